Background: an optimization exercise with open tools, aiming at small area, a short achievable clock period and few clock cycles. Do not read the settings as production practice. Where RTL was checked, it was by simulation tests only, not by an equivalence proof against the original. The runs stand in the order in which they began. Some may have run side by side, so a run need not build on the results above it, and the first need not be the original design. Not every run is shown, and edits may drop behaviour that the tests do not exercise. No functional check of the RTL was part of runs 2 to 4, 7 and 16.

==> flow/design.v <==
`timescale 1ns / 1ps
module ALU(ALUConf, Sign, In1, In2, Zero, Result);
    input [4:0] ALUConf;
    input Sign;
    input [31:0] In1;
    input [31:0] In2;
    output Zero;
    output reg [31:0] Result;
    assign Zero = (Result == 0);
    wire ss;
    wire lt_31;
    wire lt_signed;
    assign ss = {In1[31], In2[31]};
    assign lt_31 = (In1[30:0] < In2[30:0]);
    assign lt_signed = (In1[31] ^ In2[31])? ((ss == 2'b01)? 0: 1): lt_31;
    always @(*) begin
        case (ALUConf)
            5'b00000: Result <= In1 + In2;
            5'b00001: Result <= In1 | In2;
            5'b00010: Result <= In1 & In2;
            5'b00110: Result <= In1 - In2;
            5'b00111: Result <= {31'h00000000, Sign? lt_signed: (In1 < In2)};
            5'b01100: Result <= ~(In1 | In2);
            5'b01101: Result <= In1 ^ In2;
            5'b10000: Result <= (In2 >> In1[4:0]);
            5'b11000: Result <= ({{32{In2[31]}}, In2} >> In1[4:0]);
            5'b11001: Result <= (In2 << In1[4:0]);
            default: Result <= 32'h00000000;
        endcase
    end
endmodule
`timescale 1ns / 1ps
module ALUControl(ALUOp, Funct, ALUConf, Sign);
    input [3:0] ALUOp;
    input [5:0] Funct;
    output reg [4:0] ALUConf;
    output Sign;
    parameter aluADD = 5'b00000;
    parameter aluOR  = 5'b00001;
    parameter aluAND = 5'b00010;
    parameter aluSUB = 5'b00110;
    parameter aluSLT = 5'b00111;
    parameter aluNOR = 5'b01100;
    parameter aluXOR = 5'b01101;
    parameter aluSRL = 5'b10000;
    parameter aluSRA = 5'b11000;
    parameter aluSLL = 5'b11001;
    assign Sign = (ALUOp[2:0] == 3'b010)? ~Funct[0]: ~ALUOp[3];
    reg [4:0] aluFunct;
    always @(*)
        case (Funct)
            6'b00_0000: aluFunct <= aluSLL;
            6'b00_0010: aluFunct <= aluSRL;
            6'b00_0011: aluFunct <= aluSRA;
            6'b10_0000: aluFunct <= aluADD;
            6'b10_0001: aluFunct <= aluADD;
            6'b10_0010: aluFunct <= aluSUB;
            6'b10_0011: aluFunct <= aluSUB;
            6'b10_0100: aluFunct <= aluAND;
            6'b10_0101: aluFunct <= aluOR;
            6'b10_0110: aluFunct <= aluXOR;
            6'b10_0111: aluFunct <= aluNOR;
            6'b10_1010: aluFunct <= aluSLT;
            6'b10_1011: aluFunct <= aluSLT;
            default: aluFunct <= aluADD;
        endcase
    always @(*)
        case (ALUOp[2:0])
            3'b000: ALUConf <= aluADD;
            3'b001: ALUConf <= aluSUB;
            3'b100: ALUConf <= aluAND;
            3'b101: ALUConf <= aluSLT;
            3'b010: ALUConf <= aluFunct;
            default: ALUConf <= aluADD;
        endcase
endmodule
`timescale 1ns / 1ps
module ImmProcess(ExtOp, LuiOp, Immediate, ImmExtOut, ImmExtShift); 
    input ExtOp;  
    input LuiOp;  
    input [15:0] Immediate;
    output [31:0] ImmExtOut;
    output [31:0] ImmExtShift;
    wire [31:0] ImmExt;
    assign ImmExt = {ExtOp? {16{Immediate[15]}}: 16'h0000, Immediate};
    assign ImmExtShift = ImmExt << 2;
    assign ImmExtOut = LuiOp? {Immediate, 16'h0000}: ImmExt;
endmodule
`timescale 1ns / 1ps
module InstReg(reset, clk, IRWrite, Instruction, OpCode, rs, rt, rd, Shamt, Funct);
    input reset;
    input clk;
    input IRWrite;
    input [31:0] Instruction;
    output reg [5:0]  OpCode;
    output reg [4:0]  rs;
    output reg [4:0]  rt;
    output reg [4:0]  rd;
    output reg [4:0]  Shamt;
    output reg [5:0]  Funct;
    reg [31:0] instruction;
    always @(posedge reset or posedge clk) begin
        if (reset) begin
            OpCode <= 6'b000000;
            rs <= 5'b00000;
            rt <= 5'b00000;
            rd <= 5'b00000;
            Shamt <= 5'b00000;
            Funct <= 6'b000000;
            instruction <= 32'b0;
        end
        else if (IRWrite) begin
            OpCode <= Instruction[31:26];
            rs <= Instruction[25:21];
            rt <= Instruction[20:16];
            rd <= Instruction[15:11];
            Shamt <= Instruction[10:6];
            Funct <= Instruction[5:0];
            instruction <= Instruction;
        end
        else begin
            OpCode <= OpCode;
            rs <= rs;
            rt <= rt;
            rd <= rd;
            Shamt <= Shamt;
            Funct <= Funct;
            instruction <= instruction;
        end
    end
endmodule
`timescale 1ns / 1ps
module PC(reset, clk, PCWrite, PC_i, PC_o);
    input reset;             
    input clk;
    input PCWrite;
    input [31:0] PC_i;
    output reg [31:0] PC_o; 
    always@(posedge reset or posedge clk)
    begin
        if(reset) begin
            PC_o <= 0;
        end else if (PCWrite) begin
            PC_o <= PC_i;
        end else begin
            PC_o <= PC_o;
        end
    end
endmodule
`timescale 1ns / 1ps
module RegTemp(reset, clk, Data_i, Data_o);
    input reset;
    input clk;
    input [31:0] Data_i;
    output reg [31:0] Data_o;
    always@(posedge reset or posedge clk) begin
        if (reset) begin
            Data_o <= 32'h00000000;
        end else begin
            Data_o <= Data_i;
        end
    end
endmodule
`timescale 1ns / 1ps
module RegisterFile(reset, clk, RegWrite, Read_register1, Read_register2, Write_register, Write_data, Read_data1, Read_data2);
	input reset;
	input clk;
	input RegWrite;
	input [4:0] Read_register1;
	input [4:0] Read_register2; 
	input [4:0] Write_register;
	input [31:0] Write_data;
	output [31:0] Read_data1;
	output [31:0] Read_data2;
	reg [31:0] RF_data[31:1];
	assign Read_data1 = (Read_register1 == 5'b00000)? 32'h00000000: RF_data[Read_register1];
	assign Read_data2 = (Read_register2 == 5'b00000)? 32'h00000000: RF_data[Read_register2];
	integer i;
	always @(posedge reset or posedge clk) begin
		if (reset) begin
			for (i = 1; i < 32; i = i + 1) begin
				RF_data[i] <= 32'h00000000;
			end
		end else if (RegWrite && (Write_register != 5'b00000)) begin
			RF_data[Write_register] <= Write_data;
		end
	end
endmodule
`timescale 1ns / 1ps
module Controller(reset, clk, OpCode, Funct, 
                PCWrite, PCWriteCond, IorD, MemWrite, MemRead,
                IRWrite, MemtoReg, RegDst, RegWrite, ExtOp, LuiOp,
                ALUSrcA, ALUSrcB, ALUOp, PCSource);
    input reset;
    input clk;
    input  [5:0] OpCode;
    input  [5:0] Funct;
    output reg PCWrite;
    output reg PCWriteCond;
    output reg IorD;
    output reg MemWrite;
    output reg MemRead;
    output reg IRWrite;
    output reg [1:0] MemtoReg;
    output reg [1:0] RegDst;
    output reg RegWrite;
    output reg ExtOp;
    output reg LuiOp;
    output reg [1:0] ALUSrcA;
    output reg [1:0] ALUSrcB;
    output reg [3:0] ALUOp;
    output reg [1:0] PCSource;
     reg [2:0] state;  
     reg [2:0] next_state;  
     parameter sIF = 3'b0 ,sID = 3'b1; 
    always @(posedge reset or posedge clk) 
    begin
        if (reset) 
            begin
                state <= 3'b0;
                next_state <=3'b0;
                PCWrite <= 1'b0;
                PCWriteCond <= 1'b0;
                IorD <= 1'b0;
                MemWrite <= 1'b0;
                MemRead <= 1'b0;
                IRWrite <= 1'b0;
                MemtoReg <= 2'b00;
                RegDst <= 2'b0;
                RegWrite <= 1'b0;
                ExtOp <= 1'b0;
                LuiOp <= 1'b0;
                ALUSrcA <= 2'b0;
                ALUSrcB <= 2'b0;
                PCSource <=2'b0;
            end
        else
        begin
            if (next_state == sIF) 
                begin
                    state <= next_state;
                    next_state <= next_state + 3'b1;
                    MemRead <= 1'b1;
                    IRWrite <= 1'b1;
                    PCWrite <= 1'b1;
                    PCSource <= 2'b00;
                    ALUSrcA <= 2'b00;
                    IorD <= 1'b0;
                    ALUSrcB <= 2'b01;
                    PCWriteCond <= 1'b0;
                    MemWrite <= 1'b0;
                    MemtoReg <= 2'b00;
                    RegDst <= 2'b0;
                    RegWrite <= 1'b0;
                    ExtOp <= 1'b0;
                    LuiOp <= 1'b0;
                end
            else if (next_state == sID) 
                begin
                    state <= next_state;
                    next_state <= next_state + 3'b1;
                    ALUSrcA <= 2'b00;
                    ALUSrcB <= 2'b11;    
                    ExtOp <= 1'b1;
                    PCWrite <= 1'b0;
                    PCWriteCond <= 1'b0;
                    IorD <= 1'b0;
                    MemWrite <= 1'b0;
                    MemRead <= 1'b0;
                    IRWrite <= 1'b0;
                    MemtoReg <= 2'b00;
                    RegDst <= 2'b0;
                    RegWrite <= 1'b0;
                    LuiOp <= 1'b0;
                    PCSource <=2'b0;
                end
            else if (next_state == 3'd2) 
                begin
                    state <= next_state;
                    case(OpCode)
                        6'h00: 
                            begin
                                ALUSrcA <= (Funct==6'h00 || Funct==6'h02 || Funct==6'h03 ) ? 2'b10 : 2'b01; 
                                ALUSrcB <= 2'b00;                       
                                case(Funct)
                                    6'h08:      
                                        begin
                                            PCSource <= 2'b00;
                                            PCWrite  <= 1'b1;
                                            next_state <= sIF;
                                        end
                                    6'h09:        
                                        begin
                                            PCSource <= 2'b00;
                                            PCWrite  <= 1'b1;
                                            next_state <= sIF;
                                            RegDst <= 2'b01;   
                                            MemtoReg <= 2'b10;
                                            RegWrite <= 1'b1;
                                        end
                                    default:
                                        begin
                                            next_state <= next_state + 3'b1;
                                        end
                                endcase
                            end
                        6'h23,6'h2b,6'h0f,6'h08,6'h09,6'h0c,6'h0b,6'h0a:      
                            begin
                                ALUSrcA <= 2'b01;   
                                ALUSrcB <= 2'b10;   
                                ExtOp <=((OpCode==6'h0c)? 0 : 1);      
                                LuiOp <=((OpCode==6'h0f)? 1 : 0);      
                                next_state <= next_state +3'b1;
                            end
                        6'h04: 
                            begin
                                PCWriteCond <= 1'b1;
                                ALUSrcA <= 2'b01;
                                ALUSrcB <= 2'b00;
                                PCSource <= 2'b01;
                                next_state <= sIF;
                            end
                        6'h02: 
                            begin
                                PCWrite <= 1'b1;
                                PCSource <= 2'b10;
                                next_state <= sIF;
                            end
                        6'h03: 
                            begin
                                PCWrite <= 1'b1;
                                PCSource <= 2'b10;
                                RegDst <=  2'b10;   
                                MemtoReg <= 2'b10;
                                RegWrite <= 1'b1;
                                next_state <= sIF;
                            end 
                        default: 
                            begin
                                next_state <= sIF;
                            end
                    endcase
                end
            else if (next_state == 3'd3) 
                begin
                    state<=next_state;
                    case(OpCode)
                        6'h00: 
                            begin
                                RegWrite <= 1'b1;
                                RegDst <= 2'b01;
                                MemtoReg <= 2'b01;
                                next_state <= sIF;
                            end
                        6'h2b:      
                            begin
                                MemWrite<=1'b1;
                                IorD <=1'b1;
                                next_state <= sIF;
                            end
                        6'h08,6'h09,6'h0c,6'h0b,6'h0a,6'h0f:      
                            begin
                                RegWrite <= 1'b1;
                                RegDst <= 2'b00;
                                MemtoReg <= 2'b01;
                                next_state <= sIF;
                            end
                        6'h23:      
                            begin
                                MemRead <= 1'b1;
                                IorD <= 1'b1;
                                IRWrite <=1'b0;
                                next_state <= next_state +3'b001;
                            end
                        default: 
                            begin
                                next_state <= sIF;
                            end
                    endcase
                end
            else if (next_state == 3'd4) 
                begin
                    state<=next_state;
                    case(OpCode)
                        6'h23: 
                            begin
                                RegWrite <= 1'b1;
                                RegDst <= 2'b00;
                                MemtoReg <= 2'b00;
                                next_state <= sIF;
                            end
                        default: 
                            begin
                                next_state <= sIF;
                            end
                    endcase
                 end
         end
    end
    always @(*) begin
        ALUOp[3] = OpCode[0];
        if (state == sIF || state == sID) begin
            ALUOp[2:0] = 3'b000;
        end 
        else begin
            case(OpCode)
                6'h00: ALUOp[2:0] = 3'b010;
                6'h04: ALUOp[2:0] = 3'b001;
                6'h0c: ALUOp[2:0] = 3'b100;
                6'h0a, 6'h0b: ALUOp[2:0] = 3'b101;
                default: ALUOp[2:0] = 3'b000;
            endcase
        end
    end
endmodule
`timescale 1ns / 1ps
module MultiCycleCPU (reset, clk, mem_addr, mem_wdata, mem_we, mem_rdata);
    input reset;
    input clk;
    output [31:0] mem_addr;
    output [31:0] mem_wdata;
    output mem_we;
    input  [31:0] mem_rdata;
    wire PCWrite_;
    wire [31:0] PC_i;
    wire [31:0] PC_o;
    PC PC(reset, clk, PCWrite_, PC_i, PC_o);
    wire [31:0] Address;
    wire [31:0] InstAndDataMemory_Write_data;
    wire MemRead;
    wire MemWrite;
    wire [31:0] Mem_data;
    assign mem_addr = Address;
    assign mem_wdata = InstAndDataMemory_Write_data;
    assign mem_we = MemWrite;
    assign Mem_data = MemRead? mem_rdata: 32'h00000000;
    wire IRWrite;
    wire [5:0] OpCode;
    wire [4:0] rs;
    wire [4:0] rt;
    wire [4:0] rd;
    wire [4:0] Shamt;
    wire [5:0] Funct;
    InstReg InstReg(reset, clk, IRWrite, Mem_data, OpCode, rs, rt, rd, Shamt, Funct);
    wire [31:0] Mem_data_save;
    RegTemp MemDataReg(reset, clk, Mem_data, Mem_data_save);
    wire RegWrite;
    wire [4:0] Write_register;
    wire [31:0] RegisterFile_Write_data;
    wire [31:0] Read_data1;
    wire [31:0] Read_data2;
    RegisterFile RegisterFile(reset, clk, RegWrite, rs, rt, Write_register, 
                              RegisterFile_Write_data, Read_data1, Read_data2);
    wire [31:0] Read_data1_save;
    wire [31:0] Read_data2_save;
    RegTemp Read_data_A_Reg(reset, clk, Read_data1, Read_data1_save);
    RegTemp Read_data_B_Reg(reset, clk, Read_data2, Read_data2_save);
    wire [3:0] ALUop;
    wire [4:0] ALUConf;
    wire Sign;
    ALUControl ALUControl(ALUop, Funct, ALUConf, Sign);
    wire [31:0] In1;
    wire [31:0] In2;
    wire Zero;
    wire [31:0] Result;
    ALU ALU(ALUConf, Sign, In1, In2, Zero, Result);
    wire [31:0] Result_save;
    RegTemp ALUOut(reset, clk, Result, Result_save);
    wire [15:0] Immediate;
    wire ExtOp;
    wire LuiOp;
    wire [31:0] ImmExtOut;
    wire [31:0] ImmExtShift;
    ImmProcess ImmProcess(ExtOp, LuiOp, Immediate, ImmExtOut, ImmExtShift);
    wire PCWrite;
    wire PCWriteCond;
    assign PCWrite_ = PCWrite | (PCWriteCond & Zero);
    wire [1:0] PCSource;
    assign PC_i = (PCSource == 2'b00)? Result:
                  (PCSource == 2'b01)? Result_save:
                  (PCSource == 2'b10)? {PC_o[31:28], rs, rt, rd, Shamt, Funct, 2'b00}:
                  (PCSource == 2'b11)? Read_data1_save:
                  Result_save;
    wire IorD;
    assign Address = (IorD == 1'b0)? PC_o: Result_save;
    assign InstAndDataMemory_Write_data = Read_data2_save;
    wire [1:0] RegDst;
    assign Write_register = (RegDst == 2'b00)? rt:
                            (RegDst == 2'b01)? rd:
                            (RegDst == 2'b10)? 5'd31:
                            rd;
    wire [1:0] MemtoReg;
    assign RegisterFile_Write_data = (MemtoReg == 2'b00)? Mem_data_save:
                                     (MemtoReg == 2'b01)? Result_save:
                                     (MemtoReg == 2'b10)? PC_o:
                                     Result_save;
    wire [1:0] ALUSrcA;
    assign In1 = (ALUSrcA == 2'b00)? PC_o:
                 (ALUSrcA == 2'b01)? Read_data1_save:
                 (ALUSrcA == 2'b10)? Shamt:
                 Read_data1_save;
    wire [1:0] ALUSrcB;
    assign In2 = (ALUSrcB == 2'b00)? Read_data2_save:
                 (ALUSrcB == 2'b01)? 32'd4:
                 (ALUSrcB == 2'b10)? ImmExtOut:
                 (ALUSrcB == 2'b11)? ImmExtShift:
                 Read_data2_save;
    assign Immediate = {rd, Shamt, Funct};
    Controller Controller(reset, clk, OpCode, Funct, PCWrite,
                          PCWriteCond, IorD, MemWrite, MemRead,
                          IRWrite, MemtoReg, RegDst, RegWrite,
                          ExtOp, LuiOp, ALUSrcA, ALUSrcB, ALUop,PCSource);                    
endmodule
==> flow/run.sh <==
#!/bin/bash
# synth_recipe.tcl (not shown) runs the flow's synth.tcl, then flattens the netlist and writes it again
# the make line also repeats each setting of config.mk as NAME=value (left out here)
make -C /OpenROAD-flow-scripts/flow DESIGN_CONFIG=/design/flow/config.mk WORK_HOME=/design/flow/orfs CLKGATE_MAP_FILE= SYNTH_SCRIPT=/design/flow/synth_recipe.tcl finish
==> flow/config.mk <==
export PLATFORM = sky130hd
export DESIGN_NAME = MultiCycleCPU
export DESIGN_NICKNAME = MultiCycleCPU
export VERILOG_FILES = /design/flow/design.v
export SDC_FILE = /design/flow/constraint.sdc
export NUM_CORES = 8
export LEC_CHECK = 0
export CAP_MARGIN = 30
export CORE_MARGIN = 2
export CORE_UTILIZATION = 40
export SLEW_MARGIN = 30
==> flow/constraint.sdc <==
create_clock -name core_clock -period 9.0 [get_ports {clk}]
set_input_delay 1.8000 -clock core_clock [delete_from_list [all_inputs] [get_ports {clk}]]
set_output_delay 1.8000 -clock core_clock [all_outputs]
set_load 0.01 [all_outputs]
==> results of run 1 <==
[through the flow]
step | cell area [um2] | instances | hold slack, ns | setup slack (ns) | util
6_report | 76700 | 9751 | 0.506 | 1.20 | 0.458
3_5_place_dp | 71800 | 9475 | 0.494 | 1.43 | 0.429
3_3_place_gp | 71600 | 9473 | 0.483 | 1.55 | 0.428
5_1_grt | 76600 | 9728 | 0.520 | 0.982 | 0.458
2_1_floorplan | 67600 | 7603 | 0.462 | -9.49 | -
4_1_cts | 76400 | 9721 | 0.508 | 1.38 | 0.456
[cells in the mapped netlist (21+ instances only)]
cell type  count
nor2_1       296
a22oi_1      340
nand2b_1      31
inv_1        114
clkbuf_1     614
mux2i_1      130
a221oi_1     272
buf_2         23
buf_1         52
o22ai_1       33
or3_1         27
a22o_1       295
mux2_2        86
a21oi_1      349
a211oi_1      44
a21o_1        22
nand2_1     1298
a222oi_1      65
nor3_1       146
o211ai_1      46
dfrtp_1     1208
o221ai_1      22
nor2b_1       22
nor4_1        22
o21ai_0     1120
ha_1         107
nand4_1      161
and2_1        53
and3_1        32
mux4_2        30
a31oi_1       29
nand3_1      137
mux2_4        21
[layout make-up]
cell class,instances,area [um2],area share
Antenna cell,23,57.6,0.000751
Clock buffer,195,3970,0.0518
Clock inverter,51,644,0.00840
Inverter,120,459,0.00599
Multi-Input combinational cell,5578,35200,0.459
Sequential cell,1208,30200,0.394
Tap cell,2204,2760,0.0360
Timing Repair Buffer,372,3320,0.0434
[worst max-delay path, stage by stage (launching register included)]
cell      delay, ns
dfrtp_1        0.81
nand2b_1       0.51
nand2_1        0.36
nand2_1        0.09
a22oi_1        0.76
ha_1           0.51
nor4_1         0.55
and3_1         0.29
o211ai_1       0.14
nand2_1        0.13
o21ai_0        0.08
a22o_1         0.22
or3_1          0.50
or4_1          0.62
nor4_2         0.65
nand3_2        0.33
o31ai_4        0.31
buf_4          0.35
mux2_2         0.38
[metal layers]
layer | track usage | routed length (um) | vias up
li1 | - | - | 27900
met1 | 0.542 | 141000 | 34200
met2 | 0.621 | 158000 | 6293
met3 | 0.179 | 55700 | 1994
met4 | 0.326 | 37100 | 24
met5 | 0.0178 | 678 | -
[path summary, 6_finish.rpt]
| kind | startpoint | cells past startpoint | slack, ns | to |
|---|---|---|---|---|
| max reg2reg | Controller.LuiOp$_DFFE_PP0P_ | 18 | 1.20 | PC.PC_o[19]$_DFFE_PP0P_ |
| min in group asynchronous | reset | 2 | 1.35 | RegisterFile.RF_data[24][31]$_DFFE_PP0P_ |
| max | Controller.LuiOp$_DFFE_PP0P_ | 18 | 1.20 | PC.PC_o[19]$_DFFE_PP0P_ |
| max in group asynchronous | reset | 5 | 5.65 | RegisterFile.RF_data[21][0]$_DFFE_PP0P_ |
| min reg2reg | RegisterFile.RF_data[1][11]$_DFFE_PP0P_ | 2 | 0.51 | RegisterFile.RF_data[1][11]$_DFFE_PP0P_ |
| min | RegisterFile.RF_data[1][11]$_DFFE_PP0P_ | 2 | 0.51 | RegisterFile.RF_data[1][11]$_DFFE_PP0P_ |
[layout by cell type, fill, tap and decap left out, types with 20 or more instances in the layout]
| master | netlist | final |
|---|---|---|
| nand2_1 | 1298 | 1277 |
| dfrtp_1 | 1208 | 1198 |
| o21ai_0 | 1120 | 1116 |
| a22oi_1 | 340 | 340 |
| a21oi_1 | 349 | 317 |
| a22o_1 | 295 | 295 |
| a221oi_1 | 272 | 272 |
| buf_4 | 4 | 249 |
| nor2_1 | 296 | 232 |
| nand4_1 | 161 | 161 |
| clkbuf_16 | 0 | 139 |
| nor3_1 | 146 | 138 |
| nand3_1 | 137 | 137 |
| mux2i_1 | 130 | 130 |
| inv_1 | 114 | 112 |
| ha_1 | 107 | 107 |
| clkdlybuf4s50_1 | 0 | 98 |
| mux2_2 | 86 | 86 |
| a222oi_1 | 65 | 65 |
| nor2_4 | 0 | 61 |
| and2_1 | 53 | 53 |
| o211ai_1 | 46 | 46 |
| a211oi_1 | 44 | 44 |
| o22ai_1 | 33 | 33 |
| and3_1 | 32 | 32 |
| nand2b_1 | 31 | 31 |
| mux4_2 | 30 | 30 |
| a31oi_1 | 29 | 28 |
| clkbuf_1 | 614 | 28 |
| clkbuf_8 | 0 | 28 |
| clkinv_2 | 0 | 25 |
| a21oi_2 | 3 | 24 |
| diode_2 | 0 | 23 |
| nor2b_1 | 22 | 22 |
| a21o_1 | 22 | 22 |
| o221ai_1 | 22 | 22 |
| mux2_4 | 21 | 21 |
| or3_1 | 27 | 21 |
| nor4_1 | 22 | 20 |
[kinds of logic after synthesis]
family | after synthesis | synth area share
buf+inv | 817 | 0.0467
xor+xnor | 18 | 0.00233
flops | 1208 | 0.447
fa+ha+maj | 109 | 0.0204
simple gates | 2326 | 0.154
mux | 267 | 0.0483
compound gates | 2858 | 0.281
==> metrics.md, run 1 <==
| Metric | Value |
|---|---|
| CTS clk-pin slew, worst paths | `around 0.06 ns` |
| Width of the die | `415 um` |
| CP startpoint kind | `flip-flop` |
| Post-synth EDFFs | `0` |
| Drt pass-1 iters | `17` |
| Root buffer cell | `clkbuf_16` |
| Vias in the first global route | `65.1k` |
| Biggest register | `RegisterFile.RF_data` |
| Flops & latches, synth | `1208` |
| Final Hold Viols | `0` |
| RSZ-0062 raised after global routing | `no` |
| Post-CTS sizing | `0` |
| Gr ovfl total | `0` |
| Final setup fails | `0` |
| Total number of vias | `roughly 70k` |
| Synth area leader | `dfrtp_1` |
| Netlist cell types | `98` |
| Syn_area_per_cell | `between 8 and 9 um2` |
| Number of max-cap violations | `0` |
| Final Max Slew Viols | `0` |
| WL/cell | `40.2 um` |
| Area grow syn2layout | `13.5%` |
| Synth top area cells | `dfrtp_1, o21ai_0, nand2_1` |
| Ys async rst share | `1.00` |
| Fmax | `about 130 MHz` |
| GRT Total Usage | `0.442` |
| Max reg flops | `992` |
| Final min period | `about 7.8 ns` |
| TritonCTS Buffers | `138` |
| Main flop type after synthesis | `dfrtp_1` |
| H-tree depth | `4` |
| Relative slew slack | `0.238` |
| Core Box Area | `0.167 mm2` |
| Layout Nets | `7561` |
| Row count | `150` |
| Die span in y | `415 um` |
| # port buffers | `between 90 and 100` |
| Initial Utilization | `0.404` |
| CTS tree | `yes` |
| Critical Path Sink Type | `flip-flop` |
| Largest net degree at the start of global routing | `159` |
| Share of cells above drive strength 1 | `0.112` |
| Min-Delay Path Class | `reg -> reg` |
| Setup Buffers After CTS | `0` |
| Share of the synthesized area in the top cell type | `0.447` |
| Antenna Nets Post-Route | `0` |
| Detailed placement HPWL | `249 mm` |
| Worst slew pin tran | `between 1 and 1.5 ns` |
| Synth Instances | `7603` |
| Die ar. | `0.172 mm2` |
| Syn Std Cell Area | `0.0676 mm2` |
| Final WL | `392 mm` |
| Latest clock arrival within the worst-skew pair | `0.81 ns` |
| Setup CP Type | `reg -> reg` |
| Setup TNS | `0 ns` |
| Final period util | `0.866` |
| DRC Markers | `0` |
| Placer Congestion | `1.09` |
| Iter 0 DRT Violations | `12.3k` |
| Syn nets | `7746` |
| Register area share after synthesis | `0.447` |
| Crit path arrival time | `roughly 8.4 ns` |
| Clock buffer depth | `3` |
| Initial antenna violation count | `26` |
| Vias per inst | `7.22` |
| Filler cells | `16.3k` |
| Run status | `finished clean` |
| Clock Skews | `0.0843 ns` |
| Hold-fix buffers, CTS | `0` |
| Syn. warnings | `8` |
| Max FO, Critical Path | `24` |
| Worst Path Required | `9.62 ns` |
| First-pass GRT wire length | `537 mm` |
| CTS sink cnt | `about 1.2k` |
| Ports | `99` |
Testbench counts, summed over its fixed seeds: cycles 343,499.
Power of run 1 is not shown: the default activity estimate is doubtful for this run.
==> inputs of run 2 (changes only) <==
==> flow/design.v (replaced) <==
module ALU(op, a, b, shamt, result, sum);
    input [3:0] op;
    input [31:0] a;
    input [31:0] b;
    input [4:0] shamt;
    output reg [31:0] result;
    output [31:0] sum;
    wire sub = (op == 4'd1) || (op == 4'd6) || (op == 4'd7);
    wire [32:0] s = {1'b0, a} + {1'b0, b ^ {32{sub}}} + {32'd0, sub};
    assign sum = s[31:0];
    wire lt  = (a[31] ^ b[31]) ? a[31] : s[31];
    wire ltu = ~s[32];
    wire signed [31:0] bs = b;
    always @(*) begin
        case (op)
            4'd0, 4'd1: result = s[31:0];
            4'd2:  result = a & b;
            4'd3:  result = a | b;
            4'd4:  result = a ^ b;
            4'd5:  result = ~(a | b);
            4'd6:  result = {31'd0, lt};
            4'd7:  result = {31'd0, ltu};
            4'd8:  result = b << shamt;
            4'd9:  result = b >> shamt;
            4'd10: result = bs >>> shamt;
            default: result = s[31:0];
        endcase
    end
endmodule
module RegisterFile(reset, clk, we, wa, wd, ra1, ra2, rd1, rd2);
    input reset;
    input clk;
    input we;
    input [4:0] wa;
    input [31:0] wd;
    input [4:0] ra1;
    input [4:0] ra2;
    output [31:0] rd1;
    output [31:0] rd2;
    reg [31:0] data [1:31];
    reg [31:1] vld;
    wire wen = we && (wa != 5'd0);
    integer i;
    always @(posedge reset or posedge clk) begin
        if (reset)
            vld <= 31'd0;
        else if (wen)
            vld[wa] <= 1'b1;
    end
    always @(posedge clk) begin
        if (wen)
            data[wa] <= wd;
    end
    assign rd1 = (ra1 != 5'd0 && vld[ra1]) ? data[ra1] : 32'd0;
    assign rd2 = (ra2 != 5'd0 && vld[ra2]) ? data[ra2] : 32'd0;
endmodule
module MultiCycleCPU (reset, clk, mem_addr, mem_wdata, mem_we, mem_rdata);
    input reset;
    input clk;
    output [31:0] mem_addr;
    output [31:0] mem_wdata;
    output mem_we;
    input  [31:0] mem_rdata;
    reg [31:0] maddr;       
    reg        mem_cyc;     
    reg        mem_ld;      
    reg [4:0]  mem_rd;      
    reg        st_we;
    reg [31:0] st_data;
    reg        ex_valid;
    reg [31:0] ir;
    reg [31:0] ex_pc4;      
    reg [31:0] ra, rb;
    assign mem_addr  = maddr;
    assign mem_we    = st_we;
    assign mem_wdata = st_data;
    wire [5:0]  op    = ir[31:26];
    wire [5:0]  fn    = ir[5:0];
    wire [4:0]  ir_rs = ir[25:21];
    wire [4:0]  ir_rt = ir[20:16];
    wire [4:0]  ir_rd = ir[15:11];
    wire [15:0] imm   = ir[15:0];
    wire is_r    = (op == 6'h00);
    wire is_jr   = is_r && (fn == 6'h08);
    wire is_jalr = is_r && (fn == 6'h09);
    wire is_j    = (op == 6'h02);
    wire is_jal  = (op == 6'h03);
    wire is_beq  = (op == 6'h04);
    wire is_lw   = (op == 6'h23);
    wire is_sw   = (op == 6'h2b);
    wire is_andi = (op == 6'h0c);
    wire is_lui  = (op == 6'h0f);
    wire is_alui = (op == 6'h08) || (op == 6'h09) || (op == 6'h0a) ||
                   (op == 6'h0b) || is_andi || is_lui;
    reg [3:0] alu_op;
    always @(*) begin
        if (is_r) begin
            case (fn)
                6'h00: alu_op = 4'd8;
                6'h02: alu_op = 4'd9;
                6'h03: alu_op = 4'd10;
                6'h22, 6'h23: alu_op = 4'd1;
                6'h24: alu_op = 4'd2;
                6'h25: alu_op = 4'd3;
                6'h26: alu_op = 4'd4;
                6'h27: alu_op = 4'd5;
                6'h2a: alu_op = 4'd6;
                6'h2b: alu_op = 4'd7;
                default: alu_op = 4'd0;
            endcase
        end else begin
            case (op)
                6'h0a: alu_op = 4'd6;
                6'h0b: alu_op = 4'd7;
                6'h0c: alu_op = 4'd2;
                default: alu_op = 4'd0;
            endcase
        end
    end
    wire use_imm = is_alui || is_lw || is_sw;
    wire [31:0] immv = is_lui  ? {imm, 16'h0000} :
                       is_andi ? {16'h0000, imm} :
                                 {{16{imm[15]}}, imm};
    wire [31:0] opb = use_imm ? immv : rb;
    wire [31:0] alu_res, alu_sum;
    ALU ALU(.op(alu_op), .a(ra), .b(opb), .shamt(ir[10:6]), .result(alu_res), .sum(alu_sum));
    wire link = is_jal || is_jalr;
    wire [31:0] ex_wdata = link ? ex_pc4 : alu_res;
    wire ex_writes = ex_valid && ((is_r && !is_jr) || is_alui || is_jal);
    wire [4:0] ex_wreg = is_jal ? 5'd31 : is_r ? ir_rd : ir_rt;
    wire ex_run = ex_valid && !mem_cyc;
    wire taken = is_beq && (ra == rb);
    wire redirect = ex_run && (is_jr || is_jalr || taken);
    wire [31:0] btarget = ex_pc4 + {{14{imm[15]}}, imm, 2'b00};
    wire [31:0] rtarget = is_beq ? btarget : alu_sum;
    wire to_mem = ex_run && (is_lw || is_sw);
    wire [31:0] inst = mem_rdata;
    wire [4:0]  f_rs = inst[25:21];
    wire [4:0]  f_rt = inst[20:16];
    wire [31:0] pc4f = maddr + 32'd4;
    wire f_isj = (inst[31:27] == 5'b00001);   
    wire [31:0] jtarget_f = {pc4f[31:28], inst[25:0], 2'b00};
    wire rf_we = mem_cyc ? mem_ld : (ex_run && ex_writes);
    wire [4:0] rf_wa = mem_cyc ? mem_rd : ex_wreg;
    wire [31:0] rf_wd = mem_cyc ? mem_rdata : ex_wdata;
    wire [31:0] rf_a, rf_b;
    RegisterFile RegisterFile(.reset(reset), .clk(clk), .we(rf_we), .wa(rf_wa), .wd(rf_wd),
                              .ra1(f_rs), .ra2(f_rt), .rd1(rf_a), .rd2(rf_b));
    wire ex_fwd = ex_writes && (ex_wreg != 5'd0);
    wire fwd_a = ex_fwd && (ex_wreg == f_rs);
    wire fwd_b = ex_fwd && (ex_wreg == f_rt);
    wire ld_fwd = mem_ld && (mem_rd != 5'd0);
    always @(posedge reset or posedge clk) begin
        if (reset) begin
            maddr    <= 32'd0;
            mem_cyc  <= 1'b0;
            st_we    <= 1'b0;
            ex_valid <= 1'b0;
        end else if (mem_cyc) begin
            mem_cyc <= 1'b0;
            st_we   <= 1'b0;
            maddr   <= (is_j || is_jal) ? {ex_pc4[31:28], ir[25:0], 2'b00} : ex_pc4;
        end else begin
            ex_valid <= !redirect;
            if (redirect) begin
                maddr <= rtarget;
            end else if (to_mem) begin
                maddr   <= alu_sum;
                mem_cyc <= 1'b1;
                st_we   <= is_sw;
            end else if (f_isj) begin
                maddr <= jtarget_f;
            end else begin
                maddr <= pc4f;
            end
        end
    end
    always @(posedge clk) begin
        if (mem_cyc) begin
            if (ld_fwd && mem_rd == ir_rs) ra <= mem_rdata;
            if (ld_fwd && mem_rd == ir_rt) rb <= mem_rdata;
        end else begin
            ir     <= inst;
            ex_pc4 <= pc4f;
            ra     <= fwd_a ? ex_wdata : rf_a;
            rb     <= fwd_b ? ex_wdata : rf_b;
            if (to_mem) begin
                mem_ld  <= is_lw;
                mem_rd  <= ir_rt;
                st_data <= rb;
            end
        end
    end
endmodule
==> run 2 against run 1 <==
  * Count of clock-buffer cells in the layout decreased by 29
  * Sequential share of layout area increased by 7.1 points
  * Area after synthesis increased by 2.0%
  * Setup slack improved by 0.59 ns
  * Clock skew decreased by 0.019 ns
  * Critical path type unchanged
  * Largest cell class is now sequential cells
  * Highest routed layer unchanged
==> metrics.md, run 2 <==
| Metric | Value |
|---|---|
| Detailed placement HPWL | `185 mm (was 249 mm)` |
| Drt pass-1 iters | `6 (was 17)` |
| Netlist cell types | `108 (was 98)` |
| H-tree depth | `4 (unchanged)` |
| Final Max Slew Viols | `0 (unchanged)` |
| Count leader, synth | `edfxtp_1 (was nand2_1)` |
| CP bufs+invs | `2 (was 1)` |
| Final WL | `271 mm (was 392 mm)` |
| Largest family of logic cells by synthesized area | `multiplexers (was compound AO/OA/AOI/OAI gates)` |
| TritonCTS Buffers | `136 (was 138)` |
| Row count | `152 (was 150)` |
| WL/cell | `37.0 um (was 40.2 um)` |
| CP Cell Sequence | `nor3_1, nand2_1, or3_1, o41ai_4, buf_4, buf_4, xor2_1, ha_1, nand2_1, a21o_1, a211oi_1, a21o_1, a21oi_1, xor2_1, o21ai_0, o32ai_1, a21oi_4 (was nand2b_1, nand2_1, nand2_1, a22oi_1, ha_1, nor4_1, and3_1, o211ai_1, nand2_1, o21ai_0, a22o_1, or3_1, or4_1, nor4_2, nand3_2, o31ai_4, buf_4, mux2_2)` |
| Iter 0 DRT Violations | `7229 (was 12.3k)` |
| Gr ovfl total | `0 (unchanged)` |
| Crit path arrival time | `7.62 ns (was 8.42 ns)` |
| Top cells by count, synth | `edfxtp_1, mux4_2, nor2_1, nand2_1, a21oi_1 (was nand2_1, dfrtp_1, o21ai_0, clkbuf_1, a21oi_1)` |
| Post-synth EDFFs | `1158 (was 0)` |
| First-pass GRT wire length | `377 mm (was 537 mm)` |
| Syn. warnings | `3 (was 8)` |
| Layout Nets | `5074 (was 7561)` |
| Crit-path max cell delay | `0.97 ns (was 0.81 ns)` |
| DRC Markers | `0 (unchanged)` |
| Worst reg2reg setup slack | `1.80 ns (was 1.20 ns)` |
| Placer Congestion | `1.06 (was 1.09)` |
| Latest clock arrival within the worst-skew pair | `0.83 ns (was 0.81 ns)` |
| Reg2reg end | `RegisterFile.data[22][14]$_DFFE_PP_ (was PC.PC_o[19]$_DFFE_PP0P_)` |
| Footprint of the multi-input gates | `0.0313 mm2 (was 0.0352 mm2)` |
| Die ar. | `0.176 mm2 (was 0.172 mm2)` |
| Final period util | `0.801 (was 0.866)` |
| Most common cell after layout, fill and taps aside | `edfxtp_1 (was nand2_1)` |
| Synth top area cells | `edfxtp_1, mux4_2, mux2i_1 (was dfrtp_1, o21ai_0, nand2_1)` |
| Worst slew pin tran | `1.16 ns (was 1.13 ns)` |
| Syn Std Cell Area | `0.0689 mm2 (was 0.0676 mm2)` |
| Share of the synthesized area in the top cell type | `0.504 (was 0.447)` |
| Total number of vias | `48.9k (was 70.4k)` |
| CTS sink cnt | `1224 (was 1208)` |
| Syn nets | `4985 (was 7746)` |
| Relative slew slack | `0.225 (was 0.238)` |
| WHS Path Cells | `0 (was 2)` |
| Initial antenna violation count | `13 (was 26)` |
| Synth area leader | `edfxtp_1 (was dfrtp_1)` |
| Setup TNS | `0 ns (unchanged)` |
| Ys async rst share | `0.0539 (was 1.00)` |
| RSZ-0062 raised after global routing | `no (unchanged)` |
| Biggest register | `RegisterFile.data (was RegisterFile.RF_data)` |
| Worst R2R Path Depth | `17 (was 18)` |
| Share of cells above drive strength 1 | `0.233 (was 0.112)` |
| Vias in the first global route | `47.5k (was 65.1k)` |
| Multiplexer share of the synthesized area | `0.239 (was 0.0483)` |
| Register area share after synthesis | `0.528 (was 0.447)` |
| # port buffers | `98 (unchanged)` |
| Simple-Gate Fraction of Synth Area | `0.0607 (was 0.154)` |
| Max FO, Critical Path | `31 (was 24)` |
| Fin cells | `7323 (was 9751)` |
| Hold path endpoint | `ex_pc4[0]$_DFFE_PN_ (was RegisterFile.RF_data[1][11]$_DFFE_PP0P_)` |
| Root buffer cell | `clkbuf_16 (unchanged)` |
| Final min period | `7.20 ns (was 7.80 ns)` |
| Final setup fails | `0 (unchanged)` |
| Slowest CP cell | `o32ai_1 (was dfrtp_1)` |
| GRT Total Usage | `0.308 (was 0.442)` |
| Ports | `99 (unchanged)` |
| Post-synthesis adder-cell area fraction | `0.0253 (was 0.0204)` |
| Run status | `finished clean (unchanged)` |
| Width of the die | `419 um (was 415 um)` |
| Post-synthesis compound-gate area fraction | `0.0983 (was 0.281)` |
| Max reg flops | `992 (unchanged)` |
| Filler cells | `15.0k (was 16.3k)` |
| XOR/XNOR share of the synthesized area | `0.0217 (was 0.00233)` |
| CP startpoint kind | `flip-flop (unchanged)` |
| Worst Path Required | `9.41 ns (was 9.62 ns)` |
| Min-Delay Path Class | `reg -> reg (unchanged)` |
| Vias per inst | `6.67 (was 7.22)` |
| Post-CTS sizing | `0 (unchanged)` |
| Fmax | `139 MHz (was 128 MHz)` |
| Syn_area_per_cell | `14.3 um2 (was 8.89 um2)` |
| Setup Buffers After CTS | `0 (unchanged)` |
| Clock buffer depth | `3 (unchanged)` |
| Cell depth of the worst setup path | `17 (was 18)` |
| Setup CP Type | `reg -> reg (unchanged)` |
| Number of max-cap violations | `0 (unchanged)` |
| Hold-fix buffers, CTS | `0 (unchanged)` |
| Largest net degree at the start of global routing | `88 (was 159)` |
| Most frequent cells in the layout | `edfxtp_1, mux4_2, nor2_1 (was nand2_1, dfrtp_1, o21ai_0)` |
| CTS clk-pin slew, worst paths | `0.06 ns (about the same)` |
| Synth Instances | `4813 (was 7603)` |
| Initial Utilization | `0.402 (was 0.404)` |
| Main flop type after synthesis | `edfxtp_1 (was dfrtp_1)` |
| CP startpoint | `ir[27]$_DFFE_PN_ (was Controller.LuiOp$_DFFE_PP0P_)` |
| Placed insts | `7072 (was 9475)` |
| CTS tree | `yes (unchanged)` |
| Die span in y | `419 um (was 415 um)` |
| Flops & latches, synth | `1224 (was 1208)` |
| Critical Path Sink Type | `flip-flop (unchanged)` |
| Core Util, Final | `0.457 (was 0.458)` |
| Crit path max-delay family | `compound AO/OA/AOI/OAI gates (was simple AND/OR/NAND/NOR gates)` |
| Clock Skews | `0.0649 ns (was 0.0843 ns)` |
| Seq. cell area | `0.0364 mm2 (was 0.0302 mm2)` |
| Final Hold Viols | `0 (unchanged)` |
| Reg2reg start | `ir[27]$_DFFE_PN_ (was Controller.LuiOp$_DFFE_PP0P_)` |
| Area grow syn2layout | `13.6% (was 13.5%)` |
| Antenna Nets Post-Route | `0 (unchanged)` |
| Core Box Area | `0.171 mm2 (was 0.167 mm2)` |
| Critical hold path startpoint | `maddr[0]$_DFFE_PP0P_ (was RegisterFile.RF_data[1][11]$_DFFE_PP0P_)` |
-- run 2: changes by cell type after synthesis, moves of 81 or more --
cell / delta
edfxtp_1: +1158
dfrtp_1: -1142
nand2_1: -1013
o21ai_0: -889
mux4_2: +586
clkbuf_1: -386
a22oi_1: -331
a22o_1: -282
a221oi_1: -245
nand4_1: -140
a21oi_1: -92
nor3_1: -90
xnor2_1: +83
mux2i_1: +81
-- run 2: logic make-up (layout without fill, tap and decap cells) --
| logic type | Yosys count | in the layout |
|---|---|---|
| buffers and inverters | 454 | 644 |
| AO/OA/AOI/OAI | 1028 | 1028 |
| XOR/XNOR | 171 | 171 |
| other | 0 | 10 |
| adder cells (fa/ha/maj) | 138 | 138 |
| flip-flops | 1224 | 1224 |
| AND/OR/NAND/NOR | 926 | 926 |
| multiplexers | 872 | 872 |
-- run 2: layout make-up --
type,instances,share of cell area
diodes,10,0.000320
clock buffers,166,0.0458
clock inverters,73,0.00975
inverters,123,0.00593
multi-input cells,3135,0.399
flip-flops and latches,1224,0.465
well taps,2310,0.0369
repair buffers,282,0.0363
-- run 2: worst max-delay path by stage --
stage	endpoint
finish	RegisterFile.data[22][14]$_DFFE_PP_
global route	RegisterFile.data[30][23]$_DFFE_PP_
CTS	RegisterFile.data[16][14]$_DFFE_PP_
detailed placement	RegisterFile.data[13][14]$_DFFE_PP_
global placement	RegisterFile.data[13][28]$_DFFE_PP_
floorplan	RegisterFile.data[10][28]$_DFFE_PP_
-- run 2: metrics by stage --
| step | hold WS [ns] | cell area (um2) | setup slack [ns] |
|---|---|---|---|
| after floorplan | 0.439 | 68900 | 2.35 |
| after global placement | 0.461 | 73200 | 1.64 |
| after detailed placement | 0.463 | 73800 | 1.78 |
| after CTS | 0.480 | 78200 | 1.76 |
| after global routing | 0.491 | 78300 | 1.50 |
| final | 0.481 | 78300 | 1.80 |
-- run 2: layer usage --
layer | share of wire | track usage
met5 | 0.00014 | 0
met3 | 0.095 | 0.0650
met2 | 0.47 | 0.484
met4 | 0.068 | 0.182
met1 | 0.37 | 0.395
Power of run 2 is not shown: the default activity estimate is doubtful for this run.
==> inputs of run 3 (changes only) <==
==> flow/design.v (replaced) <==
module ALU(sub, rsel, shl, sha, a, b, shamt, link, sd, result, sum);
    input sub;
    input [9:0] rsel;
    input shl;
    input sha;
    input [31:0] a;
    input [31:0] b;
    input [4:0] shamt;
    input [31:0] link;
    input [31:0] sd;       
    output [31:0] result;
    output [31:0] sum;
    wire [32:0] s = {1'b0, a} + {1'b0, b ^ {32{sub}}} + {32'd0, sub};
    assign sum = s[31:0];
    wire lt  = (a[31] ^ b[31]) ? a[31] : s[31];
    wire ltu = ~s[32];
    function [31:0] rev(input [31:0] x);
        integer k;
        for (k = 0; k < 32; k = k + 1) rev[k] = x[31 - k];
    endfunction
    wire [31:0] sin = shl ? rev(b) : b;
    wire signed [32:0] sx = {sha & b[31], sin};
    wire [32:0] sr = sx >>> shamt;
    wire [31:0] shv = shl ? rev(sr[31:0]) : sr[31:0];
    assign result = ({32{rsel[0]}} & s[31:0])
                  | ({32{rsel[1]}} & (a & b))
                  | ({32{rsel[2]}} & (a | b))
                  | ({32{rsel[3]}} & (a ^ b))
                  | ({32{rsel[4]}} & ~(a | b))
                  | {31'd0, rsel[5] & lt}
                  | {31'd0, rsel[6] & ltu}
                  | ({32{rsel[7]}} & shv)
                  | ({32{rsel[8]}} & link)
                  | ({32{rsel[9]}} & sd);
endmodule
module RegisterFile(reset, clk, we, wa, wd, ra1, ra2, bpw, bpw1, bpw2, rd1, rd2);
    input reset;
    input clk;
    input we;
    input [4:0] wa;
    input [31:0] wd;
    input [4:0] ra1;
    input [4:0] ra2;
    input [31:0] bpw;
    input bpw1, bpw2;
    output [31:0] rd1;
    output [31:0] rd2;
    reg [31:0] data [1:31];
    reg [31:1] vld;
    integer i;
    always @(posedge reset or posedge clk) begin
        if (reset)
            vld <= 31'd0;
        else if (we && wa != 5'd0)
            vld[wa] <= 1'b1;
    end
    wire [31:0] s1, s2;
    assign s1[0] = bpw1;
    assign s2[0] = bpw2;
    wire [31:1] wsel;
    genvar r, b, g;
    generate
        for (r = 1; r < 32; r = r + 1) begin : row
            assign s1[r] = (ra1 == r) && vld[r] && !bpw1;
            assign s2[r] = (ra2 == r) && vld[r] && !bpw2;
            assign wsel[r] = we && (wa == r);
            wire nsel = !wsel[r];
            for (b = 0; b < 32; b = b + 1) begin : bt
                wire dn;
                RfHold hold(.we(wsel[r]), .nwe(nsel), .d(wd[b]), .q(data[r][b]), .y(dn));
                always @(posedge clk) data[r][b] <= dn;
            end
        end
        for (b = 0; b < 32; b = b + 1) begin : col
            wire [31:0] d;
            assign d[0] = bpw[b];
            for (r = 1; r < 32; r = r + 1) begin : din
                assign d[r] = data[r][b];
            end
            wire [10:0] n1, n2;
            RfAoi2 a1(.s0(s1[30]), .d0(d[30]), .s1(s1[31]), .d1(d[31]), .y(n1[10]));
            RfAoi2 a2(.s0(s2[30]), .d0(d[30]), .s1(s2[31]), .d1(d[31]), .y(n2[10]));
            for (g = 0; g < 10; g = g + 1) begin : grp
                RfAoi3 a1(.s0(s1[3*g]), .d0(d[3*g]), .s1(s1[3*g+1]), .d1(d[3*g+1]),
                          .s2(s1[3*g+2]), .d2(d[3*g+2]), .y(n1[g]));
                RfAoi3 a2(.s0(s2[3*g]), .d0(d[3*g]), .s1(s2[3*g+1]), .d1(d[3*g+1]),
                          .s2(s2[3*g+2]), .d2(d[3*g+2]), .y(n2[g]));
            end
            assign rd1[b] = ~&n1;
            assign rd2[b] = ~&n2;
        end
    endgenerate
endmodule
module RfAoi3(s0, d0, s1, d1, s2, d2, y);
    input s0, d0, s1, d1, s2, d2;
    output y;
    assign y = ~((s0 & d0) | (s1 & d1) | (s2 & d2));
endmodule
module RfAoi2(s0, d0, s1, d1, y);
    input s0, d0, s1, d1;
    output y;
    assign y = ~((s0 & d0) | (s1 & d1));
endmodule
module RfHold(we, nwe, d, q, y);
    input we, nwe, d, q;
    output y;
    assign y = (we & d) | (nwe & q);
endmodule
module MultiCycleCPU (reset, clk, mem_addr, mem_wdata, mem_we, mem_rdata);
    input reset;
    input clk;
    output [31:0] mem_addr;
    output [31:0] mem_wdata;
    output mem_we;
    input  [31:0] mem_rdata;
    reg [31:0] maddr;       
    reg        mem_cyc;     
    reg        mem_ld;      
    reg [4:0]  mem_rd;      
    reg        st_we;
    reg        ex_valid;
    reg [31:0] ir;
    reg [31:0] ex_pc4;      
    reg [31:0] ra, rb;      
    reg [31:0] opb;         
    reg        d_sub, d_useimm, d_shl;
    reg        d_wen;       
    reg [4:0]  d_wreg;
    reg        wb_we;
    reg [4:0]  wb_reg;
    reg [31:0] wb_data;
    assign mem_addr  = maddr;
    assign mem_we    = st_we;
    assign mem_wdata = wb_data;    
    wire [5:0]  op    = ir[31:26];
    wire [5:0]  fn    = ir[5:0];
    wire [4:0]  ir_rt = ir[20:16];
    wire [15:0] imm   = ir[15:0];
    wire is_r    = (op == 6'h00);
    wire is_jr   = is_r && (fn == 6'h08 || fn == 6'h09);    
    wire is_jj   = (op[5:1] == 5'b00001);                   
    wire is_beq  = (op == 6'h04);
    wire is_lw   = (op == 6'h23);
    wire is_sw   = (op == 6'h2b);
    wire [9:0] rsel;
    assign rsel[1] = (is_r && fn == 6'h24) || op == 6'h0c;
    assign rsel[2] = is_r && fn == 6'h25;
    assign rsel[3] = is_r && fn == 6'h26;
    assign rsel[4] = is_r && fn == 6'h27;
    assign rsel[5] = (is_r && fn == 6'h2a) || op == 6'h0a;
    assign rsel[6] = (is_r && fn == 6'h2b) || op == 6'h0b;
    assign rsel[7] = is_r && (fn == 6'h00 || fn == 6'h02 || fn == 6'h03);
    assign rsel[8] = (op == 6'h03) || (is_r && fn == 6'h09);
    assign rsel[9] = is_sw;
    assign rsel[0] = ~|rsel[9:1];
    wire [31:0] alu_res, alu_sum;
    ALU ALU(.sub(d_sub), .rsel(rsel), .shl(d_shl), .sha(fn[0]), .a(ra), .b(opb),
            .shamt(ir[10:6]), .link(ex_pc4), .sd(rb), .result(alu_res), .sum(alu_sum));
    wire ex_run   = ex_valid && !mem_cyc;
    wire taken    = is_beq && (ra == rb);
    wire redirect = ex_run && (is_jr || taken);
    wire [31:0] btarget = ex_pc4 + {{14{imm[15]}}, imm, 2'b00};
    wire [31:0] rtarget = is_beq ? btarget : alu_sum;
    wire to_mem   = ex_run && (is_lw || is_sw);
    wire [31:0] inst = mem_rdata;
    wire [5:0]  f_op = inst[31:26];
    wire [5:0]  f_fn = inst[5:0];
    wire [4:0]  f_rs = inst[25:21];
    wire [4:0]  f_rt = inst[20:16];
    wire [4:0]  f_rd = inst[15:11];
    wire [31:0] pc4f = maddr + 32'd4;
    wire f_isj = (f_op[5:1] == 5'b00001);   
    wire [31:0] jtarget_f = {pc4f[31:28], inst[25:0], 2'b00};
    wire f_r    = (f_op == 6'h00);
    wire f_lui  = (f_op == 6'h0f);
    wire f_andi = (f_op == 6'h0c);
    wire f_sub  = (f_r && (f_fn == 6'h22 || f_fn == 6'h23 || f_fn == 6'h2a || f_fn == 6'h2b)) ||
                  f_op == 6'h0a || f_op == 6'h0b;
    wire f_useimm = (f_op[5:3] == 3'b001) || f_op == 6'h23 || f_op == 6'h2b;
    wire [31:0] f_imm = f_lui  ? {inst[15:0], 16'h0000} :
                        f_andi ? {16'h0000, inst[15:0]} :
                                 {{16{inst[15]}}, inst[15:0]};
    wire f_jal  = (f_op == 6'h03);
    wire f_writes = (f_r && f_fn != 6'h08) || (f_op[5:3] == 3'b001) || f_jal;
    wire [4:0] f_wreg = f_jal ? 5'd31 : f_r ? f_rd : f_rt;
    wire bpe_a = ex_valid && d_wen && (d_wreg == f_rs);
    wire bpe_b = ex_valid && d_wen && (d_wreg == f_rt);
    wire bpw_a = wb_we && (wb_reg == f_rs);
    wire bpw_b = wb_we && (wb_reg == f_rt);
    wire [31:0] rf_a, rf_b;
    RegisterFile RegisterFile(.reset(reset), .clk(clk), .we(wb_we), .wa(wb_reg), .wd(wb_data),
                              .ra1(f_rs), .ra2(f_rt),
                              .bpw(wb_data), .bpw1(bpw_a), .bpw2(bpw_b),
                              .rd1(rf_a), .rd2(rf_b));
    wire ld_fwd = mem_ld && (mem_rd != 5'd0);
    always @(posedge reset or posedge clk) begin
        if (reset) begin
            maddr    <= 32'd0;
            mem_cyc  <= 1'b0;
            st_we    <= 1'b0;
            ex_valid <= 1'b0;
            wb_we    <= 1'b0;
        end else if (mem_cyc) begin
            mem_cyc <= 1'b0;
            st_we   <= 1'b0;
            wb_we   <= ld_fwd;
            maddr   <= is_jj ? {ex_pc4[31:28], ir[25:0], 2'b00} : ex_pc4;
        end else begin
            ex_valid <= !redirect;
            wb_we    <= ex_valid && d_wen;
            if (redirect) begin
                maddr <= rtarget;
            end else if (to_mem) begin
                maddr   <= alu_sum;
                mem_cyc <= 1'b1;
                st_we   <= is_sw;
            end else if (f_isj) begin
                maddr <= jtarget_f;
            end else begin
                maddr <= pc4f;
            end
        end
    end
    always @(posedge clk) begin
        if (mem_cyc) begin
            wb_reg  <= mem_rd;
            wb_data <= mem_rdata;
            if (ld_fwd && mem_rd == ir[25:21]) ra <= mem_rdata;
            if (ld_fwd && mem_rd == ir[20:16]) rb <= mem_rdata;
            if (ld_fwd && mem_rd == ir[20:16] && !d_useimm) opb <= mem_rdata;
        end else begin
            wb_reg   <= d_wreg;
            wb_data  <= alu_res;
            ir       <= inst;
            ex_pc4   <= pc4f;
            ra       <= bpe_a ? alu_res : rf_a;
            rb       <= bpe_b ? alu_res : rf_b;
            opb      <= f_useimm ? f_imm : bpe_b ? alu_res : rf_b;
            d_sub    <= f_sub;
            d_useimm <= f_useimm;
            d_shl    <= f_r && (f_fn == 6'h00);
            d_wen    <= f_writes && (f_wreg != 5'd0);
            d_wreg   <= f_wreg;
            if (to_mem) begin
                mem_ld  <= is_lw;
                mem_rd  <= ir_rt;
            end
        end
    end
endmodule
--- a/flow/config.mk
+++ b/flow/config.mk
@@ -8,4 +8,6 @@
 export CAP_MARGIN = 30
 export CORE_MARGIN = 2
 export CORE_UTILIZATION = 40
+export SETUP_SLACK_MARGIN = 5
 export SLEW_MARGIN = 30
+export SYNTH_HIERARCHICAL = 1
==> run 3 against run 2 <==
  * Setup slack better by 1.8 ns
  * Clock skew up 0.00084 ns
  * Register-to-register slack better by 2.4 ns
  * Cell area down 3.4%
  * First-iteration DRC count up 88%
  * Highest routed layer unchanged
  * Maximum frequency up 34%
  * Synthesized cell count up 18%
  * Still clean
  * Sequential share of layout area down 10 points
  * Utilization up 3.6 points
  * Die area down 10%
==> metrics.md, run 3 <==
| Metric | Value |
|---|---|
| Run status | `finished clean (unchanged)` |
| Fmax | `187 MHz (was 139 MHz)` |
| Final Hold Viols | `0 (unchanged)` |
| Share of cells above drive strength 1 | `0.179 (was 0.233)` |
| Met3 routed WL | `49.6 mm (was 25.8 mm)` |
| Pre-CTS WS | `1.89 ns (was 1.78 ns)` |
| Detailed placement HPWL | `193 mm (was 185 mm)` |
| Syn nets | `5858 (was 4985)` |
| Top cells by count, synth | `dfxtp_1, a22o_1, a222oi_1, nand2_1, nor2_1 (was edfxtp_1, mux4_2, nor2_1, nand2_1, a21oi_1)` |
| Hold-fix buffers, CTS | `0 (unchanged)` |
| Max FO, Critical Path | `7 (was 31)` |
| Area grow syn2layout | `22.6% (was 13.6%)` |
| Largest net degree at the start of global routing | `84 (was 88)` |
| Max reg flops | `992 (unchanged)` |
| Die span in y | `397 um (was 419 um)` |
| GRT Total Usage | `0.393 (was 0.308)` |
| WL/cell | `38.9 um (was 37.0 um)` |
| H-tree depth | `4 (unchanged)` |
| Min-Delay Path Class | `reg -> reg (unchanged)` |
| Syn_area_per_cell | `10.9 um2 (was 14.3 um2)` |
| Latest clock arrival within the worst-skew pair | `0.83 ns (about the same)` |
| Netlist cell types | `92 (was 108)` |
| Worst slew pin tran | `1.20 ns (was 1.16 ns)` |
| Width of the die | `397 um (was 419 um)` |
| Final setup fails | `0 (unchanged)` |
| Most frequent cells in the layout | `dfxtp_1, a22o_1, a222oi_1 (was edfxtp_1, mux4_2, nor2_1)` |
| Ys async rst share | `0.0527 (was 0.0539)` |
| TritonCTS Buffers | `136 (unchanged)` |
| Crit-path max cell delay | `0.72 ns (was 0.97 ns)` |
| Synth Instances | `5681 (was 4813)` |
| Final Instance Area | `0.0756 mm2 (was 0.0783 mm2)` |
| Initial antenna violation count | `14 (was 13)` |
| Root buffer cell | `clkbuf_16 (unchanged)` |
| Initial Utilization | `0.402 (about the same)` |
| Worst Path Required | `9.51 ns (was 9.41 ns)` |
| Synth top area cells | `dfxtp_1, a22o_1, a222oi_1 (was edfxtp_1, mux4_2, mux2i_1)` |
| CP Cell Sequence | `buf_6, buf_8, xor2_4, nor4_4, and3_4, nand2b_4, buf_12, buf_6, nor2_4, and3_4, buf_4, buf_6, a222oi_1, nand4_1, nor2_2, nand4_1, mux2i_1, a21oi_1 (was nor3_1, nand2_1, or3_1, o41ai_4, buf_4, buf_4, xor2_1, ha_1, nand2_1, a21o_1, a211oi_1, a21o_1, a21oi_1, xor2_1, o21ai_0, o32ai_1, a21oi_4)` |
| Ports | `99 (unchanged)` |
| Syn Std Cell Area | `0.0617 mm2 (was 0.0689 mm2)` |
| Antenna Nets Post-Route | `0 (unchanged)` |
| Final min period | `5.36 ns (was 7.20 ns)` |
| Setup CP Type | `in -> reg (was reg -> reg)` |
| Post-synth EDFFs | `175 (was 1158)` |
| CP startpoint kind | `input port (was flip-flop)` |
| DRC Markers | `0 (unchanged)` |
| Clock Skews | `0.0657 ns (was 0.0649 ns)` |
| Final WS setup | `3.64 ns (was 1.80 ns)` |
| Metal1 wirelength | `111 mm (was 101 mm)` |
| CTS clk-pin slew, worst paths | `0.06 ns (about the same)` |
| Vias per inst | `7.56 (was 6.67)` |
| Gr ovfl total | `0 (unchanged)` |
| Iter 0 DRT Violations | `13.6k (was 7229)` |
| Most used cell, CP | `buf_6` |
| Clock buffer depth | `3 (unchanged)` |
| Register area share after synthesis | `0.447 (was 0.528)` |
| WHS Path Cells | `1 (was 0)` |
| Setup TNS | `0 ns (unchanged)` |
| Synth area leader | `dfxtp_1 (was edfxtp_1)` |
| Layout Nets | `6356 (was 5074)` |
| Biggest register | `RegisterFile.data (unchanged)` |
| Top sig layer | `met5 (unchanged)` |
| Count leader, synth | `dfxtp_1 (was edfxtp_1)` |
| Placer Congestion | `1.03 (was 1.06)` |
| Core Box Area | `0.154 mm2 (was 0.171 mm2)` |
| Crit path arrival time | `5.87 ns (was 7.62 ns)` |
| Critical Path Sink Type | `flip-flop (unchanged)` |
| Slowest CP cell | `nand4_1 (was o32ai_1)` |
| DP Area | `0.0662 mm2 (was 0.0738 mm2)` |
| Most common cell after layout, fill and taps aside | `dfxtp_1 (was edfxtp_1)` |
| CTS sink cnt | `1271 (was 1224)` |
| Die ar. | `0.157 mm2 (was 0.176 mm2)` |
| Final WL | `324 mm (was 271 mm)` |
| RSZ-0062 raised after global routing | `yes (was no)` |
| Row count | `144 (was 152)` |
| Vias in the first global route | `57.6k (was 47.5k)` |
| Syn. warnings | `11 (was 3)` |
| First-pass GRT wire length | `448 mm (was 377 mm)` |
| Number of max-cap violations | `0 (unchanged)` |
| Metal2 WL | `131 mm (was 126 mm)` |
| Share of the synthesized area in the top cell type | `0.334 (was 0.504)` |
| Flops & latches, synth | `1271 (was 1224)` |
| Final period util | `0.595 (was 0.801)` |
| Total number of vias | `63.0k (was 48.9k)` |
| Worst R2R Path Depth | `15 (was 17)` |
| Relative slew slack | `0.195 (was 0.225)` |
| Main flop type after synthesis | `dfxtp_1 (was edfxtp_1)` |
| CTS tree | `yes (unchanged)` |
| # port buffers | `98 (unchanged)` |
| Final Max Slew Viols | `0 (unchanged)` |
| Drt pass-1 iters | `17 (was 6)` |
==> run 3: modules after synthesis, one instance, submodules excluded <==
| module | flops+latches | cells inside | copies in the design | cell area, um2 |
|---|---|---|---|---|
| ALU | 0 | 980 | 1 | 7810 |
| RfHold | 0 | 1 | 992 | 8.76 |
| RfAoi2 | 0 | 1 | 64 | 12.5 |
| MultiCycleCPU | 248 | 1390 | 1 | 13900 |
| RegisterFile | 1023 | 1615 | 1 | 24000 |
| RfAoi3 | 0 | 1 | 640 | 10.0 |
==> run 3: final cells by class <==
type,instances,area (um2)
Antenna cell,6,15.0
Clock buffer,186,3870
Clock inverter,63,915
Fill cell,13800,77900
Inverter,199,756
Multi-Input combinational cell,4066,34600
Sequential cell,1271,27600
Tap cell,2044,2560
Timing Repair Buffer,505,5270
==> run 3: final timing paths <==
check                                                  start                           endpoint  slack, ns
max                                            mem_rdata[21]                    ra[2]$_DFFE_PP_       3.64
min                        RegisterFile.data[25][28]$_DFF_P_  RegisterFile.data[25][28]$_DFF_P_       0.50
max reg2reg                                wb_reg[3]$_DFF_P_                    rb[8]$_DFFE_PP_       4.21
min reg2reg                RegisterFile.data[25][28]$_DFF_P_  RegisterFile.data[25][28]$_DFF_P_       0.50
max in group asynchronous                              reset                  mem_cyc$_DFF_PP0_       6.98
min in group asynchronous                              reset   RegisterFile.vld[17]$_DFFE_PP0P_       1.45
==> run 3: what timing repair did <==
item / in CTS / in global routing
setup buffers: 104 / 91
cloned: 42 / 2
pin swaps: 296 / 244
setup endpoints to repair: 183 / 159
gates resized for setup: 446 / 143
hold endpoints to repair: 0 / 0
==> run 3: layer usage <==
metal	up-vias	track usage
met1	30700	0.470
met2	5670	0.561
li1	25200	-
met5	-	0.0157
met4	20	0.304
met3	1497	0.156
==> run 3: worst max-delay path: cells and delay by family <==
kind,cells,cell delay (ns)
AND/OR/NAND/NOR,8,2.46
AO/OA/AOI/OAI,2,0.56
multiplexers,1,0.18
XOR/XNOR,1,0.18
buffers and inverters,6,0.67
==> run 3: cell families after synthesis <==
group / count (synthesis) / share of synthesized area
AO/OA/AOI/OAI: 2407 / 0.333
flip-flops: 1271 / 0.447
AND/OR/NAND/NOR: 1067 / 0.0882
buffers and inverters: 369 / 0.0239
multiplexers: 246 / 0.0531
XOR/XNOR: 178 / 0.0254
adder cells (fa/ha/maj): 143 / 0.0293
==> run 3: per-stage QoR <==
stage          hold slack, ns  utilization  instances
4_1_cts                 0.496        0.484       8241
3_3_place_gp            0.472        0.431       7846
2_1_floorplan           0.441            -       5681
3_5_place_dp            0.477        0.431       7846
5_1_grt                 0.508        0.492       8335
6_report                0.498        0.492       8340
Power of run 3 is not shown: the default activity estimate is doubtful for this run.
==> inputs of run 4 (changes only) <==
--- a/flow/design.v
+++ b/flow/design.v
@@ -33,7 +33,7 @@
                   | ({32{rsel[8]}} & link)
                   | ({32{rsel[9]}} & sd);
 endmodule
-module RegisterFile(reset, clk, we, wa, wd, ra1, ra2, bpw, bpw1, bpw2, rd1, rd2);
+module RegisterFile(reset, clk, we, wa, wd, ra1, ra2, rd1, rd2);
     input reset;
     input clk;
     input we;
@@ -41,8 +41,6 @@
     input [31:0] wd;
     input [4:0] ra1;
     input [4:0] ra2;
-    input [31:0] bpw;
-    input bpw1, bpw2;
     output [31:0] rd1;
     output [31:0] rd2;
     reg [31:0] data [1:31];
@@ -54,15 +52,17 @@
         else if (we && wa != 5'd0)
             vld[wa] <= 1'b1;
     end
-    wire [31:0] s1, s2;
-    assign s1[0] = bpw1;
-    assign s2[0] = bpw2;
+    wire [3:0] lo1 = 4'b0001 << ra1[1:0];
+    wire [7:0] hi1 = 8'b00000001 << ra1[4:2];
+    wire [3:0] lo2 = 4'b0001 << ra2[1:0];
+    wire [7:0] hi2 = 8'b00000001 << ra2[4:2];
+    wire [31:1] s1, s2;
     wire [31:1] wsel;
     genvar r, b, g;
     generate
         for (r = 1; r < 32; r = r + 1) begin : row
-            assign s1[r] = (ra1 == r) && vld[r] && !bpw1;
-            assign s2[r] = (ra2 == r) && vld[r] && !bpw2;
+            assign s1[r] = hi1[r / 4] && lo1[r % 4] && vld[r];
+            assign s2[r] = hi2[r / 4] && lo2[r % 4] && vld[r];
             assign wsel[r] = we && (wa == r);
             wire nsel = !wsel[r];
             for (b = 0; b < 32; b = b + 1) begin : bt
@@ -72,19 +72,18 @@
             end
         end
         for (b = 0; b < 32; b = b + 1) begin : col
-            wire [31:0] d;
-            assign d[0] = bpw[b];
+            wire [31:1] d;
             for (r = 1; r < 32; r = r + 1) begin : din
                 assign d[r] = data[r][b];
             end
             wire [10:0] n1, n2;
-            RfAoi2 a1(.s0(s1[30]), .d0(d[30]), .s1(s1[31]), .d1(d[31]), .y(n1[10]));
-            RfAoi2 a2(.s0(s2[30]), .d0(d[30]), .s1(s2[31]), .d1(d[31]), .y(n2[10]));
+            assign n1[10] = ~(s1[31] & d[31]);
+            assign n2[10] = ~(s2[31] & d[31]);
             for (g = 0; g < 10; g = g + 1) begin : grp
-                RfAoi3 a1(.s0(s1[3*g]), .d0(d[3*g]), .s1(s1[3*g+1]), .d1(d[3*g+1]),
-                          .s2(s1[3*g+2]), .d2(d[3*g+2]), .y(n1[g]));
-                RfAoi3 a2(.s0(s2[3*g]), .d0(d[3*g]), .s1(s2[3*g+1]), .d1(d[3*g+1]),
-                          .s2(s2[3*g+2]), .d2(d[3*g+2]), .y(n2[g]));
+                RfAoi3 a1(.s0(s1[3*g+1]), .d0(d[3*g+1]), .s1(s1[3*g+2]), .d1(d[3*g+2]),
+                          .s2(s1[3*g+3]), .d2(d[3*g+3]), .y(n1[g]));
+                RfAoi3 a2(.s0(s2[3*g+1]), .d0(d[3*g+1]), .s1(s2[3*g+2]), .d1(d[3*g+2]),
+                          .s2(s2[3*g+3]), .d2(d[3*g+3]), .y(n2[g]));
             end
             assign rd1[b] = ~&n1;
             assign rd2[b] = ~&n2;
@@ -95,11 +94,6 @@
     input s0, d0, s1, d1, s2, d2;
     output y;
     assign y = ~((s0 & d0) | (s1 & d1) | (s2 & d2));
-endmodule
-module RfAoi2(s0, d0, s1, d1, y);
-    input s0, d0, s1, d1;
-    output y;
-    assign y = ~((s0 & d0) | (s1 & d1));
 endmodule
 module RfHold(we, nwe, d, q, y);
     input we, nwe, d, q;
@@ -190,7 +184,6 @@
     wire [31:0] rf_a, rf_b;
     RegisterFile RegisterFile(.reset(reset), .clk(clk), .we(wb_we), .wa(wb_reg), .wd(wb_data),
                               .ra1(f_rs), .ra2(f_rt),
-                              .bpw(wb_data), .bpw1(bpw_a), .bpw2(bpw_b),
                               .rd1(rf_a), .rd2(rf_b));
     wire ld_fwd = mem_ld && (mem_rd != 5'd0);
     always @(posedge reset or posedge clk) begin
@@ -233,9 +226,9 @@
             wb_data  <= alu_res;
             ir       <= inst;
             ex_pc4   <= pc4f;
-            ra       <= bpe_a ? alu_res : rf_a;
-            rb       <= bpe_b ? alu_res : rf_b;
-            opb      <= f_useimm ? f_imm : bpe_b ? alu_res : rf_b;
+            ra       <= bpe_a ? alu_res : bpw_a ? wb_data : rf_a;
+            rb       <= bpe_b ? alu_res : bpw_b ? wb_data : rf_b;
+            opb      <= f_useimm ? f_imm : bpe_b ? alu_res : bpw_b ? wb_data : rf_b;
             d_sub    <= f_sub;
             d_useimm <= f_useimm;
             d_shl    <= f_r && (f_fn == 6'h00);
==> run 4 against run 3 <==
  * Still clean
  * Count of clock-buffer cells in the layout is 28 higher
  * Critical path depth is 3 lower
  * Non-clock buffer count is 82 higher
  * Clock skew is 0.0065 ns higher
  * Synthesized cell count is 0.44% higher
  * Sequential share of layout area is 0.39 points lower
  * Die area hardly changed
==> metrics.md, run 4 <==
| Metric | Value |
|---|---|
| Area grow syn2layout | `23.8% (was 22.6%)` |
| Iter 0 DRT Violations | `13.6k (about the same)` |
| Pre-CTS WS | `2.66 ns (was 1.89 ns)` |
| Biggest register | `RegisterFile.data (unchanged)` |
| Initial antenna violation count | `28 (was 14)` |
| Ports | `99 (unchanged)` |
| TritonCTS Buffers | `143 (was 136)` |
| CTS clk-pin slew, worst paths | `0.06 ns (about the same)` |
| Syn Std Cell Area | `0.0617 mm2 (about the same)` |
| Seq. cell area | `0.0275 mm2 (was 0.0276 mm2)` |
| Most frequent cells in the layout | `dfxtp_1, a22o_1, a222oi_1 (unchanged)` |
| Syn_area_per_cell | `10.8 um2 (was 10.9 um2)` |
| Post-synth EDFFs | `175 (unchanged)` |
| CP startpoint | `mem_rdata[16] (was mem_rdata[21])` |
| Core Box Area | `0.154 mm2 (about the same)` |
| Width of the die | `397 um (about the same)` |
| Reg2reg end | `opb[26]$_DFFE_PP_ (was rb[8]$_DFFE_PP_)` |
| Register area share after synthesis | `0.446 (was 0.447)` |
| Top cells by count, synth | `dfxtp_1, a22o_1, a222oi_1, nand2_1, o21ai_0 (was dfxtp_1, a22o_1, a222oi_1, nand2_1, nor2_1)` |
| Antenna Nets Post-Route | `0 (unchanged)` |
| Detailed placement HPWL | `197 mm (was 193 mm)` |
| Vias in the first global route | `57.9k (was 57.6k)` |
| Most common cell after layout, fill and taps aside | `dfxtp_1 (unchanged)` |
| Vias per inst | `7.54 (was 7.56)` |
| Die ar. | `0.157 mm2 (about the same)` |
| Ys async rst share | `0.0527 (unchanged)` |
| Number of max-cap violations | `0 (unchanged)` |
| Die span in y | `397 um (about the same)` |
| Share of cells above drive strength 1 | `0.160 (was 0.179)` |
| Final Max Slew Viols | `0 (unchanged)` |
| CP startpoint kind | `input port (unchanged)` |
| Synth Instances | `5706 (was 5681)` |
| Final Hold Viols | `0 (unchanged)` |
| Setup CP Type | `in -> reg (unchanged)` |
| Flops & latches, synth | `1271 (unchanged)` |
| WL/cell | `39.9 um (was 38.9 um)` |
| Final min period | `4.65 ns (was 5.36 ns)` |
| Worst slew pin tran | `1.14 ns (was 1.20 ns)` |
| Synth area leader | `dfxtp_1 (unchanged)` |
| First-pass GRT wire length | `456 mm (was 448 mm)` |
| # port buffers | `98 (unchanged)` |
| Final WL | `337 mm (was 324 mm)` |
| Layout Nets | `6441 (was 6356)` |
| Share of the synthesized area in the top cell type | `0.334 (about the same)` |
| Row count | `144 (unchanged)` |
| Initial Utilization | `0.401 (was 0.402)` |
| RSZ-0062 raised after global routing | `yes (unchanged)` |
| Main flop type after synthesis | `dfxtp_1 (unchanged)` |
| End point of the critical path | `opb[16]$_DFFE_PP_ (was ra[2]$_DFFE_PP_)` |
| Synth top area cells | `dfxtp_1, a22o_1, a222oi_1 (unchanged)` |
| Footprint of the multi-input gates | `0.0336 mm2 (was 0.0346 mm2)` |
| Fmax | `215 MHz (was 187 MHz)` |
| Total number of vias | `63.7k (was 63.0k)` |
| DRC Markers | `0 (unchanged)` |
| Netlist cell types | `95 (was 92)` |
| Final setup fails | `0 (unchanged)` |
| Gr ovfl total | `0 (unchanged)` |
| Worst reg2reg setup slack | `4.80 ns (was 4.21 ns)` |
| Reg2reg start | `d_shl$_DFFE_PN_ (was wb_reg[3]$_DFF_P_)` |
| Filler cells | `13.6k (was 13.8k)` |
| Cell depth of the worst setup path | `15 (was 18)` |
| Slowest CP cell | `a2111o_1 (was nand4_1)` |
| Placer Congestion | `1.02 (was 1.03)` |
| Max FO, Critical Path | `6 (was 7)` |
| Latest clock arrival within the worst-skew pair | `0.85 ns (was 0.83 ns)` |
| Relative slew slack | `0.237 (was 0.195)` |
| Final period util | `0.516 (was 0.595)` |
| Count leader, synth | `dfxtp_1 (unchanged)` |
| Syn. warnings | `11 (unchanged)` |
| Clock buffer depth | `3 (unchanged)` |
| Worst Path Required | `9.55 ns (was 9.51 ns)` |
| Max reg flops | `992 (unchanged)` |
| Syn nets | `5881 (was 5858)` |
| Min-Delay Path Class | `reg -> reg (unchanged)` |
| Setup TNS | `0 ns (unchanged)` |
| Worst R2R Path Depth | `12 (was 15)` |
| CP bufs+invs | `5 (was 6)` |
| Crit path arrival time | `5.19 ns (was 5.87 ns)` |
| Most used cell, CP | `buf_12 (was buf_6)` |
| H-tree depth | `4 (unchanged)` |
| Largest net degree at the start of global routing | `101 (was 84)` |
| Critical Path Sink Type | `flip-flop (unchanged)` |
| Run status | `finished clean (unchanged)` |
| Root buffer cell | `clkbuf_16 (unchanged)` |
| Crit-path max cell delay | `0.62 ns (was 0.72 ns)` |
| Crit path max-delay family | `compound AO/OA/AOI/OAI gates (was simple AND/OR/NAND/NOR gates)` |
| GRT Total Usage | `0.403 (was 0.393)` |
| Final WS setup | `4.35 ns (was 3.64 ns)` |
| Clock Skews | `0.0722 ns (was 0.0657 ns)` |
| CP Cell Sequence | `buf_6, buf_12, buf_4, nor2_2, and3_4, buf_12, bufbuf_16, a222oi_1, nand4_1, a2111o_1, mux2i_1, nand2_1, o21ai_0, nor2b_1, o31ai_1 (was buf_6, buf_8, xor2_4, nor4_4, and3_4, nand2b_4, buf_12, buf_6, nor2_4, and3_4, buf_4, buf_6, a222oi_1, nand4_1, nor2_2, nand4_1, mux2i_1, a21oi_1)` |
| CTS tree | `yes (unchanged)` |
| Drt pass-1 iters | `15 (was 17)` |
| CTS sink cnt | `1271 (unchanged)` |
==> run 4: changes by cell type after synthesis, sizes merged, moves of 18 or more <==
cell | before | now
a2111o | 0 | 65
a21oi | 191 | 127
a22oi | 133 | 59
and2 | 13 | 32
and3 | 79 | 97
nand2 | 257 | 411
nand3 | 72 | 54
nand4 | 236 | 157
nor2 | 239 | 112
o21ai | 158 | 263
==> run 4: how the worst min path moves through the flow <==
stage / from / end / depth (start not counted)
floorplan: RegisterFile.vld[12]$_DFFE_PP0P_ / RegisterFile.vld[12]$_DFFE_PP0P_ / 2
global placement: maddr[0]$_DFFE_PP0P_ / ex_pc4[0]$_DFFE_PN_ / 0
detailed placement: maddr[0]$_DFFE_PP0P_ / ex_pc4[0]$_DFFE_PN_ / 0
CTS: maddr[0]$_DFFE_PP0P_ / ex_pc4[0]$_DFFE_PN_ / 0
global route: RegisterFile.data[2][0]$_DFF_P_ / RegisterFile.data[2][0]$_DFF_P_ / 1
finish: maddr[0]$_DFFE_PP0P_ / ex_pc4[0]$_DFFE_PN_ / 0
==> run 4: per-stage QoR <==
step	hold WS [ns]	cells	area (um2)	utilization
6_report	0.479	8448	76400	0.497
5_1_grt	0.504	8433	76300	0.497
4_1_cts	0.481	8346	75100	0.489
3_5_place_dp	0.467	7873	66200	0.431
3_3_place_gp	0.466	7871	66100	0.430
2_1_floorplan	0.441	5706	61800	-
==> run 4: timing repair <==
action,4_1_cts,5_1_grt
gates resized for setup,415,113
hold buffers,0,0
gates cloned,42,14
buffers inserted,168,68
pin swaps,195,150
setup endpoints to repair,161,138
==> run 4: worst reg2reg max path, delay by kind of cell, from the launching register on <==
family          cells  cell delay (ns)
mux                 2             1.10
simple gates        2             0.34
buf+inv             2             0.49
flops               1             0.53
compound gates      6             1.45
==> run 4: final cells by class <==
type / instances / area share
diodes: 20 / 0.000655
clock buffers: 214 / 0.0550
clock inverters: 49 / 0.00988
inverters: 191 / 0.00942
multi-input cells: 4072 / 0.440
flip-flops and latches: 1271 / 0.361
well taps: 2044 / 0.0335
repair buffers: 587 / 0.0910
==> run 4: logic make-up (layout without fill, tap and decap cells) <==
logic type      after synthesis  after routing  synth area share
fa+ha+maj                   141            141            0.0288
flops                      1271           1271             0.446
xor+xnor                    177            177            0.0256
buf+inv                     374           1041            0.0249
compound gates             2469           2469             0.339
mux                         245            245            0.0526
simple gates               1029           1040            0.0828
other cells                   0             20                 0
==> run 4: modules after synthesis, one instance, submodules excluded <==
| module | cell area (um2) | copies in the design |
|---|---|---|
| ALU | 7810 | 1 |
| MultiCycleCPU | 14400 | 1 |
| RegisterFile | 24400 | 1 |
| RfAoi3 | 10.0 | 640 |
| RfHold | 8.76 | 992 |
==> run 4: per-layer routing <==
metal,part of all wire,wire [um],vias up,global-route usage
met3,0.15,51800,1602,0.175
li1,-,-,25400,-
met5,0.0020,662,-,0.0185
met4,0.095,32200,34,0.286
met2,0.40,135000,5712,0.570
met1,0.35,118000,31000,0.484
Power of run 4 is not shown: the default activity estimate is doubtful for this run.
==> inputs of run 5 (changes only) <==
--- a/flow/design.v
+++ b/flow/design.v
@@ -33,7 +33,7 @@
                   | ({32{rsel[8]}} & link)
                   | ({32{rsel[9]}} & sd);
 endmodule
-module RegisterFile(reset, clk, we, wa, wd, ra1, ra2, rd1, rd2);
+module RegisterFile(reset, clk, we, wa, wd, ra1, ra2, rn1, rn2);
     input reset;
     input clk;
     input we;
@@ -41,8 +41,8 @@
     input [31:0] wd;
     input [4:0] ra1;
     input [4:0] ra2;
-    output [31:0] rd1;
-    output [31:0] rd2;
+    output [351:0] rn1;
+    output [351:0] rn2;
     reg [31:0] data [1:31];
     reg [31:1] vld;
     integer i;
@@ -85,8 +85,8 @@
                 RfAoi3 a2(.s0(s2[3*g+1]), .d0(d[3*g+1]), .s1(s2[3*g+2]), .d1(d[3*g+2]),
                           .s2(s2[3*g+3]), .d2(d[3*g+3]), .y(n2[g]));
             end
-            assign rd1[b] = ~&n1;
-            assign rd2[b] = ~&n2;
+            assign rn1[11*b +: 11] = n1;
+            assign rn2[11*b +: 11] = n2;
         end
     endgenerate
 endmodule
@@ -181,11 +181,33 @@
     wire bpe_b = ex_valid && d_wen && (d_wreg == f_rt);
     wire bpw_a = wb_we && (wb_reg == f_rs);
     wire bpw_b = wb_we && (wb_reg == f_rt);
-    wire [31:0] rf_a, rf_b;
+    wire [351:0] rn_a, rn_b;
     RegisterFile RegisterFile(.reset(reset), .clk(clk), .we(wb_we), .wa(wb_reg), .wd(wb_data),
-                              .ra1(f_rs), .ra2(f_rt),
-                              .rd1(rf_a), .rd2(rf_b));
+                              .ra1(f_rs), .ra2(f_rt), .rn1(rn_a), .rn2(rn_b));
     wire ld_fwd = mem_ld && (mem_rd != 5'd0);
+    wire ld_a = ld_fwd && (mem_rd == ir[25:21]);
+    wire ld_b = ld_fwd && (mem_rd == ir[20:16]);
+    function [31:0] opsel(input s_ld, input s_hold, input s_alu, input s_wb, input s_imm,
+                          input s_rf, input [31:0] hold, input [31:0] alu, input [351:0] rn);
+        integer k;
+        for (k = 0; k < 32; k = k + 1)
+            opsel[k] = (s_ld & mem_rdata[k]) | (s_hold & hold[k]) | (s_alu & alu[k]) |
+                       (s_wb & wb_data[k]) | (s_imm & f_imm[k]) | (s_rf & ~&rn[11*k +: 11]);
+    endfunction
+    wire fa_alu = !mem_cyc && bpe_a;
+    wire fa_wb  = !mem_cyc && !bpe_a && bpw_a;
+    wire fa_rf  = !mem_cyc && !bpe_a && !bpw_a;
+    wire fb_alu = !mem_cyc && bpe_b;
+    wire fb_wb  = !mem_cyc && !bpe_b && bpw_b;
+    wire fb_rf  = !mem_cyc && !bpe_b && !bpw_b;
+    wire fo_imm = !mem_cyc && f_useimm;
+    wire fo_ld  = mem_cyc && ld_b && !d_useimm;
+    wire [31:0] ra_n  = opsel(mem_cyc && ld_a, mem_cyc && !ld_a, fa_alu, fa_wb, 1'b0, fa_rf,
+                              ra, alu_res, rn_a);
+    wire [31:0] rb_n  = opsel(mem_cyc && ld_b, mem_cyc && !ld_b, fb_alu, fb_wb, 1'b0, fb_rf,
+                              rb, alu_res, rn_b);
+    wire [31:0] opb_n = opsel(fo_ld, mem_cyc && !fo_ld, fb_alu && !f_useimm, fb_wb && !f_useimm,
+                              fo_imm, fb_rf && !f_useimm, opb, alu_res, rn_b);
     always @(posedge reset or posedge clk) begin
         if (reset) begin
             maddr    <= 32'd0;
@@ -215,20 +237,17 @@
         end
     end
     always @(posedge clk) begin
+        ra  <= ra_n;
+        rb  <= rb_n;
+        opb <= opb_n;
         if (mem_cyc) begin
             wb_reg  <= mem_rd;
             wb_data <= mem_rdata;
-            if (ld_fwd && mem_rd == ir[25:21]) ra <= mem_rdata;
-            if (ld_fwd && mem_rd == ir[20:16]) rb <= mem_rdata;
-            if (ld_fwd && mem_rd == ir[20:16] && !d_useimm) opb <= mem_rdata;
         end else begin
             wb_reg   <= d_wreg;
             wb_data  <= alu_res;
             ir       <= inst;
             ex_pc4   <= pc4f;
-            ra       <= bpe_a ? alu_res : bpw_a ? wb_data : rf_a;
-            rb       <= bpe_b ? alu_res : bpw_b ? wb_data : rf_b;
-            opb      <= f_useimm ? f_imm : bpe_b ? alu_res : bpw_b ? wb_data : rf_b;
             d_sub    <= f_sub;
             d_useimm <= f_useimm;
             d_shl    <= f_r && (f_fn == 6'h00);
==> run 5 against run 4 <==
  * Setup slack better by 0.39 ns
  * Critical path depth is 4 lower
  * Wire length is 3.2% lower
  * Critical path type unchanged
  * Highest routed layer unchanged
==> metrics.md, run 5 <==
| Metric | Value |
|---|---|
| Run status | `finished clean (unchanged)` |
| Clock buffer depth | `3 (unchanged)` |
| Clock Skews | `0.0566 ns (was 0.0722 ns)` |
| Ys async rst share | `0.0527 (unchanged)` |
| Share of cells above drive strength 1 | `0.158 (was 0.160)` |
| Placed insts | `8024 (was 7873)` |
| Number of max-cap violations | `0 (unchanged)` |
| Main flop type after synthesis | `dfxtp_1 (unchanged)` |
| Fmax | `235 MHz (was 215 MHz)` |
| Layout Nets | `6433 (was 6441)` |
| Final WL | `327 mm (was 337 mm)` |
| Vias in the first global route | `57.3k (was 57.9k)` |
| Hold-fix buffers, CTS | `0 (unchanged)` |
| Post-synth EDFFs | `79 (was 175)` |
| Register area share after synthesis | `0.430 (was 0.446)` |
| Syn_area_per_cell | `10.5 um2 (was 10.8 um2)` |
| Fin cells | `8415 (was 8448)` |
| Worst slew pin tran | `1.07 ns (was 1.14 ns)` |
| Drt pass-1 iters | `17 (was 15)` |
| First-pass GRT wire length | `449 mm (was 456 mm)` |
| Syn. warnings | `11 (unchanged)` |
| WL/cell | `38.8 um (was 39.9 um)` |
| Worst Path Required | `9.65 ns (was 9.55 ns)` |
| Antenna Nets Post-Route | `0 (unchanged)` |
| Root buffer cell | `clkbuf_16 (unchanged)` |
| Netlist cell types | `106 (was 95)` |
| Width of the die | `397 um (about the same)` |
| # port buffers | `98 (unchanged)` |
| Share of the synthesized area in the top cell type | `0.365 (was 0.334)` |
| Global route hottest layer | `met2 (unchanged)` |
| Area grow syn2layout | `20.3% (was 23.8%)` |
| Relative slew slack | `0.283 (was 0.237)` |
| Most frequent cells in the layout | `dfxtp_1, a22o_1, a222oi_1 (unchanged)` |
| Count leader, synth | `dfxtp_1 (unchanged)` |
| Max FO, Critical Path | `32 (was 6)` |
| Detailed placement HPWL | `201 mm (was 197 mm)` |
| Final min period | `4.25 ns (was 4.65 ns)` |
| Largest net degree at the start of global routing | `56 (was 101)` |
| CP startpoint kind | `input port (unchanged)` |
| Critical Path Sink Type | `flip-flop (unchanged)` |
| Worst R2R Path Depth | `15 (was 12)` |
| Iter 0 DRT Violations | `13.1k (was 13.6k)` |
| Die span in y | `397 um (about the same)` |
| Core Box Area | `0.154 mm2 (unchanged)` |
| Final setup fails | `0 (unchanged)` |
| Vias per inst | `7.49 (was 7.54)` |
| RSZ-0062 raised after global routing | `yes (unchanged)` |
| Row count | `144 (unchanged)` |
| Setup TNS | `0 ns (unchanged)` |
| Synth Instances | `5903 (was 5706)` |
| Syn Std Cell Area | `0.0618 mm2 (was 0.0617 mm2)` |
| Final Max Slew Viols | `0 (unchanged)` |
| Placer Congestion | `1.01 (was 1.02)` |
| Die ar. | `0.158 mm2 (was 0.157 mm2)` |
| WHS Path Cells | `1 (was 0)` |
| Biggest register | `RegisterFile.data (unchanged)` |
| CTS sink cnt | `1271 (unchanged)` |
| Setup CP Type | `in -> reg (unchanged)` |
| GRT Total Usage | `0.392 (was 0.403)` |
| Latest clock arrival within the worst-skew pair | `0.82 ns (was 0.85 ns)` |
| H-tree depth | `4 (unchanged)` |
| TritonCTS Buffers | `142 (was 143)` |
| Syn nets | `6079 (was 5881)` |
| Top cells by count, synth | `dfxtp_1, a22o_1, a222oi_1, nand2_1, nor2_1 (was dfxtp_1, a22o_1, a222oi_1, nand2_1, o21ai_0)` |
| Crit path arrival time | `4.91 ns (was 5.19 ns)` |
| Flops & latches, synth | `1271 (unchanged)` |
| Met3 Use GR | `0.124 (was 0.175)` |
| Routing usage on met1 | `0.496 (was 0.484)` |
| Min-Delay Path Class | `reg -> reg (unchanged)` |
| Final Hold Viols | `0 (unchanged)` |
| DRC Markers | `0 (unchanged)` |
| CTS tree | `yes (unchanged)` |
| Final period util | `0.473 (was 0.516)` |
| CTS clk-pin slew, worst paths | `0.06 ns (about the same)` |
| Ports | `99 (unchanged)` |
| Most common cell after layout, fill and taps aside | `dfxtp_1 (unchanged)` |
| Initial antenna violation count | `19 (was 28)` |
| Synth area leader | `dfxtp_1 (unchanged)` |
| Synth top area cells | `dfxtp_1, a22o_1, a222oi_1 (unchanged)` |
| Initial Utilization | `0.402 (was 0.401)` |
| Total number of vias | `63.0k (was 63.7k)` |
| Gr ovfl total | `0 (unchanged)` |
| Max reg flops | `992 (unchanged)` |
| Met2 GRT Util | `0.563 (was 0.570)` |
[run 5: cell types whose count changed in the layout (fill, tap and decap cells not counted), sizes merged, moves of 73 or more]
cell    change
o21ai      -76
buf       -159
nor2       +99
nand3      +96
dfxtp      +96
nor3       +73
edfxtp     -96
[run 5: area by class of cell]
type | count | area [um2]
diodes | 6 | 15.0
inverters | 144 | 544
flip-flops and latches | 1271 | 26600
clock inverters | 51 | 647
fillers | 14100 | 79300
well taps | 2044 | 2560
multi-input cells | 4278 | 35500
clock buffers | 201 | 4070
repair buffers | 420 | 4430
[run 5: timing repair]
item | 4_1_cts | 5_1_grt
hold endpoints to repair | 0 | 0
resized for setup | 376 | 137
cloned | 20 | 13
endpoints found under the setup margin | 169 | 130
buffers inserted | 39 | 61
pin swaps | 132 | 83
[run 5: modules after synthesis, one instance, submodules excluded]
module	flip-flops and latches	cells inside	area, um2	times used
RegisterFile	1023	1389	22800	1
RfHold	0	1	8.76	992
MultiCycleCPU	248	1902	16100	1
RfAoi3	0	1	10.0	640
ALU	0	980	7810	1
[run 5: kinds of logic after synthesis]
logic type,after synthesis,share of synthesized area
AOI/OAI and AO/OA,2420,0.331
DFF,1271,0.430
and+or+nand+nor,1255,0.103
buffers and inverters,365,0.0241
muxes,278,0.0585
xor gates and xnor gates,172,0.0247
adders and majority gates,142,0.0290
[run 5: stage by stage]
| step | setup slack [ns] | cell area (um2) | utilization | hold WS [ns] |
|---|---|---|---|---|
| after floorplan | 5.10 | 61800 | - | 0.442 |
| after global placement | 3.04 | 66100 | 0.430 | 0.469 |
| after detailed placement | 3.05 | 66100 | 0.430 | 0.470 |
| after CTS | 4.85 | 73000 | 0.475 | 0.493 |
| after global routing | 4.77 | 74300 | 0.484 | 0.504 |
| final | 4.75 | 74400 | 0.484 | 0.495 |
[run 5: critical path, stage by stage]
cell and delay, ns:
buf_6 0.10, buf_12 0.13, and2_4 0.16, and3_1 0.18
buf_6 0.23, a222oi_1 0.50, nand4_1 0.81, nor3_4 0.58
a21oi_2 0.11, mux2i_1 0.19, mux2i_1 0.09
[run 5: final timing paths]
path / startpoint / to / slack, ns
max: mem_rdata[19] / rb[11]$_DFF_P_ / 4.75
min: RegisterFile.vld[26]$_DFFE_PP0P_ / RegisterFile.vld[26]$_DFFE_PP0P_ / 0.49
max reg2reg: d_sub$_DFFE_PN_ / opb[25]$_DFF_P_ / 4.94
min reg2reg: RegisterFile.vld[26]$_DFFE_PP0P_ / RegisterFile.vld[26]$_DFFE_PP0P_ / 0.49
max in group asynchronous: reset / RegisterFile.vld[1]$_DFFE_PP0P_ / 6.61
min in group asynchronous: reset / RegisterFile.vld[31]$_DFFE_PP0P_ / 1.67
[run 5: metal layers]
metal | routed length [um] | vias up
met3 | 45500 | 1289
met1 | 118000 | 30800
met2 | 133000 | 5284
met4 | 29800 | 26
li1 | - | 25700
met5 | 244 | -
Testbench counts for the RTL of run 5, summed over its fixed seeds: cycles 111,946.
Power of run 5 is not shown: the default activity estimate is doubtful for this run.
==> inputs of run 6 (changes only) <==
--- a/flow/config.mk
+++ b/flow/config.mk
@@ -8,6 +8,6 @@
 export CAP_MARGIN = 30
 export CORE_MARGIN = 2
 export CORE_UTILIZATION = 40
-export SETUP_SLACK_MARGIN = 5
+export SETUP_SLACK_MARGIN = 4
 export SLEW_MARGIN = 30
 export SYNTH_HIERARCHICAL = 1
==> run 6 against run 5 <==
  * Setup slack got worse by 0.93 ns
  * Cell area decreased by 4.4%
  * Global-route usage shrank 1.3 points
  * Die area unchanged
  * Utilization shrank 2.1 points
  * Clock skew decreased by 0.0022 ns
  * First-iteration DRC count is 8.5% lower
  * Flip-flop and latch count did not move
  * Area after synthesis stayed put
  * Critical path depth is 1 higher
  * Non-clock buffer count fell by 122
  * Register-to-register slack worse by 0.74 ns
  * Still clean
==> metrics.md, run 6 <==
| Metric | Value |
|---|---|
| CTS tree | `yes (unchanged)` |
| Vias in the first global route | `56.6k (was 57.3k)` |
| Largest net degree at the start of global routing | `56 (unchanged)` |
| Die ar. | `0.158 mm2 (unchanged)` |
| Final WL | `312 mm (was 327 mm)` |
| Count leader, synth | `dfxtp_1 (unchanged)` |
| RSZ-0062 raised after global routing | `yes (unchanged)` |
| Core Box Area | `0.154 mm2 (unchanged)` |
| Clock buffer depth | `3 (unchanged)` |
| Syn. warnings | `11 (unchanged)` |
| WHS Path Cells | `1 (unchanged)` |
| Worst reg2reg setup slack | `4.20 ns (was 4.94 ns)` |
| Worst Hold Margin | `0.494 ns (was 0.495 ns)` |
| Layout Nets | `6300 (was 6433)` |
| Die span in y | `397 um (unchanged)` |
| # port buffers | `98 (unchanged)` |
| Top cells by count, synth | `dfxtp_1, a22o_1, a222oi_1, nand2_1, nor2_1 (unchanged)` |
| Crit path arrival time | `5.86 ns (was 4.91 ns)` |
| Root buffer cell | `clkbuf_16 (unchanged)` |
| Core Util, Final | `0.462 (was 0.484)` |
| Clock Skews | `0.0544 ns (was 0.0566 ns)` |
| Setup CP Type | `in -> reg (unchanged)` |
| Syn_area_per_cell | `10.5 um2 (unchanged)` |
| Iter 0 DRT Violations | `12.0k (was 13.1k)` |
| Total number of vias | `61.2k (was 63.0k)` |
| Area grow syn2layout | `15.0% (was 20.3%)` |
| Run status | `finished clean (unchanged)` |
| Synth area leader | `dfxtp_1 (unchanged)` |
| Netlist cell types | `106 (unchanged)` |
| Fmax | `193 MHz (was 235 MHz)` |
| Worst slew pin tran | `1.12 ns (was 1.07 ns)` |
| Reg2reg end | `opb[25]$_DFF_P_ (unchanged)` |
| Vias per inst | `7.40 (was 7.49)` |
| GRT Total Usage | `0.379 (was 0.392)` |
| Final period util | `0.576 (was 0.473)` |
| Syn Std Cell Area | `0.0618 mm2 (unchanged)` |
| Setup Buffers After CTS | `0 (was 39)` |
| Antenna Nets Post-Route | `0 (unchanged)` |
| Most frequent cells in the layout | `dfxtp_1, a22o_1, a222oi_1 (unchanged)` |
| Biggest register | `RegisterFile.data (unchanged)` |
| Share of cells above drive strength 1 | `0.112 (was 0.158)` |
| Ys async rst share | `0.0527 (unchanged)` |
| Initial Utilization | `0.402 (unchanged)` |
| Flops & latches, synth | `1271 (unchanged)` |
| Critical hold path startpoint | `RegisterFile.vld[29]$_DFFE_PP0P_ (was RegisterFile.vld[26]$_DFFE_PP0P_)` |
| Synth top area cells | `dfxtp_1, a22o_1, a222oi_1 (unchanged)` |
| H-tree depth | `4 (unchanged)` |
| CTS clk-pin slew, worst paths | `0.06 ns (about the same)` |
| Worst R2R Path Depth | `13 (was 15)` |
| Drt pass-1 iters | `14 (was 17)` |
| Final min period | `5.18 ns (was 4.25 ns)` |
| Worst Path Required | `9.68 ns (was 9.65 ns)` |
| Final Max Slew Viols | `0 (unchanged)` |
| DRC Markers | `0 (unchanged)` |
| Placer Congestion | `1.01 (unchanged)` |
| CTS sink cnt | `1271 (unchanged)` |
| Hold path endpoint | `RegisterFile.vld[29]$_DFFE_PP0P_ (was RegisterFile.vld[26]$_DFFE_PP0P_)` |
| Min-Delay Path Class | `reg -> reg (unchanged)` |
| Most common cell after layout, fill and taps aside | `dfxtp_1 (unchanged)` |
| Detailed placement HPWL | `201 mm (unchanged)` |
| Syn nets | `6079 (unchanged)` |
| Reg2reg start | `opb[6]$_DFF_P_ (was d_sub$_DFFE_PN_)` |
| CP startpoint kind | `input port (unchanged)` |
| Max reg flops | `992 (unchanged)` |
| Register area share after synthesis | `0.430 (unchanged)` |
| WL/cell | `37.7 um (was 38.8 um)` |
| Post-synth EDFFs | `79 (unchanged)` |
| Final Hold Viols | `0 (unchanged)` |
| First-pass GRT wire length | `436 mm (was 449 mm)` |
| Filler cells | `14.4k (was 14.1k)` |
| Width of the die | `397 um (unchanged)` |
| Setup TNS | `0 ns (unchanged)` |
| Ports | `99 (unchanged)` |
| Row count | `144 (unchanged)` |
| Max FO, Critical Path | `32 (unchanged)` |
| Main flop type after synthesis | `dfxtp_1 (unchanged)` |
| Share of the synthesized area in the top cell type | `0.365 (unchanged)` |
| Initial antenna violation count | `5 (was 19)` |
| TritonCTS Buffers | `142 (unchanged)` |
| Final setup fails | `0 (unchanged)` |
| Relative slew slack | `0.250 (was 0.283)` |
| Synth Instances | `5903 (unchanged)` |
| Gr ovfl total | `0 (unchanged)` |
| Latest clock arrival within the worst-skew pair | `0.82 ns (about the same)` |
| Critical Path Sink Type | `flip-flop (unchanged)` |
| Number of max-cap violations | `0 (unchanged)` |
## run 6: cell counts after synthesis
No cell type changed its count.
## run 6: final cells by class
class	count	area [um2]	share of cell area
Tap cell	2044	2560	0.0360
Clock inverter	51	647	0.00910
Sequential cell	1271	26600	0.374
Multi-Input combinational cell	4267	34100	0.480
Antenna cell	1	2.50	0.0000352
Clock buffer	201	4070	0.0572
Inverter	144	543	0.00764
Timing Repair Buffer	298	2490	0.0351
## run 6: critical path, stage by stage
cell	delay [ns]
clkdlybuf4s50_1	0.45
buf_4	0.31
nor2b_1	0.17
and2_1	0.22
and3_1	0.18
buf_4	0.29
a222oi_1	0.73
nand4_1	0.63
nor4_1	0.70
nor3_1	0.13
a21oi_1	0.15
nand2_1	0.07
## run 6: worst max-delay path by stage
stage / slack (ns) / startpoint / to
6_report: 3.82 / mem_rdata[25] / ra[12]$_DFF_P_
5_1_grt: 3.90 / mem_rdata[17] / rb[18]$_DFF_P_
4_1_cts: 4.00 / mem_rdata[17] / opb[25]$_DFF_P_
3_5_place_dp: 3.05 / mem_rdata[17] / rb[18]$_DFF_P_
3_3_place_gp: 3.04 / mem_rdata[16] / opb[16]$_DFF_P_
2_1_floorplan: 5.10 / mem_rdata[18] / opb[29]$_DFF_P_
## run 6: cells by family (layout without fill, tap and decap cells)
| group | Yosys count | count (layout) | share of synthesized area |
|---|---|---|---|
| AO/OA/AOI/OAI | 2420 | 2420 | 0.331 |
| flip-flops | 1271 | 1271 | 0.430 |
| AND/OR/NAND/NOR | 1255 | 1255 | 0.103 |
| buffers and inverters | 365 | 694 | 0.0241 |
| multiplexers | 278 | 278 | 0.0585 |
| XOR/XNOR | 172 | 172 | 0.0247 |
| adder cells (fa/ha/maj) | 142 | 142 | 0.0290 |
| other | 0 | 1 | 0 |
## run 6: per-stage QoR
step | area [um2] | std cells | setup slack [ns]
3_5_place_dp | 66100 | 8024 | 3.05
3_3_place_gp | 66100 | 8023 | 3.04
4_1_cts | 70900 | 8276 | 4.00
5_1_grt | 71100 | 8276 | 3.90
6_report | 71100 | 8277 | 3.82
2_1_floorplan | 61800 | 5903 | 5.10
## run 6: timing repair
| action | CTS | global route |
|---|---|---|
| pin swaps | 0 | 10 |
| hold buffers | 0 | 0 |
| endpoints found under the setup margin | 23 | 50 |
| resized for setup | 16 | 33 |
## run 6: Yosys stat by module, one instance, submodules excluded
module / times used / cells inside
MultiCycleCPU: 1 / 1902
ALU: 1 / 980
RegisterFile: 1 / 1389
RfHold: 992 / 1
RfAoi3: 640 / 1
## run 6: layer usage
metal,wire [um],part of all wire,vias up,global-route usage
li1,-,-,25300,-
met1,116000,0.37,30000,0.481
met2,129000,0.41,4841,0.552
met3,41200,0.13,1053,0.116
met4,25500,0.082,8,0.252
met5,48,0.00015,-,0
Power of run 6 is not shown: the default activity estimate is doubtful for this run.
==> inputs of run 7 (changes only) <==
--- a/flow/design.v
+++ b/flow/design.v
@@ -1,38 +1,3 @@
-module ALU(sub, rsel, shl, sha, a, b, shamt, link, sd, result, sum);
-    input sub;
-    input [9:0] rsel;
-    input shl;
-    input sha;
-    input [31:0] a;
-    input [31:0] b;
-    input [4:0] shamt;
-    input [31:0] link;
-    input [31:0] sd;       
-    output [31:0] result;
-    output [31:0] sum;
-    wire [32:0] s = {1'b0, a} + {1'b0, b ^ {32{sub}}} + {32'd0, sub};
-    assign sum = s[31:0];
-    wire lt  = (a[31] ^ b[31]) ? a[31] : s[31];
-    wire ltu = ~s[32];
-    function [31:0] rev(input [31:0] x);
-        integer k;
-        for (k = 0; k < 32; k = k + 1) rev[k] = x[31 - k];
-    endfunction
-    wire [31:0] sin = shl ? rev(b) : b;
-    wire signed [32:0] sx = {sha & b[31], sin};
-    wire [32:0] sr = sx >>> shamt;
-    wire [31:0] shv = shl ? rev(sr[31:0]) : sr[31:0];
-    assign result = ({32{rsel[0]}} & s[31:0])
-                  | ({32{rsel[1]}} & (a & b))
-                  | ({32{rsel[2]}} & (a | b))
-                  | ({32{rsel[3]}} & (a ^ b))
-                  | ({32{rsel[4]}} & ~(a | b))
-                  | {31'd0, rsel[5] & lt}
-                  | {31'd0, rsel[6] & ltu}
-                  | ({32{rsel[7]}} & shv)
-                  | ({32{rsel[8]}} & link)
-                  | ({32{rsel[9]}} & sd);
-endmodule
 module RegisterFile(reset, clk, we, wa, wd, ra1, ra2, rn1, rn2);
     input reset;
     input clk;
@@ -147,9 +112,28 @@
     assign rsel[8] = (op == 6'h03) || (is_r && fn == 6'h09);
     assign rsel[9] = is_sw;
     assign rsel[0] = ~|rsel[9:1];
-    wire [31:0] alu_res, alu_sum;
-    ALU ALU(.sub(d_sub), .rsel(rsel), .shl(d_shl), .sha(fn[0]), .a(ra), .b(opb),
-            .shamt(ir[10:6]), .link(ex_pc4), .sd(rb), .result(alu_res), .sum(alu_sum));
+    wire [32:0] alu_s = {1'b0, ra} + {1'b0, opb ^ {32{d_sub}}} + {32'd0, d_sub};
+    wire [31:0] alu_sum = alu_s[31:0];
+    wire alu_lt  = (ra[31] ^ opb[31]) ? ra[31] : alu_s[31];
+    wire alu_ltu = ~alu_s[32];
+    function [31:0] rev(input [31:0] x);
+        integer k;
+        for (k = 0; k < 32; k = k + 1) rev[k] = x[31 - k];
+    endfunction
+    wire [31:0] sh_in = d_shl ? rev(opb) : opb;
+    wire signed [32:0] sh_x = {fn[0] & opb[31], sh_in};
+    wire [32:0] sh_r = sh_x >>> ir[10:6];
+    wire [31:0] shv = d_shl ? rev(sh_r[31:0]) : sh_r[31:0];
+    wire [31:0] alu_res = ({32{rsel[0]}} & alu_s[31:0])
+                        | ({32{rsel[1]}} & (ra & opb))
+                        | ({32{rsel[2]}} & (ra | opb))
+                        | ({32{rsel[3]}} & (ra ^ opb))
+                        | ({32{rsel[4]}} & ~(ra | opb))
+                        | {31'd0, rsel[5] & alu_lt}
+                        | {31'd0, rsel[6] & alu_ltu}
+                        | ({32{rsel[7]}} & shv)
+                        | ({32{rsel[8]}} & ex_pc4)
+                        | ({32{rsel[9]}} & rb);
     wire ex_run   = ex_valid && !mem_cyc;
     wire taken    = is_beq && (ra == rb);
     wire redirect = ex_run && (is_jr || taken);
--- a/flow/config.mk
+++ b/flow/config.mk
@@ -8,6 +8,6 @@
 export CAP_MARGIN = 30
 export CORE_MARGIN = 2
 export CORE_UTILIZATION = 40
-export SETUP_SLACK_MARGIN = 4
+export SETUP_SLACK_MARGIN = 5
 export SLEW_MARGIN = 30
 export SYNTH_HIERARCHICAL = 1
==> run 7 against run 6 <==
  * Die area is 1.3% lower
  * Critical path type unchanged
  * Maximum frequency is 16% higher
  * Count of clock-buffer cells in the layout is 3 lower
  * Critical path depth stayed put
  * Global-route usage is 5.2 points higher
  * First-iteration DRC count is 29% higher
  * Highest routed layer unchanged
  * Non-clock buffer count is 208 higher
==> metrics.md, run 7 <==
| Metric | Value |
|---|---|
| Crit-path max cell delay | `0.75 ns (was 0.73 ns)` |
| # port buffers | `98 (unchanged)` |
| Synth top area cells | `dfxtp_1, a22o_1, a222oi_1 (unchanged)` |
| Netlist cell types | `99 (was 106)` |
| Detailed placement HPWL | `223 mm (was 201 mm)` |
| Root buffer cell | `clkbuf_16 (unchanged)` |
| Relative slew slack | `0.238 (was 0.250)` |
| Clock Skews | `0.0492 ns (was 0.0544 ns)` |
| Initial Utilization | `0.402 (about the same)` |
| Final setup fails | `0 (unchanged)` |
| CP startpoint kind | `input port (unchanged)` |
| Share of cells above drive strength 1 | `0.173 (was 0.112)` |
| Fmax | `224 MHz (was 193 MHz)` |
| Final Max Slew Viols | `0 (unchanged)` |
| DRC Markers | `0 (unchanged)` |
| Row count | `143 (was 144)` |
| Syn Std Cell Area | `0.0610 mm2 (was 0.0618 mm2)` |
| Max FO, Critical Path | `5 (was 32)` |
| CTS clk-pin slew, worst paths | `0.06 ns (about the same)` |
| Gr ovfl total | `0 (unchanged)` |
| GRT Total Usage | `0.430 (was 0.379)` |
| Initial antenna violation count | `41 (was 5)` |
| Worst reg2reg setup slack | `4.93 ns (was 4.20 ns)` |
| Main flop type after synthesis | `dfxtp_1 (unchanged)` |
| Setup TNS | `0 ns (unchanged)` |
| CP Cell Sequence | `buf_6, buf_8, and2_4, nor2b_4, and3_4, buf_12, a222oi_1, nand4_1, or4_4, o21ai_4, nor2_1, a211o_1 (was clkdlybuf4s50_1, buf_4, nor2b_1, and2_1, and3_1, buf_4, a222oi_1, nand4_1, nor4_1, nor3_1, a21oi_1, nand2_1)` |
| Area grow syn2layout | `22.9% (was 15.0%)` |
| RSZ-0062 raised after global routing | `yes (unchanged)` |
| Vias per inst | `7.71 (was 7.40)` |
| Hold-fix buffers, CTS | `0 (unchanged)` |
| CTS sink cnt | `1271 (unchanged)` |
| Final Instance Area | `0.0749 mm2 (was 0.0711 mm2)` |
| Fin cells | `8473 (was 8277)` |
| Worst Hold Margin | `0.496 ns (was 0.494 ns)` |
| Core Box Area | `0.152 mm2 (was 0.154 mm2)` |
| Final Hold Viols | `0 (unchanged)` |
| Max reg flops | `992 (unchanged)` |
| WL/cell | `41.7 um (was 37.7 um)` |
| Run status | `finished clean (unchanged)` |
| Clock buffer depth | `3 (unchanged)` |
| Share of the synthesized area in the top cell type | `0.369 (was 0.365)` |
| Most common cell after layout, fill and taps aside | `dfxtp_1 (unchanged)` |
| Synth area leader | `dfxtp_1 (unchanged)` |
| Vias in the first global route | `59.2k (was 56.6k)` |
| CTS tree | `yes (unchanged)` |
| Width of the die | `394 um (was 397 um)` |
| Worst slew pin tran | `1.14 ns (was 1.12 ns)` |
| Drt pass-1 iters | `15 (was 14)` |
| Top cells by count, synth | `dfxtp_1, a22o_1, a222oi_1, nand2_1, nor2_1 (unchanged)` |
| Layout Nets | `6490 (was 6300)` |
| Number of max-cap violations | `0 (unchanged)` |
| Min-Delay Path Class | `reg -> reg (unchanged)` |
| TritonCTS Buffers | `143 (was 142)` |
| Die span in y | `394 um (was 397 um)` |
| Setup CP Type | `in -> reg (unchanged)` |
| Syn_area_per_cell | `10.4 um2 (was 10.5 um2)` |
| Final period util | `0.495 (was 0.576)` |
| Ports | `99 (unchanged)` |
| Final WL | `353 mm (was 312 mm)` |
| Register area share after synthesis | `0.436 (was 0.430)` |
| Flops & latches, synth | `1271 (unchanged)` |
| Total number of vias | `65.4k (was 61.2k)` |
| Slowest CP cell | `nand4_1 (was a222oi_1)` |
| Die ar. | `0.156 mm2 (was 0.158 mm2)` |
| Placer Congestion | `1.09 (was 1.01)` |
| DP Area | `0.0658 mm2 (was 0.0661 mm2)` |
| First-pass GRT wire length | `481 mm (was 436 mm)` |
| H-tree depth | `4 (unchanged)` |
| Critical Path Sink Type | `flip-flop (unchanged)` |
| CP bufs+invs | `3 (unchanged)` |
| Ys async rst share | `0.0527 (unchanged)` |
| Final min period | `4.46 ns (was 5.18 ns)` |
| Iter 0 DRT Violations | `15.5k (was 12.0k)` |
| Crit path max-delay family | `simple AND/OR/NAND/NOR gates (unchanged)` |
| Largest net degree at the start of global routing | `53 (was 56)` |
| Latest clock arrival within the worst-skew pair | `0.83 ns (was 0.82 ns)` |
| Synth Instances | `5841 (was 5903)` |
| Most frequent cells in the layout | `dfxtp_1, a22o_1, a222oi_1 (unchanged)` |
| Post-synth EDFFs | `79 (unchanged)` |
| Placed insts | `8008 (was 8024)` |
| Antenna Nets Post-Route | `0 (unchanged)` |
| Count leader, synth | `dfxtp_1 (unchanged)` |
| Biggest register | `RegisterFile.data (unchanged)` |
| Syn nets | `6017 (was 6079)` |
| Worst Path Required | `9.69 ns (was 9.68 ns)` |
| Syn. warnings | `10 (was 11)` |
| Crit path arrival time | `5.15 ns (was 5.86 ns)` |
run 7: changes by cell type after synthesis, moves of 18 or more:
cell,before,now
a221oi_1,14,35
nor2_1,209,235
o211ai_1,29,48
o221ai_1,1,20
nor3_1,100,74
a22oi_1,108,7
mux2i_1,157,101
mux4_2,58,39
nand3_1,148,125
a21oi_1,171,153
a222oi_1,642,665
run 7: through the flow:
step	utilization	worst slack, ns
after floorplan	-	5.00
after global placement	0.433	2.68
after detailed placement	0.433	2.65
after CTS	0.486	4.84
after global routing	0.494	4.74
final	0.494	4.54
run 7: layout make-up:
cell class / instances / area [um2]
Multi-Input combinational cell: 4233 / 35000
Tap cell: 2030 / 2540
Sequential cell: 1271 / 26600
Inverter: 159 / 604
Fill cell: 13900 / 76800
Clock inverter: 62 / 716
Antenna cell: 14 / 35.0
Clock buffer: 198 / 4140
Timing Repair Buffer: 506 / 5300
run 7: cell families (layout without fill, tap and decap cells):
| family | Yosys count | after routing | share of synthesized area |
|---|---|---|---|
| AOI/OAI and AO/OA | 2429 | 2429 | 0.340 |
| DFF | 1271 | 1271 | 0.436 |
| and+or+nand+nor | 1264 | 1282 | 0.104 |
| buffers and inverters | 355 | 925 | 0.0228 |
| muxes | 207 | 207 | 0.0435 |
| xor gates and xnor gates | 173 | 173 | 0.0251 |
| adders and majority gates | 142 | 142 | 0.0294 |
| other | 0 | 14 | 0 |
run 7: per-layer routing:
| metal | routed length [um] | track usage | part of all wire |
|---|---|---|---|
| met1 | 121000 | 0.509 | 0.34 |
| met2 | 140000 | 0.605 | 0.40 |
| met4 | 35300 | 0.328 | 0.10 |
| met5 | 427 | 0.00616 | 0.0012 |
| met3 | 55900 | 0.194 | 0.16 |
run 7: worst register-to-register path, stage by stage, from the launching register on:
cell and delay, ns:
edfxtp_1 0.44, buf_12 0.21, xor2_1 0.17, ha_1 0.41, a21oi_1 0.43, nor3b_2 0.37
a211oi_1 0.12, a311oi_1 0.43, xor2_2 0.23, o211ai_1 0.78, a221o_1 0.38
run 7: per-module statistics from Yosys (local to each module, per instance):
module	flops+latches	cells inside	cell area, um2	times used
MultiCycleCPU	248	2820	23100	1
RegisterFile	1023	1389	22800	1
RfAoi3	0	1	10.0	640
RfHold	0	1	8.76	992
run 7: repair_timing:
item | in CTS | in global routing
setup endpoints to repair | 177 | 125
buffers inserted | 101 | 51
pin swaps | 178 | 141
cloned | 32 | 6
resized for setup | 441 | 153
run 7: worst paths after layout:
path                                                    from                                 to  cells after the start
hold reg to reg            RegisterFile.data[28][23]$_DFF_P_  RegisterFile.data[28][23]$_DFF_P_                      1
setup / recovery                               mem_rdata[17]                     rb[26]$_DFF_P_                     12
setup reg to reg                             d_sub$_DFFE_PN_                     ra[16]$_DFF_P_                     10
min in group asynchronous                              reset                 maddr[8]$_DFF_PP0_                      2
hold / removal             RegisterFile.data[28][23]$_DFF_P_  RegisterFile.data[28][23]$_DFF_P_                      1
max in group asynchronous                              reset                  mem_cyc$_DFF_PP0_                      3
Power of run 7 is not shown: the default activity estimate is doubtful for this run.
==> inputs of run 8 (changes only) <==
--- a/flow/design.v
+++ b/flow/design.v
@@ -171,13 +171,6 @@
     wire ld_fwd = mem_ld && (mem_rd != 5'd0);
     wire ld_a = ld_fwd && (mem_rd == ir[25:21]);
     wire ld_b = ld_fwd && (mem_rd == ir[20:16]);
-    function [31:0] opsel(input s_ld, input s_hold, input s_alu, input s_wb, input s_imm,
-                          input s_rf, input [31:0] hold, input [31:0] alu, input [351:0] rn);
-        integer k;
-        for (k = 0; k < 32; k = k + 1)
-            opsel[k] = (s_ld & mem_rdata[k]) | (s_hold & hold[k]) | (s_alu & alu[k]) |
-                       (s_wb & wb_data[k]) | (s_imm & f_imm[k]) | (s_rf & ~&rn[11*k +: 11]);
-    endfunction
     wire fa_alu = !mem_cyc && bpe_a;
     wire fa_wb  = !mem_cyc && !bpe_a && bpw_a;
     wire fa_rf  = !mem_cyc && !bpe_a && !bpw_a;
@@ -186,12 +179,25 @@
     wire fb_rf  = !mem_cyc && !bpe_b && !bpw_b;
     wire fo_imm = !mem_cyc && f_useimm;
     wire fo_ld  = mem_cyc && ld_b && !d_useimm;
-    wire [31:0] ra_n  = opsel(mem_cyc && ld_a, mem_cyc && !ld_a, fa_alu, fa_wb, 1'b0, fa_rf,
-                              ra, alu_res, rn_a);
-    wire [31:0] rb_n  = opsel(mem_cyc && ld_b, mem_cyc && !ld_b, fb_alu, fb_wb, 1'b0, fb_rf,
-                              rb, alu_res, rn_b);
-    wire [31:0] opb_n = opsel(fo_ld, mem_cyc && !fo_ld, fb_alu && !f_useimm, fb_wb && !f_useimm,
-                              fo_imm, fb_rf && !f_useimm, opb, alu_res, rn_b);
+    wire [31:0] ra_x  = ({32{mem_cyc && ld_a}} & mem_rdata) | ({32{mem_cyc && !ld_a}} & ra) |
+                        ({32{fa_wb}} & wb_data);
+    wire [31:0] rb_x  = ({32{mem_cyc && ld_b}} & mem_rdata) | ({32{mem_cyc && !ld_b}} & rb) |
+                        ({32{fb_wb}} & wb_data);
+    wire [31:0] opb_x = ({32{fo_ld}} & mem_rdata) | ({32{mem_cyc && !fo_ld}} & opb) |
+                        ({32{fb_wb && !f_useimm}} & wb_data) | ({32{fo_imm}} & f_imm);
+    wire [31:0] ra_n, rb_n, opb_n;
+    genvar k;
+    generate
+        for (k = 0; k < 32; k = k + 1) begin : opf
+            OpFinal fa(.m0(~&rn_a[11*k +: 4]), .m1(~&rn_a[11*k+4 +: 4]), .m2(~&rn_a[11*k+8 +: 3]),
+                       .s(fa_rf), .a(alu_res[k]), .t(fa_alu), .x(ra_x[k]), .y(ra_n[k]));
+            OpFinal fb(.m0(~&rn_b[11*k +: 4]), .m1(~&rn_b[11*k+4 +: 4]), .m2(~&rn_b[11*k+8 +: 3]),
+                       .s(fb_rf), .a(alu_res[k]), .t(fb_alu), .x(rb_x[k]), .y(rb_n[k]));
+            OpFinal fo(.m0(~&rn_b[11*k +: 4]), .m1(~&rn_b[11*k+4 +: 4]), .m2(~&rn_b[11*k+8 +: 3]),
+                       .s(fb_rf && !f_useimm), .a(alu_res[k]), .t(fb_alu && !f_useimm),
+                       .x(opb_x[k]), .y(opb_n[k]));
+        end
+    endgenerate
     always @(posedge reset or posedge clk) begin
         if (reset) begin
             maddr    <= 32'd0;
@@ -244,3 +250,8 @@
         end
     end
 endmodule
+module OpFinal(m0, m1, m2, s, a, t, x, y);
+    input m0, m1, m2, s, a, t, x;
+    output y;
+    assign y = (s & (m0 | m1 | m2)) | (t & a) | x;
+endmodule
==> run 8 against run 7 <==
  * Still clean on timing, DRC and antenna
  * Critical path depth fell by 3
  * First-iteration DRC count rose by 0.33%
  * Wire length fell by 8.7%
  * Clock skew rose by 0.0027 ns
  * Global-route usage fell by 4.0 points
  * Critical endpoint is now ra[26]$_DFF_P_
  * Largest cell class unchanged
==> metrics.md, run 8 <==
| Metric | Value |
|---|---|
| CTS tree | `yes (unchanged)` |
| CP startpoint kind | `input port (unchanged)` |
| Die span in y | `395 um (was 394 um)` |
| Count leader, synth | `dfxtp_1 (unchanged)` |
| Placer Congestion | `1.08 (was 1.09)` |
| Largest net degree at the start of global routing | `74 (was 53)` |
| Layout Nets | `6386 (was 6490)` |
| Setup TNS | `0 ns (unchanged)` |
| GRT Total Usage | `0.390 (was 0.430)` |
| Antenna Nets Post-Route | `0 (unchanged)` |
| RSZ-0062 raised after global routing | `yes (unchanged)` |
| Synth area leader | `dfxtp_1 (unchanged)` |
| Max reg flops | `992 (unchanged)` |
| WL/cell | `38.6 um (was 41.7 um)` |
| Critical hold path startpoint | `RegisterFile.vld[27]$_DFFE_PP0P_ (was RegisterFile.data[28][23]$_DFF_P_)` |
| CTS sink cnt | `1271 (unchanged)` |
| Hold path endpoint | `RegisterFile.vld[27]$_DFFE_PP0P_ (was RegisterFile.data[28][23]$_DFF_P_)` |
| Worst Path Required | `9.71 ns (was 9.69 ns)` |
| Drt pass-1 iters | `14 (was 15)` |
| Final min period | `4.29 ns (was 4.46 ns)` |
| Share of cells above drive strength 1 | `0.138 (was 0.173)` |
| Critical Path Sink Type | `flip-flop (unchanged)` |
| WHS Path Cells | `1 (unchanged)` |
| Syn Std Cell Area | `0.0611 mm2 (was 0.0610 mm2)` |
| Syn_area_per_cell | `10.4 um2 (about the same)` |
| TritonCTS Buffers | `139 (was 143)` |
| Width of the die | `395 um (was 394 um)` |
| Ys async rst share | `0.0527 (unchanged)` |
| Synth top area cells | `dfxtp_1, a22o_1, a222oi_1 (unchanged)` |
| Netlist cell types | `105 (was 99)` |
| Share of the synthesized area in the top cell type | `0.369 (about the same)` |
| Reg2reg start | `d_sub$_DFFE_PN_ (unchanged)` |
| Synth Instances | `5857 (was 5841)` |
| First-pass GRT wire length | `445 mm (was 481 mm)` |
| Syn. warnings | `10 (unchanged)` |
| Min-Delay Path Class | `reg -> reg (unchanged)` |
| Main flop type after synthesis | `dfxtp_1 (unchanged)` |
| Final period util | `0.476 (was 0.495)` |
| # port buffers | `98 (unchanged)` |
| Final Max Slew Viols | `0 (unchanged)` |
| Syn nets | `6033 (was 6017)` |
| Area grow syn2layout | `19.0% (was 22.9%)` |
| Max FO, Critical Path | `32 (was 5)` |
| H-tree depth | `4 (unchanged)` |
| Most common cell after layout, fill and taps aside | `dfxtp_1 (unchanged)` |
| Hold-fix buffers, CTS | `0 (unchanged)` |
| Most frequent cells in the layout | `dfxtp_1, a22o_1, a222oi_1 (unchanged)` |
| Crit path arrival time | `4.99 ns (was 5.15 ns)` |
| Vias per inst | `7.61 (was 7.71)` |
| Initial Utilization | `0.402 (about the same)` |
| Setup CP Type | `in -> reg (unchanged)` |
| CTS clk-pin slew, worst paths | `0.06 ns (about the same)` |
| DRC Markers | `0 (unchanged)` |
| Fmax | `233 MHz (was 224 MHz)` |
| Run status | `finished clean (unchanged)` |
| Vias in the first global route | `58.2k (was 59.2k)` |
| Row count | `143 (unchanged)` |
| Ports | `99 (unchanged)` |
| Final Hold Viols | `0 (unchanged)` |
| Worst R2R Path Depth | `14 (was 10)` |
| Clock buffer depth | `3 (unchanged)` |
| Worst slew pin tran | `1.09 ns (was 1.14 ns)` |
| Relative slew slack | `0.273 (was 0.238)` |
| Iter 0 DRT Violations | `15.5k (about the same)` |
| Clock Skews | `0.0519 ns (was 0.0492 ns)` |
| Top cells by count, synth | `dfxtp_1, a22o_1, a222oi_1, nand2_1, a21oi_1 (was dfxtp_1, a22o_1, a222oi_1, nand2_1, nor2_1)` |
| Latest clock arrival within the worst-skew pair | `0.84 ns (was 0.83 ns)` |
| Flops & latches, synth | `1271 (unchanged)` |
| Reg2reg end | `rb[15]$_DFF_P_ (was ra[16]$_DFF_P_)` |
| Total number of vias | `63.6k (was 65.4k)` |
| Biggest register | `RegisterFile.data (unchanged)` |
| Worst reg2reg setup slack | `4.99 ns (was 4.93 ns)` |
| Number of max-cap violations | `0 (unchanged)` |
| Final WL | `322 mm (was 353 mm)` |
| Die ar. | `0.156 mm2 (about the same)` |
| Detailed placement HPWL | `198 mm (was 223 mm)` |
| Final setup fails | `0 (unchanged)` |
| Initial antenna violation count | `10 (was 41)` |
| Gr ovfl total | `0 (unchanged)` |
| Post-synth EDFFs | `79 (unchanged)` |
| Register area share after synthesis | `0.435 (was 0.436)` |
| Root buffer cell | `clkbuf_16 (unchanged)` |
| Core Box Area | `0.152 mm2 (unchanged)` |
==> run 8: critical path, stage by stage <==
cell and delay [ns]:
clkdlybuf4s50_1 0.51, buf_12 0.18, nor3_1 0.12, and3_1 0.22, buf_12 0.20, a222oi_1 0.53, nand4_1 0.84, o31ai_2 0.47
nand2_1 0.08
==> run 8: timing repair <==
| item | 4_1_cts | 5_1_grt |
|---|---|---|
| buffers inserted | 64 | 25 |
| pin swaps | 65 | 50 |
| gates cloned | 2 | 5 |
| setup endpoints to repair | 161 | 121 |
| gates resized for setup | 150 | 140 |
==> run 8: kinds of logic after synthesis <==
group | count (synthesis) | synth area share
AO/OA/AOI/OAI | 2478 | 0.343
flip-flops | 1271 | 0.435
AND/OR/NAND/NOR | 1231 | 0.0984
buffers and inverters | 330 | 0.0219
multiplexers | 232 | 0.0473
XOR/XNOR | 173 | 0.0251
adder cells (fa/ha/maj) | 142 | 0.0293
==> run 8: stage by stage <==
stage | instance area (um2) | cells | hold WS, ns | util | setup WS [ns]
after floorplan | 61100 | 5857 | 0.442 | - | 5.02
after global placement | 65600 | 8002 | 0.469 | 0.432 | 3.33
after detailed placement | 65600 | 8002 | 0.470 | 0.432 | 3.26
after CTS | 71700 | 8320 | 0.477 | 0.473 | 4.68
after global routing | 72600 | 8351 | 0.505 | 0.479 | 4.83
final | 72600 | 8360 | 0.479 | 0.479 | 4.71
==> run 8: Yosys stat by module, one instance, submodules excluded <==
module	cells inside	flip-flops and latches	times used
OpFinal	3	0	96
RfHold	1	0	992
RegisterFile	1389	1023	1
MultiCycleCPU	2548	248	1
RfAoi3	1	0	640
==> run 8: cell type report <==
type | count | area, um2
inverters | 147 | 557
well taps | 2030 | 2540
multi-input cells | 4258 | 34200
fillers | 14000 | 79100
repair buffers | 393 | 3830
diodes | 9 | 22.5
flip-flops and latches | 1271 | 26600
clock buffers | 196 | 4050
clock inverters | 56 | 858
==> run 8: metal layers <==
metal	up-vias	global-route usage	share of wire
li1	25400	-	-
met3	1352	0.155	0.17
met4	20	0.259	0.081
met1	30700	0.504	0.36
met5	-	0.0108	0.0017
met2	6227	0.530	0.39
==> run 8: worst max path at each step <==
stage,startpoint,cells past startpoint,endpoint
after global placement,mem_rdata[18],8,opb[2]$_DFF_P_
after global routing,mem_rdata[24],9,ra[26]$_DFF_P_
after detailed placement,mem_rdata[18],8,opb[2]$_DFF_P_
after CTS,mem_rdata[21],10,ra[26]$_DFF_P_
final,mem_rdata[24],9,ra[26]$_DFF_P_
after floorplan,mem_rdata[19],7,opb[0]$_DFF_P_
Testbench counts for the RTL of run 8, summed over its fixed seeds: cycles 111,946.
Power of run 8 is not shown: the default activity estimate is doubtful for this run.
==> inputs of run 9 (changes only) <==
--- a/flow/config.mk
+++ b/flow/config.mk
@@ -8,6 +8,8 @@
 export CAP_MARGIN = 30
 export CORE_MARGIN = 2
 export CORE_UTILIZATION = 40
+export CTS_BUF_LIST = sky130_fd_sc_hd__clkbuf_8
+export CTS_CLUSTER_SIZE = 20
 export SETUP_SLACK_MARGIN = 5
 export SLEW_MARGIN = 30
 export SYNTH_HIERARCHICAL = 1
==> run 9 against run 8 <==
  * Still clean on timing, DRC and antenna
  * Setup slack better by 0.11 ns
  * Maximum frequency is 2.6% higher
  * Non-clock buffer count increased by 13
  * Synthesized cell count did not move
  * Global-route usage grew 0.50 points
  * Cell count is 1.7% higher
  * Critical path depth rose by 1
  * Die area unchanged
  * Register-to-register slack got worse by 0.07 ns
  * First-iteration DRC count decreased by 0.57%
  * Critical path type unchanged
==> metrics.md, run 9 <==
| Metric | Value |
|---|---|
| Run status | `finished clean (unchanged)` |
| CP startpoint kind | `input port (unchanged)` |
| Crit path arrival time | `5.09 ns (was 4.99 ns)` |
| Final WS setup | `4.82 ns (was 4.71 ns)` |
| Worst Path Required | `9.91 ns (was 9.71 ns)` |
| Gr ovfl total | `0 (unchanged)` |
| Syn. warnings | `10 (unchanged)` |
| Initial Utilization | `0.402 (unchanged)` |
| Critical Path Sink Type | `flip-flop (unchanged)` |
| Core Box Area | `0.152 mm2 (unchanged)` |
| Top cells by count, synth | `dfxtp_1, a22o_1, a222oi_1, nand2_1, a21oi_1 (unchanged)` |
| Slowest CP cell | `nand4_1 (unchanged)` |
| Flops & latches, synth | `1271 (unchanged)` |
| CTS sink cnt | `1271 (unchanged)` |
| Latest clock arrival within the worst-skew pair | `1.03 ns (was 0.84 ns)` |
| Detailed placement HPWL | `198 mm (unchanged)` |
| Most used cell, CP | `buf_12 (unchanged)` |
| Pre-CTS WS | `3.26 ns (unchanged)` |
| Final WL | `326 mm (was 322 mm)` |
| Ports | `99 (unchanged)` |
| CP bufs+invs | `3 (unchanged)` |
| Min-Delay Path Class | `reg -> reg (unchanged)` |
| TritonCTS Buffers | `208 (was 139)` |
| Synth top area cells | `dfxtp_1, a22o_1, a222oi_1 (unchanged)` |
| Netlist cell types | `105 (unchanged)` |
| Die ar. | `0.156 mm2 (unchanged)` |
| Row count | `143 (unchanged)` |
| CTS clk-pin slew, worst paths | `0.07 ns (was 0.06 ns)` |
| First-pass GRT wire length | `449 mm (was 445 mm)` |
| Post-synth EDFFs | `79 (unchanged)` |
| Most common cell after layout, fill and taps aside | `dfxtp_1 (unchanged)` |
| Setup CP Type | `in -> reg (unchanged)` |
| Main flop type after synthesis | `dfxtp_1 (unchanged)` |
| Final period util | `0.464 (was 0.476)` |
| Final min period | `4.18 ns (was 4.29 ns)` |
| Initial antenna violation count | `22 (was 10)` |
| CTS tree | `yes (unchanged)` |
| Die span in y | `395 um (unchanged)` |
| Most frequent cells in the layout | `dfxtp_1, a22o_1, a222oi_1 (unchanged)` |
| Share of cells above drive strength 1 | `0.150 (was 0.138)` |
| CP Cell Sequence | `clkdlybuf4s50_1, buf_12, nor2b_4, nor2b_2, and3_4, buf_12, a222oi_1, nand4_1, o31ai_2, nand2_1 (was clkdlybuf4s50_1, buf_12, nor3_1, and3_1, buf_12, a222oi_1, nand4_1, o31ai_2, nand2_1)` |
| Vias per inst | `7.55 (was 7.61)` |
| WL/cell | `38.3 um (was 38.6 um)` |
| Synth Instances | `5857 (unchanged)` |
| Number of max-cap violations | `0 (unchanged)` |
| Filler cells | `14.1k (was 14.0k)` |
| DRC Markers | `0 (unchanged)` |
| Fmax | `239 MHz (was 233 MHz)` |
| Setup TNS | `0 ns (unchanged)` |
| Max reg flops | `992 (unchanged)` |
| Ys async rst share | `0.0527 (unchanged)` |
| Syn nets | `6033 (unchanged)` |
| Layout Nets | `6468 (was 6386)` |
| Width of the die | `395 um (unchanged)` |
| Vias in the first global route | `58.6k (was 58.2k)` |
| Register area share after synthesis | `0.435 (unchanged)` |
| Antenna Nets Post-Route | `0 (unchanged)` |
| H-tree depth | `4 (unchanged)` |
| Final Hold Viols | `0 (unchanged)` |
| Share of the synthesized area in the top cell type | `0.369 (unchanged)` |
| Root buffer cell | `clkbuf_8 (was clkbuf_16)` |
| Iter 0 DRT Violations | `15.4k (was 15.5k)` |
| Placer Congestion | `1.08 (unchanged)` |
| Clock buffer depth | `3 (unchanged)` |
| Largest net degree at the start of global routing | `74 (unchanged)` |
| Crit-path max cell delay | `0.86 ns (was 0.84 ns)` |
| Final setup fails | `0 (unchanged)` |
| Core Util, Final | `0.479 (about the same)` |
| Synth area leader | `dfxtp_1 (unchanged)` |
| Final Max Slew Viols | `0 (unchanged)` |
| Drt pass-1 iters | `17 (was 14)` |
| Crit path max-delay family | `simple AND/OR/NAND/NOR gates (unchanged)` |
| Clock Skews | `0.122 ns (was 0.0519 ns)` |
| Max FO, Critical Path | `16 (was 32)` |
| Syn_area_per_cell | `10.4 um2 (unchanged)` |
| Syn Std Cell Area | `0.0611 mm2 (unchanged)` |
| Total number of vias | `64.2k (was 63.6k)` |
| Relative slew slack | `0.256 (was 0.273)` |
| Area grow syn2layout | `18.9% (was 19.0%)` |
| Hold-fix buffers, CTS | `0 (unchanged)` |
| Biggest register | `RegisterFile.data (unchanged)` |
| GRT Total Usage | `0.395 (was 0.390)` |
| Fin cells | `8505 (was 8360)` |
| Placed insts | `8002 (unchanged)` |
| Count leader, synth | `dfxtp_1 (unchanged)` |
| # port buffers | `98 (unchanged)` |
| Worst slew pin tran | `1.10 ns (was 1.09 ns)` |
| RSZ-0062 raised after global routing | `yes (unchanged)` |
-- run 9: cell types whose count changed in the layout (fill, tap and decap cells not counted), sizes merged, moves of 6 or more --
cell and change:
bufbuf +7, clkbuf +74, buf +9, diode +6, inv +55, clkinv -7
-- run 9: layer usage --
metal / global-route usage / vias up / share of wire
li1: - / 25600 / -
met1: 0.503 / 30900 / 0.36
met3: 0.166 / 1416 / 0.17
met5: 0.0188 / - / 0.0017
met4: 0.279 / 30 / 0.086
met2: 0.531 / 6267 / 0.38
-- run 9: stage by stage --
stage / hold slack, ns / area (um2)
6_report: 0.486 / 72600
3_5_place_dp: 0.470 / 65600
2_1_floorplan: 0.442 / 61100
5_1_grt: 0.490 / 72600
3_3_place_gp: 0.469 / 65600
4_1_cts: 0.478 / 71300
-- run 9: what timing repair did --
action / CTS / global route
buffers inserted: 35 / 61
gates cloned: 9 / 4
resized for setup: 118 / 131
pin swaps: 18 / 67
setup endpoints to repair: 162 / 117
-- run 9: path summary, 6_finish.rpt --
kind | from | end | slack [ns] | depth (start not counted)
max in group asynchronous | reset | mem_cyc$_DFF_PP0_ | 7.13 | 3
worst max register to register | d_sub$_DFFE_PN_ | rb[15]$_DFF_P_ | 4.92 | 13
min in group asynchronous | reset | RegisterFile.vld[1]$_DFFE_PP0P_ | 1.36 | 3
worst min register to register | RegisterFile.vld[27]$_DFFE_PP0P_ | RegisterFile.vld[27]$_DFFE_PP0P_ | 0.49 | 1
worst max-delay path | mem_rdata[21] | ra[26]$_DFF_P_ | 4.82 | 10
worst min-delay path | RegisterFile.vld[27]$_DFFE_PP0P_ | RegisterFile.vld[27]$_DFFE_PP0P_ | 0.49 | 1
-- run 9: Yosys stat by module (local to each module, per instance) --
module,cell area [um2],flip-flops and latches,copies in the design,cells
RegisterFile,22800,1023,1,1389
OpFinal,16.3,0,96,3
MultiCycleCPU,21600,248,1,2548
RfHold,8.76,0,992,1
RfAoi3,10.0,0,640,1
-- run 9: final cells by class --
cell class | instances | area [um2] | area share
Multi-Input combinational cell | 4258 | 34100 | 0.470
Clock inverter | 105 | 967 | 0.0133
Inverter | 147 | 557 | 0.00767
Tap cell | 2030 | 2540 | 0.0350
Antenna cell | 15 | 37.5 | 0.000517
Clock buffer | 273 | 3760 | 0.0517
Timing Repair Buffer | 406 | 4000 | 0.0551
Sequential cell | 1271 | 26600 | 0.367
-- run 9: worst register-to-register path, delay by kind of cell, from the launching register on --
kind            cells  cell delay [ns]
compound gates      6             1.99
xor+xnor            2             0.63
fa+ha+maj           1             0.37
buf+inv             2             0.33
flops               1             0.43
simple gates        2             0.31
-- run 9: cell families after synthesis --
family,after synthesis,share of synthesized area
AOI/OAI and AO/OA,2478,0.343
muxes,232,0.0473
DFF,1271,0.435
xor gates and xnor gates,173,0.0251
adders and majority gates,142,0.0293
and+or+nand+nor,1231,0.0984
buffers and inverters,330,0.0219
Power of run 9 is not shown: the default activity estimate is doubtful for this run.
==> inputs of run 10 (changes only) <==
==> flow/flow/run.sh (new file) <==
#!/bin/bash
# The standard layout (standard.sh), unchanged except that the port
# buffers that global placement inserts on every input and output are
# sky130_fd_sc_hd__buf_4 cells instead of the delay cells buffer_ports picks by
# default. All of make's output goes to standard.log in this folder; ORFS's
# per-step logs are under orfs/logs/.
set -euo pipefail
bash standard.sh "BUFFER_PORTS_ARGS=-buffer_cell sky130_fd_sc_hd__buf_4" finish > standard.log 2>&1
==> flow/standard.sh (new file) <==
#!/bin/bash
# synth_recipe.tcl (not shown) runs the flow's synth.tcl, then flattens the netlist and writes it again
# the make line also repeats each setting of config.mk as NAME=value (left out here)
make -C /OpenROAD-flow-scripts/flow DESIGN_CONFIG=/design/flow/config.mk WORK_HOME=/design/flow/orfs CLKGATE_MAP_FILE= SYNTH_SCRIPT=/design/flow/synth_recipe.tcl "${@:-finish}"
--- a/flow/config.mk
+++ b/flow/config.mk
@@ -8,8 +8,6 @@
 export CAP_MARGIN = 30
 export CORE_MARGIN = 2
 export CORE_UTILIZATION = 40
-export CTS_BUF_LIST = sky130_fd_sc_hd__clkbuf_8
-export CTS_CLUSTER_SIZE = 20
 export SETUP_SLACK_MARGIN = 5
 export SLEW_MARGIN = 30
 export SYNTH_HIERARCHICAL = 1
removed: flow/run.sh
==> run 10 against run 9 <==
  * Die area unchanged
  * Count of clock-buffer cells in the layout shrank 77
  * Sequential share of layout area rose by 0.94 points
  * Cell area fell by 2.6%
  * Area after synthesis is the same
  * Non-clock buffer count is 94 lower
  * Register-to-register slack worse by 0.02 ns
  * Cell count is 2.7% lower
  * Utilization shrank 1.2 points
==> metrics.md, run 10 <==
| Metric | Value |
|---|---|
| Run status | `finished clean (unchanged)` |
| Met2 GRT Util | `0.516 (was 0.531)` |
| WHS Path Cells | `1 (unchanged)` |
| Met3 Use GR | `0.142 (was 0.166)` |
| Placer Congestion | `1.08 (about the same)` |
| Die span in y | `395 um (unchanged)` |
| Crit-path max cell delay | `0.80 ns (was 0.86 ns)` |
| Setup TNS | `0 ns (unchanged)` |
| CTS sink cnt | `1271 (unchanged)` |
| Worst R2R Path Depth | `11 (was 13)` |
| Critical Path Sink Type | `flip-flop (unchanged)` |
| Syn Std Cell Area | `0.0611 mm2 (unchanged)` |
| RSZ-0062 raised after global routing | `yes (unchanged)` |
| # port buffers | `98 (unchanged)` |
| DP Area | `0.0653 mm2 (was 0.0656 mm2)` |
| CP Cell Sequence | `buf_4, nor2b_1, and2_1, and3_2, a222oi_1, nand4_1, o31ai_1, nand2_1 (was clkdlybuf4s50_1, buf_12, nor2b_4, nor2b_2, and3_4, buf_12, a222oi_1, nand4_1, o31ai_2, nand2_1)` |
| Final setup fails | `0 (unchanged)` |
| Die ar. | `0.156 mm2 (unchanged)` |
| Syn. warnings | `10 (unchanged)` |
| Final Instance Area | `0.0707 mm2 (was 0.0726 mm2)` |
| CP bufs+invs | `1 (was 3)` |
| CTS clk-pin slew, worst paths | `0.06 ns (was 0.07 ns)` |
| H-tree depth | `4 (unchanged)` |
| Largest net degree at the start of global routing | `97 (was 74)` |
| Seq. cell area | `0.0266 mm2 (about the same)` |
| Critical hold path startpoint | `RegisterFile.vld[31]$_DFFE_PP0P_ (was RegisterFile.vld[27]$_DFFE_PP0P_)` |
| Biggest register | `RegisterFile.data (unchanged)` |
| Worst Hold Margin | `0.484 ns (was 0.486 ns)` |
| Fmax | `237 MHz (was 239 MHz)` |
| Min-Delay Path Class | `reg -> reg (unchanged)` |
| Area grow syn2layout | `15.8% (was 18.9%)` |
| Relative slew slack | `0.285 (was 0.256)` |
| Final Hold Viols | `0 (unchanged)` |
| Footprint of the multi-input gates | `0.0337 mm2 (was 0.0341 mm2)` |
| Crit path arrival time | `4.87 ns (was 5.09 ns)` |
| First-pass GRT wire length | `431 mm (was 449 mm)` |
| Netlist cell types | `105 (unchanged)` |
| Total number of vias | `62.2k (was 64.2k)` |
| Latest clock arrival within the worst-skew pair | `0.82 ns (was 1.03 ns)` |
| CTS tree | `yes (unchanged)` |
| Vias per inst | `7.52 (was 7.55)` |
| Synth area leader | `dfxtp_1 (unchanged)` |
| Gr ovfl total | `0 (unchanged)` |
| Row count | `143 (unchanged)` |
| Detailed placement HPWL | `195 mm (was 198 mm)` |
| Slowest CP cell | `o31ai_1 (was nand4_1)` |
| CP startpoint kind | `input port (unchanged)` |
| Post-synth EDFFs | `79 (unchanged)` |
| Count leader, synth | `dfxtp_1 (unchanged)` |
| Width of the die | `395 um (unchanged)` |
| Iter 0 DRT Violations | `14.3k (was 15.4k)` |
| GRT Total Usage | `0.376 (was 0.395)` |
| Antenna Nets Post-Route | `0 (unchanged)` |
| Syn nets | `6033 (unchanged)` |
| Filler cells | `14.1k (about the same)` |
| Crit path max-delay family | `simple AND/OR/NAND/NOR gates (unchanged)` |
| Ports | `99 (unchanged)` |
| Final WL | `310 mm (was 326 mm)` |
| Final min period | `4.22 ns (was 4.18 ns)` |
| Share of the synthesized area in the top cell type | `0.369 (unchanged)` |
| TritonCTS Buffers | `141 (was 208)` |
| Initial antenna violation count | `10 (was 22)` |
| Main flop type after synthesis | `dfxtp_1 (unchanged)` |
| Synth top area cells | `dfxtp_1, a22o_1, a222oi_1 (unchanged)` |
| Worst reg2reg setup slack | `4.90 ns (was 4.92 ns)` |
| Global route hottest layer | `met2 (unchanged)` |
| Reg2reg start | `d_sub$_DFFE_PN_ (unchanged)` |
| Initial Utilization | `0.402 (unchanged)` |
| Vias in the first global route | `56.8k (was 58.6k)` |
| Syn_area_per_cell | `10.4 um2 (unchanged)` |
| Share of cells above drive strength 1 | `0.134 (was 0.150)` |
| Number of max-cap violations | `0 (unchanged)` |
| Hold path endpoint | `RegisterFile.vld[31]$_DFFE_PP0P_ (was RegisterFile.vld[27]$_DFFE_PP0P_)` |
| Root buffer cell | `clkbuf_16 (was clkbuf_8)` |
| Ys async rst share | `0.0527 (unchanged)` |
| Most common cell after layout, fill and taps aside | `dfxtp_1 (unchanged)` |
| Max reg flops | `992 (unchanged)` |
| Synth Instances | `5857 (unchanged)` |
| DRC Markers | `0 (unchanged)` |
| Final Max Slew Viols | `0 (unchanged)` |
| Clock Skews | `0.0658 ns (was 0.122 ns)` |
| Worst slew pin tran | `1.07 ns (was 1.10 ns)` |
| Most frequent cells in the layout | `dfxtp_1, a22o_1, a222oi_1 (unchanged)` |
| Hold-fix buffers, CTS | `0 (unchanged)` |
| Worst Path Required | `9.65 ns (was 9.91 ns)` |
| Clock buffer depth | `3 (unchanged)` |
| Drt pass-1 iters | `15 (was 17)` |
| Register area share after synthesis | `0.435 (unchanged)` |
| Flops & latches, synth | `1271 (unchanged)` |
| Setup CP Type | `in -> reg (unchanged)` |
| Layout Nets | `6306 (was 6468)` |
| Final period util | `0.469 (was 0.464)` |
| Core Box Area | `0.152 mm2 (unchanged)` |
| WL/cell | `37.4 um (was 38.3 um)` |
| Reg2reg end | `wb_data[17]$_DFF_P_ (was rb[15]$_DFF_P_)` |
| Max FO, Critical Path | `32 (was 16)` |
| Routing usage on met1 | `0.492 (was 0.503)` |
| Top cells by count, synth | `dfxtp_1, a22o_1, a222oi_1, nand2_1, a21oi_1 (unchanged)` |
[run 10: cell counts after synthesis]
Identical to the previous run, type by type.
[run 10: what timing repair did]
action                                 CTS  global route
setup endpoints to repair               60           101
resized for setup                       26            52
gates cloned                             1             1
pin swaps                                4            15
buffers inserted                         3            11
endpoints found under the hold margin    0             0
[run 10: Yosys stat by module (local to each module, per instance)]
module	copies in the design	flops+latches	area (um2)
RfHold	992	0	8.76
RegisterFile	1	1023	22800
RfAoi3	640	0	10.0
OpFinal	96	0	16.3
MultiCycleCPU	1	248	21600
[run 10: layout make-up]
cell class / instances / area share
timing repair buffer: 312 / 0.0338
clock buffer: 196 / 0.0572
multi-input combinational: 4257 / 0.477
clock inverter: 52 / 0.0114
tap: 2030 / 0.0359
inverter: 147 / 0.00787
antenna: 7 / 0.000248
sequential: 1271 / 0.376
[run 10: cell families after synthesis]
group	count (synthesis)	synth area share
muxes	232	0.0473
DFF	1271	0.435
AOI/OAI and AO/OA	2478	0.343
adders and majority gates	142	0.0293
xor gates and xnor gates	173	0.0251
and+or+nand+nor	1231	0.0984
buffers and inverters	330	0.0219
[run 10: worst max-delay path by stage]
stage / start / end / slack [ns] / cells after the start
5_1_grt: mem_rdata[18] / opb[19]$_DFF_P_ / 4.94 / 8
6_report: mem_rdata[18] / opb[19]$_DFF_P_ / 4.78 / 8
2_1_floorplan: mem_rdata[19] / opb[0]$_DFF_P_ / 5.02 / 7
3_5_place_dp: mem_rdata[25] / ra[25]$_DFF_P_ / 4.10 / 8
4_1_cts: d_sub$_DFFE_PN_ / wb_data[23]$_DFF_P_ / 5.00 / 12
3_3_place_gp: mem_rdata[25] / ra[25]$_DFF_P_ / 4.11 / 8
[run 10: per-stage QoR]
| stage | util | worst slack, ns | cells |
|---|---|---|---|
| after floorplan | - | 5.02 | 5857 |
| after global placement | 0.430 | 4.11 | 8001 |
| after detailed placement | 0.430 | 4.10 | 8001 |
| after CTS | 0.463 | 5.00 | 8253 |
| after global routing | 0.466 | 4.94 | 8266 |
| final | 0.466 | 4.78 | 8272 |
[run 10: layer usage]
metal | part of all wire | vias to the layer above
li1 | - | 25200
met1 | 0.37 | 30100
met2 | 0.39 | 5802
met3 | 0.16 | 1116
met4 | 0.076 | 14
met5 | 0.00084 | -
Power of run 10 is not shown: the default activity estimate is doubtful for this run.
==> inputs of run 11 (changes only) <==
==> flow/flow/run.sh (replaced) <==
#!/bin/bash
# The standard layout (standard.sh), with two changes to how timing is
# repaired: the port buffers that global placement inserts on every input and
# output are sky130_fd_sc_hd__buf_4 cells instead of the delay cells
# buffer_ports picks by default, and the resizer may change a cell's drive
# strength even when that changes its width (MATCH_CELL_FOOTPRINT=0).
# All of make's output goes to standard.log in this folder; ORFS's per-step
# logs are under orfs/logs/.
set -euo pipefail
bash standard.sh "BUFFER_PORTS_ARGS=-buffer_cell sky130_fd_sc_hd__buf_4" MATCH_CELL_FOOTPRINT=0 finish > standard.log 2>&1
==> run 11 against run 10 <==
  * Still clean
  * Cell count down 0.19%
  * Non-clock buffer count fell by 20
  * Cell area is 0.47% lower
  * Critical endpoint is now rb[21]$_DFF_P_
  * Largest cell class unchanged
  * Highest routed layer unchanged
==> metrics.md, run 11 <==
| Metric | Value |
|---|---|
| Run status | `finished clean (unchanged)` |
| Placed insts | `7979 (was 8001)` |
| RSZ-0062 raised after global routing | `yes (unchanged)` |
| CTS tree | `yes (unchanged)` |
| Most frequent cells in the layout | `dfxtp_1, a22o_1, a222oi_1 (unchanged)` |
| Relative slew slack | `0.246 (was 0.285)` |
| Syn nets | `6033 (unchanged)` |
| CTS clk-pin slew, worst paths | `0.07 ns (was 0.06 ns)` |
| Syn_area_per_cell | `10.4 um2 (unchanged)` |
| Share of cells above drive strength 1 | `0.131 (was 0.134)` |
| Core Box Area | `0.152 mm2 (unchanged)` |
| WHS Path Cells | `0 (was 1)` |
| Worst R2R Path Depth | `13 (was 11)` |
| Register area share after synthesis | `0.435 (unchanged)` |
| Setup CP Type | `in -> reg (unchanged)` |
| Synth Instances | `5857 (unchanged)` |
| Fmax | `242 MHz (was 237 MHz)` |
| Detailed placement HPWL | `202 mm (was 195 mm)` |
| Synth top area cells | `dfxtp_1, a22o_1, a222oi_1 (unchanged)` |
| Iter 0 DRT Violations | `13.5k (was 14.3k)` |
| H-tree depth | `4 (unchanged)` |
| Flops & latches, synth | `1271 (unchanged)` |
| Seq. cell area | `0.0266 mm2 (about the same)` |
| GRT Total Usage | `0.388 (was 0.376)` |
| Ports | `99 (unchanged)` |
| Fin cells | `8256 (was 8272)` |
| Most common cell after layout, fill and taps aside | `dfxtp_1 (unchanged)` |
| Die span in y | `395 um (unchanged)` |
| Ys async rst share | `0.0527 (unchanged)` |
| Crit path arrival time | `4.84 ns (was 4.87 ns)` |
| CTS sink cnt | `1271 (unchanged)` |
| Clock buffer depth | `3 (unchanged)` |
| Worst Path Required | `9.70 ns (was 9.65 ns)` |
| Max reg flops | `992 (unchanged)` |
| Hold-fix buffers, CTS | `0 (unchanged)` |
| Syn Std Cell Area | `0.0611 mm2 (unchanged)` |
| Top cells by count, synth | `dfxtp_1, a22o_1, a222oi_1, nand2_1, a21oi_1 (unchanged)` |
| Final Max Slew Viols | `0 (unchanged)` |
| Netlist cell types | `105 (unchanged)` |
| Syn. warnings | `10 (unchanged)` |
| Final Hold Viols | `0 (unchanged)` |
| Root buffer cell | `clkbuf_16 (unchanged)` |
| Count leader, synth | `dfxtp_1 (unchanged)` |
| Filler cells | `14.3k (was 14.1k)` |
| Share of the synthesized area in the top cell type | `0.369 (unchanged)` |
| CP startpoint kind | `input port (unchanged)` |
| Width of the die | `395 um (unchanged)` |
| Vias per inst | `7.55 (was 7.52)` |
| Antenna Nets Post-Route | `0 (unchanged)` |
| Die ar. | `0.156 mm2 (unchanged)` |
| # port buffers | `98 (unchanged)` |
| First-pass GRT wire length | `440 mm (was 431 mm)` |
| Vias in the first global route | `56.8k (about the same)` |
| Layout Nets | `6284 (was 6306)` |
| Post-synth EDFFs | `79 (unchanged)` |
| Final period util | `0.460 (was 0.469)` |
| Critical Path Sink Type | `flip-flop (unchanged)` |
| DRC Markers | `0 (unchanged)` |
| Gr ovfl total | `0 (unchanged)` |
| Final min period | `4.14 ns (was 4.22 ns)` |
| Placer Congestion | `1.10 (was 1.08)` |
| Final WL | `318 mm (was 310 mm)` |
| Min-Delay Path Class | `reg -> reg (unchanged)` |
| Largest net degree at the start of global routing | `83 (was 97)` |
| Initial Utilization | `0.402 (unchanged)` |
| Drt pass-1 iters | `17 (was 15)` |
| Footprint of the multi-input gates | `0.0337 mm2 (about the same)` |
| Max FO, Critical Path | `25 (was 32)` |
| Worst slew pin tran | `1.13 ns (was 1.07 ns)` |
| Biggest register | `RegisterFile.data (unchanged)` |
| Final setup fails | `0 (unchanged)` |
| Synth area leader | `dfxtp_1 (unchanged)` |
| Number of max-cap violations | `0 (unchanged)` |
| WL/cell | `38.5 um (was 37.4 um)` |
| Total number of vias | `62.3k (was 62.2k)` |
| TritonCTS Buffers | `139 (was 141)` |
| Latest clock arrival within the worst-skew pair | `0.84 ns (was 0.82 ns)` |
| Initial antenna violation count | `10 (unchanged)` |
| Clock Skews | `0.0876 ns (was 0.0658 ns)` |
| Setup TNS | `0 ns (unchanged)` |
| Area grow syn2layout | `15.3% (was 15.8%)` |
| Row count | `143 (unchanged)` |
| Main flop type after synthesis | `dfxtp_1 (unchanged)` |
[run 11: cell counts after synthesis]
No cell type changed its count.
[run 11: per-stage QoR]
| step | worst slack [ns] | utilization | instance area [um2] | hold WS, ns |
|---|---|---|---|---|
| 6_report | 4.86 | 0.464 | 70400 | 0.448 |
| 4_1_cts | 4.92 | 0.462 | 70000 | 0.464 |
| 3_3_place_gp | 3.99 | 0.429 | 65100 | 0.465 |
| 2_1_floorplan | 5.02 | - | 61100 | 0.442 |
| 5_1_grt | 4.96 | 0.464 | 70400 | 0.457 |
| 3_5_place_dp | 4.00 | 0.429 | 65100 | 0.466 |
[run 11: critical path, cell delays in order]
cell      delay (ns)
buf_4           0.20
nor2b_1         0.22
nor2b_1         0.21
and3_2          0.39
buf_4           0.35
a222oi_1        0.54
nand4_1         0.37
o31ai_2         0.57
nand2_1         0.11
[run 11: what timing repair did]
action	CTS	global route
pin swaps	5	11
buffers inserted	4	12
gates resized for setup	29	45
setup endpoints to repair	92	127
cloned	1	0
hold endpoints to repair	0	0
[run 11: worst paths after layout]
kind / start / to / slack [ns]
worst max-delay path: mem_rdata[16] / rb[21]$_DFF_P_ / 4.86
worst min-delay path: ir[17]$_DFFE_PN_ / mem_rd[1]$_DFFE_PP_ / 0.45
worst max register to register: d_sub$_DFFE_PN_ / opb[18]$_DFF_P_ / 5.02
worst min register to register: ir[17]$_DFFE_PN_ / mem_rd[1]$_DFFE_PP_ / 0.45
max in group asynchronous: reset / mem_cyc$_DFF_PP0_ / 7.24
min in group asynchronous: reset / RegisterFile.vld[16]$_DFFE_PP0P_ / 1.14
[run 11: per-module statistics from Yosys, one instance, submodules excluded]
module / times used / flip-flops and latches
MultiCycleCPU: 1 / 248
RfHold: 992 / 0
RfAoi3: 640 / 0
OpFinal: 96 / 0
RegisterFile: 1 / 1023
[run 11: logic make-up (layout without fill, tap and decap cells)]
logic type      count (synthesis)  count (layout)  synth area share
xor+xnor                      173             173            0.0251
fa+ha+maj                     142             142            0.0293
flops                        1271            1271             0.435
buf+inv                       330             692            0.0219
mux                           232             232            0.0473
other cells                     0               6                 0
compound gates               2478            2478             0.343
simple gates                 1231            1232            0.0984
[run 11: cell type report]
| cell class | count | area share |
|---|---|---|
| multi-input cells | 4257 | 0.479 |
| clock inverters | 50 | 0.00994 |
| inverters | 147 | 0.00803 |
| repair buffers | 292 | 0.0319 |
| flip-flops and latches | 1271 | 0.378 |
| well taps | 2030 | 0.0361 |
| diodes | 6 | 0.000213 |
| clock buffers | 203 | 0.0568 |
[run 11: routing by layer]
metal	GRT usage	vias up	part of all wire
li1	-	25200	-
met1	0.498	30200	0.36
met2	0.531	5688	0.39
met3	0.148	1230	0.16
met4	0.266	14	0.083
met5	0.00862	-	0.00074
Power of run 11 is not shown: the default activity estimate is doubtful for this run.
==> inputs of run 12 (changes only) <==
==> flow/flow/run.sh (replaced) <==
#!/bin/bash
# The standard layout (standard.sh), with two changes to how timing is
# repaired: the port buffers that global placement inserts on every input and
# output are sky130_fd_sc_hd__buf_4 cells instead of the delay cells
# buffer_ports picks by default, and the resizer may change a cell's drive
# strength even when that changes its width (MATCH_CELL_FOOTPRINT=0), and
# timing repair aims for a setup slack of 5 ns at the design's clock period.
# All of make's output goes to standard.log in this folder; ORFS's per-step
# logs are under orfs/logs/.
set -euo pipefail
bash standard.sh "BUFFER_PORTS_ARGS=-buffer_cell sky130_fd_sc_hd__buf_4" MATCH_CELL_FOOTPRINT=0 SETUP_SLACK_MARGIN=5 finish > standard.log 2>&1
--- a/flow/config.mk
+++ b/flow/config.mk
@@ -8,6 +8,6 @@
 export CAP_MARGIN = 30
 export CORE_MARGIN = 2
 export CORE_UTILIZATION = 40
-export SETUP_SLACK_MARGIN = 5
 export SLEW_MARGIN = 30
 export SYNTH_HIERARCHICAL = 1
+export TNS_END_PERCENT = 5
==> run 12 against run 11 <==
  * Sequential share of layout area barely moved
  * Die area did not move
  * First-iteration DRC count fell by 5.1%
  * Utilization fell by 0.060 points
  * Via count rose by 0.11%
  * Still clean
  * Hold slack improved by 0.030 ns
  * Highest routed layer unchanged
  * Area after synthesis did not move
  * Cell count barely moved
  * Maximum frequency fell by 5.3%
  * Clock skew fell by 0.060 ns
  * Register-to-register slack got worse by 0.18 ns
  * Flip-flop and latch count did not move
==> metrics.md, run 12 <==
| Metric | Value |
|---|---|
| Most frequent cells in the layout | `dfxtp_1, a22o_1, a222oi_1 (unchanged)` |
| Drt pass-1 iters | `14 (was 17)` |
| Syn Std Cell Area | `0.0611 mm2 (unchanged)` |
| Detailed placement HPWL | `193 mm (was 202 mm)` |
| DRC Markers | `0 (unchanged)` |
| Largest net degree at the start of global routing | `96 (was 83)` |
| CTS clk-pin slew, worst paths | `0.06 ns (was 0.07 ns)` |
| CTS sink cnt | `1271 (unchanged)` |
| Layout Nets | `6287 (was 6284)` |
| Setup CP Type | `in -> reg (unchanged)` |
| Final setup fails | `0 (unchanged)` |
| Core Box Area | `0.152 mm2 (unchanged)` |
| Initial Utilization | `0.402 (unchanged)` |
| Area grow syn2layout | `15.1% (was 15.3%)` |
| Most common cell after layout, fill and taps aside | `dfxtp_1 (unchanged)` |
| Relative slew slack | `0.225 (was 0.246)` |
| Syn nets | `6033 (unchanged)` |
| First-pass GRT wire length | `437 mm (was 440 mm)` |
| Register area share after synthesis | `0.435 (unchanged)` |
| Min-Delay Path Class | `reg -> reg (unchanged)` |
| Worst slew pin tran | `1.16 ns (was 1.13 ns)` |
| Antenna Nets Post-Route | `0 (unchanged)` |
| Latest clock arrival within the worst-skew pair | `0.83 ns (was 0.84 ns)` |
| Die span in y | `395 um (unchanged)` |
| Main flop type after synthesis | `dfxtp_1 (unchanged)` |
| CTS tree | `yes (unchanged)` |
| Critical Path Sink Type | `flip-flop (unchanged)` |
| Width of the die | `395 um (unchanged)` |
| WL/cell | `38.0 um (was 38.5 um)` |
| Max reg flops | `992 (unchanged)` |
| Synth top area cells | `dfxtp_1, a22o_1, a222oi_1 (unchanged)` |
| Root buffer cell | `clkbuf_16 (unchanged)` |
| Total number of vias | `62.4k (was 62.3k)` |
| Final Max Slew Viols | `0 (unchanged)` |
| Worst Path Required | `9.65 ns (was 9.70 ns)` |
| Top cells by count, synth | `dfxtp_1, a22o_1, a222oi_1, nand2_1, a21oi_1 (unchanged)` |
| Fmax | `229 MHz (was 242 MHz)` |
| Clock Skews | `0.0280 ns (was 0.0876 ns)` |
| Post-synth EDFFs | `79 (unchanged)` |
| Die ar. | `0.156 mm2 (unchanged)` |
| GRT Total Usage | `0.383 (was 0.388)` |
| Number of max-cap violations | `0 (unchanged)` |
| Vias per inst | `7.55 (about the same)` |
| Ys async rst share | `0.0527 (unchanged)` |
| Count leader, synth | `dfxtp_1 (unchanged)` |
| Ports | `99 (unchanged)` |
| # port buffers | `98 (unchanged)` |
| Initial antenna violation count | `6 (was 10)` |
| Share of the synthesized area in the top cell type | `0.369 (unchanged)` |
| Synth area leader | `dfxtp_1 (unchanged)` |
| Final Hold Viols | `0 (unchanged)` |
| Syn. warnings | `10 (unchanged)` |
| Placer Congestion | `1.04 (was 1.10)` |
| RSZ-0062 raised after global routing | `yes (unchanged)` |
| H-tree depth | `4 (unchanged)` |
| Iter 0 DRT Violations | `12.8k (was 13.5k)` |
| Syn_area_per_cell | `10.4 um2 (unchanged)` |
| Gr ovfl total | `0 (unchanged)` |
| Netlist cell types | `105 (unchanged)` |
| Final min period | `4.37 ns (was 4.14 ns)` |
| CP startpoint kind | `input port (unchanged)` |
| Row count | `143 (unchanged)` |
| Filler cells | `14.2k (was 14.3k)` |
| Synth Instances | `5857 (unchanged)` |
| Max FO, Critical Path | `32 (was 25)` |
| Crit path arrival time | `5.03 ns (was 4.84 ns)` |
| Vias in the first global route | `57.3k (was 56.8k)` |
| Final period util | `0.486 (was 0.460)` |
| Run status | `finished clean (unchanged)` |
| Biggest register | `RegisterFile.data (unchanged)` |
| Placed insts | `7993 (was 7979)` |
| Setup TNS | `0 ns (unchanged)` |
| Share of cells above drive strength 1 | `0.125 (was 0.131)` |
| Fin cells | `8264 (was 8256)` |
| Final WL | `314 mm (was 318 mm)` |
| TritonCTS Buffers | `142 (was 139)` |
| Flops & latches, synth | `1271 (unchanged)` |
| Clock buffer depth | `3 (unchanged)` |
[run 12: cell count changes in the layout (fill, tap and decap cells not counted), sizes merged]
cell / change
clkinv: +2
diode: +4
inv: -4
clkinvlp: -1
clkbuf: +7
[run 12: path summary, 6_finish.rpt]
path                            cells past startpoint                                to  slack (ns)                        startpoint
worst min-delay path                                1  RegisterFile.vld[26]$_DFFE_PP0P_        0.48  RegisterFile.vld[26]$_DFFE_PP0P_
max in group asynchronous                           3                 mem_cyc$_DFF_PP0_        7.34                             reset
worst min register to register                      1  RegisterFile.vld[26]$_DFFE_PP0P_        0.48  RegisterFile.vld[26]$_DFFE_PP0P_
min in group asynchronous                           3  RegisterFile.vld[12]$_DFFE_PP0P_        1.14                             reset
worst max-delay path                                9                   opb[23]$_DFF_P_        4.63                     mem_rdata[16]
worst max register to register                     11                    rb[27]$_DFF_P_        4.84                   d_shl$_DFFE_PN_
[run 12: cell families after synthesis]
logic type	share of synthesized area
buffers and inverters	0.0219
XOR/XNOR	0.0251
multiplexers	0.0473
adder cells (fa/ha/maj)	0.0293
AO/OA/AOI/OAI	0.343
flip-flops	0.435
AND/OR/NAND/NOR	0.0984
[run 12: critical path, stage by stage]
cell      delay, ns
buf_4          0.26
nor2b_1        0.19
nor2b_1        0.22
and3_2         0.22
buf_4          0.36
a222oi_1       0.51
nand4_1        0.36
o31ai_1        0.92
nand2_1        0.13
[run 12: repair_timing]
action / 4_1_cts / 5_1_grt
endpoints found under the setup margin: 92 / 103
hold endpoints to repair: 0 / 0
setup buffers: 2 / 1
gates cloned: 0 / 1
gates resized for setup: 7 / 15
hold buffers: 0 / 0
pin swaps: 0 / 1
[run 12: area by class of cell]
type                    count  area, um2  share of cell area
diodes                     10       25.0            0.000356
clock buffers             210       4280              0.0609
clock inverters            47        602             0.00856
inverters                 147        557             0.00792
multi-input cells        4257      33500               0.476
flip-flops and latches   1271      26600               0.379
well taps                2030       2540              0.0361
repair buffers            292       2210              0.0315
[run 12: Yosys stat by module (local to each module, per instance)]
module / copies in the design / area [um2]
OpFinal: 96 / 16.3
RfHold: 992 / 8.76
RegisterFile: 1 / 22800
MultiCycleCPU: 1 / 21600
RfAoi3: 640 / 10.0
[run 12: routing by layer]
layer  GRT usage  routed length (um)  vias to the layer above
li1            -                   -                    25200
met1       0.501              116000                    30200
met2       0.524              123000                     5766
met3       0.143               50700                     1247
met4       0.246               25000                        4
met5           0                  21                        -
[run 12: stage by stage]
stage | instance area, um2 | util | hold slack, ns | setup WS [ns]
2_1_floorplan | 61100 | - | 0.442 | 4.62
3_3_place_gp | 65200 | 0.430 | 0.465 | 4.13
3_5_place_dp | 65200 | 0.430 | 0.469 | 4.16
4_1_cts | 70200 | 0.462 | 0.482 | 4.91
5_1_grt | 70300 | 0.463 | 0.504 | 4.79
6_report | 70300 | 0.463 | 0.479 | 4.63
Power of run 12 is not shown: the default activity estimate is doubtful for this run.
==> inputs of run 13 (changes only) <==
==> flow/flow/run.sh (replaced) <==
#!/bin/bash
# The standard layout (standard.sh), with two changes to how timing is
# repaired: the port buffers that global placement inserts on every input and
# output are sky130_fd_sc_hd__buf_4 cells instead of the delay cells
# buffer_ports picks by default, and the resizer may change a cell's drive
# strength even when that changes its width (MATCH_CELL_FOOTPRINT=0), and
# timing repair aims for a setup slack of 6 ns at the design's clock period.
# All of make's output goes to standard.log in this folder; ORFS's per-step
# logs are under orfs/logs/.
set -euo pipefail
bash standard.sh "BUFFER_PORTS_ARGS=-buffer_cell sky130_fd_sc_hd__buf_4" MATCH_CELL_FOOTPRINT=0 SETUP_SLACK_MARGIN=6 finish > standard.log 2>&1
==> run 13 against run 12 <==
  * First-iteration DRC count is 5.3% higher
  * Setup slack improved by 0.46 ns
  * Cell area up 4.5%
  * Critical path depth is the same
  * Synthesized cell count did not move
  * Area after synthesis did not move
  * Clock skew up 0.040 ns
  * Non-clock buffer count is 134 higher
  * Maximum frequency increased by 12%
  * Via count grew 0.87%
  * Global-route usage shrank 0.052 points
  * Largest cell class unchanged
  * Highest routed layer unchanged
==> metrics.md, run 13 <==
| Metric | Value |
|---|---|
| Largest net degree at the start of global routing | `70 (was 96)` |
| Biggest register | `RegisterFile.data (unchanged)` |
| Area grow syn2layout | `20.3% (was 15.1%)` |
| Register area share after synthesis | `0.435 (unchanged)` |
| Clock buffer depth | `3 (unchanged)` |
| Count leader, synth | `dfxtp_1 (unchanged)` |
| Relative slew slack | `0.287 (was 0.225)` |
| Final min period | `3.91 ns (was 4.37 ns)` |
| Setup CP Type | `in -> reg (unchanged)` |
| CP startpoint kind | `input port (unchanged)` |
| Share of the synthesized area in the top cell type | `0.369 (unchanged)` |
| Met2 GRT Util | `0.529 (was 0.524)` |
| Syn Std Cell Area | `0.0611 mm2 (unchanged)` |
| Latest clock arrival within the worst-skew pair | `0.82 ns (was 0.83 ns)` |
| Final setup fails | `0 (unchanged)` |
| Hold path endpoint | `RegisterFile.vld[27]$_DFFE_PP0P_ (was RegisterFile.vld[26]$_DFFE_PP0P_)` |
| Final period util | `0.435 (was 0.486)` |
| First-pass GRT wire length | `437 mm (about the same)` |
| Synth Instances | `5857 (unchanged)` |
| Number of max-cap violations | `0 (unchanged)` |
| Min-Delay Path Class | `reg -> reg (unchanged)` |
| GRT Total Usage | `0.382 (was 0.383)` |
| Gr ovfl total | `0 (unchanged)` |
| Max reg flops | `992 (unchanged)` |
| Root buffer cell | `clkbuf_16 (unchanged)` |
| H-tree depth | `4 (unchanged)` |
| Ports | `99 (unchanged)` |
| Total number of vias | `63.0k (was 62.4k)` |
| WL/cell | `37.8 um (was 38.0 um)` |
| Critical hold path startpoint | `RegisterFile.vld[27]$_DFFE_PP0P_ (was RegisterFile.vld[26]$_DFFE_PP0P_)` |
| Crit path arrival time | `4.59 ns (was 5.03 ns)` |
| Critical Path Sink Type | `flip-flop (unchanged)` |
| Global route hottest layer | `met2 (unchanged)` |
| Main flop type after synthesis | `dfxtp_1 (unchanged)` |
| Flops & latches, synth | `1271 (unchanged)` |
| CTS sink cnt | `1271 (unchanged)` |
| CTS clk-pin slew, worst paths | `0.07 ns (was 0.06 ns)` |
| WHS Path Cells | `1 (unchanged)` |
| Routing usage on met1 | `0.499 (was 0.501)` |
| Antenna Nets Post-Route | `0 (unchanged)` |
| Die ar. | `0.156 mm2 (unchanged)` |
| DRC Markers | `0 (unchanged)` |
| Layout Nets | `6421 (was 6287)` |
| Synth area leader | `dfxtp_1 (unchanged)` |
| Most common cell after layout, fill and taps aside | `dfxtp_1 (unchanged)` |
| Most frequent cells in the layout | `dfxtp_1, a22o_1, a222oi_1 (unchanged)` |
| Setup TNS | `0 ns (unchanged)` |
| Worst Path Required | `9.67 ns (was 9.65 ns)` |
| Reg2reg start | `d_sub$_DFFE_PN_ (was d_shl$_DFFE_PN_)` |
| CTS tree | `yes (unchanged)` |
| Run status | `finished clean (unchanged)` |
| RSZ-0062 raised after global routing | `yes (unchanged)` |
| Synth top area cells | `dfxtp_1, a22o_1, a222oi_1 (unchanged)` |
| Share of cells above drive strength 1 | `0.175 (was 0.125)` |
| Syn. warnings | `10 (unchanged)` |
| Worst slew pin tran | `1.07 ns (was 1.16 ns)` |
| TritonCTS Buffers | `139 (was 142)` |
| # port buffers | `98 (unchanged)` |
| Worst R2R Path Depth | `13 (was 11)` |
| Core Box Area | `0.152 mm2 (unchanged)` |
| Netlist cell types | `105 (unchanged)` |
| Reg2reg end | `wb_data[11]$_DFF_P_ (was rb[27]$_DFF_P_)` |
| Post-synth EDFFs | `79 (unchanged)` |
| Fmax | `256 MHz (was 229 MHz)` |
| Final Hold Viols | `0 (unchanged)` |
| Max FO, Critical Path | `32 (unchanged)` |
| Initial Utilization | `0.402 (unchanged)` |
| Syn nets | `6033 (unchanged)` |
| Met3 Use GR | `0.133 (was 0.143)` |
| Die span in y | `395 um (unchanged)` |
| Ys async rst share | `0.0527 (unchanged)` |
| Iter 0 DRT Violations | `13.5k (was 12.8k)` |
| Detailed placement HPWL | `194 mm (was 193 mm)` |
| Vias in the first global route | `57.3k (about the same)` |
| Filler cells | `13.9k (was 14.2k)` |
| Drt pass-1 iters | `16 (was 14)` |
| Initial antenna violation count | `16 (was 6)` |
| Placer Congestion | `1.04 (about the same)` |
| Vias per inst | `7.50 (was 7.55)` |
| Syn_area_per_cell | `10.4 um2 (unchanged)` |
| Worst reg2reg setup slack | `5.10 ns (was 4.84 ns)` |
| Clock Skews | `0.0683 ns (was 0.0280 ns)` |
| Final WL | `317 mm (was 314 mm)` |
| Width of the die | `395 um (unchanged)` |
| Top cells by count, synth | `dfxtp_1, a22o_1, a222oi_1, nand2_1, a21oi_1 (unchanged)` |
| Final Max Slew Viols | `0 (unchanged)` |
| Row count | `143 (unchanged)` |
run 13: final cells by class:
cell class	count	area (um2)	area share
flip-flops and latches	1271	26600	0.363
inverters	147	561	0.00763
repair buffers	426	4030	0.0548
clock buffers	210	4150	0.0564
clock inverters	46	589	0.00802
diodes	5	12.5	0.000170
well taps	2030	2540	0.0346
multi-input cells	4260	35000	0.476
run 13: repair_timing:
item                                    in CTS  in global routing
gates resized for setup                    295                180
hold buffers                                 0                  0
pin swaps                                   80                 87
buffers inserted                            61                 64
endpoints found under the setup margin     570                892
gates cloned                                13                  7
run 13: per-module statistics from Yosys, one instance, submodules excluded:
| module | cells | flip-flops and latches | area [um2] |
|---|---|---|---|
| RfHold | 1 | 0 | 8.76 |
| MultiCycleCPU | 2548 | 248 | 21600 |
| RegisterFile | 1389 | 1023 | 22800 |
| RfAoi3 | 1 | 0 | 10.0 |
| OpFinal | 3 | 0 | 16.3 |
run 13: worst max path at each step:
stage | startpoint | to | slack (ns) | cells after the start
final | mem_rdata[18] | opb[16]$_DFF_P_ | 5.09 | 9
after global placement | mem_rdata[20] | opb[9]$_DFF_P_ | 4.06 | 11
after floorplan | mem_rdata[20] | opb[0]$_DFF_P_ | 5.12 | 7
after global routing | d_sub$_DFFE_PN_ | ra[30]$_DFF_P_ | 5.07 | 15
after detailed placement | mem_rdata[17] | opb[15]$_DFF_P_ | 4.10 | 11
after CTS | wb_reg[1]$_DFF_P_ | RegisterFile.vld[12]$_DFFE_PP0P_ | 5.21 | 13
run 13: routing by layer:
layer / wire length, um / share of wire / vias to the layer above
met5: 250 / 0.00079 / -
met4: 25800 / 0.081 / 18
met3: 50000 / 0.16 / 1203
met2: 126000 / 0.40 / 5639
met1: 116000 / 0.36 / 30700
li1: - / - / 25400
run 13: cells by family (layout without fill, tap and decap cells):
family	count (synthesis)	in the layout	share of synthesized area
compound gates	2478	2478	0.343
flops	1271	1271	0.435
simple gates	1231	1235	0.0984
buf+inv	330	829	0.0219
mux	232	232	0.0473
xor+xnor	173	173	0.0251
fa+ha+maj	142	142	0.0293
other cells	0	5	0
run 13: stage by stage:
| step | cells | hold WS [ns] | utilization | cell area, um2 | setup WS, ns |
|---|---|---|---|---|---|
| 6_report | 8395 | 0.489 | 0.484 | 73500 | 5.09 |
| 5_1_grt | 8390 | 0.505 | 0.484 | 73500 | 5.07 |
| 4_1_cts | 8318 | 0.484 | 0.474 | 72000 | 5.21 |
| 3_3_place_gp | 7987 | 0.464 | 0.430 | 65200 | 4.06 |
| 3_5_place_dp | 7988 | 0.470 | 0.430 | 65300 | 4.10 |
| 2_1_floorplan | 5857 | 0.442 | - | 61200 | 5.12 |
run 13: critical path, stage by stage:
cell and delay (ns):
buf_6 0.15, nor2b_1 0.20, and2_1 0.21, and3_2 0.21, buf_4 0.28, a222oi_1 0.55, nand4_1 0.46, o31ai_1 0.55
nand2_1 0.10
Power of run 13 is not shown: the default activity estimate is doubtful for this run.
==> inputs of run 14 (changes only) <==
--- a/flow/design.v
+++ b/flow/design.v
@@ -82,7 +82,8 @@
     reg [31:0] ex_pc4;      
     reg [31:0] ra, rb;      
     reg [31:0] opb;         
-    reg        d_sub, d_useimm, d_shl;
+    reg        d_useimm;
+    reg        d_sub, d_shl;    
     reg        d_wen;       
     reg [4:0]  d_wreg;
     reg        wb_we;
@@ -226,7 +227,12 @@
             end
         end
     end
+    wire d_sub_n, d_shl_n;
+    RfHold sub_hold(.we(!mem_cyc), .nwe(mem_cyc), .d(f_sub), .q(d_sub), .y(d_sub_n));
+    RfHold shl_hold(.we(!mem_cyc), .nwe(mem_cyc), .d(f_r && (f_fn == 6'h00)), .q(d_shl), .y(d_shl_n));
     always @(posedge clk) begin
+        d_sub <= d_sub_n;
+        d_shl <= d_shl_n;
         ra  <= ra_n;
         rb  <= rb_n;
         opb <= opb_n;
@@ -238,9 +244,7 @@
             wb_data  <= alu_res;
             ir       <= inst;
             ex_pc4   <= pc4f;
-            d_sub    <= f_sub;
             d_useimm <= f_useimm;
-            d_shl    <= f_r && (f_fn == 6'h00);
             d_wen    <= f_writes && (f_wreg != 5'd0);
             d_wreg   <= f_wreg;
             if (to_mem) begin
==> run 14 against run 13 <==
  * Global-route usage rose by 2.9 points
  * Flip-flop and latch count stayed put
  * Count of clock-buffer cells in the layout decreased by 7
  * Highest routed layer unchanged
  * Critical endpoint is now rb[28]$_DFF_P_
  * Still clean
==> metrics.md, run 14 <==
| Metric | Value |
|---|---|
| Run status | `finished clean (unchanged)` |
| CP bufs+invs | `4 (was 2)` |
| TritonCTS Buffers | `141 (was 139)` |
| Reg2reg start | `d_sub$_DFF_P_ (was d_sub$_DFFE_PN_)` |
| Drt pass-1 iters | `15 (was 16)` |
| Fmax | `272 MHz (was 256 MHz)` |
| Top cells by count, synth | `dfxtp_1, a22o_1, a222oi_1, nand2_1, a21oi_1 (unchanged)` |
| Clock Skews | `0.0426 ns (was 0.0683 ns)` |
| First-pass GRT wire length | `464 mm (was 437 mm)` |
| Seq. cell area | `0.0266 mm2 (about the same)` |
| Share of the synthesized area in the top cell type | `0.370 (was 0.369)` |
| Synth top area cells | `dfxtp_1, a22o_1, a222oi_1 (unchanged)` |
| WL/cell | `39.9 um (was 37.8 um)` |
| Width of the die | `395 um (about the same)` |
| CTS tree | `yes (unchanged)` |
| Hold path endpoint | `RegisterFile.vld[27]$_DFFE_PP0P_ (unchanged)` |
| Ys async rst share | `0.0527 (unchanged)` |
| Ports | `99 (unchanged)` |
| Min-Delay Path Class | `reg -> reg (unchanged)` |
| Final Hold Viols | `0 (unchanged)` |
| Detailed placement HPWL | `200 mm (was 194 mm)` |
| Hold-fix buffers, CTS | `0 (unchanged)` |
| Clock buffer depth | `3 (unchanged)` |
| Root buffer cell | `clkbuf_16 (unchanged)` |
| Simple-Gate Fraction of Synth Area | `0.0984 (about the same)` |
| Die ar. | `0.156 mm2 (about the same)` |
| Syn. warnings | `9 (was 10)` |
| Footprint of the multi-input gates | `0.0355 mm2 (was 0.0350 mm2)` |
| Max FO, Critical Path | `6 (was 32)` |
| Filler cells | `13.8k (was 13.9k)` |
| Final setup fails | `0 (unchanged)` |
| Syn_area_per_cell | `10.4 um2 (about the same)` |
| RSZ-0062 raised after global routing | `yes (unchanged)` |
| Most frequent cells in the layout | `dfxtp_1, a22o_1, a222oi_1 (unchanged)` |
| Layout Nets | `6528 (was 6421)` |
| Area grow syn2layout | `23.4% (was 20.3%)` |
| Max reg flops | `992 (unchanged)` |
| XOR/XNOR share of the synthesized area | `0.0251 (about the same)` |
| Relative slew slack | `0.326 (was 0.287)` |
| GRT Total Usage | `0.412 (was 0.382)` |
| Syn nets | `6035 (was 6033)` |
| Largest net degree at the start of global routing | `86 (was 70)` |
| Setup TNS | `0 ns (unchanged)` |
| Crit path max-delay family | `compound AO/OA/AOI/OAI gates (was simple AND/OR/NAND/NOR gates)` |
| Worst reg2reg setup slack | `5.32 ns (was 5.10 ns)` |
| Worst slew pin tran | `1.01 ns (was 1.07 ns)` |
| Initial antenna violation count | `15 (was 16)` |
| Final WL | `339 mm (was 317 mm)` |
| Number of max-cap violations | `0 (unchanged)` |
| CP startpoint kind | `flip-flop (was input port)` |
| WHS Path Cells | `1 (unchanged)` |
| Crit path arrival time | `4.36 ns (was 4.59 ns)` |
| Core Box Area | `0.152 mm2 (unchanged)` |
| Synth Instances | `5859 (was 5857)` |
| Share of cells above drive strength 1 | `0.201 (was 0.175)` |
| Antenna Nets Post-Route | `0 (unchanged)` |
| Crit-path max cell delay | `0.40 ns (was 0.55 ns)` |
| Row count | `143 (unchanged)` |
| CTS clk-pin slew, worst paths | `0.06 ns (was 0.07 ns)` |
| Reg2reg end | `rb[28]$_DFF_P_ (was wb_data[11]$_DFF_P_)` |
| CP Cell Sequence | `clkbuf_16, buf_6, xor2_1, ha_2, o211ai_1, a21oi_4, o21ai_4, o21ai_4, a311oi_4, buf_6, o21ai_4, buf_4, a31o_4, mux2i_4, nand2_4, a21oi_2, nand2_1 (was buf_6, nor2b_1, and2_1, and3_2, buf_4, a222oi_1, nand4_1, o31ai_1, nand2_1)` |
| Setup CP Type | `reg -> reg (was in -> reg)` |
| Vias in the first global route | `59.1k (was 57.3k)` |
| Latest clock arrival within the worst-skew pair | `0.83 ns (was 0.82 ns)` |
| Die span in y | `395 um (about the same)` |
| Largest family of logic cells by synthesized area | `compound AO/OA/AOI/OAI gates (unchanged)` |
| Iter 0 DRT Violations | `14.3k (was 13.5k)` |
| Initial Utilization | `0.402 (about the same)` |
| Main flop type after synthesis | `dfxtp_1 (unchanged)` |
| Critical Path Sink Type | `flip-flop (unchanged)` |
| Worst Path Required | `9.68 ns (was 9.67 ns)` |
| Syn Std Cell Area | `0.0611 mm2 (about the same)` |
| Flops & latches, synth | `1271 (unchanged)` |
| Post-synthesis compound-gate area fraction | `0.343 (about the same)` |
| Netlist cell types | `105 (unchanged)` |
| Post-synthesis adder-cell area fraction | `0.0293 (about the same)` |
| Slowest CP cell | `dfxtp_4 (was a222oi_1)` |
| Final min period | `3.68 ns (was 3.91 ns)` |
| Biggest register | `RegisterFile.data (unchanged)` |
| Gr ovfl total | `0 (unchanged)` |
| Most common cell after layout, fill and taps aside | `dfxtp_1 (unchanged)` |
| Register area share after synthesis | `0.435 (about the same)` |
| # port buffers | `98 (unchanged)` |
| H-tree depth | `4 (unchanged)` |
| CTS sink cnt | `1271 (unchanged)` |
| Worst R2R Path Depth | `17 (was 13)` |
| Multiplexer share of the synthesized area | `0.0473 (about the same)` |
| Final period util | `0.409 (was 0.435)` |
| Post-synth EDFFs | `77 (was 79)` |
| Final Max Slew Viols | `0 (unchanged)` |
| Most used cell, CP | `o21ai_4` |
| Critical hold path startpoint | `RegisterFile.vld[27]$_DFFE_PP0P_ (unchanged)` |
| Synth area leader | `dfxtp_1 (unchanged)` |
| Vias per inst | `7.60 (was 7.50)` |
| DRC Markers | `0 (unchanged)` |
| Placer Congestion | `1.09 (was 1.04)` |
| Total number of vias | `64.6k (was 63.0k)` |
| Count leader, synth | `dfxtp_1 (unchanged)` |
## run 14: worst reg2reg max path: cells and delay by family, from the launching register on
kind	cells	cell delay [ns]
flip-flops	1	0.40
multiplexers	1	0.38
adder cells (fa/ha/maj)	1	0.40
buffers and inverters	4	0.62
XOR/XNOR	1	0.15
AO/OA/AOI/OAI	8	1.38
AND/OR/NAND/NOR	2	0.19
## run 14: how the worst max path moves through the flow
stage / from / endpoint / slack [ns] / cells past startpoint
6_report: d_sub$_DFF_P_ / rb[28]$_DFF_P_ / 5.32 / 17
5_1_grt: d_sub$_DFF_P_ / ra[28]$_DFF_P_ / 5.30 / 17
4_1_cts: wb_data[28]$_DFF_P_ / mem_wdata[28] / 5.46 / 2
3_5_place_dp: mem_rdata[31] / opb[17]$_DFF_P_ / 4.00 / 9
3_3_place_gp: mem_rdata[31] / opb[20]$_DFF_P_ / 3.96 / 9
2_1_floorplan: mem_rdata[20] / opb[0]$_DFF_P_ / 5.12 / 7
## run 14: per-stage QoR
stage               worst slack, ns  std cells  hold WS, ns   util  instance area [um2]
floorplan                      5.12       5859        0.437      -                61200
global placement               3.96       7992        0.473  0.430                65300
detailed placement             4.00       7992        0.476  0.430                65300
CTS                            5.46       8418        0.489  0.487                73900
global route                   5.30       8494        0.499  0.496                75300
finish                         5.32       8495        0.493  0.496                75300
## run 14: final cells by class
type | instances | share of cell area
multi-input cells | 4265 | 0.472
clock inverters | 47 | 0.00767
flip-flops and latches | 1271 | 0.354
diodes | 6 | 0.000199
clock buffers | 203 | 0.0548
inverters | 147 | 0.00756
well taps | 2030 | 0.0337
repair buffers | 526 | 0.0707
## run 14: metal layers
metal,routed length (um),track usage
met5,440,0.0185
met4,30800,0.299
met3,56300,0.178
met2,131000,0.554
met1,120000,0.517
## run 14: kinds of logic (layout without fill, tap and decap cells)
logic type	count (synthesis)	in the layout
muxes	232	232
DFF	1271	1271
other	0	6
xor gates and xnor gates	173	173
buffers and inverters	330	923
AOI/OAI and AO/OA	2480	2480
and+or+nand+nor	1231	1238
adders and majority gates	142	142
## run 14: Yosys stat by module, one instance, submodules excluded
module	area [um2]	times used	flops+latches	cells inside
OpFinal	16.3	96	0	3
RfAoi3	10.0	640	0	1
RfHold	8.76	994	0	1
RegisterFile	22800	1	1023	1389
MultiCycleCPU	21600	1	248	2548
## run 14: timing repair
| item | 4_1_cts | 5_1_grt |
|---|---|---|
| resized for setup | 497 | 171 |
| gates cloned | 25 | 7 |
| endpoints found under the setup margin | 819 | 979 |
| setup buffers | 151 | 64 |
| pin swaps | 197 | 79 |
Testbench counts for the RTL of run 14, summed over its fixed seeds: cycles 111,946.
Power of run 14 is not shown: the default activity estimate is doubtful for this run.
==> inputs of run 15 (changes only) <==
==> flow/flow/run.sh (replaced) <==
#!/bin/bash
# The standard layout (standard.sh), with two changes to how timing is
# repaired: the port buffers that global placement inserts on every input and
# output are sky130_fd_sc_hd__buf_4 cells instead of the delay cells
# buffer_ports picks by default, and the resizer may change a cell's drive
# strength even when that changes its width (MATCH_CELL_FOOTPRINT=0), and
# timing repair aims for a setup slack of 6.5 ns at the design's clock period.
# All of make's output goes to standard.log in this folder; ORFS's per-step
# logs are under orfs/logs/.
set -euo pipefail
bash standard.sh "BUFFER_PORTS_ARGS=-buffer_cell sky130_fd_sc_hd__buf_4" MATCH_CELL_FOOTPRINT=0 SETUP_SLACK_MARGIN=6.5 finish > standard.log 2>&1
--- a/flow/config.mk
+++ b/flow/config.mk
@@ -10,4 +10,4 @@
 export CORE_UTILIZATION = 40
 export SLEW_MARGIN = 30
 export SYNTH_HIERARCHICAL = 1
-export TNS_END_PERCENT = 5
+export TNS_END_PERCENT = 1
==> run 15 against run 14 <==
  * Still clean on timing, DRC and antenna
  * Sequential share of layout area grew 1.0 points
  * First-iteration DRC count shrank 2.6%
  * Clock skew grew 0.0035 ns
  * Critical endpoint is now ra[30]$_DFF_P_
  * Largest cell class unchanged
==> metrics.md, run 15 <==
| Metric | Value |
|---|---|
| Run status | `finished clean (unchanged)` |
| Synth area leader | `dfxtp_1 (unchanged)` |
| Ports | `99 (unchanged)` |
| Share of cells above drive strength 1 | `0.174 (was 0.201)` |
| Clock Skews | `0.0460 ns (was 0.0426 ns)` |
| CP startpoint kind | `input port (was flip-flop)` |
| # port buffers | `98 (unchanged)` |
| CP startpoint | `mem_rdata[21] (was d_sub$_DFF_P_)` |
| Main flop type after synthesis | `dfxtp_1 (unchanged)` |
| Post-synth EDFFs | `77 (unchanged)` |
| Syn nets | `6035 (unchanged)` |
| Syn. warnings | `9 (unchanged)` |
| Iter 0 DRT Violations | `13.9k (was 14.3k)` |
| Crit path arrival time | `4.46 ns (was 4.36 ns)` |
| H-tree depth | `4 (unchanged)` |
| Final min period | `3.76 ns (was 3.68 ns)` |
| Max reg flops | `992 (unchanged)` |
| Register area share after synthesis | `0.435 (unchanged)` |
| Die span in y | `395 um (unchanged)` |
| Netlist cell types | `105 (unchanged)` |
| Root buffer cell | `clkbuf_16 (unchanged)` |
| Latest clock arrival within the worst-skew pair | `0.83 ns (about the same)` |
| Final Max Slew Viols | `0 (unchanged)` |
| Synth Instances | `5859 (unchanged)` |
| Gr ovfl total | `0 (unchanged)` |
| Layout Nets | `6431 (was 6528)` |
| Syn_area_per_cell | `10.4 um2 (unchanged)` |
| Antenna Nets Post-Route | `0 (unchanged)` |
| Width of the die | `395 um (unchanged)` |
| Final period util | `0.418 (was 0.409)` |
| Largest net degree at the start of global routing | `86 (unchanged)` |
| Min-Delay Path Class | `reg -> reg (unchanged)` |
| Synth top area cells | `dfxtp_1, a22o_1, a222oi_1 (unchanged)` |
| Critical hold path startpoint | `RegisterFile.data[8][14]$_DFF_P_ (was RegisterFile.vld[27]$_DFFE_PP0P_)` |
| Total number of vias | `63.7k (was 64.6k)` |
| Initial antenna violation count | `19 (was 15)` |
| Fmax | `266 MHz (was 272 MHz)` |
| Core Box Area | `0.152 mm2 (unchanged)` |
| Setup TNS | `0 ns (unchanged)` |
| Detailed placement HPWL | `200 mm (unchanged)` |
| Reg2reg start | `d_sub$_DFF_P_ (unchanged)` |
| Worst slew pin tran | `1.04 ns (was 1.01 ns)` |
| Vias in the first global route | `58.4k (was 59.1k)` |
| Die ar. | `0.156 mm2 (unchanged)` |
| Most common cell after layout, fill and taps aside | `dfxtp_1 (unchanged)` |
| Met3 routed WL | `53.3 mm (was 56.3 mm)` |
| Syn Std Cell Area | `0.0611 mm2 (unchanged)` |
| Clock buffer depth | `3 (unchanged)` |
| CTS clk-pin slew, worst paths | `0.06 ns (about the same)` |
| Metal2 WL | `129 mm (was 131 mm)` |
| Count leader, synth | `dfxtp_1 (unchanged)` |
| Final setup fails | `0 (unchanged)` |
| First-pass GRT wire length | `456 mm (was 464 mm)` |
| Ys async rst share | `0.0527 (unchanged)` |
| Placer Congestion | `1.09 (unchanged)` |
| Top sig layer | `met5 (unchanged)` |
| Max FO, Critical Path | `32 (was 6)` |
| Row count | `143 (unchanged)` |
| Area grow syn2layout | `19.9% (was 23.4%)` |
| Top cells by count, synth | `dfxtp_1, a22o_1, a222oi_1, nand2_1, a21oi_1 (unchanged)` |
| Drt pass-1 iters | `14 (was 15)` |
| RSZ-0062 raised after global routing | `yes (unchanged)` |
| Most frequent cells in the layout | `dfxtp_1, a22o_1, a222oi_1 (unchanged)` |
| DRC Markers | `0 (unchanged)` |
| Critical Path Sink Type | `flip-flop (unchanged)` |
| TritonCTS Buffers | `141 (unchanged)` |
| Initial Utilization | `0.402 (unchanged)` |
| Number of max-cap violations | `0 (unchanged)` |
| Final WL | `330 mm (was 339 mm)` |
| Flops & latches, synth | `1271 (unchanged)` |
| Biggest register | `RegisterFile.data (unchanged)` |
| Worst Path Required | `9.70 ns (was 9.68 ns)` |
| Filler cells | `14.0k (was 13.8k)` |
| Share of the synthesized area in the top cell type | `0.370 (unchanged)` |
| Metal1 wirelength | `119 mm (was 120 mm)` |
| Vias per inst | `7.59 (was 7.60)` |
| Relative slew slack | `0.299 (was 0.326)` |
| Final Hold Viols | `0 (unchanged)` |
| GRT Total Usage | `0.403 (was 0.412)` |
| Setup CP Type | `in -> reg (was reg -> reg)` |
| CTS sink cnt | `1271 (unchanged)` |
| WL/cell | `39.3 um (was 39.9 um)` |
| CTS tree | `yes (unchanged)` |
-- run 15: kinds of logic after synthesis --
kind of cell               synth area share
muxes                                0.0473
buffers and inverters                0.0219
AOI/OAI and AO/OA                     0.343
xor gates and xnor gates             0.0251
and+or+nand+nor                      0.0984
adders and majority gates            0.0293
DFF                                   0.435
-- run 15: what timing repair did --
action / 4_1_cts / 5_1_grt
buffers inserted: 109 / 28
endpoints found under the hold margin: 0 / 0
endpoints found under the setup margin: 1259 / 1269
pin swaps: 152 / 23
hold buffers: 0 / 0
cloned: 13 / 0
gates resized for setup: 382 / 53
-- run 15: cell type report --
cell class | instances | area, um2 | area share
multi-input cells | 4264 | 34700 | 0.475
flip-flops and latches | 1271 | 26600 | 0.364
clock buffers | 203 | 4130 | 0.0564
repair buffers | 430 | 4010 | 0.0547
well taps | 2030 | 2540 | 0.0347
clock inverters | 47 | 578 | 0.00790
inverters | 147 | 569 | 0.00778
diodes | 5 | 12.5 | 0.000171
-- run 15: routing by layer --
layer  up-vias  global-route usage
met3      1316               0.159
met5         -             0.00585
li1      25500                   -
met4        22               0.281
met1     31000               0.515
met2      5900               0.549
-- run 15: worst paths after layout --
path | endpoint | slack, ns | cells past startpoint
max in group asynchronous | mem_cyc$_DFF_PP0_ | 7.32 | 2
setup / recovery | ra[30]$_DFF_P_ | 5.24 | 9
hold reg to reg | RegisterFile.data[8][14]$_DFF_P_ | 0.49 | 1
hold / removal | RegisterFile.data[8][14]$_DFF_P_ | 0.49 | 1
setup reg to reg | wb_data[18]$_DFF_P_ | 5.31 | 16
min in group asynchronous | wb_we$_DFF_PP0_ | 1.12 | 2
-- run 15: worst max-delay path, cell delays in order --
cell and delay, ns:
buf_4 0.20, nor2b_1 0.21, nor2b_4 0.19, and3_2 0.24
buf_12 0.16, a222oi_1 0.46, nand4_1 0.56, o31ai_1 0.44
nand2_1 0.08
-- run 15: per-module statistics from Yosys, one instance, submodules excluded --
module,times used,flip-flops and latches,cells inside,area [um2]
RegisterFile,1,1023,1389,22800
MultiCycleCPU,1,248,2548,21600
OpFinal,96,0,3,16.3
RfAoi3,640,0,1,10.0
RfHold,994,0,1,8.76
-- run 15: through the flow --
stage          std cells  hold slack [ns]  instance area (um2)  worst slack (ns)   util
6_report            8397            0.493                73200              5.24  0.483
5_1_grt             8394            0.505                73200              5.27  0.482
3_3_place_gp        7992            0.473                65300              3.96  0.430
2_1_floorplan       5859            0.437                61200              5.12      -
4_1_cts             8364            0.489                72700              5.46  0.479
3_5_place_dp        7992            0.476                65300              4.00  0.430
Power of run 15 is not shown: the default activity estimate is doubtful for this run.
==> inputs of run 16 (changes only) <==
--- a/flow/design.v
+++ b/flow/design.v
@@ -1,4 +1,4 @@
-module RegisterFile(reset, clk, we, wa, wd, ra1, ra2, rn1, rn2);
+module RegisterFile(reset, clk, we, wa, wd, ra1, ra2, rn1, rn2, rv1, rv2);
     input reset;
     input clk;
     input we;
@@ -8,6 +8,8 @@
     input [4:0] ra2;
     output [351:0] rn1;
     output [351:0] rn2;
+    output rv1;
+    output rv2;
     reg [31:0] data [1:31];
     reg [31:1] vld;
     integer i;
@@ -17,6 +19,9 @@
         else if (we && wa != 5'd0)
             vld[wa] <= 1'b1;
     end
+    wire [31:0] vld0 = {vld, 1'b0};
+    assign rv1 = vld0[ra1];
+    assign rv2 = vld0[ra2];
     wire [3:0] lo1 = 4'b0001 << ra1[1:0];
     wire [7:0] hi1 = 8'b00000001 << ra1[4:2];
     wire [3:0] lo2 = 4'b0001 << ra2[1:0];
@@ -26,8 +31,8 @@
     genvar r, b, g;
     generate
         for (r = 1; r < 32; r = r + 1) begin : row
-            assign s1[r] = hi1[r / 4] && lo1[r % 4] && vld[r];
-            assign s2[r] = hi2[r / 4] && lo2[r % 4] && vld[r];
+            assign s1[r] = hi1[r / 4] && lo1[r % 4];
+            assign s2[r] = hi2[r / 4] && lo2[r % 4];
             assign wsel[r] = we && (wa == r);
             wire nsel = !wsel[r];
             for (b = 0; b < 32; b = b + 1) begin : bt
@@ -167,17 +172,19 @@
     wire bpw_a = wb_we && (wb_reg == f_rs);
     wire bpw_b = wb_we && (wb_reg == f_rt);
     wire [351:0] rn_a, rn_b;
+    wire rv_a, rv_b;
     RegisterFile RegisterFile(.reset(reset), .clk(clk), .we(wb_we), .wa(wb_reg), .wd(wb_data),
-                              .ra1(f_rs), .ra2(f_rt), .rn1(rn_a), .rn2(rn_b));
+                              .ra1(f_rs), .ra2(f_rt), .rn1(rn_a), .rn2(rn_b),
+                              .rv1(rv_a), .rv2(rv_b));
     wire ld_fwd = mem_ld && (mem_rd != 5'd0);
     wire ld_a = ld_fwd && (mem_rd == ir[25:21]);
     wire ld_b = ld_fwd && (mem_rd == ir[20:16]);
     wire fa_alu = !mem_cyc && bpe_a;
     wire fa_wb  = !mem_cyc && !bpe_a && bpw_a;
-    wire fa_rf  = !mem_cyc && !bpe_a && !bpw_a;
+    wire fa_rf  = !mem_cyc && !bpe_a && !bpw_a && rv_a;
     wire fb_alu = !mem_cyc && bpe_b;
     wire fb_wb  = !mem_cyc && !bpe_b && bpw_b;
-    wire fb_rf  = !mem_cyc && !bpe_b && !bpw_b;
+    wire fb_rf  = !mem_cyc && !bpe_b && !bpw_b && rv_b;
     wire fo_imm = !mem_cyc && f_useimm;
     wire fo_ld  = mem_cyc && ld_b && !d_useimm;
     wire [31:0] ra_x  = ({32{mem_cyc && ld_a}} & mem_rdata) | ({32{mem_cyc && !ld_a}} & ra) |
==> run 16 against run 15 <==
  * Still clean on timing, DRC and antenna
  * First-iteration DRC count decreased by 2.2%
  * Die area is 0.14% higher
  * Area after synthesis up 0.14%
  * Via count decreased by 1.1%
  * Cell area grew 0.21%
  * Non-clock buffer count shrank 7
  * Hold slack worse by 0.014 ns
  * Maximum frequency fell by 5.3%
  * Synthesized cell count about the same
  * Critical path type unchanged
  * Highest routed layer unchanged
==> metrics.md, run 16 <==
| Metric | Value |
|---|---|
| Largest family of logic cells by synthesized area | `compound AO/OA/AOI/OAI gates (unchanged)` |
| Final period util | `0.441 (was 0.418)` |
| CTS clk-pin slew, worst paths | `0.06 ns (about the same)` |
| Count leader, synth | `dfxtp_1 (unchanged)` |
| Worst Path Required | `9.66 ns (was 9.70 ns)` |
| Initial antenna violation count | `30 (was 19)` |
| Biggest register | `RegisterFile.data (unchanged)` |
| Antenna Nets Post-Route | `0 (unchanged)` |
| Area grow syn2layout | `20.0% (was 19.9%)` |
| Share of cells above drive strength 1 | `0.169 (was 0.174)` |
| Die ar. | `0.156 mm2 (about the same)` |
| Number of max-cap violations | `0 (unchanged)` |
| Hold-fix buffers, CTS | `0 (unchanged)` |
| Syn nets | `6038 (was 6035)` |
| Post-synth EDFFs | `77 (unchanged)` |
| Post-synthesis compound-gate area fraction | `0.342 (was 0.343)` |
| Initial Utilization | `0.403 (was 0.402)` |
| # port buffers | `98 (unchanged)` |
| Share of the synthesized area in the top cell type | `0.369 (was 0.370)` |
| XOR/XNOR share of the synthesized area | `0.0268 (was 0.0251)` |
| Latest clock arrival within the worst-skew pair | `0.85 ns (was 0.83 ns)` |
| H-tree depth | `4 (unchanged)` |
| Max reg flops | `992 (unchanged)` |
| Critical Path Sink Type | `flip-flop (unchanged)` |
| Final Hold Viols | `0 (unchanged)` |
| Final min period | `3.97 ns (was 3.76 ns)` |
| Syn_area_per_cell | `10.4 um2 (about the same)` |
| Width of the die | `395 um (about the same)` |
| Layout Nets | `6425 (was 6431)` |
| DRC Markers | `0 (unchanged)` |
| Ports | `99 (unchanged)` |
| Crit-path max cell delay | `0.70 ns (was 0.56 ns)` |
| Min-Delay Path Class | `reg -> reg (unchanged)` |
| Iter 0 DRT Violations | `13.6k (was 13.9k)` |
| WL/cell | `39.4 um (was 39.3 um)` |
| Flops & latches, synth | `1271 (unchanged)` |
| Clock Skews | `0.0551 ns (was 0.0460 ns)` |
| Synth Instances | `5863 (was 5859)` |
| Multiplexer share of the synthesized area | `0.0543 (was 0.0473)` |
| Netlist cell types | `102 (was 105)` |
| CP bufs+invs | `2 (unchanged)` |
| Crit path arrival time | `4.63 ns (was 4.46 ns)` |
| Ys async rst share | `0.0527 (unchanged)` |
| Crit path max-delay family | `simple AND/OR/NAND/NOR gates (unchanged)` |
| Worst slew pin tran | `1.16 ns (was 1.04 ns)` |
| Row count | `143 (unchanged)` |
| Syn. warnings | `9 (unchanged)` |
| Core Box Area | `0.152 mm2 (about the same)` |
| Slowest CP cell | `o31ai_1 (was nand4_1)` |
| Detailed placement HPWL | `214 mm (was 200 mm)` |
| CP startpoint kind | `input port (unchanged)` |
| Die span in y | `395 um (about the same)` |
| GRT Total Usage | `0.404 (was 0.403)` |
| Register area share after synthesis | `0.434 (was 0.435)` |
| Final setup fails | `0 (unchanged)` |
| Main flop type after synthesis | `dfxtp_1 (unchanged)` |
| Largest net degree at the start of global routing | `86 (unchanged)` |
| Top cells by count, synth | `dfxtp_1, a22o_1, a222oi_1, nand2_1, nor2_1 (was dfxtp_1, a22o_1, a222oi_1, nand2_1, a21oi_1)` |
| Most common cell after layout, fill and taps aside | `dfxtp_1 (unchanged)` |
| Setup CP Type | `in -> reg (unchanged)` |
| Drt pass-1 iters | `15 (was 14)` |
| Most frequent cells in the layout | `dfxtp_1, a22o_1, a222oi_1 (unchanged)` |
| Fmax | `252 MHz (was 266 MHz)` |
| Post-synthesis adder-cell area fraction | `0.0291 (was 0.0293)` |
| CTS sink cnt | `1271 (unchanged)` |
| RSZ-0062 raised after global routing | `yes (unchanged)` |
| Synth area leader | `dfxtp_1 (unchanged)` |
| Relative slew slack | `0.224 (was 0.299)` |
| Vias in the first global route | `58.0k (was 58.4k)` |
| Synth top area cells | `dfxtp_1, a22o_1, a222oi_1 (unchanged)` |
| Placer Congestion | `1.02 (was 1.09)` |
| Run status | `finished clean (unchanged)` |
| Final WL | `331 mm (was 330 mm)` |
| Vias per inst | `7.50 (was 7.59)` |
| Gr ovfl total | `0 (unchanged)` |
| Root buffer cell | `clkbuf_16 (unchanged)` |
| Max FO, Critical Path | `18 (was 32)` |
| First-pass GRT wire length | `457 mm (was 456 mm)` |
| Final Max Slew Viols | `0 (unchanged)` |
| Total number of vias | `63.1k (was 63.7k)` |
| CP Cell Sequence | `buf_12, nand3b_1, nor2_4, buf_4, a222oi_1, nand4_1, o31ai_1, nand2_1 (was buf_4, nor2b_1, nor2b_4, and3_2, buf_12, a222oi_1, nand4_1, o31ai_1, nand2_1)` |
| Simple-Gate Fraction of Synth Area | `0.0918 (was 0.0984)` |
| Clock buffer depth | `3 (unchanged)` |
| CTS tree | `yes (unchanged)` |
| TritonCTS Buffers | `145 (was 141)` |
| Setup TNS | `0 ns (unchanged)` |
| Syn Std Cell Area | `0.0611 mm2 (about the same)` |
-- run 16: cell count changes in the layout (fill, tap and decap cells not counted), moves of 27 or more --
cell,before,now
and3_2,30,0
a221oi_1,35,4
nor2_1,189,162
buf_4,337,376
a31o_1,32,1
nor2_4,6,52
buf_6,43,14
-- run 16: through the flow --
| step | worst slack (ns) | hold slack [ns] | utilization | instance area [um2] | std cells |
|---|---|---|---|---|---|
| after detailed placement | 3.38 | 0.450 | 0.434 | 65900 | 8022 |
| after CTS | 5.21 | 0.480 | 0.478 | 72700 | 8365 |
| final | 5.03 | 0.479 | 0.483 | 73400 | 8405 |
| after floorplan | 5.11 | 0.437 | - | 61400 | 5863 |
| after global routing | 5.13 | 0.498 | 0.483 | 73300 | 8396 |
| after global placement | 3.44 | 0.447 | 0.433 | 65800 | 8019 |
-- run 16: path summary, 6_finish.rpt --
| kind | from | to | slack (ns) | cells past startpoint |
|---|---|---|---|---|
| min in group asynchronous | reset | RegisterFile.vld[20]$_DFFE_PP0P_ | 1.07 | 3 |
| max reg2reg | d_sub$_DFF_P_ | ra[0]$_DFF_P_ | 5.13 | 14 |
| max | mem_rdata[24] | ra[3]$_DFF_P_ | 5.03 | 8 |
| min | maddr[0]$_DFFE_PP0P_ | ex_pc4[0]$_DFFE_PN_ | 0.48 | 0 |
| max in group asynchronous | reset | maddr[2]$_DFF_PP0_ | 7.40 | 3 |
| min reg2reg | maddr[0]$_DFFE_PP0P_ | ex_pc4[0]$_DFFE_PN_ | 0.48 | 0 |
-- run 16: cell families after synthesis --
| family | after synthesis |
|---|---|
| AO/OA/AOI/OAI | 2485 |
| XOR/XNOR | 186 |
| adder cells (fa/ha/maj) | 141 |
| buffers and inverters | 342 |
| flip-flops | 1271 |
| multiplexers | 257 |
| AND/OR/NAND/NOR | 1181 |
-- run 16: layout make-up --
| type | instances | area (um2) |
|---|---|---|
| fill | 13800 | 78500 |
| multi-input combinational | 4254 | 34900 |
| sequential | 1271 | 26600 |
| clock buffer | 222 | 4510 |
| timing repair buffer | 423 | 3660 |
| tap | 2030 | 2540 |
| inverter | 155 | 598 |
| clock inverter | 40 | 520 |
| antenna | 10 | 25.0 |
-- run 16: layer usage --
| layer | track usage | wire length [um] |
|---|---|---|
| met5 | 0 | 199 |
| met4 | 0.287 | 29000 |
| met3 | 0.145 | 48400 |
| met2 | 0.583 | 136000 |
| met1 | 0.498 | 118000 |
-- run 16: timing repair --
item                       4_1_cts  5_1_grt
buffers inserted                73       30
resized for setup              208       79
gates cloned                     8        0
pin swaps                       69       31
setup endpoints to repair     1302     1316
-- run 16: modules after synthesis, one instance, submodules excluded --
module | times used | area [um2] | cells
MultiCycleCPU | 1 | 21400 | 2515
RfHold | 994 | 8.76 | 1
RegisterFile | 1 | 23100 | 1426
RfAoi3 | 640 | 10.0 | 1
OpFinal | 96 | 16.3 | 3
Power of run 16 is not shown: the default activity estimate is doubtful for this run.
==> inputs of run 17 (changes only) <==
--- a/flow/design.v
+++ b/flow/design.v
@@ -1,4 +1,4 @@
-module RegisterFile(reset, clk, we, wa, wd, ra1, ra2, rn1, rn2, rv1, rv2);
+module RegisterFile(reset, clk, we, wa, wd, ra1, ra2, rn1, rn2);
     input reset;
     input clk;
     input we;
@@ -8,8 +8,6 @@
     input [4:0] ra2;
     output [351:0] rn1;
     output [351:0] rn2;
-    output rv1;
-    output rv2;
     reg [31:0] data [1:31];
     reg [31:1] vld;
     integer i;
@@ -19,9 +17,6 @@
         else if (we && wa != 5'd0)
             vld[wa] <= 1'b1;
     end
-    wire [31:0] vld0 = {vld, 1'b0};
-    assign rv1 = vld0[ra1];
-    assign rv2 = vld0[ra2];
     wire [3:0] lo1 = 4'b0001 << ra1[1:0];
     wire [7:0] hi1 = 8'b00000001 << ra1[4:2];
     wire [3:0] lo2 = 4'b0001 << ra2[1:0];
@@ -31,8 +26,8 @@
     genvar r, b, g;
     generate
         for (r = 1; r < 32; r = r + 1) begin : row
-            assign s1[r] = hi1[r / 4] && lo1[r % 4];
-            assign s2[r] = hi2[r / 4] && lo2[r % 4];
+            assign s1[r] = hi1[r / 4] && lo1[r % 4] && vld[r];
+            assign s2[r] = hi2[r / 4] && lo2[r % 4] && vld[r];
             assign wsel[r] = we && (wa == r);
             wire nsel = !wsel[r];
             for (b = 0; b < 32; b = b + 1) begin : bt
@@ -172,19 +167,17 @@
     wire bpw_a = wb_we && (wb_reg == f_rs);
     wire bpw_b = wb_we && (wb_reg == f_rt);
     wire [351:0] rn_a, rn_b;
-    wire rv_a, rv_b;
     RegisterFile RegisterFile(.reset(reset), .clk(clk), .we(wb_we), .wa(wb_reg), .wd(wb_data),
-                              .ra1(f_rs), .ra2(f_rt), .rn1(rn_a), .rn2(rn_b),
-                              .rv1(rv_a), .rv2(rv_b));
+                              .ra1(f_rs), .ra2(f_rt), .rn1(rn_a), .rn2(rn_b));
     wire ld_fwd = mem_ld && (mem_rd != 5'd0);
     wire ld_a = ld_fwd && (mem_rd == ir[25:21]);
     wire ld_b = ld_fwd && (mem_rd == ir[20:16]);
     wire fa_alu = !mem_cyc && bpe_a;
     wire fa_wb  = !mem_cyc && !bpe_a && bpw_a;
-    wire fa_rf  = !mem_cyc && !bpe_a && !bpw_a && rv_a;
+    wire fa_rf  = !mem_cyc && !bpe_a && !bpw_a;
     wire fb_alu = !mem_cyc && bpe_b;
     wire fb_wb  = !mem_cyc && !bpe_b && bpw_b;
-    wire fb_rf  = !mem_cyc && !bpe_b && !bpw_b && rv_b;
+    wire fb_rf  = !mem_cyc && !bpe_b && !bpw_b;
     wire fo_imm = !mem_cyc && f_useimm;
     wire fo_ld  = mem_cyc && ld_b && !d_useimm;
     wire [31:0] ra_x  = ({32{mem_cyc && ld_a}} & mem_rdata) | ({32{mem_cyc && !ld_a}} & ra) |
--- a/flow/config.mk
+++ b/flow/config.mk
@@ -8,6 +8,9 @@
 export CAP_MARGIN = 30
 export CORE_MARGIN = 2
 export CORE_UTILIZATION = 40
+export CTS_BUF_LIST = sky130_fd_sc_hd__clkbuf_16
+export CTS_CLUSTER_DIAMETER = 80
+export CTS_CLUSTER_SIZE = 28
 export SLEW_MARGIN = 30
 export SYNTH_HIERARCHICAL = 1
 export TNS_END_PERCENT = 1
==> run 17 against run 16 <==
  * Clock skew is 0.035 ns higher
  * Utilization shrank 0.45 points
  * Count of clock-buffer cells in the layout decreased by 143
  * Synthesized cell count barely moved
  * Sequential share of layout area grew 0.43 points
  * Die area is 0.14% lower
  * First-iteration DRC count is 0.56% higher
  * Hold slack better by 0.022 ns
  * Flip-flop and latch count unchanged
  * Critical path type unchanged
  * Critical endpoint is now ra[22]$_DFF_P_
  * Highest routed layer unchanged
==> metrics.md, run 17 <==
| Metric | Value |
|---|---|
| CTS sink cnt | `1271 (unchanged)` |
| Die span in y | `395 um (about the same)` |
| Max reg flops | `992 (unchanged)` |
| Post-synthesis adder-cell area fraction | `0.0293 (was 0.0291)` |
| XOR/XNOR share of the synthesized area | `0.0251 (was 0.0268)` |
| Final WL | `334 mm (was 331 mm)` |
| CTS tree | `yes (unchanged)` |
| GRT Total Usage | `0.403 (was 0.404)` |
| CTS clk-pin slew, worst paths | `0.09 ns (was 0.06 ns)` |
| Syn. warnings | `9 (unchanged)` |
| Initial antenna violation count | `11 (was 30)` |
| Ports | `99 (unchanged)` |
| Largest family of logic cells by synthesized area | `compound AO/OA/AOI/OAI gates (unchanged)` |
| Vias in the first global route | `57.9k (was 58.0k)` |
| CP startpoint | `mem_rdata[21] (was mem_rdata[24])` |
| Reg2reg start | `d_sub$_DFF_P_ (unchanged)` |
| Fmax | `272 MHz (was 252 MHz)` |
| Netlist cell types | `105 (was 102)` |
| Flops & latches, synth | `1271 (unchanged)` |
| Crit path arrival time | `4.31 ns (was 4.63 ns)` |
| Critical hold path startpoint | `RegisterFile.data[8][14]$_DFF_P_ (was maddr[0]$_DFFE_PP0P_)` |
| Simple-Gate Fraction of Synth Area | `0.0984 (was 0.0918)` |
| Ys async rst share | `0.0527 (unchanged)` |
| Run status | `finished clean (unchanged)` |
| Antenna Nets Post-Route | `0 (unchanged)` |
| Most common cell after layout, fill and taps aside | `dfxtp_1 (unchanged)` |
| Vias per inst | `7.62 (was 7.50)` |
| Biggest register | `RegisterFile.data (unchanged)` |
| Syn Std Cell Area | `0.0611 mm2 (about the same)` |
| Row count | `143 (unchanged)` |
| Share of cells above drive strength 1 | `0.179 (was 0.169)` |
| Gr ovfl total | `0 (unchanged)` |
| # port buffers | `98 (unchanged)` |
| Hold path endpoint | `RegisterFile.data[8][14]$_DFF_P_ (was ex_pc4[0]$_DFFE_PN_)` |
| Share of the synthesized area in the top cell type | `0.370 (was 0.369)` |
| Final Max Slew Viols | `0 (unchanged)` |
| Max FO, Critical Path | `16 (was 18)` |
| RSZ-0062 raised after global routing | `yes (unchanged)` |
| Initial Utilization | `0.402 (was 0.403)` |
| Hold-fix buffers, CTS | `0 (unchanged)` |
| Setup TNS | `0 ns (unchanged)` |
| Total number of vias | `63.6k (was 63.1k)` |
| Reg2reg end | `wb_data[22]$_DFF_P_ (was ra[0]$_DFF_P_)` |
| Width of the die | `395 um (about the same)` |
| Detailed placement HPWL | `200 mm (was 214 mm)` |
| Setup CP Type | `in -> reg (unchanged)` |
| Root buffer cell | `clkbuf_16 (unchanged)` |
| Core Box Area | `0.152 mm2 (about the same)` |
| Synth area leader | `dfxtp_1 (unchanged)` |
| WL/cell | `40.1 um (was 39.4 um)` |
| Register area share after synthesis | `0.435 (was 0.434)` |
| Worst R2R Path Depth | `15 (was 14)` |
| Critical Path Sink Type | `flip-flop (unchanged)` |
| Synth top area cells | `dfxtp_1, a22o_1, a222oi_1 (unchanged)` |
| First-pass GRT wire length | `457 mm (about the same)` |
| Synth Instances | `5859 (was 5863)` |
| Layout Nets | `6425 (unchanged)` |
| Syn_area_per_cell | `10.4 um2 (about the same)` |
| Count leader, synth | `dfxtp_1 (unchanged)` |
| Worst reg2reg setup slack | `5.41 ns (was 5.13 ns)` |
| Clock buffer depth | `3 (unchanged)` |
| H-tree depth | `3 (was 4)` |
| Latest clock arrival within the worst-skew pair | `0.79 ns (was 0.85 ns)` |
| Largest net degree at the start of global routing | `86 (unchanged)` |
| Relative slew slack | `0.307 (was 0.224)` |
| Die ar. | `0.156 mm2 (about the same)` |
| Top cells by count, synth | `dfxtp_1, a22o_1, a222oi_1, nand2_1, a21oi_1 (was dfxtp_1, a22o_1, a222oi_1, nand2_1, nor2_1)` |
| Clock Skews | `0.0899 ns (was 0.0551 ns)` |
| Worst Path Required | `9.64 ns (was 9.66 ns)` |
| Iter 0 DRT Violations | `13.7k (was 13.6k)` |
| Placer Congestion | `1.09 (was 1.02)` |
| WHS Path Cells | `1 (was 0)` |
| DRC Markers | `0 (unchanged)` |
| Fin cells | `8340 (was 8405)` |
| Placed insts | `7992 (was 8022)` |
| Post-synth EDFFs | `77 (unchanged)` |
| Area grow syn2layout | `18.9% (was 20.0%)` |
| Final min period | `3.68 ns (was 3.97 ns)` |
| Post-synthesis compound-gate area fraction | `0.343 (was 0.342)` |
| Most frequent cells in the layout | `dfxtp_1, a22o_1, a222oi_1 (unchanged)` |
| Final setup fails | `0 (unchanged)` |
| Min-Delay Path Class | `reg -> reg (unchanged)` |
| Main flop type after synthesis | `dfxtp_1 (unchanged)` |
| Multiplexer share of the synthesized area | `0.0473 (was 0.0543)` |
| Drt pass-1 iters | `15 (unchanged)` |
| Final period util | `0.409 (was 0.441)` |
| Number of max-cap violations | `0 (unchanged)` |
| Worst slew pin tran | `1.04 ns (was 1.16 ns)` |
| Final Hold Viols | `0 (unchanged)` |
| TritonCTS Buffers | `79 (was 145)` |
| CP startpoint kind | `input port (unchanged)` |
| Syn nets | `6035 (was 6038)` |
[run 17: per-layer routing]
layer / track usage / vias up / wire [um]
met5: 0.0172 / - / 269
met4: 0.286 / 13 / 31100
met3: 0.157 / 1358 / 54500
met2: 0.549 / 5844 / 129000
met1: 0.515 / 30900 / 119000
li1: - / 25400 / -
[run 17: final cells by class]
class                   instances  area (um2)
flip-flops and latches       1271       26700
fillers                     14000       79100
repair buffers                486        4900
diodes                          2        5.00
clock buffers                  79        1980
clock inverters                61         965
well taps                    2030        2540
multi-input cells            4264       35000
inverters                     147         564
[run 17: metrics by stage]
stage	util	setup slack [ns]	area (um2)	hold slack (ns)
finish	0.479	5.32	72600	0.501
floorplan	-	5.12	61200	0.437
detailed placement	0.430	4.00	65300	0.476
global placement	0.430	3.96	65300	0.473
CTS	0.469	5.50	71200	0.499
global route	0.478	5.38	72600	0.517
[run 17: critical path: stages]
cell	delay, ns
buf_12	0.13
nor2b_4	0.14
nor2b_4	0.17
and3_4	0.27
buf_12	0.17
clkbuf_16	0.20
a222oi_1	0.44
nand4_1	0.27
o31ai_2	0.55
nand2_1	0.11
[run 17: how the worst max path moves through the flow]
stage,to,slack (ns),cells past startpoint
floorplan,opb[0]$_DFF_P_,5.12,7
global placement,opb[20]$_DFF_P_,3.96,9
detailed placement,opb[17]$_DFF_P_,4.00,9
CTS,maddr[25]$_DFF_PP0_,5.50,9
global route,opb[0]$_DFF_P_,5.38,16
finish,ra[22]$_DFF_P_,5.32,10
[run 17: repair_timing]
item                                    4_1_cts  5_1_grt
gates resized for setup                     379      165
pin swaps                                   141       67
buffers inserted                            114       64
endpoints found under the setup margin     1264     1256
endpoints found under the hold margin         0        0
cloned                                       21        7
[run 17: kinds of logic (layout without fill, tap and decap cells)]
group	Yosys count	in the layout
other	0	2
and+or+nand+nor	1231	1237
adders and majority gates	142	142
AOI/OAI and AO/OA	2480	2480
DFF	1271	1271
xor gates and xnor gates	173	173
muxes	232	232
buffers and inverters	330	773
[run 17: modules after synthesis (local to each module, per instance)]
module / flops+latches / cell area [um2]
MultiCycleCPU: 248 / 21600
OpFinal: 0 / 16.3
RegisterFile: 1023 / 22800
RfAoi3: 0 / 10.0
RfHold: 0 / 8.76
Testbench counts for the RTL of run 17, summed over its fixed seeds: cycles 111,946.
Power of run 17 is not shown: the default activity estimate is doubtful for this run.
==> inputs of run 18 (changes only) <==
--- a/flow/config.mk
+++ b/flow/config.mk
@@ -9,8 +9,8 @@
 export CORE_MARGIN = 2
 export CORE_UTILIZATION = 40
 export CTS_BUF_LIST = sky130_fd_sc_hd__clkbuf_16
-export CTS_CLUSTER_DIAMETER = 80
-export CTS_CLUSTER_SIZE = 28
+export CTS_CLUSTER_DIAMETER = 60
+export CTS_CLUSTER_SIZE = 20
 export SLEW_MARGIN = 30
 export SYNTH_HIERARCHICAL = 1
 export TNS_END_PERCENT = 1
==> run 18 against run 17 <==
  * Synthesized cell count stayed put
  * Utilization is 0.65 points higher
  * Clock skew is 0.022 ns higher
  * Critical path type unchanged
  * Critical endpoint is now ra[19]$_DFF_P_
==> metrics.md, run 18 <==
| Metric | Value |
|---|---|
| Setup CP Type | `in -> reg (unchanged)` |
| First-pass GRT wire length | `457 mm (about the same)` |
| Post-synth EDFFs | `77 (unchanged)` |
| Layout Nets | `6465 (was 6425)` |
| Syn_area_per_cell | `10.4 um2 (unchanged)` |
| Seq. cell area | `0.0267 mm2 (about the same)` |
| Main flop type after synthesis | `dfxtp_1 (unchanged)` |
| Row count | `143 (unchanged)` |
| Worst Path Required | `9.61 ns (was 9.64 ns)` |
| Drt pass-1 iters | `15 (unchanged)` |
| GRT Total Usage | `0.403 (about the same)` |
| Most used cell, CP | `nor2b_4` |
| Antenna Nets Post-Route | `0 (unchanged)` |
| WL/cell | `40.1 um (about the same)` |
| TritonCTS Buffers | `106 (was 79)` |
| Footprint of the multi-input gates | `0.0350 mm2 (about the same)` |
| Crit-path max cell delay | `0.53 ns (was 0.55 ns)` |
| Most common cell after layout, fill and taps aside | `dfxtp_1 (unchanged)` |
| Final min period | `3.68 ns (about the same)` |
| Core Box Area | `0.152 mm2 (unchanged)` |
| Synth top area cells | `dfxtp_1, a22o_1, a222oi_1 (unchanged)` |
| Run status | `finished clean (unchanged)` |
| Met3 routed WL | `54.6 mm (was 54.5 mm)` |
| CP bufs+invs | `2 (was 3)` |
| Most frequent cells in the layout | `dfxtp_1, a22o_1, a222oi_1 (unchanged)` |
| Area grow syn2layout | `20.5% (was 18.9%)` |
| Final period util | `0.409 (about the same)` |
| Latest clock arrival within the worst-skew pair | `0.82 ns (was 0.79 ns)` |
| Total number of vias | `64.1k (was 63.6k)` |
| Worst slew pin tran | `0.984 ns (was 1.04 ns)` |
| Metal1 wirelength | `120 mm (was 119 mm)` |
| Final Max Slew Viols | `0 (unchanged)` |
| Crit path arrival time | `4.29 ns (was 4.31 ns)` |
| Detailed placement HPWL | `200 mm (unchanged)` |
| Register area share after synthesis | `0.435 (unchanged)` |
| Clock buffer depth | `3 (unchanged)` |
| Min-Delay Path Class | `reg -> reg (unchanged)` |
| Biggest register | `RegisterFile.data (unchanged)` |
| Number of max-cap violations | `0 (unchanged)` |
| Final setup fails | `0 (unchanged)` |
| Crit path max-delay family | `simple AND/OR/NAND/NOR gates (was compound AO/OA/AOI/OAI gates)` |
| Vias per inst | `7.62 (about the same)` |
| Vias in the first global route | `58.2k (was 57.9k)` |
| Placer Congestion | `1.09 (unchanged)` |
| H-tree depth | `3 (unchanged)` |
| Hold-fix buffers, CTS | `0 (unchanged)` |
| Top cells by count, synth | `dfxtp_1, a22o_1, a222oi_1, nand2_1, a21oi_1 (unchanged)` |
| Ys async rst share | `0.0527 (unchanged)` |
| Max reg flops | `992 (unchanged)` |
| Synth Instances | `5859 (unchanged)` |
| CTS clk-pin slew, worst paths | `0.07 ns (was 0.09 ns)` |
| RSZ-0062 raised after global routing | `yes (unchanged)` |
| Setup TNS | `0 ns (unchanged)` |
| Initial Utilization | `0.402 (unchanged)` |
| # port buffers | `98 (unchanged)` |
| Final WL | `337 mm (was 334 mm)` |
| Fmax | `272 MHz (about the same)` |
| CTS sink cnt | `1271 (unchanged)` |
| Ports | `99 (unchanged)` |
| Relative slew slack | `0.341 (was 0.307)` |
| Metal2 WL | `129 mm (about the same)` |
| Iter 0 DRT Violations | `14.0k (was 13.7k)` |
| Count leader, synth | `dfxtp_1 (unchanged)` |
| Largest net degree at the start of global routing | `86 (unchanged)` |
| CTS tree | `yes (unchanged)` |
| Top sig layer | `met5 (unchanged)` |
| Die ar. | `0.156 mm2 (unchanged)` |
| Netlist cell types | `105 (unchanged)` |
| Slowest CP cell | `nand4_1 (was o31ai_2)` |
| Width of the die | `395 um (unchanged)` |
| Filler cells | `13.9k (was 14.0k)` |
| Die span in y | `395 um (unchanged)` |
| CP Cell Sequence | `buf_12, nor2b_4, nor2b_4, and3_2, buf_6, a222oi_1, nand4_1, o31ai_4, nand2_1 (was buf_12, nor2b_4, nor2b_4, and3_4, buf_12, clkbuf_16, a222oi_1, nand4_1, o31ai_2, nand2_1)` |
| Synth area leader | `dfxtp_1 (unchanged)` |
| Syn Std Cell Area | `0.0611 mm2 (unchanged)` |
| Share of the synthesized area in the top cell type | `0.370 (unchanged)` |
| Flops & latches, synth | `1271 (unchanged)` |
| Share of cells above drive strength 1 | `0.185 (was 0.179)` |
| Syn. warnings | `9 (unchanged)` |
| Final Hold Viols | `0 (unchanged)` |
| Root buffer cell | `clkbuf_16 (unchanged)` |
| Syn nets | `6035 (unchanged)` |
| Max FO, Critical Path | `32 (was 16)` |
| Gr ovfl total | `0 (unchanged)` |
| Critical Path Sink Type | `flip-flop (unchanged)` |
| Clock Skews | `0.111 ns (was 0.0899 ns)` |
| DRC Markers | `0 (unchanged)` |
| Initial antenna violation count | `14 (was 11)` |
| CP startpoint kind | `input port (unchanged)` |
## run 18: cell types whose count changed in the layout (fill, tap and decap cells not counted), sizes merged
cell          before  now
and3              92   94
diode              2    5
clkbuf           101  137
inv              167  175
clkinvlp           3   11
dlymetal6s2s       0    1
bufinv             3    9
buf              464  466
## run 18: worst paths after layout
| kind | startpoint | end | slack (ns) | cells after the start |
|---|---|---|---|---|
| min in group asynchronous | reset | RegisterFile.vld[19]$_DFFE_PP0P_ | 1.13 | 3 |
| min reg2reg | RegisterFile.data[25][27]$_DFF_P_ | RegisterFile.data[25][27]$_DFF_P_ | 0.50 | 1 |
| max reg2reg | d_sub$_DFF_P_ | opb[20]$_DFF_P_ | 5.37 | 16 |
| min | RegisterFile.data[25][27]$_DFF_P_ | RegisterFile.data[25][27]$_DFF_P_ | 0.50 | 1 |
| max in group asynchronous | reset | mem_cyc$_DFF_PP0_ | 7.26 | 2 |
| max | mem_rdata[21] | ra[19]$_DFF_P_ | 5.32 | 9 |
## run 18: worst register-to-register path: cells and delay by family (launching register included)
kind                       cells  cell delay, ns
adders and majority gates      1            0.39
xor gates and xnor gates       2            0.31
DFF                            1            0.39
and+or+nand+nor                1            0.08
buffers and inverters          4            0.61
AOI/OAI and AO/OA              8            1.82
## run 18: kinds of logic after synthesis
logic type | count (synthesis) | synth area share
DFF | 1271 | 0.435
xor gates and xnor gates | 173 | 0.0251
muxes | 232 | 0.0473
adders and majority gates | 142 | 0.0293
buffers and inverters | 330 | 0.0219
and+or+nand+nor | 1231 | 0.0984
AOI/OAI and AO/OA | 2480 | 0.343
## run 18: repair_timing
action | 4_1_cts | 5_1_grt
buffers inserted | 126 | 55
resized for setup | 409 | 171
endpoints found under the setup margin | 1246 | 1255
gates cloned | 22 | 16
pin swaps | 139 | 78
## run 18: final cells by class
type | instances | area share
antenna | 5 | 0.000170
sequential | 1271 | 0.362
multi-input combinational | 4266 | 0.475
tap | 2030 | 0.0345
timing repair buffer | 497 | 0.0701
inverter | 147 | 0.00767
clock inverter | 83 | 0.0138
clock buffer | 107 | 0.0364
## run 18: Yosys stat by module (local to each module, per instance)
module         cells inside  times used  flops+latches
OpFinal                   3          96              0
RegisterFile           1389           1           1023
RfAoi3                    1         640              0
RfHold                    1         994              0
MultiCycleCPU          2548           1            248
## run 18: stage by stage
step / utilization / hold WS [ns] / worst slack (ns) / cells / instance area (um2)
3_5_place_dp: 0.430 / 0.476 / 4.00 / 7992 / 65300
3_3_place_gp: 0.430 / 0.473 / 3.96 / 7992 / 65300
4_1_cts: 0.475 / 0.492 / 5.49 / 8330 / 72000
2_1_floorplan: - / 0.437 / 5.12 / 5859 / 61200
6_report: 0.485 / 0.497 / 5.32 / 8406 / 73600
5_1_grt: 0.485 / 0.512 / 5.34 / 8402 / 73600
## run 18: per-layer routing
metal / vias to the layer above / global-route usage
met5: - / 0.00431
met4: 14 / 0.295
met3: 1427 / 0.153
met2: 6096 / 0.548
met1: 31000 / 0.516
li1: 25500 / -
Power of run 18 is not shown: the default activity estimate is doubtful for this run.
==> inputs of run 19 (changes only) <==
--- a/flow/config.mk
+++ b/flow/config.mk
@@ -11,6 +11,7 @@
 export CTS_BUF_LIST = sky130_fd_sc_hd__clkbuf_16
 export CTS_CLUSTER_DIAMETER = 60
 export CTS_CLUSTER_SIZE = 20
+export PLACE_DENSITY = 0.7
 export SLEW_MARGIN = 30
 export SYNTH_HIERARCHICAL = 1
 export TNS_END_PERCENT = 1
==> run 19 against run 18 <==
  * Sequential share of layout area rose by 1.1 points
  * Flip-flop and latch count did not move
  * Synthesized cell count did not move
  * Cell area fell by 3.1%
  * Global-route usage fell by 2.7 points
  * Largest cell class unchanged
  * Highest routed layer unchanged
==> metrics.md, run 19 <==
| Metric | Value |
|---|---|
| Final setup fails | `0 (unchanged)` |
| CTS clk-pin slew, worst paths | `0.08 ns (was 0.07 ns)` |
| H-tree depth | `3 (unchanged)` |
| Synth area leader | `dfxtp_1 (unchanged)` |
| Final Hold Viols | `0 (unchanged)` |
| Hold-fix buffers, CTS | `0 (unchanged)` |
| Max reg flops | `992 (unchanged)` |
| Initial Utilization | `0.402 (unchanged)` |
| Area grow syn2layout | `16.8% (was 20.5%)` |
| Most common cell after layout, fill and taps aside | `dfxtp_1 (unchanged)` |
| RSZ-0062 raised after global routing | `yes (unchanged)` |
| Main flop type after synthesis | `dfxtp_1 (unchanged)` |
| First-pass GRT wire length | `435 mm (was 457 mm)` |
| Crit path arrival time | `4.39 ns (was 4.29 ns)` |
| Flops & latches, synth | `1271 (unchanged)` |
| Die span in y | `395 um (unchanged)` |
| Latest clock arrival within the worst-skew pair | `0.78 ns (was 0.82 ns)` |
| Worst slew pin tran | `0.972 ns (was 0.984 ns)` |
| # port buffers | `98 (unchanged)` |
| Vias per inst | `7.68 (was 7.62)` |
| Ys async rst share | `0.0527 (unchanged)` |
| Number of max-cap violations | `0 (unchanged)` |
| Seq. cell area | `0.0266 mm2 (was 0.0267 mm2)` |
| Filler cells | `14.0k (was 13.9k)` |
| Crit-path max cell delay | `0.61 ns (was 0.53 ns)` |
| CP Cell Sequence | `buf_6, nor2b_2, nor2b_1, and3_4, buf_12, a222oi_1, nand4_1, o31ai_2, nand2_1 (was buf_12, nor2b_4, nor2b_4, and3_2, buf_6, a222oi_1, nand4_1, o31ai_4, nand2_1)` |
| Syn Std Cell Area | `0.0611 mm2 (unchanged)` |
| Gr ovfl total | `0 (unchanged)` |
| Layout Nets | `6379 (was 6465)` |
| WL/cell | `37.6 um (was 40.1 um)` |
| CP startpoint kind | `input port (unchanged)` |
| Root buffer cell | `clkbuf_16 (unchanged)` |
| Vias in the first global route | `57.9k (was 58.2k)` |
| Routing usage on met1 | `0.492 (was 0.516)` |
| Worst reg2reg setup slack | `5.30 ns (was 5.37 ns)` |
| Total number of vias | `63.8k (was 64.1k)` |
| Setup CP Type | `in -> reg (unchanged)` |
| Post-synth EDFFs | `77 (unchanged)` |
| Biggest register | `RegisterFile.data (unchanged)` |
| Syn_area_per_cell | `10.4 um2 (unchanged)` |
| Final Max Slew Viols | `0 (unchanged)` |
| Antenna Nets Post-Route | `0 (unchanged)` |
| Netlist cell types | `105 (unchanged)` |
| Run status | `finished clean (unchanged)` |
| Drt pass-1 iters | `15 (unchanged)` |
| DRC Markers | `0 (unchanged)` |
| Setup TNS | `0 ns (unchanged)` |
| CTS tree | `yes (unchanged)` |
| Most frequent cells in the layout | `dfxtp_1, a22o_1, a222oi_1 (unchanged)` |
| Largest net degree at the start of global routing | `87 (was 86)` |
| Clock buffer depth | `3 (unchanged)` |
| Count leader, synth | `dfxtp_1 (unchanged)` |
| Ports | `99 (unchanged)` |
| Met3 Use GR | `0.155 (was 0.153)` |
| Final period util | `0.420 (was 0.409)` |
| Worst Path Required | `9.61 ns (about the same)` |
| CTS sink cnt | `1271 (unchanged)` |
| Min-Delay Path Class | `reg -> reg (unchanged)` |
| Initial antenna violation count | `9 (was 14)` |
| Critical Path Sink Type | `flip-flop (unchanged)` |
| Top cells by count, synth | `dfxtp_1, a22o_1, a222oi_1, nand2_1, a21oi_1 (unchanged)` |
| Row count | `143 (unchanged)` |
| Iter 0 DRT Violations | `15.2k (was 14.0k)` |
| Placer Congestion | `1.08 (was 1.09)` |
| Synth Instances | `5859 (unchanged)` |
| Relative slew slack | `0.345 (was 0.341)` |
| Register area share after synthesis | `0.435 (unchanged)` |
| Slowest CP cell | `o31ai_2 (was nand4_1)` |
| Share of cells above drive strength 1 | `0.159 (was 0.185)` |
| Syn nets | `6035 (unchanged)` |
| Synth top area cells | `dfxtp_1, a22o_1, a222oi_1 (unchanged)` |
| Max FO, Critical Path | `13 (was 32)` |
| Share of the synthesized area in the top cell type | `0.370 (unchanged)` |
| Detailed placement HPWL | `194 mm (was 200 mm)` |
| Die ar. | `0.156 mm2 (unchanged)` |
| Core Box Area | `0.152 mm2 (unchanged)` |
| GRT Total Usage | `0.376 (was 0.403)` |
| Width of the die | `395 um (unchanged)` |
| Footprint of the multi-input gates | `0.0345 mm2 (was 0.0350 mm2)` |
| TritonCTS Buffers | `96 (was 106)` |
| Final WL | `313 mm (was 337 mm)` |
| Fmax | `265 MHz (was 272 MHz)` |
| Final min period | `3.78 ns (was 3.68 ns)` |
| Global route hottest layer | `met2 (unchanged)` |
| Met2 GRT Util | `0.502 (was 0.548)` |
| Clock Skews | `0.0633 ns (was 0.111 ns)` |
| Syn. warnings | `9 (unchanged)` |
-- run 19: cell counts after synthesis --
No cell type changed its count.
-- run 19: worst max-delay path, delay by kind of cell --
kind / cells / cell delay, ns
AO/OA/AOI/OAI: 2 / 1.04
AND/OR/NAND/NOR: 5 / 1.15
buffers and inverters: 2 / 0.36
-- run 19: modules after synthesis, one instance, submodules excluded --
module / times used / area (um2)
RfHold: 994 / 8.76
OpFinal: 96 / 16.3
MultiCycleCPU: 1 / 21600
RfAoi3: 640 / 10.0
RegisterFile: 1 / 22800
-- run 19: per-layer routing --
metal | vias up | wire, um
li1 | 25400 | -
met1 | 30700 | 112000
met2 | 6330 | 119000
met3 | 1428 | 54700
met4 | 12 | 27400
met5 | - | 199
-- run 19: cell families (layout without fill, tap and decap cells) --
kind of cell | Yosys count | count (layout) | share of synthesized area
AND/OR/NAND/NOR | 1231 | 1235 | 0.0984
multiplexers | 232 | 232 | 0.0473
XOR/XNOR | 173 | 173 | 0.0251
flip-flops | 1271 | 1271 | 0.435
AO/OA/AOI/OAI | 2480 | 2480 | 0.343
buffers and inverters | 330 | 738 | 0.0219
adder cells (fa/ha/maj) | 142 | 142 | 0.0293
other | 0 | 10 | 0
-- run 19: repair_timing --
item,CTS,global route
endpoints found under the setup margin,1302,1304
gates resized for setup,223,129
pin swaps,94,72
buffers inserted,73,43
gates cloned,8,7
-- run 19: worst paths after layout --
check / from / end / cells after the start
setup / recovery: mem_rdata[22] / ra[20]$_DFF_P_ / 9
hold / removal: RegisterFile.data[8][12]$_DFF_P_ / RegisterFile.data[8][12]$_DFF_P_ / 1
setup reg to reg: d_sub$_DFF_P_ / ra[21]$_DFF_P_ / 15
hold reg to reg: RegisterFile.data[8][12]$_DFF_P_ / RegisterFile.data[8][12]$_DFF_P_ / 1
max in group asynchronous: reset / mem_cyc$_DFF_PP0_ / 3
min in group asynchronous: reset / maddr[25]$_DFF_PP0_ / 2
-- run 19: metrics by stage --
stage	util	setup slack [ns]	instance area [um2]	hold slack, ns	std cells
after floorplan	-	5.12	61200	0.437	5859
after global routing	0.470	5.31	71300	0.516	8301
final	0.470	5.22	71300	0.499	8311
after CTS	0.463	5.39	70200	0.500	8250
after detailed placement	0.430	3.95	65300	0.476	8003
after global placement	0.430	3.96	65300	0.472	8002
-- run 19: final cells by class --
class,instances,area share
repair buffers,425,0.0537
inverters,147,0.00786
diodes,10,0.000351
clock buffers,99,0.0347
clock inverters,67,0.0102
multi-input cells,4262,0.484
flip-flops and latches,1271,0.373
well taps,2030,0.0356
Power of run 19 is not shown: the default activity estimate is doubtful for this run.
==> inputs of run 20 (changes only) <==
--- a/flow/config.mk
+++ b/flow/config.mk
@@ -11,7 +11,7 @@
 export CTS_BUF_LIST = sky130_fd_sc_hd__clkbuf_16
 export CTS_CLUSTER_DIAMETER = 60
 export CTS_CLUSTER_SIZE = 20
-export PLACE_DENSITY = 0.7
+export PLACE_DENSITY = 0.8
 export SLEW_MARGIN = 30
 export SYNTH_HIERARCHICAL = 1
 export TNS_END_PERCENT = 1
==> run 20 against run 19 <==
  * Cell count shrank 0.22%
  * Utilization grew 0.32 points
  * Setup slack gained 0.051 ns
  * Flip-flop and latch count is the same
  * Register-to-register slack gained 0.04 ns
  * First-iteration DRC count grew 0.95%
  * Non-clock buffer count grew 7
  * Wire length shrank 2.1%
  * Hold slack gained 0.0018 ns
  * Area after synthesis is the same
==> metrics.md, run 20 <==
| Metric | Value |
|---|---|
| CTS clk-pin slew, worst paths | `0.08 ns (about the same)` |
| Setup TNS | `0 ns (unchanged)` |
| Final min period | `3.73 ns (was 3.78 ns)` |
| Worst reg2reg setup slack | `5.34 ns (was 5.30 ns)` |
| Syn_area_per_cell | `10.4 um2 (unchanged)` |
| Seq. cell area | `0.0266 mm2 (about the same)` |
| Filler cells | `13.9k (was 14.0k)` |
| Largest net degree at the start of global routing | `77 (was 87)` |
| Worst R2R Path Depth | `12 (was 15)` |
| Syn nets | `6035 (unchanged)` |
| Root buffer cell | `clkbuf_16 (unchanged)` |
| Final period util | `0.414 (was 0.420)` |
| Critical Path Sink Type | `flip-flop (unchanged)` |
| Share of cells above drive strength 1 | `0.163 (was 0.159)` |
| CTS sink cnt | `1271 (unchanged)` |
| Relative slew slack | `0.259 (was 0.345)` |
| Placer Congestion | `1.04 (was 1.08)` |
| DRC Markers | `0 (unchanged)` |
| End point of the critical path | `ra[26]$_DFF_P_ (was ra[20]$_DFF_P_)` |
| H-tree depth | `3 (unchanged)` |
| Synth area leader | `dfxtp_1 (unchanged)` |
| Fmax | `268 MHz (was 265 MHz)` |
| Vias in the first global route | `59.5k (was 57.9k)` |
| RSZ-0062 raised after global routing | `yes (unchanged)` |
| Max reg flops | `992 (unchanged)` |
| Row count | `143 (unchanged)` |
| Biggest register | `RegisterFile.data (unchanged)` |
| CP startpoint | `mem_rdata[21] (was mem_rdata[22])` |
| Register area share after synthesis | `0.435 (unchanged)` |
| Detailed placement HPWL | `189 mm (was 194 mm)` |
| Most common cell after layout, fill and taps aside | `dfxtp_1 (unchanged)` |
| Synth top area cells | `dfxtp_1, a22o_1, a222oi_1 (unchanged)` |
| Initial antenna violation count | `8 (was 9)` |
| Die span in y | `395 um (unchanged)` |
| Run status | `finished clean (unchanged)` |
| TritonCTS Buffers | `90 (was 96)` |
| Syn Std Cell Area | `0.0611 mm2 (unchanged)` |
| Share of the synthesized area in the top cell type | `0.370 (unchanged)` |
| Count leader, synth | `dfxtp_1 (unchanged)` |
| Latest clock arrival within the worst-skew pair | `0.78 ns (about the same)` |
| Syn. warnings | `9 (unchanged)` |
| Drt pass-1 iters | `15 (unchanged)` |
| Layout Nets | `6378 (was 6379)` |
| Main flop type after synthesis | `dfxtp_1 (unchanged)` |
| Reg2reg end | `ra[29]$_DFF_P_ (was ra[21]$_DFF_P_)` |
| CP startpoint kind | `input port (unchanged)` |
| Max FO, Critical Path | `32 (was 13)` |
| Post-synth EDFFs | `77 (unchanged)` |
| Flops & latches, synth | `1271 (unchanged)` |
| Die ar. | `0.156 mm2 (unchanged)` |
| # port buffers | `98 (unchanged)` |
| Width of the die | `395 um (unchanged)` |
| Ys async rst share | `0.0527 (unchanged)` |
| Number of max-cap violations | `0 (unchanged)` |
| Top cells by count, synth | `dfxtp_1, a22o_1, a222oi_1, nand2_1, a21oi_1 (unchanged)` |
| Hold-fix buffers, CTS | `0 (unchanged)` |
| WL/cell | `36.9 um (was 37.6 um)` |
| Vias per inst | `7.74 (was 7.68)` |
| Synth Instances | `5859 (unchanged)` |
| Clock buffer depth | `3 (unchanged)` |
| Setup CP Type | `in -> reg (unchanged)` |
| Min-Delay Path Class | `reg -> reg (unchanged)` |
| Final setup fails | `0 (unchanged)` |
| Netlist cell types | `105 (unchanged)` |
| Clock Skews | `0.0656 ns (was 0.0633 ns)` |
| CTS tree | `yes (unchanged)` |
| Final Hold Viols | `0 (unchanged)` |
| Final WL | `306 mm (was 313 mm)` |
| Worst Path Required | `9.60 ns (was 9.61 ns)` |
| Ports | `99 (unchanged)` |
| Initial Utilization | `0.402 (unchanged)` |
| Worst slew pin tran | `1.11 ns (was 0.972 ns)` |
| Reg2reg start | `opb[21]$_DFF_P_ (was d_sub$_DFF_P_)` |
| WHS Path Cells | `1 (unchanged)` |
| Final Max Slew Viols | `0 (unchanged)` |
| Crit path arrival time | `4.32 ns (was 4.39 ns)` |
| Area grow syn2layout | `17.6% (was 16.8%)` |
| GRT Total Usage | `0.369 (was 0.376)` |
| First-pass GRT wire length | `430 mm (was 435 mm)` |
| Core Box Area | `0.152 mm2 (unchanged)` |
| Gr ovfl total | `0 (unchanged)` |
| Footprint of the multi-input gates | `0.0350 mm2 (was 0.0345 mm2)` |
| Most frequent cells in the layout | `dfxtp_1, a22o_1, a222oi_1 (unchanged)` |
| Iter 0 DRT Violations | `15.4k (was 15.2k)` |
| Total number of vias | `64.2k (was 63.8k)` |
| Antenna Nets Post-Route | `0 (unchanged)` |
## run 20: cell counts after synthesis
No cell type changed its count.
## run 20: final cells by class
class / count / area share
diodes: 3 / 0.000105
clock buffers: 92 / 0.0321
multi-input cells: 4260 / 0.487
inverters: 147 / 0.00781
clock inverters: 58 / 0.00922
repair buffers: 432 / 0.0571
well taps: 2030 / 0.0354
flip-flops and latches: 1271 / 0.371
## run 20: logic make-up after synthesis
kind of cell,synth area share
and+or+nand+nor,0.0984
xor gates and xnor gates,0.0251
adders and majority gates,0.0293
AOI/OAI and AO/OA,0.343
DFF,0.435
muxes,0.0473
buffers and inverters,0.0219
## run 20: Yosys stat by module (local to each module, per instance)
module	times used	flip-flops and latches	cell area (um2)	cells inside
MultiCycleCPU	1	248	21600	2548
RfHold	994	0	8.76	1
RfAoi3	640	0	10.0	1
OpFinal	96	0	16.3	3
RegisterFile	1	1023	22800	1389
## run 20: through the flow
stage               worst slack, ns  area [um2]  cells  utilization  hold slack (ns)
finish                         5.27       71800   8293        0.473            0.501
global route                   5.31       71800   8291        0.473            0.516
detailed placement             4.05       65200   7997        0.430            0.477
global placement               4.10       65200   7996        0.430            0.472
CTS                            5.49       70900   8265        0.468            0.500
floorplan                      5.12       61200   5859            -            0.437
## run 20: critical path, stage by stage
cell and delay, ns:
buf_8 0.14, nor2b_4 0.17, nor2b_2 0.19, and3_4 0.21
buf_12 0.18, a222oi_1 0.42, nand4_1 0.55, o31ai_2 0.47
nand2_1 0.08
## run 20: worst min-delay path by stage
stage                                                 start                                 to  slack (ns)
after detailed placement   RegisterFile.data[8][25]$_DFF_P_   RegisterFile.data[8][25]$_DFF_P_        0.48
after CTS                 RegisterFile.data[14][16]$_DFF_P_  RegisterFile.data[14][16]$_DFF_P_        0.50
after floorplan                               d_sub$_DFF_P_                      d_sub$_DFF_P_        0.44
after global routing       RegisterFile.data[5][13]$_DFF_P_   RegisterFile.data[5][13]$_DFF_P_        0.52
final                     RegisterFile.data[26][31]$_DFF_P_  RegisterFile.data[26][31]$_DFF_P_        0.50
after global placement    RegisterFile.data[22][18]$_DFF_P_  RegisterFile.data[22][18]$_DFF_P_        0.47
## run 20: repair_timing
item	CTS	global route
endpoints found under the hold margin	0	0
pin swaps	130	49
resized for setup	410	117
endpoints found under the setup margin	1242	1258
buffers inserted	109	22
gates cloned	9	3
## run 20: metal layers
metal,global-route usage,up-vias,routed length [um]
met1,0.470,30600,106000
met5,0.0148,-,557
li1,-,25300,-
met3,0.164,1599,56200
met4,0.254,18,28700
met2,0.493,6622,115000
Power of run 20 is not shown: the default activity estimate is doubtful for this run.

afterwards: timing with drivers on the ports:
How much do the figures lean on ideal ports? The routed layouts below were timed once more, with nothing changed but the port constraints. Step 1, drivers: a clkbuf_16 drives clk and a buf_2 each remaining input, both assumed. Step 2 moves the port delays by t, midway between the first and last clock arrival at a register: inputs arrive t later, outputs are due t later. That takes back most of the time a late clock gives input paths. a / b / c = ideal ports / drivers / drivers and shift; a / b = the first two.
run | t, ns | setup WS [ns] | hold WS [ns] | slew at the worst register clock pin (ns) | worst slew at a driven data input, ns
run 1 | 0.857 | 1.204 / 1.204 / 1.204 | 0.506 / 0.506 / 0.506 | 0.07 / 0.07 | 0.08
run 2 | 0.873 | 1.795 / 1.795 / 1.795 | 0.481 / 0.481 / 0.481 | 0.09 / 0.09 | 0.05
run 3 | 0.877 | 3.641 / 3.688 / 2.810 | 0.498 / 0.498 / 0.498 | 0.07 / 0.07 | 0.04
run 4 | 0.897 | 4.353 / 4.395 / 3.498 | 0.479 / 0.479 / 0.479 | 0.07 / 0.07 | 0.07
run 5 | 0.873 | 4.745 / 4.771 / 3.899 | 0.495 / 0.495 / 0.495 | 0.07 / 0.07 | 0.07
run 6 | 0.875 | 3.819 / 3.878 / 3.003 | 0.494 / 0.494 / 0.494 | 0.07 / 0.07 | 0.04
run 7 | 0.890 | 4.541 / 4.590 / 3.700 | 0.496 / 0.496 / 0.496 | 0.07 / 0.07 | 0.08
run 8 | 0.891 | 4.714 / 4.766 / 3.875 | 0.479 / 0.479 / 0.479 | 0.07 / 0.07 | 0.07
run 9 | 1.050 | 4.821 / 4.876 / 3.825 | 0.486 / 0.486 / 0.486 | 0.07 / 0.07 | 0.07
run 10 | 0.876 | 4.780 / 4.842 / 3.966 | 0.484 / 0.484 / 0.484 | 0.07 / 0.07 | 0.14
run 11 | 0.873 | 4.859 / 4.913 / 4.040 | 0.448 / 0.448 / 0.448 | 0.07 / 0.07 | 0.06
run 12 | 0.903 | 4.626 / 4.674 / 3.771 | 0.479 / 0.479 / 0.479 | 0.07 / 0.07 | 0.14
run 13 | 0.867 | 5.087 / 5.100 / 4.264 | 0.489 / 0.489 / 0.489 | 0.07 / 0.07 | 0.07
run 14 | 0.889 | 5.321 / 5.282 / 4.393 | 0.493 / 0.493 / 0.493 | 0.07 / 0.07 | 0.19
run 15 | 0.890 | 5.239 / 5.296 / 4.406 | 0.493 / 0.493 / 0.493 | 0.07 / 0.07 | 0.07
run 16 | 0.903 | 5.029 / 5.047 / 4.144 | 0.479 / 0.479 / 0.479 | 0.07 / 0.07 | 0.20
run 17 | 0.824 | 5.322 / 5.247 / 4.423 | 0.501 / 0.501 / 0.501 | 0.12 / 0.12 | 0.23
run 18 | 0.845 | 5.319 / 5.338 / 4.493 | 0.497 / 0.497 / 0.497 | 0.09 / 0.09 | 0.09
run 19 | 0.830 | 5.221 / 5.266 / 4.436 | 0.499 / 0.499 / 0.499 | 0.09 / 0.09 | 0.06
run 20 | 0.837 | 5.272 / 5.320 / 4.483 | 0.501 / 0.501 / 0.501 | 0.09 / 0.09 | 0.07
After both steps setup and hold are still met in every run listed. The setup slack of run 9, which loses most, moves by +0.055 ns with the drivers and by -0.996 ns with both steps.
